What follows belongs to an exercise in optimizing a design on an open flow for small area, a short achievable clock period and few clock cycles per item; a production flow would make more cautious choices.
Only simulation tests tie the RTL to the original design; equivalence was not proved.
Order is by start time. A run may have started before the one above it ended, and the first run may already hold edits.
Not every run is shown, and edits may drop behaviour that the tests do not exercise.
No activity file was given, so power comes from the tool's default toggle rates.

File: constraint.sdc
create_clock -name core_clock -period 12.0 [get_ports {clk_i}]
set_input_delay 2.4000 -clock core_clock [delete_from_list [all_inputs] [get_ports {clk_i}]]
set_output_delay 2.4000 -clock core_clock [all_outputs]
set_load 0.01 [all_outputs]
File: run.sh
#!/bin/bash
# synth_recipe.tcl (not shown) runs the flow's synth.tcl, then flattens the netlist and writes it again
# the make line also repeats each setting of config.mk as NAME=value (left out here)
make -C /OpenROAD-flow-scripts/flow DESIGN_CONFIG=/design/flow/config.mk WORK_HOME=/design/flow/orfs CLKGATE_MAP_FILE= SYNTH_SCRIPT=/design/flow/synth_recipe.tcl finish
File: design.v
`timescale 1ns / 1ps
module ControlPID(dataf_oo,y_k_i,clk_i,dataf_i,reset,coeff_1,coeff_2,coeff_3, ref_i, servo_o
    );
	 parameter WIDTH=12;
	 input wire clk_i;
	 input wire reset;
	 input wire dataf_i;
	 output wire dataf_oo;
	 output wire signed [WIDTH-1:0] servo_o;
	 input wire [WIDTH-1:0] y_k_i;
	 input signed [WIDTH-1:0] ref_i;
	 input wire signed [WIDTH-1:0] coeff_1;
	 input wire signed [WIDTH-1:0] coeff_2;
	 input wire signed [WIDTH-1:0] coeff_3;
	 function [11:0] ssub(input [11:0] a, input [11:0] b);
		reg [11:0] d;
		begin
			d = a - b;
			if (!a[11] && b[11] && d[11])       ssub = 12'h7FF;
			else if (a[11] && !b[11] && !d[11]) ssub = 12'hFFF;
			else                                ssub = d;
		end
	 endfunction
	 function [11:0] sadd(input [11:0] a, input [11:0] b);
		reg [11:0] s;
		begin
			s = a + b;
			if (!a[11] && !b[11] && s[11])      sadd = 12'h7FF;
			else if (a[11] && b[11] && !s[11])  sadd = 12'hFFF;
			else                                sadd = s;
		end
	 endfunction
	 function [11:0] smul(input [11:0] a, input [11:0] b);
		reg signed [23:0] p;
		begin
			p = $signed(a) * $signed(b);
			if (!p[23] && (|p[22:12]))          smul = 12'h7FF;
			else if (p[23] && !(&p[22:12]))     smul = 12'hFFF;
			else                                smul = {p[23], p[10:0]};
		end
	 endfunction
	 reg [WIDTH-1:0] Regy_k_1, Reg_I_1, Reg_servo;
	 wire [WIDTH-1:0] P  = smul(y_k_i, coeff_2);
	 wire [WIDTH-1:0] I  = sadd(smul(ssub(ref_i, y_k_i), coeff_3), Reg_I_1);
	 wire [WIDTH-1:0] D  = smul(ssub(y_k_i, Regy_k_1), coeff_1);
	 wire [WIDTH-1:0] u  = ssub(ssub(I, P), D);
	 wire done = dataf_i & ~reset;
	 assign dataf_oo = done;
	 assign servo_o  = done ? u : Reg_servo;
	 always @(posedge clk_i, posedge reset)
		if (reset) begin
			Regy_k_1  <= 12'b0;
			Reg_I_1   <= 12'b0;
			Reg_servo <= 12'b0;
		end else if (dataf_i) begin
			Regy_k_1  <= y_k_i;
			Reg_I_1   <= I;
			Reg_servo <= u;
		end
endmodule
File: config.mk
export PLATFORM = sky130hd
export DESIGN_NAME = ControlPID
export DESIGN_NICKNAME = ControlPID
export VERILOG_FILES = /design/flow/design.v
export SDC_FILE = /design/flow/constraint.sdc
export NUM_CORES = 4
export LEC_CHECK = 0
export CAP_MARGIN = 20
export CORE_MARGIN = 2
export CORE_UTILIZATION = 40
export SLEW_MARGIN = 20
==> results of run 1 <==
[final cells by class]
cell class,count,area (sq um)
multi-input cells,1797,18630
well taps,680,850.8
repair buffers,618,4977
clock inverters,2,13.76
diodes,2,5.005
clock buffers,6,138.9
flip-flops and latches,36,900.9
fillers,4754,24120
inverters,524,1979
[cells in the mapped netlist (3+ instances only)]
master,instances
a211o_1,4
a31oi_1,39
nand3b_1,3
o2111ai_1,3
o21ai_0,77
o22ai_1,4
inv_1,524
or4_1,4
a2111o_1,3
xnor2_1,67
o31ai_1,6
nand2_1,336
clkbuf_1,90
nor3_1,22
mux2_2,3
o21ai_1,6
o21a_1,16
a21oi_2,9
nand3_1,14
and3_1,5
a21o_1,27
xor2_1,32
or2_2,13
dfrtp_1,36
buf_2,11
ha_1,218
or3_1,10
nor2_1,99
a21oi_1,70
and2_1,118
nand4_1,19
a211oi_1,18
nand2b_1,12
o211ai_1,4
mux2i_1,8
o21bai_1,17
a21boi_0,7
nor4_1,7
fa_1,421
nor2b_1,39
[registers in the layout, indices dropped and copies added, names as in the netlist]
name / cells
Reg_servo: 12
Reg_I_1: 12
Regy_k_1: 12
[per-stage QoR]
step / hold slack (ns) / instances
finish: 0.5250 / 3665
global route: 0.5461 / 3663
CTS: 0.5265 / 3644
detailed placement: 0.5134 / 3615
global placement: 0.5001 / 3615
floorplan: 0.4849 / 2462
[critical path, delay by kind of cell]
family	cells	cell delay, ns
AND/OR/NAND/NOR	15	2.91
buffers and inverters	11	1.21
XOR/XNOR	2	0.32
multiplexers	3	0.66
AO/OA/AOI/OAI	28	4.44
adder cells (fa/ha/maj)	12	4.90
[timing repair]
action,CTS,global route
cloned,1,0
pin swaps,33,70
gates resized for setup,84,162
endpoints found under the setup margin,36,36
setup buffers,20,22
[cells by family (layout without fill, tap and decap cells)]
| group | Yosys count | count (layout) | synth area share, % |
|---|---|---|---|
| compound gates | 332 | 332 | 10.29 |
| xor+xnor | 100 | 100 | 4.236 |
| fa+ha+maj | 639 | 639 | 53.12 |
| buf+inv | 629 | 1150 | 11.39 |
| flops | 36 | 36 | 4.290 |
| mux | 11 | 11 | 0.5422 |
| other cells | 0 | 2 | 0 |
| simple gates | 715 | 715 | 16.13 |
[worst max path at each step]
stage	to	from	slack, ns
6_report	servo_o[2]	ref_i[1]	-7.25
5_1_grt	servo_o[2]	y_k_i[6]	-7.95
4_1_cts	servo_o[4]	y_k_i[6]	-7.81
3_5_place_dp	servo_o[5]	y_k_i[6]	-8.60
3_3_place_gp	servo_o[9]	y_k_i[0]	-8.19
2_1_floorplan	servo_o[2]	y_k_i[1]	-6.88
[metal layers]
metal | share of wire, % | routed length (microns)
met5 | 0 | 0
met4 | 1.2 | 663
met3 | 3.8 | 2073
met2 | 51 | 28000
met1 | 44 | 24380
==> summary.txt, run 1 <==
Status
  • Status: complete, but fails checks
  • Failed Checks: setup timing

Drt
  • Final wirelength: around 55000 microns
  • DR WL/cell: 15.04 microns
  • Vias per cell: between 4 and 5
  • DRT Pass-1 Iters: 5
  • Starting DRT DRC Count: a little over 800
  • Drt drc: 0
  • Post-DRT Antenna Nets: 0
  • DR vias: roughly 18k

Clocking
  • TritonCTS clock tree: built
  • Num Clock Sinks: 36
  • Num CTS Buffers: 5
  • Cts hold-fix bufs: 0
  • Worst-Skew Late Latency: 0.30 ns
  • CTS HTree Levels: 2
  • CTS Buffer Depth: 2
  • Clk slew on worst S/H paths: approximately 0.060 ns
  • Clk root buf: clkbuf_16

Logic synthesis
  • Avg Inst Size Synth: 8.530 sq um
  • Post-Synthesis Cells: 2462
  • Register bit total from synthesis: 36
  • Synth Flop Type: dfrtp_1
  • Synthesized cell area: roughly 21000 sq um
  • Sequential cell area fraction in the yosys report: around 4.3%
  • Fraction of registers with async set or reset after synthesis: 100.0%
  • Post-synth top area share: about 40%
  • Post-synth EDFFs: 0
  • Netlist cell types: 76
  • Synthesis Warnings: 1
  • Ranking of synthesized cells by area: fa_1, ha_1, inv_1, nand2_1, dfrtp_1
  • Cell type with the largest total area after synthesis: fa_1
  • Mapped Nets: approximately 3.2k

Global route
  • GR Layer Usage met1: between 20 and 30%
  • Busiest grt layer: met2
  • Global route overflow: 0
  • Largest net degree at the start of global routing: 72
  • M3 GR Usage: 1.697%
  • Initial antenna violation count: 2
  • Vias in the first global route: 19.63k
  • First-pass GRT wire length: 94300 microns
  • Total GRT Usage: a little over a fifth
  • Met2 Track Usage GR: 38.73%

Floorplan
  • IO Count: between 70 and 80
  • Die Height: between 200 and 250 microns
  • Rows: slightly above 80
  • Die area: about 54000 sq um
  • Core Region: between 50000 and 60000 sq um
  • Die Width: about 230 microns
  • Initial Util: about two fifths

Placed design
  • DP HPWL: slightly below 50000 microns
  • Placement-stage worst setup slack: -8.603 ns
  • Post-Place Cell Area: between 20000 and 30000 sq um
  • Final GP Congestion: about 0.9
  • Buffers on Ports: between 70 and 80

Timing
  • Final Hold Fails: 0
  • Worst setup margin: -7.249 ns
  • Slew @ Worst Pin: about 0.73 ns
  • Tmin final: around 19 ns
  • Final Cycle Share: 160.4%
  • Sum Neg Setup Slack: -143.01 ns
  • Clk_skew: around 0.006 ns
  • Final setup violating endpoints: 34
  • Slew margin rel.: between 50% and 60%
  • F_max: just over 50 MHz
  • Final Max Tran Viols: 0
  • RSZ-0062 raised after global routing: yes

Finish
  • P&R area growth vs syn: 30.93%
  • Most frequent cells in the layout: buf_4, inv_1, fa_1, nand2_1, ha_1
  • Final #Nets: ~3.7k
  • Final core utilization: approximately 53%
  • Layout cells sized above 1: 25.14%
  • Final Cell Area: between 20000 and 30000 sq um
  • Most common cell after layout, fill and taps aside: buf_4

Setup path
  • CP Max Fanout: 6
  • Crit path top cell by count: fa_1
  • Worst-case reg-to-reg path depth: 42
  • Critical Path Start Type: primary input
  • Worst Setup Path Type: primary input to output port
  • Highest-delay cell along the critical path: fa_2
  • CP arrival: between 15 and 20 ns
  • Slowest stage delay, CP: ~0.56 ns
  • Critical Path RT: 9.60 ns
  • R2r startpoint: Regy_k_1[1]
  • Critical Path End Type: output port
  • Critical R2R Capture: Reg_servo[1]
  • Reg2reg setup slack: 1.39 ns

Hold path
  • End point of the worst hold path: Reg_servo[11]
  • Hold_sp: Reg_servo[11]
  • Worst Hold Class: flip-flop to flip-flop
  • Worst hold stages: 2

Job
  • Max Cap Viol: 0
Testbench counts, summed over its fixed seeds: cycles 2,400, items 2,400.
Power of run 1 is left out: the tool's default activity adds up to more than one toggle a clock period on the data nets, which glitch-free logic cannot reach.
==> inputs of run 2 (changes only) <==
--- a/design.v
+++ b/design.v
@@ -32,29 +32,45 @@
 	 endfunction
 	 function [11:0] smul(input [11:0] a, input [11:0] b);
-		reg signed [23:0] p;
+		reg [13:0] p;
+		reg [11:1] ta, tb;
+		reg big;
+		integer i;
 		begin
 			p = $signed(a) * $signed(b);
-			if (!p[23] && (|p[22:12]))          smul = 12'h7FF;
-			else if (p[23] && !(&p[22:12]))     smul = 12'hFFF;
-			else                                smul = {p[23], p[10:0]};
+			for (i = 1; i <= 11; i = i + 1) begin
+				ta[i] = |((a[10:0] ^ {11{a[11]}}) >> (i-1));
+				tb[i] = |((b[10:0] ^ {11{b[11]}}) >> (i-1));
+			end
+			big = 1'b0;
+			for (i = 3; i <= 11; i = i + 1) big = big | (ta[i] & tb[14-i]);
+			if (big || (p[13] != p[12])) smul = (a[11] ^ b[11]) ? 12'hFFF : 12'h7FF;
+			else                         smul = {p[13], p[10:0]};
 		end
 	 endfunction
 	 reg [WIDTH-1:0] Regy_k_1, Reg_I_1, Reg_servo;
-	 wire [WIDTH-1:0] P  = smul(y_k_i, coeff_2);
-	 wire [WIDTH-1:0] I  = sadd(smul(ssub(ref_i, y_k_i), coeff_3), Reg_I_1);
-	 wire [WIDTH-1:0] D  = smul(ssub(y_k_i, Regy_k_1), coeff_1);
-	 wire [WIDTH-1:0] u  = ssub(ssub(I, P), D);
-	 wire done = dataf_i & ~reset;
-	 assign dataf_oo = done;
-	 assign servo_o  = done ? u : Reg_servo;
+	 reg [WIDTH-1:0] Reg_p, Reg_m, Reg_d;
+	 reg s2;
+	 always @(posedge clk_i) begin
+		Reg_p <= smul(y_k_i, coeff_2);
+		Reg_m <= smul(ssub(ref_i, y_k_i), coeff_3);
+		Reg_d <= smul(ssub(y_k_i, Regy_k_1), coeff_1);
+	 end
+	 wire [WIDTH-1:0] I = sadd(Reg_m, Reg_I_1);
+	 wire [WIDTH-1:0] u = ssub(ssub(I, Reg_p), Reg_d);
+	 assign dataf_oo = s2;
+	 assign servo_o  = s2 ? u : Reg_servo;
 	 always @(posedge clk_i, posedge reset)
 		if (reset) begin
+			s2        <= 1'b0;
 			Regy_k_1  <= 12'b0;
 			Reg_I_1   <= 12'b0;
 			Reg_servo <= 12'b0;
-		end else if (dataf_i) begin
-			Regy_k_1  <= y_k_i;
-			Reg_I_1   <= I;
-			Reg_servo <= u;
+		end else begin
+			s2 <= dataf_i;
+			if (s2) begin
+				Reg_I_1   <= I;
+				Regy_k_1  <= y_k_i;
+				Reg_servo <= u;
+			end
 		end
 endmodule
==> run 2 against run 1 <==
  * The run now finishes clean
  * Die area is 27% lower
  * Area after synthesis shrank 27%
  * Via count fell by 32%
  * Final area down 39%
  * Global-route usage decreased by 1.2 points
==> summary.txt, run 2 <==
Status
  • Status: timing/DRC/antenna clean

Logic synthesis
  • Register bit total from synthesis: 73 (+100%)
  • Synthesis Warnings: 1 (unchanged)
  • Avg Inst Size Synth: 8.212 sq um (-3.7%)
  • Leading cell types by count after synthesis: inv_1, nand2_1, fa_1
  • Netlist cell types: 91 (+20%)
  • Synth Area in Compound Gates: 11.26% (+0.96 points)
  • Sequential cell area fraction in the yosys report: 10.75% (+6.5 points)
  • Post-Synth Simple-Gate Area: 18.99% (+2.9 points)
  • Largest family of logic cells by synthesized area: adder cells
  • Post-synthesis xor/xnor area fraction: 7.337% (+3.1 points)
  • Post-synth top area share: 24.71% (-15 points)
  • Count leader, synth: inv_1
  • Synth Area in Adders: 39.33% (-14 points)
  • Post-synth EDFFs: 0 (unchanged)
  • Synth Flop Type: dfrtp_1
  • Multiplexer share of the synthesized area: 1.185% (+0.64 points)
  • Synthesized cell area: 15310 sq um (-27%)
  • Cell type with the largest total area after synthesis: fa_1
  • Mapped Nets: 2296 (-27%)
  • Post-Synthesis Cells: 1865 (-24%)
  • Fraction of registers with async set or reset after synthesis: 50.68% (-49 points)
  • Ranking of synthesized cells by area: fa_1, ha_1, inv_1, nand2_1, dfrtp_1

Global route
  • Total GRT Usage: 20.00% (-1.2 points)
  • Vias in the first global route: 12.58k (-36%)
  • Global route overflow: 0 (unchanged)
  • First-pass GRT wire length: 63360 microns (-33%)
  • Largest net degree at the start of global routing: 63 (-13%)
  • Initial antenna violation count: 0 (-2)

Clocking
  • Clk root buf: clkbuf_16
  • Worst-Skew Late Latency: 0.35 ns (+0.05 ns)
  • Num CTS Buffers: 9 (+4)
  • Clk slew on worst S/H paths: 0.07 ns (about the same)
  • TritonCTS clock tree: built
  • CTS Buffer Depth: 2 (unchanged)
  • Num Clock Sinks: 73 (+100%)
  • CTS HTree Levels: 3 (+1)

Floorplan
  • Die area: 39870 sq um (-27%)
  • Rows: 71 (-14%)
  • Die Height: 199.7 microns (-14%)
  • IO Count: 76 (unchanged)
  • Core Region: 37670 sq um (-27%)
  • Initial Util: 40.66% (about the same)
  • Die Width: 199.7 microns (-14%)

Setup path
  • Slowest stage delay, CP: 0.52 ns (-0.04 ns)
  • Worst Setup Path Type: flip-flop to output port
  • Crit path top cell by count: a21oi_1
  • Highest-delay cell along the critical path: fa_1
  • CP arrival: 8.91 ns (-7.94 ns)
  • Critical Path End Type: output port
  • Critical Path RT: 9.60 ns (about the same)
  • Critical Path Start Type: flip-flop
  • CP Max Fanout: 18 (+12)

Finish
  • Filler cell count: 3805 (-20%)
  • Most frequent cells in the layout: inv_1, nand2_1, fa_1, ha_1, and2_1
  • Antenna fix cells: 0 (-2)
  • P&R area growth vs syn: 10.07%
  • Final #Nets: 2331 (-37%)
  • Most common cell after layout, fill and taps aside: inv_1
  • Layout cells sized above 1: 4.829% (-20 points)

Timing
  • Final Max Tran Viols: 0 (unchanged)
  • Clk_skew: 0.01430 ns (+0.008389 ns)
  • Final setup violating endpoints: 0 (-100%)
  • RSZ-0062 raised after global routing: no
  • Slew @ Worst Pin: 0.7320 ns (+0.003963 ns)
  • Final Hold Fails: 0 (unchanged)
  • Sum Neg Setup Slack: 0 ns (+143.01 ns)
  • Slew margin rel.: 51.05% (-0.42 points)
  • Tmin final: 11.31 ns (-7.939 ns)
  • F_max: 88.42 MHz (+70%)
  • Final Cycle Share: 94.25% (-66 points)

Drt
  • Final wirelength: 37790 microns (-31%)
  • Drt drc: 0 (unchanged)
  • Vias per cell: 5.092 (+3.1%)
  • DR WL/cell: 15.64 microns (+4.0%)
  • DR vias: 12.30k (-32%)
  • Starting DRT DRC Count: 707 (-15%)
  • DRT Pass-1 Iters: 5 (unchanged)
  • Post-DRT Antenna Nets: 0 (unchanged)

Placed design
  • DP HPWL: 30300 microns (-37%)
  • Final GP Congestion: 0.8876 (+0.77%)
  • Buffers on Ports: 75 (unchanged)

Job
  • Max Cap Viol: 0 (unchanged)

Hold path
  • Worst Hold Class: flip-flop to flip-flop
## run 2: critical path: cells and delay by family (launching register included)
| family | cells | cell delay [ns] |
|---|---|---|
| DFF | 1 | 0.39 |
| adders and majority gates | 6 | 2.01 |
| AOI/OAI and AO/OA | 25 | 4.07 |
| buffers and inverters | 3 | 0.88 |
| and+or+nand+nor | 5 | 0.56 |
| muxes | 3 | 0.65 |
## run 2: area by class of cell
class | count | area, sq um | share of cell area (%)
Inverter | 353 | 1325 | 7.860
Multi-Input combinational cell | 1357 | 11990 | 71.11
Clock inverter | 6 | 42.54 | 0.2524
Sequential cell | 73 | 1648 | 9.775
Clock buffer | 10 | 229.0 | 1.358
Timing Repair Buffer | 106 | 987.2 | 5.856
Tap cell | 511 | 639.4 | 3.793
## run 2: per-stage QoR
step | util [%] | worst slack, ns | hold slack [ns] | cell area [sq um] | instances
after detailed placement | 43.91 | 0.5837 | 0.5050 | 16540 | 2397
after global placement | 43.91 | 0.6607 | 0.4970 | 16540 | 2397
after CTS | 44.64 | 0.1879 | 0.5205 | 16810 | 2413
after floorplan | - | 1.513 | 0.4849 | 15310 | 1865
final | 44.75 | 0.6903 | 0.5179 | 16860 | 2416
after global routing | 44.75 | 0.01909 | 0.5404 | 16860 | 2416
## run 2: path summary, 6_finish.rpt
| check | start | end | cells past startpoint | slack (ns) |
|---|---|---|---|---|
| max | Reg_I_1[1] | servo_o[10] | 42 | 0.69 |
| min | Regy_k_1[0] | Regy_k_1[0] | 1 | 0.52 |
| max reg2reg | Regy_k_1[4] | Reg_d[4] | 34 | 3.05 |
| min reg2reg | Regy_k_1[0] | Regy_k_1[0] | 1 | 0.52 |
| max in group asynchronous | reset | Regy_k_1[10] | 3 | 9.11 |
| min in group asynchronous | reset | Reg_servo[2] | 3 | 2.49 |
## run 2: cells by family (layout without fill, tap and decap cells)
group           count (synthesis)  after routing
simple gates                  594            595
compound gates                261            261
xor+xnor                      117            117
flops                          73             73
mux                            16             16
fa+ha+maj                     368            368
buf+inv                       436            475
## run 2: timing repair
action | 4_1_cts | 5_1_grt
setup buffers | 0 | 2
endpoints found under the setup margin | 0 | 12
hold buffers | 0 | 0
gates resized for setup | 0 | 14
## run 2: metal layers
layer  track usage, %  wire length (microns)
met2            33.95                  17540
met3            1.688                   1493
met1            27.76                  18130
met5                0                      0
met4            4.280                    631
Testbench counts for the RTL of run 2, summed over its fixed seeds: cycles 4,800, items 2,400.
Power of run 2 is left out for the same reason.
==> inputs of run 3 (changes only) <==
--- a/config.mk
+++ b/config.mk
@@ -6,4 +6,5 @@
 export NUM_CORES = 4
 export LEC_CHECK = 0
+export ABC_AREA = 1
 export CAP_MARGIN = 20
 export CORE_MARGIN = 2
==> run 3 against run 2 <==
  * Still clean on timing, DRC and antenna
  * Via count up 8.6%
  * Wire length up 7.7%
  * Worst hold slack worse by 0.026 ns
  * Cell count up 15%
  * Global-route usage up 0.76 points
  * Die area up 3.0%
  * Critical endpoint unchanged
  * Largest cell class unchanged
  * Highest routed layer unchanged
==> summary.txt, run 3 <==
Status
  • Status: timing/DRC/antenna clean

Setup path
  • R2r startpoint: Regy_k_1[6]
  • Crit path top cell by count: nand2_1
  • Worst Setup Path Type: flip-flop to output port
  • Reg2reg setup slack: 3.79 ns (+0.74 ns)
  • Critical Path End Type: output port
  • CP Max Fanout: 10 (-8)
  • Critical Path RT: 9.60 ns (about the same)
  • Critical Path Start Type: flip-flop
  • CP arrival: 8.67 ns (-0.24 ns)
  • Highest-delay cell along the critical path: clkdlybuf4s50_1
  • Slowest stage delay, CP: 0.62 ns (+0.10 ns)
  • Worst setup path startpoint: Reg_I_1[2]

Logic synthesis
  • Leading cell types by count after synthesis: inv_1, nand2_1, fa_1
  • Netlist cell types: 48 (-47%)
  • Sequential cell area fraction in the yosys report: 10.43% (-0.32 points)
  • Synth Flop Type: dfrtp_1
  • Count leader, synth: inv_1
  • Mapped Nets: 2653 (+16%)
  • Ranking of synthesized cells by area: fa_1, ha_1, inv_1, nand2_1, dfrtp_1
  • Fraction of registers with async set or reset after synthesis: 50.68% (unchanged)
  • Post-synth EDFFs: 0 (unchanged)
  • Register bit total from synthesis: 73 (unchanged)
  • Cell type with the largest total area after synthesis: fa_1
  • Synthesis Warnings: 1 (unchanged)
  • Synthesized cell area: 15790 sq um (+3.1%)
  • Avg Inst Size Synth: 7.106 sq um (-13%)
  • Post-synth top area share: 23.96% (-0.74 points)
  • Post-Synthesis Cells: 2222 (+19%)

Placed design
  • DP HPWL: 33730 microns (+11%)
  • Final GP Congestion: 0.9008 (+1.5%)
  • Post-Place Cell Area: 16980 sq um (+2.6%)
  • Buffers on Ports: 75 (unchanged)

Finish
  • Filler cell count: 3964 (+4.2%)
  • Layout cells sized above 1: 4.503% (-0.33 points)
  • Final #Nets: 2691 (+15%)
  • P&R area growth vs syn: 9.256%
  • Most common cell after layout, fill and taps aside: inv_1
  • Most frequent cells in the layout: inv_1, nand2_1, fa_1, ha_1, nor2_1
  • Area of the multi-input gates: 11640 sq um (-2.9%)
  • Final Cell Area: 17250 sq um (+2.3%)
  • Final core utilization: 44.43% (-0.33 points)
  • Antenna fix cells: 0 (unchanged)
  • Storage cell area: 1647 sq um (about the same)

Global route
  • Largest net degree at the start of global routing: 50 (-21%)
  • M3 GR Usage: 2.119% (+0.43 points)
  • Total GRT Usage: 20.76% (+0.76 points)
  • Initial antenna violation count: 0 (unchanged)
  • Met2 Track Usage GR: 36.59% (+2.6 points)
  • Busiest grt layer: met2
  • Vias in the first global route: 13.64k (+8.5%)
  • First-pass GRT wire length: 68430 microns (+8.0%)
  • GR Layer Usage met1: 27.55% (-0.21 points)
  • Global route overflow: 0 (unchanged)

Drt
  • Final wirelength: 40700 microns (+7.7%)
  • Vias per cell: 4.800 (-5.7%)
  • Drt drc: 0 (unchanged)
  • DR vias: 13.36k (+8.6%)
  • Starting DRT DRC Count: 698 (-1.3%)
  • DR WL/cell: 14.62 microns (-6.5%)
  • Post-DRT Antenna Nets: 0 (unchanged)
  • DRT Pass-1 Iters: 5 (unchanged)

Clocking
  • Setup bufs post-CTS: 0 (unchanged)
  • Clk slew on worst S/H paths: 0.06 ns (about the same)
  • Num Clock Sinks: 73 (unchanged)
  • CTS Buffer Depth: 2 (unchanged)
  • Clk root buf: clkbuf_16
  • CTS HTree Levels: 3 (unchanged)
  • Worst-Skew Late Latency: 0.34 ns (about the same)
  • Num CTS Buffers: 9 (unchanged)
  • TritonCTS clock tree: built
  • Cts hold-fix bufs: 0 (unchanged)
  • CTS resizes: 0 (unchanged)

Timing
  • Final Max Tran Viols: 0 (unchanged)
  • WHS: 0.4922 ns (-0.02575 ns)
  • Final setup violating endpoints: 0 (unchanged)
  • Clk_skew: 0.01004 ns (-0.004262 ns)
  • Final Hold Fails: 0 (unchanged)
  • Tmin final: 11.07 ns (-0.2381 ns)
  • Slew @ Worst Pin: 0.9292 ns (+0.1972 ns)
  • Final Cycle Share: 92.26% (-2.0 points)
  • F_max: 90.32 MHz (+2.2%)
  • Slew margin rel.: 37.59% (-13 points)
  • Sum Neg Setup Slack: 0 ns (unchanged)
  • RSZ-0062 raised after global routing: no

Floorplan
  • Rows: 72 (+1.4%)
  • Initial Util: 40.66% (about the same)
  • IO Count: 76 (unchanged)
  • Die area: 41080 sq um (+3.0%)
  • Die Width: 202.7 microns (+1.5%)
  • Core Region: 38830 sq um (+3.1%)
  • Die Height: 202.7 microns (+1.5%)

Job
  • Max Cap Viol: 0 (unchanged)

Hold path
  • Worst Hold Class: flip-flop to flip-flop
  • Hold_sp: Reg_I_1[9]
## run 3: cell types whose count changed after synthesis, sizes merged, moves of 13 or more
| cell | change |
|---|---|
| nor3 | -24 |
| nand4 | +49 |
| o21ai | -17 |
| xnor2 | -43 |
| xor2 | +24 |
| nor2 | +68 |
| or3 | -16 |
| clkbuf | -29 |
| nand2 | +324 |
| nand3 | +60 |
| and2 | -106 |
| inv | +224 |
| a21boi | -13 |
| nor2b | -18 |
## run 3: path summary, 6_finish.rpt
path	endpoint	depth (start not counted)
setup / recovery	servo_o[10]	49
hold / removal	Reg_I_1[9]	2
setup reg to reg	Reg_d[11]	41
hold reg to reg	Reg_I_1[9]	2
max in group asynchronous	Reg_I_1[8]	3
min in group asynchronous	Regy_k_1[5]	3
## run 3: area by class of cell
class,count,share of cell area (%)
multi-input combinational,1506,67.46
timing repair buffer,92,5.092
sequential,73,9.545
inverter,578,12.58
clock inverter,6,0.2466
tap,518,3.757
clock buffer,10,1.327
## run 3: critical path: cells and delay by family, from the launching register on
family	cells	cell delay, ns
AO/OA/AOI/OAI	16	3.08
adder cells (fa/ha/maj)	6	1.99
AND/OR/NAND/NOR	20	1.59
buffers and inverters	7	1.27
flip-flops	1	0.38
## run 3: layer usage
metal	share of wire (%)	up-vias
met5	0	-
li1	-	6716
met4	1.6	0
met3	3.7	41
met2	48	224
met1	46	6378
## run 3: cell families (layout without fill, tap and decap cells)
kind of cell | count (synthesis) | after routing | share of synthesized area, %
muxes | 3 | 3 | 0.2139
and+or+nand+nor | 884 | 884 | 24.50
xor gates and xnor gates | 91 | 91 | 5.096
buffers and inverters | 643 | 686 | 15.89
DFF | 73 | 73 | 10.43
AOI/OAI and AO/OA | 160 | 160 | 5.722
adders and majority gates | 368 | 368 | 38.15
## run 3: metrics by stage
step | cells | setup slack, ns
CTS | 2783 | 0.7674
floorplan | 2222 | 2.264
finish | 2783 | 0.9284
global route | 2783 | 0.02596
detailed placement | 2767 | 0.7465
global placement | 2767 | 0.9266
Power of run 3 is left out for the same reason.
==> inputs of run 4 (changes only) <==
==> flow/run.sh (new file) <==
#!/bin/bash
# Standard layout, but synthesis leaves adders to ABC: with ADDER_MAP_FILE
# empty, Yosys does not extract full/half-adder cells, so ABC maps the
# whole datapath itself.
set -euo pipefail
bash standard.sh ADDER_MAP_FILE= finish > standard_flow.log 2>&1
==> standard.sh (new file) <==
#!/bin/bash
# synth_recipe.tcl (not shown) runs the flow's synth.tcl, then flattens the netlist and writes it again
# the make line also repeats each setting of config.mk as NAME=value (left out here)
make -C /OpenROAD-flow-scripts/flow DESIGN_CONFIG=/design/flow/config.mk WORK_HOME=/design/flow/orfs CLKGATE_MAP_FILE= SYNTH_SCRIPT=/design/flow/synth_recipe.tcl "${@:-finish}"
removed: run.sh
==> run 4 against run 3 <==
  * Setup slack gained 2.8 ns
  * Wire length grew 29%
  * Still clean on timing, DRC and antenna
  * Synthesized cell count grew 63%
  * Cell count grew 52%
  * Clock skew grew 0.0026 ns
  * Critical path depth shrank 13
  * Critical endpoint unchanged
  * Sequential cell count is the same
  * Sequential share of layout area shrank 1.2 points
==> summary.txt, run 4 <==
Status
  • Status: timing/DRC/antenna clean

Timing
  • Final Max Tran Viols: 0 (unchanged)
  • Clk_skew: 0.01269 ns (+0.002646 ns)
  • Tmin final: 8.265 ns (-2.807 ns)
  • Slew @ Worst Pin: 1.050 ns (+0.1212 ns)
  • Final Hold Fails: 0 (unchanged)
  • F_max: 121.0 MHz (+34%)
  • Slew margin rel.: 29.97% (-7.6 points)
  • RSZ-0062 raised after global routing: no
  • Final Cycle Share: 68.87% (-23 points)
  • Sum Neg Setup Slack: 0 ns (unchanged)
  • Final setup violating endpoints: 0 (unchanged)

Drt
  • DR WL/cell: 12.42 microns (-15%)
  • Post-DRT Antenna Nets: 0 (unchanged)
  • DR vias: 20.79k (+56%)
  • Final wirelength: 52650 microns (+29%)
  • Vias per cell: 4.904 (+2.2%)
  • Starting DRT DRC Count: 1320 (+89%)
  • Drt drc: 0 (unchanged)
  • DRT Pass-1 Iters: 5 (unchanged)

Floorplan
  • IO Count: 76 (unchanged)
  • Core Region: 45480 sq um (+17%)
  • Die Width: 218.9 microns (+8.0%)
  • Rows: 78 (+8.3%)
  • Die Height: 218.9 microns (+8.0%)
  • Initial Util: 40.62% (about the same)
  • Die area: 47920 sq um (+17%)

Finish
  • Most frequent cells in the layout: nand2_1, inv_1, nand3_1, nor2_1, o21ai_0
  • Final #Nets: 3696 (+37%)
  • P&R area growth vs syn: 6.942%
  • Layout cells sized above 1: 7.559% (+3.1 points)
  • Most common cell after layout, fill and taps aside: nand2_1
  • Antenna fix cells: 0 (unchanged)

Setup path
  • Critical Path RT: 9.60 ns (about the same)
  • Slowest stage delay, CP: 0.64 ns (+0.02 ns)
  • Highest-delay cell along the critical path: clkdlybuf4s50_1
  • Worst Setup Path Type: flip-flop to output port
  • Crit path top cell by count: nand2_1
  • Critical Path End Type: output port
  • Critical Path Start Type: flip-flop
  • CP arrival: 5.86 ns (-2.81 ns)
  • CP Max Fanout: 18 (+8)

Job
  • Max Cap Viol: 0 (unchanged)

Logic synthesis
  • Sequential cell area fraction in the yosys report: 8.912% (-1.5 points)
  • Synth Flop Type: dfrtp_1
  • Fraction of registers with async set or reset after synthesis: 50.68% (unchanged)
  • Netlist cell types: 67 (+40%)
  • Leading cell types by count after synthesis: nand2_1, inv_1, nand3_1
  • Post-synth top area share: 30.62% (+6.7 points)
  • Ranking of synthesized cells by area: nand2_1, nand3_1, inv_1, nor2_1, dfrtp_1
  • Post-synth EDFFs: 0 (unchanged)
  • Cell type with the largest total area after synthesis: nand2_1
  • Synthesized cell area: 18480 sq um (+17%)
  • Mapped Nets: 3681 (+39%)
  • Synthesis Warnings: 1 (unchanged)
  • Register bit total from synthesis: 73 (unchanged)
  • Avg Inst Size Synth: 5.106 sq um (-28%)
  • Post-Synthesis Cells: 3618 (+63%)
  • Count leader, synth: nand2_1

Clocking
  • Worst-Skew Late Latency: 0.36 ns (+0.02 ns)
  • Setup bufs post-CTS: 0 (unchanged)
  • CTS HTree Levels: 3 (unchanged)
  • Num Clock Sinks: 73 (unchanged)
  • Clk slew on worst S/H paths: 0.06 ns (about the same)
  • Num CTS Buffers: 9 (unchanged)
  • Cts hold-fix bufs: 0 (unchanged)
  • CTS resizes: 0 (unchanged)
  • TritonCTS clock tree: built
  • CTS Buffer Depth: 2 (unchanged)
  • Clk root buf: clkbuf_16

Placed design
  • Buffers on Ports: 75 (unchanged)
  • DP HPWL: 43510 microns (+29%)
  • Final GP Congestion: 0.9408 (+4.4%)

Global route
  • First-pass GRT wire length: 88840 microns (+30%)
  • Busiest grt layer: met2
  • M3 GR Usage: 2.758% (+0.64 points)
  • Vias in the first global route: 18.81k (+38%)
  • GR Layer Usage met1: 31.19% (+3.6 points)
  • Total GRT Usage: 22.36% (+1.6 points)
  • Initial antenna violation count: 0 (unchanged)
  • Met2 Track Usage GR: 37.43% (+0.83 points)
  • Largest net degree at the start of global routing: 46 (-8.0%)
  • Global route overflow: 0 (unchanged)

Hold path
  • Worst Hold Class: flip-flop to flip-flop
==> run 4: changes by cell type in the layout (fill, tap and decap cells not counted), sizes merged, moves of 20 or more <==
| cell | previous run | this run |
|---|---|---|
| nand2 | 575 | 1586 |
| nand3 | 96 | 436 |
| fa | 189 | 0 |
| nor2 | 141 | 329 |
| ha | 179 | 0 |
| inv | 578 | 486 |
| o21ai | 57 | 141 |
| xor2 | 58 | 100 |
| nand3b | 5 | 46 |
| a21boi | 2 | 37 |
| or2 | 7 | 35 |
| xnor2 | 33 | 53 |
==> run 4: layout make-up <==
type                       instances  area, sq um
fill                            5146        25720
multi-input combinational       2981        14450
inverter                         487         1833
sequential                        73         1647
timing repair buffer              81        795.8
tap                              600        750.7
clock buffer                      13        260.3
clock inverter                     3        17.52
==> run 4: path summary, 6_finish.rpt <==
check	start	end	slack [ns]	depth (start not counted)
worst min-delay path	Reg_servo[2]	Reg_servo[2]	0.49	2
min in group asynchronous	reset	Regy_k_1[10]	2.54	2
worst max register to register	Reg_I_1[1]	Reg_servo[10]	6.96	35
max in group asynchronous	reset	Reg_servo[6]	8.86	2
worst max-delay path	Reg_I_1[1]	servo_o[10]	3.74	36
worst min register to register	Reg_servo[2]	Reg_servo[2]	0.49	2
==> run 4: critical path: cells and delay by family, from the launching register on <==
kind	cells	cell delay (ns)
compound gates	3	0.82
buf+inv	5	1.02
flops	1	0.39
simple gates	28	3.30
==> run 4: cells by family (layout without fill, tap and decap cells) <==
logic type | Yosys count | after routing | synth area share, %
buffers and inverters | 564 | 584 | 12.89
flip-flops | 73 | 73 | 8.912
AO/OA/AOI/OAI | 308 | 308 | 10.24
XOR/XNOR | 153 | 153 | 7.294
multiplexers | 2 | 2 | 0.1219
AND/OR/NAND/NOR | 2518 | 2518 | 60.54
==> run 4: per-stage QoR <==
stage	std cells	hold WS (ns)	setup WS (ns)	area, sq um	util [%]
floorplan	3618	0.4666	5.767	18480	-
global placement	4222	0.4618	4.190	19480	42.83
detailed placement	4222	0.4615	4.151	19480	42.83
CTS	4238	0.4886	3.740	19760	43.44
global route	4238	0.5050	2.991	19760	43.44
finish	4238	0.4851	3.735	19760	43.44
==> run 4: per-layer routing <==
metal / wire length [microns] / up-vias
met2: 22970 / 392
li1: - / 11410
met1: 26640 / 8938
met3: 2421 / 44
met5: 0 / -
met4: 612 / 0
Power of run 4 is not shown: the default activity estimate is doubtful for this run.
==> inputs of run 5 (changes only) <==
--- a/design.v
+++ b/design.v
@@ -31,28 +31,15 @@
 		end
 	 endfunction
-	 function [11:0] smul(input [11:0] a, input [11:0] b);
-		reg [13:0] p;
-		reg [11:1] ta, tb;
-		reg big;
-		integer i;
-		begin
-			p = $signed(a) * $signed(b);
-			for (i = 1; i <= 11; i = i + 1) begin
-				ta[i] = |((a[10:0] ^ {11{a[11]}}) >> (i-1));
-				tb[i] = |((b[10:0] ^ {11{b[11]}}) >> (i-1));
-			end
-			big = 1'b0;
-			for (i = 3; i <= 11; i = i + 1) big = big | (ta[i] & tb[14-i]);
-			if (big || (p[13] != p[12])) smul = (a[11] ^ b[11]) ? 12'hFFF : 12'h7FF;
-			else                         smul = {p[13], p[10:0]};
-		end
-	 endfunction
 	 reg [WIDTH-1:0] Regy_k_1, Reg_I_1, Reg_servo;
 	 reg [WIDTH-1:0] Reg_p, Reg_m, Reg_d;
 	 reg s2;
+	 wire [WIDTH-1:0] p_w, m_w, d_w;
+	 smul_booth mul_p(.a(y_k_i), .b(coeff_2), .q(p_w));
+	 smul_booth mul_m(.a(ssub(ref_i, y_k_i)), .b(coeff_3), .q(m_w));
+	 smul_booth mul_d(.a(ssub(y_k_i, Regy_k_1)), .b(coeff_1), .q(d_w));
 	 always @(posedge clk_i) begin
-		Reg_p <= smul(y_k_i, coeff_2);
-		Reg_m <= smul(ssub(ref_i, y_k_i), coeff_3);
-		Reg_d <= smul(ssub(y_k_i, Regy_k_1), coeff_1);
+		Reg_p <= p_w;
+		Reg_m <= m_w;
+		Reg_d <= d_w;
 	 end
 	 wire [WIDTH-1:0] I = sadd(Reg_m, Reg_I_1);
@@ -75,2 +62,165 @@
 		end
 endmodule
+module smul_booth(input [11:0] a, input [11:0] b, output [11:0] q);
+  wire one0 = b[0] ^ 1'b0;
+  wire two0 = (b[1] & ~b[0] & ~1'b0) | (~b[1] & b[0] & 1'b0);
+  wire neg0 = b[1];
+  wire r0_0 = ((one0 & a[0]) | (two0 & 1'b0)) ^ neg0;
+  wire r0_1 = ((one0 & a[1]) | (two0 & a[0])) ^ neg0;
+  wire r0_2 = ((one0 & a[2]) | (two0 & a[1])) ^ neg0;
+  wire r0_3 = ((one0 & a[3]) | (two0 & a[2])) ^ neg0;
+  wire r0_4 = ((one0 & a[4]) | (two0 & a[3])) ^ neg0;
+  wire r0_5 = ((one0 & a[5]) | (two0 & a[4])) ^ neg0;
+  wire r0_6 = ((one0 & a[6]) | (two0 & a[5])) ^ neg0;
+  wire r0_7 = ((one0 & a[7]) | (two0 & a[6])) ^ neg0;
+  wire r0_8 = ((one0 & a[8]) | (two0 & a[7])) ^ neg0;
+  wire r0_9 = ((one0 & a[9]) | (two0 & a[8])) ^ neg0;
+  wire r0_10 = ((one0 & a[10]) | (two0 & a[9])) ^ neg0;
+  wire r0_11 = ((one0 & a[11]) | (two0 & a[10])) ^ neg0;
+  wire r0_12 = ((one0 & a[11]) | (two0 & a[11])) ^ neg0;
+  wire r0_13 = ((one0 & a[11]) | (two0 & a[11])) ^ neg0;
+  wire one1 = b[2] ^ b[1];
+  wire two1 = (b[3] & ~b[2] & ~b[1]) | (~b[3] & b[2] & b[1]);
+  wire neg1 = b[3];
+  wire r1_0 = ((one1 & a[0]) | (two1 & 1'b0)) ^ neg1;
+  wire r1_1 = ((one1 & a[1]) | (two1 & a[0])) ^ neg1;
+  wire r1_2 = ((one1 & a[2]) | (two1 & a[1])) ^ neg1;
+  wire r1_3 = ((one1 & a[3]) | (two1 & a[2])) ^ neg1;
+  wire r1_4 = ((one1 & a[4]) | (two1 & a[3])) ^ neg1;
+  wire r1_5 = ((one1 & a[5]) | (two1 & a[4])) ^ neg1;
+  wire r1_6 = ((one1 & a[6]) | (two1 & a[5])) ^ neg1;
+  wire r1_7 = ((one1 & a[7]) | (two1 & a[6])) ^ neg1;
+  wire r1_8 = ((one1 & a[8]) | (two1 & a[7])) ^ neg1;
+  wire r1_9 = ((one1 & a[9]) | (two1 & a[8])) ^ neg1;
+  wire r1_10 = ((one1 & a[10]) | (two1 & a[9])) ^ neg1;
+  wire r1_11 = ((one1 & a[11]) | (two1 & a[10])) ^ neg1;
+  wire one2 = b[4] ^ b[3];
+  wire two2 = (b[5] & ~b[4] & ~b[3]) | (~b[5] & b[4] & b[3]);
+  wire neg2 = b[5];
+  wire r2_0 = ((one2 & a[0]) | (two2 & 1'b0)) ^ neg2;
+  wire r2_1 = ((one2 & a[1]) | (two2 & a[0])) ^ neg2;
+  wire r2_2 = ((one2 & a[2]) | (two2 & a[1])) ^ neg2;
+  wire r2_3 = ((one2 & a[3]) | (two2 & a[2])) ^ neg2;
+  wire r2_4 = ((one2 & a[4]) | (two2 & a[3])) ^ neg2;
+  wire r2_5 = ((one2 & a[5]) | (two2 & a[4])) ^ neg2;
+  wire r2_6 = ((one2 & a[6]) | (two2 & a[5])) ^ neg2;
+  wire r2_7 = ((one2 & a[7]) | (two2 & a[6])) ^ neg2;
+  wire r2_8 = ((one2 & a[8]) | (two2 & a[7])) ^ neg2;
+  wire r2_9 = ((one2 & a[9]) | (two2 & a[8])) ^ neg2;
+  wire one3 = b[6] ^ b[5];
+  wire two3 = (b[7] & ~b[6] & ~b[5]) | (~b[7] & b[6] & b[5]);
+  wire neg3 = b[7];
+  wire r3_0 = ((one3 & a[0]) | (two3 & 1'b0)) ^ neg3;
+  wire r3_1 = ((one3 & a[1]) | (two3 & a[0])) ^ neg3;
+  wire r3_2 = ((one3 & a[2]) | (two3 & a[1])) ^ neg3;
+  wire r3_3 = ((one3 & a[3]) | (two3 & a[2])) ^ neg3;
+  wire r3_4 = ((one3 & a[4]) | (two3 & a[3])) ^ neg3;
+  wire r3_5 = ((one3 & a[5]) | (two3 & a[4])) ^ neg3;
+  wire r3_6 = ((one3 & a[6]) | (two3 & a[5])) ^ neg3;
+  wire r3_7 = ((one3 & a[7]) | (two3 & a[6])) ^ neg3;
+  wire one4 = b[8] ^ b[7];
+  wire two4 = (b[9] & ~b[8] & ~b[7]) | (~b[9] & b[8] & b[7]);
+  wire neg4 = b[9];
+  wire r4_0 = ((one4 & a[0]) | (two4 & 1'b0)) ^ neg4;
+  wire r4_1 = ((one4 & a[1]) | (two4 & a[0])) ^ neg4;
+  wire r4_2 = ((one4 & a[2]) | (two4 & a[1])) ^ neg4;
+  wire r4_3 = ((one4 & a[3]) | (two4 & a[2])) ^ neg4;
+  wire r4_4 = ((one4 & a[4]) | (two4 & a[3])) ^ neg4;
+  wire r4_5 = ((one4 & a[5]) | (two4 & a[4])) ^ neg4;
+  wire one5 = b[10] ^ b[9];
+  wire two5 = (b[11] & ~b[10] & ~b[9]) | (~b[11] & b[10] & b[9]);
+  wire neg5 = b[11];
+  wire r5_0 = ((one5 & a[0]) | (two5 & 1'b0)) ^ neg5;
+  wire r5_1 = ((one5 & a[1]) | (two5 & a[0])) ^ neg5;
+  wire r5_2 = ((one5 & a[2]) | (two5 & a[1])) ^ neg5;
+  wire r5_3 = ((one5 & a[3]) | (two5 & a[2])) ^ neg5;
+  wire t1 = r0_10^r1_8;
+  wire t2 = r0_10&r1_8;
+  wire t3 = r0_11^r1_9;
+  wire t4 = r0_11&r1_9;
+  wire t5 = r0_12^r1_10;
+  wire t6 = r0_12&r1_10;
+  wire t7 = r0_13^r1_11;
+  wire t9 = r0_6^r1_4;
+  wire t10 = r0_6&r1_4;
+  wire t11 = r0_7^r1_5;
+  wire t12 = r0_7&r1_5;
+  wire t13 = r0_8^r1_6^r2_4;
+  wire t14 = (r0_8&r1_6)|(r0_8&r2_4)|(r1_6&r2_4);
+  wire t15 = r3_2^r4_0;
+  wire t16 = r3_2&r4_0;
+  wire t17 = r0_9^r1_7^r2_5;
+  wire t18 = (r0_9&r1_7)|(r0_9&r2_5)|(r1_7&r2_5);
+  wire t19 = r3_3^r4_1;
+  wire t20 = r3_3&r4_1;
+  wire t21 = r2_6^r3_4^r4_2;
+  wire t22 = (r2_6&r3_4)|(r2_6&r4_2)|(r3_4&r4_2);
+  wire t23 = r5_0^neg5^t1;
+  wire t24 = (r5_0&neg5)|(r5_0&t1)|(neg5&t1);
+  wire t25 = r2_7^r3_5^r4_3;
+  wire t26 = (r2_7&r3_5)|(r2_7&r4_3)|(r3_5&r4_3);
+  wire t27 = r5_1^t2^t3;
+  wire t28 = (r5_1&t2)|(r5_1&t3)|(t2&t3);
+  wire t29 = r2_8^r3_6^r4_4;
+  wire t30 = (r2_8&r3_6)|(r2_8&r4_4)|(r3_6&r4_4);
+  wire t31 = r5_2^t4^t5;
+  wire t32 = (r5_2&t4)|(r5_2&t5)|(t4&t5);
+  wire t33 = r2_9^r3_7^r4_5;
+  wire t35 = r5_3^t6^t7;
+  wire t37 = r0_4^r1_2;
+  wire t38 = r0_4&r1_2;
+  wire t39 = r0_5^r1_3;
+  wire t40 = r0_5&r1_3;
+  wire t41 = r2_2^r3_0^neg3;
+  wire t42 = (r2_2&r3_0)|(r2_2&neg3)|(r3_0&neg3);
+  wire t43 = r2_3^r3_1^t10;
+  wire t44 = (r2_3&r3_1)|(r2_3&t10)|(r3_1&t10);
+  wire t45 = neg4^t12^t13;
+  wire t46 = (neg4&t12)|(neg4&t13)|(t12&t13);
+  wire t47 = t14^t16^t17;
+  wire t48 = (t14&t16)|(t14&t17)|(t16&t17);
+  wire t49 = t18^t20^t21;
+  wire t50 = (t18&t20)|(t18&t21)|(t20&t21);
+  wire t51 = t22^t24^t25;
+  wire t52 = (t22&t24)|(t22&t25)|(t24&t25);
+  wire t53 = t26^t28^t29;
+  wire t54 = (t26&t28)|(t26&t29)|(t28&t29);
+  wire t55 = t30^t32^t33;
+  wire t57 = r0_2^r1_0;
+  wire t58 = r0_2&r1_0;
+  wire t59 = r0_3^r1_1;
+  wire t60 = r0_3&r1_1;
+  wire t61 = r2_0^neg2^t37;
+  wire t62 = (r2_0&neg2)|(r2_0&t37)|(neg2&t37);
+  wire t63 = r2_1^t38^t39;
+  wire t64 = (r2_1&t38)|(r2_1&t39)|(t38&t39);
+  wire t65 = t9^t40^t41;
+  wire t66 = (t9&t40)|(t9&t41)|(t40&t41);
+  wire t67 = t11^t42^t43;
+  wire t68 = (t11&t42)|(t11&t43)|(t42&t43);
+  wire t69 = t15^t44^t45;
+  wire t70 = (t15&t44)|(t15&t45)|(t44&t45);
+  wire t71 = t19^t46^t47;
+  wire t72 = (t19&t46)|(t19&t47)|(t46&t47);
+  wire t73 = t23^t48^t49;
+  wire t74 = (t23&t48)|(t23&t49)|(t48&t49);
+  wire t75 = t27^t50^t51;
+  wire t76 = (t27&t50)|(t27&t51)|(t50&t51);
+  wire t77 = t31^t52^t53;
+  wire t78 = (t31&t52)|(t31&t53)|(t52&t53);
+  wire t79 = t35^t54^t55;
+  wire [13:0] q0 = {t78,t76,t74,t72,t70,t68,t66,t64,t62,t60,t58,neg1,r0_1,r0_0};
+  wire [13:0] q1 = {t79,t77,t75,t73,t71,t69,t67,t65,t63,t61,t59,t57,1'b0,neg0};
+  wire [10:0] xa = a[10:0] ^ {11{a[11]}};
+  wire [10:0] xb = b[10:0] ^ {11{b[11]}};
+  wire [11:1] ta, tb;
+  genvar i;
+  generate for (i = 1; i <= 11; i = i + 1) begin : th
+    assign ta[i] = |xa[10:i-1];
+    assign tb[i] = |xb[10:i-1];
+  end endgenerate
+  wire big_w = (ta[3]&tb[11])|(ta[4]&tb[10])|(ta[5]&tb[9])|(ta[6]&tb[8])|(ta[7]&tb[7])|
+               (ta[8]&tb[6])|(ta[9]&tb[5])|(ta[10]&tb[4])|(ta[11]&tb[3]);
+  wire [13:0] p = q0 + q1;
+  assign q = (big_w || (p[13] != p[12])) ? ((a[11]^b[11]) ? 12'hFFF : 12'h7FF) : {p[13], p[10:0]};
+endmodule
==> run 5 against run 4 <==
  * Highest routed layer is now met5
  * Still clean on timing, DRC and antenna
  * Clock skew is 0.0011 ns lower
  * Wire length is 2.0% lower
  * Via count is 6.5% lower
  * Core utilization is 0.28 points higher
  * Clock-buffer cell count is 3 lower
  * Worst hold slack better by 0.0015 ns
  * Critical path depth is 5 lower
  * Sequential cell count stayed put
  * Area after synthesis is 7.4% lower
  * Die area is 7.3% lower
  * Synthesized cell count is 9.8% lower
  * Cell count is 10% lower
==> summary.txt, run 5 <==
Status
  • Status: timing/DRC/antenna clean

Logic synthesis
  • Ranking of synthesized cells by area: nand2_1, nand3_1, xor2_1, inv_1, dfrtp_1
  • Count leader, synth: nand2_1
  • Fraction of registers with async set or reset after synthesis: 50.68% (unchanged)
  • Leading cell types by count after synthesis: nand2_1, inv_1, nand3_1
  • Post-synth EDFFs: 0 (unchanged)
  • Netlist cell types: 62 (-7.5%)
  • Post-synth top area share: 30.78% (+0.17 points)
  • Avg Inst Size Synth: 5.243 sq um (+2.7%)
  • Sequential cell area fraction in the yosys report: 9.625% (+0.71 points)
  • Cell type with the largest total area after synthesis: nand2_1
  • Post-Synthesis Cells: 3263 (-9.8%)
  • Synthesized cell area: 17110 sq um (-7.4%)
  • Synth Flop Type: dfrtp_1
  • Register bit total from synthesis: 73 (unchanged)
  • Synthesis Warnings: 1 (unchanged)
  • Mapped Nets: 3326 (-9.6%)

Power and ir drop
  • Peak supply drop: 0.1697 mV
  • Leak: around 0.011 uW
  • Combinational power share: a little over four fifths
  • Clock share of power: 7.3%
  • PwrDens: around 210 nW/um^2
  • Flop pwr share: under 10%
  • P_sw: 2347 uW
  • Internal power: 1495 uW
  • Switching Share: between 60 and 70%

Finish
  • P&R area growth vs syn: 7.445%
  • Most frequent cells in the layout: nand2_1, inv_1, nand3_1, nor2_1, xor2_1
  • Area of the multi-input gates: 13460 sq um (-6.8%)
  • Filler cell count: 4633 (-10%)
  • Layout cells sized above 1: 10.29% (+2.7 points)
  • Final #Nets: 3333 (-9.8%)
  • Final core utilization: 43.72% (+0.28 points)
  • Antenna fix cells: 0 (unchanged)
  • Storage cell area: 1648 sq um (about the same)
  • Finished Layout Cells: 3814 (-10%)
  • Most common cell after layout, fill and taps aside: nand2_1

Clocking
  • Num CTS Buffers: 9 (unchanged)
  • Clk slew on worst S/H paths: 0.07 ns (about the same)
  • Cts hold-fix bufs: 0 (unchanged)
  • TritonCTS clock tree: built
  • CTS HTree Levels: 3 (unchanged)
  • Worst-Skew Late Latency: 0.36 ns (about the same)
  • Num Clock Sinks: 73 (unchanged)
  • CTS Buffer Depth: 2 (unchanged)
  • Clk root buf: clkbuf_16
  • CTS resizes: 0 (unchanged)
  • Setup bufs post-CTS: 0 (unchanged)

Drt
  • DRT Pass-1 Iters: 6 (+1)
  • Starting DRT DRC Count: 1224 (-7.3%)
  • DR vias: 19.43k (-6.5%)
  • Post-DRT Antenna Nets: 0 (unchanged)
  • Final wirelength: 51590 microns (-2.0%)
  • Vias per cell: 5.094 (+3.9%)
  • Drt drc: 0 (unchanged)
  • DR WL/cell: 13.53 microns (+8.9%)

Timing
  • F_max: 136.7 MHz (+13%)
  • Final Hold Fails: 0 (unchanged)
  • Final Cycle Share: 60.96% (-7.9 points)
  • RSZ-0062 raised after global routing: no
  • Clk_skew: 0.01157 ns (-0.001116 ns)
  • Sum Neg Setup Slack: 0 ns (unchanged)
  • Slew @ Worst Pin: 1.072 ns (+0.02144 ns)
  • Tmin final: 7.316 ns (-0.9491 ns)
  • Slew margin rel.: 28.27% (-1.7 points)
  • Worst setup margin: 4.684 ns (+0.9491 ns)
  • WHS: 0.4866 ns (+0.001509 ns)
  • Final Max Tran Viols: 0 (unchanged)
  • Final setup violating endpoints: 0 (unchanged)

Floorplan
  • IO Count: 76 (unchanged)
  • Initial Util: 40.69% (+0.069 points)
  • Die Height: 210.8 microns (-3.7%)
  • Die area: 44440 sq um (-7.3%)
  • Die Width: 210.8 microns (-3.7%)
  • Rows: 75 (-3.8%)
  • Core Region: 42040 sq um (-7.6%)

Job
  • Max Cap Viol: 0 (unchanged)

Setup path
  • Slowest stage delay, CP: 0.55 ns (-0.09 ns)
  • Worst-case reg-to-reg path depth: 27 (-23%)
  • CP arrival: 4.92 ns (-0.94 ns)
  • Highest-delay cell along the critical path: clkdlybuf4s50_1
  • Critical Path End Type: output port
  • Critical R2R Capture: Reg_d[3]
  • CP Max Fanout: 20 (+2)
  • Critical Path RT: 9.60 ns (about the same)
  • Critical Path Start Type: flip-flop
  • Crit path top cell by count: nand2_1
  • Worst Setup Path Type: flip-flop to output port
  • R2r startpoint: Regy_k_1[5]
  • Reg2reg setup slack: 7.77 ns (+0.81 ns)

Placed design
  • Placement-stage worst setup slack: 4.642 ns (+0.4907 ns)
  • Final GP Congestion: 0.9458 (+0.53%)
  • Buffers on Ports: 75 (unchanged)
  • DP HPWL: 42040 microns (-3.4%)
  • Cell Count Post-Placement: 3797 (-10%)

Global route
  • Total GRT Usage: 23.41% (+1.0 points)
  • Global route overflow: 0 (unchanged)
  • First-pass GRT wire length: 86750 microns (-2.4%)
  • Vias in the first global route: 18.24k (-3.0%)
  • Initial antenna violation count: 1 (+1)
  • Largest net degree at the start of global routing: 54 (+17%)

Hold path
  • End point of the worst hold path: Reg_servo[2]
  • Worst Hold Class: flip-flop to flip-flop
  • Hold_sp: Reg_servo[2]
  • Worst hold stages: 2 (unchanged)
run 5: cell count changes after synthesis, moves of 17 or more:
cell	before	now
nand3b_1	40	18
nand3_1	388	305
inv_1	449	308
o21ai_0	111	89
a21boi_0	20	3
nor2_1	300	240
xor2_1	99	157
nand2_2	68	104
nand2_1	1507	1403
nand4_1	63	39
inv_2	35	68
o22ai_1	7	37
run 5: layout make-up:
class | count | share of cell area, %
Clock buffer | 10 | 1.361
Clock inverter | 6 | 0.3063
Inverter | 392 | 8.080
Multi-Input combinational cell | 2713 | 73.25
Sequential cell | 73 | 8.965
Tap cell | 539 | 3.669
Timing Repair Buffer | 81 | 4.370
run 5: critical path, delay by kind of cell (launching register included):
kind,cells,cell delay (ns)
compound gates,1,0.23
buf+inv,4,0.93
xor+xnor,1,0.35
simple gates,25,2.63
flops,1,0.40
run 5: power groups by stage:
stage | logic, uW | registers [uW] | clock network, uW
after detailed placement | 3240 | 311 | 0
final | 3260 | 306 | 279
after floorplan | 2700 | 305 | 0
after global routing | 3720 | 311 | 293
after CTS | 3260 | 306 | 284
after global placement | 3180 | 310 | 0
run 5: how the worst max path moves through the flow:
stage	from	end
3_5_place_dp	y_k_i[3]	Reg_m[6]
3_3_place_gp	y_k_i[5]	Reg_m[6]
6_report	Reg_I_1[4]	servo_o[3]
2_1_floorplan	Reg_I_1[2]	servo_o[0]
5_1_grt	Reg_I_1[4]	servo_o[3]
4_1_cts	Reg_I_1[2]	servo_o[7]
run 5: metrics by stage:
step / instance area, sq um / total power, uW
6_report: 18380 / 3842
5_1_grt: 18380 / 4321
4_1_cts: 18360 / 3847
3_5_place_dp: 18050 / 3554
3_3_place_gp: 18050 / 3493
2_1_floorplan: 17110 / 3001
run 5: metal layers:
layer	part of all wire [%]	track usage, %	vias to the layer above
met1	46	30.09	8661
met3	4.1	1.769	79
li1	-	-	10240
met5	0.021	0	-
met2	47	41.69	446
met4	2.5	7.042	2
run 5: logic make-up after synthesis:
| group | Yosys count | synth area share [%] |
|---|---|---|
| simple gates | 2249 | 58.88 |
| buf+inv | 477 | 11.75 |
| compound gates | 251 | 8.667 |
| xor+xnor | 212 | 11.03 |
| flops | 73 | 9.625 |
| mux | 1 | 0.05851 |
Testbench counts for the RTL of run 5, summed over its fixed seeds: cycles 4,800, items 2,400.
==> inputs of run 6 (changes only) <==
--- a/design.v
+++ b/design.v
@@ -31,6 +31,5 @@
 		end
 	 endfunction
-	 reg [WIDTH-1:0] Regy_k_1, Reg_I_1, Reg_servo;
-	 reg [WIDTH-1:0] Reg_p, Reg_m, Reg_d;
+	 reg [WIDTH-1:0] Regy_k_1, Reg_I_1, Reg_p, Reg_d;
 	 reg s2;
 	 wire [WIDTH-1:0] p_w, m_w, d_w;
@@ -38,13 +37,4 @@
 	 smul_booth mul_m(.a(ssub(ref_i, y_k_i)), .b(coeff_3), .q(m_w));
 	 smul_booth mul_d(.a(ssub(y_k_i, Regy_k_1)), .b(coeff_1), .q(d_w));
-	 always @(posedge clk_i) begin
-		Reg_p <= p_w;
-		Reg_m <= m_w;
-		Reg_d <= d_w;
-	 end
-	 wire [WIDTH-1:0] I = sadd(Reg_m, Reg_I_1);
-	 wire [WIDTH-1:0] u = ssub(ssub(I, Reg_p), Reg_d);
-	 assign dataf_oo = s2;
-	 assign servo_o  = s2 ? u : Reg_servo;
 	 always @(posedge clk_i, posedge reset)
 		if (reset) begin
@@ -52,13 +42,17 @@
 			Regy_k_1  <= 12'b0;
 			Reg_I_1   <= 12'b0;
-			Reg_servo <= 12'b0;
+			Reg_p     <= 12'b0;
+			Reg_d     <= 12'b0;
 		end else begin
 			s2 <= dataf_i;
-			if (s2) begin
-				Reg_I_1   <= I;
+			if (dataf_i) begin
+				Reg_I_1   <= sadd(m_w, Reg_I_1);
 				Regy_k_1  <= y_k_i;
-				Reg_servo <= u;
+				Reg_p     <= p_w;
+				Reg_d     <= d_w;
 			end
 		end
+	 assign dataf_oo = s2;
+	 assign servo_o  = ssub(ssub(Reg_I_1, Reg_p), Reg_d);
 endmodule
 module smul_booth(input [11:0] a, input [11:0] b, output [11:0] q);
==> run 6 against run 5 <==
  * Combinational power decreased by 29%
  * Clock-buffer cell count decreased by 5
  * Non-clock buffer count decreased by 1
  * Clock power decreased by about 30%
  * Worst hold slack got worse by 0.0036 ns
  * Area after synthesis decreased by 15%
  * Via count decreased by 13%
  * Fmax decreased by 15%
  * Cell count decreased by 13%
  * Largest cell class unchanged
  * Highest routed layer is now met4
==> summary.txt, run 6 <==
Logic synthesis
  • Leading cell types by count after synthesis: nand2_1, inv_1, nor2_1
  • Post-Synth Simple-Gate Area: 52.25% (-6.6 points)
  • Avg Inst Size Synth: 5.162 sq um (-1.5%)
  • Multiplexer share of the synthesized area: 0.1457% (+0.087 points)
  • Sequential cell area fraction in the yosys report: 8.399% (-1.2 points)
  • Count leader, synth: nand2_1
  • Synth Area in Compound Gates: 12.96% (+4.3 points)
  • Synthesis Warnings: 1 (unchanged)
  • Cell type with the largest total area after synthesis: nand2_1
  • Post-synth top area share: 27.64% (-3.1 points)
  • Post-synthesis xor/xnor area fraction: 14.57% (+3.5 points)
  • Fraction of registers with async set or reset after synthesis: 100.0% (+49 points)
  • Mapped Nets: 2891 (-13%)
  • Synth Flop Type: dfrtp_1
  • Largest family of logic cells by synthesized area: simple AND/OR/NAND/NOR gates
  • Register bit total from synthesis: 49 (-33%)
  • Netlist cell types: 55 (-11%)
  • Synth Area in Adders: 0% (unchanged)
  • Ranking of synthesized cells by area: nand2_1, xor2_1, dfrtp_1, nand3_1, inv_1
  • Synthesized cell area: 14600 sq um (-15%)
  • Post-synth EDFFs: 0 (unchanged)
  • Post-Synthesis Cells: 2828 (-13%)

Setup path
  • R2r startpoint: Regy_k_1[3]
  • Worst-case reg-to-reg path depth: 36 (+33%)
  • CP arrival: 6.23 ns (+1.31 ns)
  • Critical Path Start Type: flip-flop
  • Slowest stage delay, CP: 0.69 ns (+0.14 ns)
  • Critical R2R Capture: Reg_d[6]
  • Critical Path RT: 9.60 ns (about the same)
  • Highest-delay cell along the critical path: nor2_1
  • Worst Setup Path Type: flip-flop to output port
  • Reg2reg setup slack: 6.53 ns (-1.24 ns)
  • CP Max Fanout: 16 (-20%)
  • Critical Path End Type: output port
  • Crit path top cell by count: nand2_1

Floorplan
  • Rows: 69 (-8.0%)
  • Die Width: 195.0 microns (-7.5%)
  • Core Region: 35740 sq um (-15%)
  • Initial Util: 40.85% (+0.15 points)
  • Die area: 38040 sq um (-14%)
  • IO Count: 76 (unchanged)
  • Die Height: 195.0 microns (-7.5%)

Timing
  • Sum Neg Setup Slack: 0 ns (unchanged)
  • Tmin final: 8.627 ns (+1.312 ns)
  • RSZ-0062 raised after global routing: no
  • Final Cycle Share: 71.89% (+11 points)
  • Final Max Tran Viols: 0 (unchanged)
  • Clk_skew: 0.01398 ns (+0.002412 ns)
  • Final setup violating endpoints: 0 (unchanged)
  • Final Hold Fails: 0 (unchanged)
  • F_max: 115.9 MHz (-15%)
  • Slew margin rel.: 28.16% (-0.12 points)
  • Slew @ Worst Pin: 1.074 ns (+0.002355 ns)

Clocking
  • Num CTS Buffers: 5 (-4)
  • CTS Buffer Depth: 2 (unchanged)
  • Num Clock Sinks: 49 (-33%)
  • TritonCTS clock tree: built
  • Clk root buf: clkbuf_16
  • Worst-Skew Late Latency: 0.31 ns (-0.05 ns)
  • CTS HTree Levels: 2 (-1)
  • Clk slew on worst S/H paths: 0.07 ns (about the same)
  • CTS resizes: 0 (unchanged)
  • Setup bufs post-CTS: 0 (unchanged)
  • Cts hold-fix bufs: 0 (unchanged)

Global route
  • GR Layer Usage met1: 31.40% (+1.3 points)
  • Total GRT Usage: 22.95% (-0.46 points)
  • Initial antenna violation count: 0 (-1)
  • Vias in the first global route: 15.35k (-16%)
  • Met2 Track Usage GR: 39.81% (-1.9 points)
  • Global route overflow: 0 (unchanged)
  • First-pass GRT wire length: 73120 microns (-16%)
  • Busiest grt layer: met2
  • M3 GR Usage: 1.710% (-0.059 points)
  • Largest net degree at the start of global routing: 72 (+33%)

Drt
  • DRT Pass-1 Iters: 21 (+15)
  • Drt drc: 0 (unchanged)
  • DR WL/cell: 13.47 microns (-0.45%)
  • Post-DRT Antenna Nets: 0 (unchanged)
  • DR vias: 16.95k (-13%)
  • Final wirelength: 44520 microns (-14%)
  • Starting DRT DRC Count: 1143 (-6.6%)
  • Vias per cell: 5.127 (+0.64%)

Power and ir drop
  • Leak: 0.008968 uW (-17%)
  • PwrDens: 171.5 nW/um^2 (-18%)
  • Overall power: 2710 uW (-29%)
  • Peak supply drop: 0.09309 mV (-45%)

Placed design
  • Buffers on Ports: 75 (unchanged)
  • Final GP Congestion: 0.9747 (+3.1%)
  • DP HPWL: 35900 microns (-15%)

Hold path
  • Worst Hold Class: flip-flop to flip-flop
  • End point of the worst hold path: Reg_d[11]
  • Worst hold stages: 2 (unchanged)
  • Hold_sp: Reg_d[11]

Finish
  • P&R area growth vs syn: 8.262%
  • Most frequent cells in the layout: nand2_1, inv_1, nor2_1, nand3_1, xor2_1
  • Most common cell after layout, fill and taps aside: nand2_1
  • Final #Nets: 2907 (-13%)
  • Antenna fix cells: 0 (unchanged)
  • Layout cells sized above 1: 6.467% (-3.8 points)

Job
  • Max Cap Viol: 0 (unchanged)

Status
  • Status: timing/DRC/antenna clean
## run 6: cell families (layout without fill, tap and decap cells)
| logic type | count (synthesis) | in the layout |
|---|---|---|
| AOI/OAI and AO/OA | 327 | 327 |
| xor gates and xnor gates | 242 | 242 |
| buffers and inverters | 431 | 448 |
| DFF | 49 | 49 |
| muxes | 2 | 2 |
| and+or+nand+nor | 1777 | 1777 |
## run 6: how the worst max path moves through the flow
stage / start / endpoint / slack, ns / depth (start not counted)
global route: Reg_I_1[1] / servo_o[7] / 2.49 / 31
floorplan: y_k_i[5] / Reg_I_1[10] / 5.52 / 46
finish: Reg_I_1[1] / servo_o[10] / 3.37 / 30
global placement: y_k_i[11] / Reg_I_1[10] / 3.52 / 30
CTS: Reg_I_1[1] / servo_o[10] / 3.39 / 30
detailed placement: y_k_i[11] / Reg_I_1[10] / 3.39 / 35
## run 6: layer usage
metal  up-vias  wire length [microns]
met5         -                      0
li1       8920                      -
met4         0                    587
met3        48                   1861
met2       390                  20540
met1      7592                  21530
## run 6: final cells by class
| type | instances | area, sq um |
|---|---|---|
| flip-flops and latches | 49 | 1226 |
| well taps | 461 | 576.8 |
| repair buffers | 80 | 783.3 |
| inverters | 360 | 1356 |
| clock inverters | 3 | 68.82 |
| fillers | 3957 | 19940 |
| clock buffers | 5 | 125.1 |
| multi-input cells | 2348 | 11670 |
## run 6: report_power, final
group	switching, uW	internal [uW]
Clock	73.9	121
Combinational	1500	825
Sequential	10.6	176
## run 6: through the flow
| step | hold WS (ns) | utilization (%) | area (sq um) | setup slack [ns] | cells |
|---|---|---|---|---|---|
| after floorplan | 0.4488 | - | 14600 | 5.518 | 2828 |
| after global routing | 0.5062 | 44.22 | 15810 | 2.493 | 3306 |
| after detailed placement | 0.4670 | 43.68 | 15610 | 3.392 | 3298 |
| final | 0.4829 | 44.22 | 15810 | 3.373 | 3306 |
| after global placement | 0.4686 | 43.67 | 15610 | 3.522 | 3298 |
| after CTS | 0.4851 | 44.22 | 15810 | 3.392 | 3306 |
## run 6: critical path: cells and delay by family (launching register included)
kind | cells | cell delay (ns)
simple gates | 18 | 2.68
compound gates | 9 | 1.93
buf+inv | 2 | 0.63
flops | 1 | 0.42
xor+xnor | 1 | 0.25
Testbench counts for the RTL of run 6, summed over its fixed seeds: cycles 4,800, items 2,400.
==> inputs of run 7 (changes only) <==
==> flow/run.sh (replaced) <==
#!/bin/bash
# Standard layout with two changes:
#  - synthesis leaves adders to ABC (ADDER_MAP_FILE empty: no full/half-adder
#    cell extraction), so ABC maps the whole datapath itself;
#  - the port buffers are buf_2 cells instead of the default choice.
set -euo pipefail
bash standard.sh ADDER_MAP_FILE= "BUFFER_PORTS_ARGS=-buffer_cell sky130_fd_sc_hd__buf_2" finish > standard_flow.log 2>&1
==> run 7 against run 6 <==
  * Sequential cell count did not move
  * Setup slack gained 0.38 ns
  * Worst hold slack better by 0.014 ns
  * Via count about the same
  * Global-route usage shrank 0.27 points
  * Clock-buffer cell count did not move
  * Register-to-register slack better by 0.12 ns
  * Cell count unchanged
  * First-iteration DRC count is 7.9% lower
  * Largest power group unchanged
  * Highest routed layer unchanged
==> summary.txt, run 7 <==
Status
  • Status: timing/DRC/antenna clean

Drt
  • Final wirelength: 43560 microns (-2.2%)
  • Drt drc: 0 (unchanged)
  • DRT Pass-1 Iters: 16 (-24%)
  • Starting DRT DRC Count: 1053 (-7.9%)
  • DR WL/cell: 13.17 microns (-2.2%)
  • Post-DRT Antenna Nets: 0 (unchanged)
  • DR vias: 16.96k (+0.077%)
  • Vias per cell: 5.131 (about the same)

Finish
  • Antenna fix cells: 0 (unchanged)
  • Most common cell after layout, fill and taps aside: nand2_1
  • Most frequent cells in the layout: nand2_1, inv_1, nor2_1, nand3_1, xor2_1
  • Filler cell count: 3997 (+1.0%)
  • Layout cells sized above 1: 9.104% (+2.6 points)
  • Storage cell area: 1226 sq um (unchanged)
  • Final #Nets: 2907 (unchanged)
  • P&R area growth vs syn: 5.442%
  • Area of the multi-input gates: 11670 sq um (about the same)

Placed design
  • Buffers on Ports: 75 (unchanged)
  • Final GP Congestion: 0.9298 (-4.6%)
  • Placement-stage worst setup slack: 4.065 ns (+0.6729 ns)
  • DP HPWL: 35640 microns (-0.72%)

Setup path
  • Crit path top cell by count: nand2_1
  • Delay-heaviest family, CP: simple AND/OR/NAND/NOR gates
  • WP buf/inv: 3 (+1)
  • Critical Path End Type: output port
  • Worst Setup Path Type: flip-flop to output port
  • Highest-delay cell along the critical path: nor2_1
  • Slowest stage delay, CP: 0.75 ns (+0.06 ns)
  • CP Max Fanout: 16 (unchanged)
  • CP arrival: 5.84 ns (-0.39 ns)
  • Critical Path Start Type: flip-flop
  • Critical Path RT: 9.60 ns (about the same)

Logic synthesis
  • Synthesized cell area: 14600 sq um (unchanged)
  • Fraction of registers with async set or reset after synthesis: 100.0% (unchanged)
  • Avg Inst Size Synth: 5.162 sq um (unchanged)
  • Post-Synthesis Cells: 2828 (unchanged)
  • Ranking of synthesized cells by area: nand2_1, xor2_1, dfrtp_1, nand3_1, inv_1
  • Netlist cell types: 55 (unchanged)
  • Mapped Nets: 2891 (unchanged)
  • Count leader, synth: nand2_1
  • Synth Flop Type: dfrtp_1
  • Post-synth top area share: 27.64% (unchanged)
  • Sequential cell area fraction in the yosys report: 8.399% (unchanged)
  • Synthesis Warnings: 1 (unchanged)
  • Post-synth EDFFs: 0 (unchanged)
  • Register bit total from synthesis: 49 (unchanged)
  • Cell type with the largest total area after synthesis: nand2_1
  • Leading cell types by count after synthesis: nand2_1, inv_1, nor2_1

Timing
  • Final Hold Fails: 0 (unchanged)
  • Worst setup margin: 3.757 ns (+0.3845 ns)
  • Slew @ Worst Pin: 1.127 ns (+0.05256 ns)
  • Clk_skew: 0.01386 ns (-0.0001250 ns)
  • Final setup violating endpoints: 0 (unchanged)
  • Final Cycle Share: 68.69% (-3.2 points)
  • Final Max Tran Viols: 0 (unchanged)
  • Slew margin rel.: 22.94% (-5.2 points)
  • Sum Neg Setup Slack: 0 ns (unchanged)
  • F_max: 121.3 MHz (+4.7%)
  • RSZ-0062 raised after global routing: no
  • Tmin final: 8.243 ns (-0.3845 ns)

Floorplan
  • Die area: 38040 sq um (unchanged)
  • Initial Util: 40.85% (unchanged)
  • Die Width: 195.0 microns (unchanged)
  • IO Count: 76 (unchanged)
  • Core Region: 35740 sq um (unchanged)
  • Rows: 69 (unchanged)
  • Die Height: 195.0 microns (unchanged)

Clocking
  • Num CTS Buffers: 5 (unchanged)
  • CTS resizes: 0 (unchanged)
  • CTS Buffer Depth: 2 (unchanged)
  • Num Clock Sinks: 49 (unchanged)
  • TritonCTS clock tree: built
  • Clk slew on worst S/H paths: 0.08 ns (about the same)
  • Setup bufs post-CTS: 0 (unchanged)
  • Cts hold-fix bufs: 0 (unchanged)
  • CTS HTree Levels: 2 (unchanged)
  • Worst-Skew Late Latency: 0.31 ns (about the same)
  • Clk root buf: clkbuf_16

Power and ir drop
  • PwrDens: 169.4 nW/um^2 (-1.2%)
  • Leak: 0.008931 uW (-0.41%)
  • Peak supply drop: 0.08415 mV (-9.6%)

Global route
  • First-pass GRT wire length: 72880 microns (-0.32%)
  • Global route overflow: 0 (unchanged)
  • Largest net degree at the start of global routing: 72 (unchanged)
  • Total GRT Usage: 22.67% (-0.27 points)
  • Vias in the first global route: 15.51k (+1.0%)
  • Initial antenna violation count: 0 (unchanged)

Hold path
  • Worst Hold Class: flip-flop to flip-flop

Job
  • Max Cap Viol: 0 (unchanged)
[run 7: tightest hold or removal path, stage by stage (launching register included)]
cell	delay [ns]
dfrtp_1	0.36
nand2_1	0.06
nand2_1	0.05
[run 7: stage by stage]
stage	area, sq um	cells	utilization, %	hold slack, ns	power (uW)
after floorplan	14600	2828	-	0.4488	1971
after global placement	15240	3298	42.64	0.4732	2406
after detailed placement	15240	3298	42.65	0.4811	2450
after CTS	15390	3306	43.07	0.4988	2611
after global routing	15390	3306	43.07	0.5340	2942
final	15390	3306	43.07	0.4968	2608
[run 7: final cells by class]
| cell class | count | share of cell area, % |
|---|---|---|
| clock buffers | 5 | 0.8128 |
| clock inverters | 3 | 0.1707 |
| inverters | 360 | 8.811 |
| multi-input cells | 2348 | 75.81 |
| flip-flops and latches | 49 | 7.966 |
| well taps | 461 | 3.747 |
| repair buffers | 80 | 2.682 |
[run 7: kinds of logic after synthesis]
| kind of cell | count (synthesis) | synth area share [%] |
|---|---|---|
| muxes | 2 | 0.1457 |
| buffers and inverters | 431 | 11.68 |
| xor gates and xnor gates | 242 | 14.57 |
| DFF | 49 | 8.399 |
| AOI/OAI and AO/OA | 327 | 12.96 |
| and+or+nand+nor | 1777 | 52.25 |
[run 7: worst paths after layout]
path,startpoint,to,slack (ns),depth (start not counted)
worst max-delay path,Reg_I_1[1],servo_o[0],3.76,31
worst min-delay path,Reg_d[11],Reg_d[11],0.50,2
worst max register to register,Regy_k_1[1],Reg_d[5],6.65,34
worst min register to register,Reg_d[11],Reg_d[11],0.50,2
max in group asynchronous,reset,Reg_p[4],9.28,3
min in group asynchronous,reset,Reg_d[0],2.26,3
[run 7: report_power, final]
| group | internal [uW] | leakage [uW] | switching, uW |
|---|---|---|---|
| registers | 176 | 0.000488 | 10.6 |
| logic | 777 | 0.00838 | 1490 |
| clock network | 79.1 | 0.0000680 | 76.1 |
[run 7: routing by layer]
layer  GRT usage [%]  wire length (microns)
met2           39.22                  19880
met3           2.124                   2406
met1           30.56                  20530
met5               0                      0
met4           4.891                    735
==> inputs of run 8 (changes only) <==
--- a/design.v
+++ b/design.v
@@ -31,5 +31,6 @@
 		end
 	 endfunction
-	 reg [WIDTH-1:0] Regy_k_1, Reg_I_1, Reg_p, Reg_d;
+	 reg [WIDTH-1:0] Regy_k_1, Reg_I_1, Reg_servo;
+	 reg [WIDTH-1:0] Reg_p, Reg_m, Reg_d;
 	 reg s2;
 	 wire [WIDTH-1:0] p_w, m_w, d_w;
@@ -37,4 +38,13 @@
 	 smul_booth mul_m(.a(ssub(ref_i, y_k_i)), .b(coeff_3), .q(m_w));
 	 smul_booth mul_d(.a(ssub(y_k_i, Regy_k_1)), .b(coeff_1), .q(d_w));
+	 always @(posedge clk_i) begin
+		Reg_p <= p_w;
+		Reg_m <= m_w;
+		Reg_d <= d_w;
+	 end
+	 wire [WIDTH-1:0] I = sadd(Reg_m, Reg_I_1);
+	 wire [WIDTH-1:0] u = ssub(ssub(I, Reg_p), Reg_d);
+	 assign dataf_oo = s2;
+	 assign servo_o  = s2 ? u : Reg_servo;
 	 always @(posedge clk_i, posedge reset)
 		if (reset) begin
@@ -42,17 +52,13 @@
 			Regy_k_1  <= 12'b0;
 			Reg_I_1   <= 12'b0;
-			Reg_p     <= 12'b0;
-			Reg_d     <= 12'b0;
+			Reg_servo <= 12'b0;
 		end else begin
 			s2 <= dataf_i;
-			if (dataf_i) begin
-				Reg_I_1   <= sadd(m_w, Reg_I_1);
+			if (s2) begin
+				Reg_I_1   <= I;
 				Regy_k_1  <= y_k_i;
-				Reg_p     <= p_w;
-				Reg_d     <= d_w;
+				Reg_servo <= u;
 			end
 		end
-	 assign dataf_oo = s2;
-	 assign servo_o  = ssub(ssub(Reg_I_1, Reg_p), Reg_d);
 endmodule
 module smul_booth(input [11:0] a, input [11:0] b, output [11:0] q);
==> run 8 against run 7 <==
  * Sequential cell count is 24 higher
  * Highest routed layer is now met5
  * Setup slack better by 1.4 ns
  * Worst hold slack worse by 0.015 ns
  * Core utilization is 0.35 points lower
  * Largest power group unchanged
  * Wire length is 11% higher
  * Global-route usage is 0.57 points lower
  * Critical path type unchanged
  * Critical endpoint is now servo_o[6]
  * Register-to-register slack better by 1.1 ns
==> summary.txt, run 8 <==
Job
  • Max Cap Viol: 0 (unchanged)

Placed design
  • Post-Place Cell Area: 17670 sq um (+16%)
  • Buffers on Ports: 75 (unchanged)
  • DP HPWL: 39760 microns (+12%)
  • Final GP Congestion: 0.9215 (-0.89%)

Timing
  • F_max: 145.2 MHz (+20%)
  • Final Max Tran Viols: 0 (unchanged)
  • Clk_skew: 0.01588 ns (+0.002025 ns)
  • RSZ-0062 raised after global routing: no
  • WHS: 0.4815 ns (-0.01536 ns)
  • Slew margin rel.: 32.26% (+9.3 points)
  • Slew @ Worst Pin: 1.016 ns (-0.1107 ns)
  • Sum Neg Setup Slack: 0 ns (unchanged)
  • Tmin final: 6.886 ns (-1.357 ns)
  • Final Hold Fails: 0 (unchanged)
  • Final Cycle Share: 57.38% (-11 points)
  • Final setup violating endpoints: 0 (unchanged)

Logic synthesis
  • Cell type with the largest total area after synthesis: nand2_1
  • Ranking of synthesized cells by area: nand2_1, nand3_1, xor2_1, inv_1, dfrtp_1
  • Count leader, synth: nand2_1
  • Synthesis Warnings: 1 (unchanged)
  • Post-synth EDFFs: 0 (unchanged)
  • Leading cell types by count after synthesis: nand2_1, inv_1, nand3_1
  • Sequential cell area fraction in the yosys report: 9.625% (+1.2 points)
  • Register bit total from synthesis: 73 (+49%)
  • Avg Inst Size Synth: 5.243 sq um (+1.6%)
  • Post-Synthesis Cells: 3263 (+15%)
  • Mapped Nets: 3326 (+15%)
  • Netlist cell types: 62 (+13%)
  • Fraction of registers with async set or reset after synthesis: 50.68% (-49 points)
  • Synth Flop Type: dfrtp_1
  • Synthesized cell area: 17110 sq um (+17%)
  • Post-synth top area share: 30.78% (+3.1 points)

Setup path
  • Highest-delay cell along the critical path: dfrtp_1
  • Slowest stage delay, CP: 0.40 ns (-0.35 ns)
  • Delay-heaviest family, CP: simple AND/OR/NAND/NOR gates
  • Critical Path End Type: output port
  • Critical Path RT: 9.60 ns (about the same)
  • WP buf/inv: 3 (unchanged)
  • CP arrival: 4.49 ns (-1.35 ns)
  • Crit path top cell by count: nand2_1
  • CP Max Fanout: 20 (+4)
  • Worst Setup Path Type: flip-flop to output port
  • Critical Path Start Type: flip-flop

Clocking
  • Clk root buf: clkbuf_16
  • TritonCTS clock tree: built
  • CTS Buffer Depth: 2 (unchanged)
  • Worst-Skew Late Latency: 0.36 ns (+0.05 ns)
  • Num CTS Buffers: 9 (+4)
  • CTS resizes: 0 (unchanged)
  • CTS HTree Levels: 3 (+1)
  • Setup bufs post-CTS: 0 (unchanged)
  • Clk slew on worst S/H paths: 0.07 ns (about the same)
  • Cts hold-fix bufs: 0 (unchanged)
  • Num Clock Sinks: 73 (+49%)

Drt
  • DR vias: 18.86k (+11%)
  • Post-DRT Antenna Nets: 0 (unchanged)
  • Drt drc: 0 (unchanged)
  • Vias per cell: 4.947 (-3.6%)
  • DR WL/cell: 12.67 microns (-3.8%)
  • Starting DRT DRC Count: 1275 (+21%)
  • DRT Pass-1 Iters: 5 (-11)
  • Final wirelength: 48290 microns (+11%)

Status
  • Status: timing/DRC/antenna clean

Finish
  • Final #Nets: 3331 (+15%)
  • Most frequent cells in the layout: nand2_1, inv_1, nand3_1, nor2_1, xor2_1
  • Antenna fix cells: 0 (unchanged)
  • Final Cell Area: 17960 sq um (+17%)
  • Layout cells sized above 1: 12.50% (+3.4 points)
  • P&R area growth vs syn: 4.980%
  • Most common cell after layout, fill and taps aside: nand2_1

Global route
  • Global route overflow: 0 (unchanged)
  • First-pass GRT wire length: 82230 microns (+13%)
  • Largest net degree at the start of global routing: 40 (-44%)
  • Total GRT Usage: 22.10% (-0.57 points)
  • Vias in the first global route: 17.26k (+11%)
  • Initial antenna violation count: 1 (+1)

Floorplan
  • IO Count: 76 (unchanged)
  • Core Region: 42040 sq um (+18%)
  • Die Width: 210.8 microns (+8.1%)
  • Die area: 44440 sq um (+17%)
  • Rows: 75 (+8.7%)
  • Initial Util: 40.69% (-0.15 points)
  • Die Height: 210.8 microns (+8.1%)

Power and ir drop
  • PwrDens: 208.6 nW/um^2 (+23%)
  • Peak supply drop: 0.1550 mV (+84%)
  • Leak: 0.01082 uW (+21%)

Hold path
  • Worst Hold Class: flip-flop to flip-flop
-- run 8: changes by cell type after synthesis, moves of 29 or more --
cell | before | now
nand2_2 | 60 | 104
inv_2 | 27 | 68
nand3_1 | 241 | 305
nor2_1 | 279 | 240
a21oi_1 | 76 | 47
nand2_1 | 1075 | 1403
dfxtp_1 | 0 | 36
xor2_1 | 194 | 157
-- run 8: power by group --
part / total [uW] / internal (uW) / switching (uW)
Sequential: 307 / 284 / 23.0
Combinational: 3170 / 1010 / 2170
Clock: 265 / 144 / 121
Total: 3750 / 1440 / 2310
-- run 8: metrics by stage --
| stage | utilization (%) | setup slack [ns] | total power, uW | cells |
|---|---|---|---|---|
| floorplan | - | 6.202 | 3001 | 3263 |
| global placement | 42.03 | 5.340 | 3474 | 3796 |
| detailed placement | 42.03 | 5.362 | 3485 | 3796 |
| CTS | 42.71 | 5.129 | 3763 | 3812 |
| global route | 42.72 | 4.443 | 4255 | 3812 |
| finish | 42.72 | 5.114 | 3747 | 3812 |
-- run 8: layout make-up --
class                   count  area [sq um]
repair buffers             79         405.4
flip-flops and latches     73          1648
multi-input cells        2713         13460
clock buffers               9         225.2
inverters                 392          1485
well taps                 539         674.4
fillers                  4729         24080
clock inverters             7         61.31
-- run 8: worst paths after layout --
path,slack [ns],cells past startpoint,to,start
setup / recovery,5.11,29,servo_o[6],Reg_I_1[2]
hold / removal,0.48,2,Reg_servo[11],Reg_servo[11]
setup reg to reg,7.76,17,Reg_d[11],Regy_k_1[10]
hold reg to reg,0.48,2,Reg_servo[11],Reg_servo[11]
min in group asynchronous,2.17,3,s2,reset
max in group asynchronous,9.43,3,s2,reset
-- run 8: cell families (layout without fill, tap and decap cells) --
kind of cell / count (synthesis) / in the layout / share of synthesized area [%]
and+or+nand+nor: 2249 / 2249 / 58.88
buffers and inverters: 477 / 487 / 11.75
AOI/OAI and AO/OA: 251 / 251 / 8.667
xor gates and xnor gates: 212 / 212 / 11.03
DFF: 73 / 73 / 9.625
muxes: 1 / 1 / 0.05851
-- run 8: per-layer routing --
metal  share of wire, %  up-vias  GRT usage, %
met5              0.033        -             0
met1                 49     8217         29.77
met2                 45      341         38.72
met4                1.9        2         4.687
li1                   -    10240             -
met3                3.5       57         1.487
-- run 8: worst min-delay path: stages (launching register included) --
cell and delay [ns]:
dfrtp_1 0.33, nand2_1 0.05, nand2_1 0.07
Testbench counts for the RTL of run 8, summed over its fixed seeds: cycles 4,800, items 2,400.
==> inputs of run 9 (changes only) <==
--- a/design.v
+++ b/design.v
@@ -31,6 +31,5 @@
 		end
 	 endfunction
-	 reg [WIDTH-1:0] Regy_k_1, Reg_I_1, Reg_servo;
-	 reg [WIDTH-1:0] Reg_p, Reg_m, Reg_d;
+	 reg [WIDTH-1:0] Regy_k_1, Reg_I_1, Reg_p, Reg_d;
 	 reg s2;
 	 wire [WIDTH-1:0] p_w, m_w, d_w;
@@ -38,13 +37,4 @@
 	 smul_booth mul_m(.a(ssub(ref_i, y_k_i)), .b(coeff_3), .q(m_w));
 	 smul_booth mul_d(.a(ssub(y_k_i, Regy_k_1)), .b(coeff_1), .q(d_w));
-	 always @(posedge clk_i) begin
-		Reg_p <= p_w;
-		Reg_m <= m_w;
-		Reg_d <= d_w;
-	 end
-	 wire [WIDTH-1:0] I = sadd(Reg_m, Reg_I_1);
-	 wire [WIDTH-1:0] u = ssub(ssub(I, Reg_p), Reg_d);
-	 assign dataf_oo = s2;
-	 assign servo_o  = s2 ? u : Reg_servo;
 	 always @(posedge clk_i, posedge reset)
 		if (reset) begin
@@ -52,13 +42,25 @@
 			Regy_k_1  <= 12'b0;
 			Reg_I_1   <= 12'b0;
-			Reg_servo <= 12'b0;
+			Reg_p     <= 12'b0;
+			Reg_d     <= 12'b0;
 		end else begin
 			s2 <= dataf_i;
-			if (s2) begin
-				Reg_I_1   <= I;
+			if (dataf_i) begin
+				Reg_I_1   <= sadd(m_w, Reg_I_1);
 				Regy_k_1  <= y_k_i;
-				Reg_servo <= u;
+				Reg_p     <= p_w;
+				Reg_d     <= d_w;
 			end
 		end
+	 assign dataf_oo = s2;
+	 wire [12:0] x_w = {Reg_I_1[11], Reg_I_1} - {Reg_p[11], Reg_p};
+	 wire [13:0] w_w = {{2{Reg_I_1[11]}}, Reg_I_1} - {{2{Reg_p[11]}}, Reg_p} - {{2{Reg_d[11]}}, Reg_d};
+	 wire x_hi = ~x_w[12] &  x_w[11];
+	 wire x_lo =  x_w[12] & ~x_w[11];
+	 wire w_hi = ~w_w[13] & (w_w[12] | w_w[11]);
+	 wire w_lo =  w_w[13] & ~(w_w[12] & w_w[11]);
+	 wire [11:0] u_n = w_hi ? 12'h7FF : w_lo ? 12'hFFF : w_w[11:0];
+	 assign servo_o  = x_hi ? (Reg_d[11] ? 12'h7FF : Reg_d ^ 12'h7FF) :
+	                   x_lo ? ~Reg_d : u_n;
 endmodule
 module smul_booth(input [11:0] a, input [11:0] b, output [11:0] q);
==> run 9 against run 8 <==
  * Combinational power is 23% lower
  * Die area shrank 12%
  * Critical path depth is 2 higher
  * Cell count is 12% lower
  * Clock power fell by 43%
  * Global-route usage grew 2.4 points
  * Via count is 8.2% lower
  * Final area down 13%
  * Clock skew hardly changed
  * Sequential cell count is 24 lower
  * Sequential share of layout area is 1.4 points lower
  * Largest cell class unchanged
  * Largest power group unchanged
==> summary.txt, run 9 <==
Status
  • Status: timing/DRC/antenna clean

Timing
  • Slew @ Worst Pin: 0.9846 ns (-0.03153 ns)
  • Slew margin rel.: 34.36% (+2.1 points)
  • F_max: 127.5 MHz (-12%)
  • Final Hold Fails: 0 (unchanged)
  • Final Max Tran Viols: 0 (unchanged)
  • RSZ-0062 raised after global routing: no
  • Sum Neg Setup Slack: 0 ns (unchanged)
  • Final Cycle Share: 65.34% (+8.0 points)
  • Tmin final: 7.841 ns (+0.9550 ns)
  • Clk_skew: 0.01616 ns (+0.0002752 ns)
  • Final setup violating endpoints: 0 (unchanged)
  • WHS: 0.5599 ns (+0.07837 ns)

Floorplan
  • Die Width: 197.8 microns (-6.2%)
  • Rows: 70 (-6.7%)
  • IO Count: 76 (unchanged)
  • Core Region: 36790 sq um (-12%)
  • Die Height: 197.8 microns (-6.2%)
  • Initial Util: 40.83% (+0.14 points)
  • Die area: 39120 sq um (-12%)

Setup path
  • Highest-delay cell along the critical path: a31oi_1
  • Worst-case reg-to-reg path depth: 28 (+11)
  • CP Max Fanout: 19 (-5.0%)
  • Critical Path End Type: flip-flop
  • CP arrival: 8.05 ns (+3.56 ns)
  • Slowest stage delay, CP: 0.63 ns (+0.23 ns)
  • Crit path top cell by count: nand2_1
  • Worst Setup Path Type: primary input to flip-flop
  • Critical Path Start Type: primary input
  • Critical Path RT: 12.20 ns (+2.60 ns)

Drt
  • Vias per cell: 5.154 (+4.2%)
  • DR WL/cell: 14.15 microns (+12%)
  • Final wirelength: 47500 microns (-1.6%)
  • DRT Pass-1 Iters: 5 (unchanged)
  • DR vias: 17.31k (-8.2%)
  • Drt drc: 0 (unchanged)
  • Post-DRT Antenna Nets: 0 (unchanged)
  • Starting DRT DRC Count: 1006 (-21%)

Logic synthesis
  • Post-synth EDFFs: 0 (unchanged)
  • Register bit total from synthesis: 49 (-33%)
  • Sequential cell area fraction in the yosys report: 8.163% (-1.5 points)
  • Avg Inst Size Synth: 5.216 sq um (-0.52%)
  • Fraction of registers with async set or reset after synthesis: 100.0% (+49 points)
  • Netlist cell types: 63 (+1.6%)
  • Cell type with the largest total area after synthesis: nand2_1
  • Mapped Nets: 2943 (-12%)
  • Leading cell types by count after synthesis: nand2_1, inv_1, nand3_1
  • Synth Flop Type: dfrtp_1
  • Synthesis Warnings: 1 (unchanged)
  • Post-Synthesis Cells: 2880 (-12%)
  • Count leader, synth: nand2_1
  • Post-synth top area share: 27.06% (-3.7 points)
  • Ranking of synthesized cells by area: nand2_1, xor2_1, inv_1, dfrtp_1, nand3_1
  • Synthesized cell area: 15020 sq um (-12%)

Global route
  • Vias in the first global route: 16.32k (-5.4%)
  • Largest net degree at the start of global routing: 69 (+73%)
  • Global route overflow: 0 (unchanged)
  • Total GRT Usage: 24.55% (+2.4 points)
  • First-pass GRT wire length: 79010 microns (-3.9%)
  • Initial antenna violation count: 0 (-1)

Finish
  • Antenna fix cells: 0 (unchanged)
  • Final Cell Area: 15710 sq um (-13%)
  • Finished Layout Cells: 3358 (-12%)
  • Most frequent cells in the layout: nand2_1, inv_1, nand3_1, nor2_1, xor2_1
  • P&R area growth vs syn: 4.615%
  • Layout cells sized above 1: 9.619% (-2.9 points)
  • Final #Nets: 2952 (-11%)
  • Most common cell after layout, fill and taps aside: nand2_1

Clocking
  • Worst-Skew Late Latency: 0.31 ns (-0.05 ns)
  • Cts hold-fix bufs: 0 (unchanged)
  • Clk slew on worst S/H paths: 0.08 ns (about the same)
  • Num CTS Buffers: 5 (-4)
  • CTS resizes: 0 (unchanged)
  • CTS HTree Levels: 2 (-1)
  • Num Clock Sinks: 49 (-33%)
  • CTS Buffer Depth: 2 (unchanged)
  • TritonCTS clock tree: built
  • Clk root buf: clkbuf_16
  • Setup bufs post-CTS: 0 (unchanged)

Job
  • Max Cap Viol: 0 (unchanged)

Power and ir drop
  • Leak: 0.009037 uW (-17%)
  • Peak supply drop: 0.1037 mV (-33%)
  • Overall power: 2776 uW (-26%)
  • PwrDens: 176.7 nW/um^2 (-15%)

Hold path
  • Worst Hold Class: flip-flop to flip-flop
  • Worst hold stages: 2 (unchanged)

Placed design
  • Final GP Congestion: 0.9680 (+5.0%)
  • Buffers on Ports: 75 (unchanged)
  • DP HPWL: 38530 microns (-3.1%)
  • Post-Place Cell Area: 15570 sq um (-12%)
  • Cell Count Post-Placement: 3350 (-12%)
## run 9: changes by cell type in the layout (fill, tap and decap cells not counted), moves of 24 or more
cell / previous run / this run
inv_2: 68 / 38
nand3_1: 305 / 240
dfxtp_1: 36 / 0
o21ai_0: 89 / 125
nand4_1: 39 / 15
a21oi_1: 46 / 77
nand2_1: 1403 / 1083
xor2_1: 157 / 201
o22ai_1: 37 / 72
nand2_2: 104 / 31
## run 9: area by class of cell
cell class	count	area, sq um
clock buffer	5	125.1
clock inverter	3	21.27
multi-input combinational	2373	11900
fill	4147	21070
sequential	49	1226
tap	468	585.6
timing repair buffer	79	405.4
inverter	381	1448
## run 9: per-stage QoR
step	worst slack, ns	utilization (%)
after global routing	3.454	42.72
after floorplan	5.501	-
after detailed placement	3.882	42.32
after global placement	3.911	42.32
after CTS	4.186	42.72
final	4.159	42.72
## run 9: worst paths after layout
| kind | start | to | slack [ns] |
|---|---|---|---|
| setup / recovery | y_k_i[9] | Reg_I_1[4] | 4.16 |
| hold / removal | Regy_k_1[7] | Regy_k_1[7] | 0.56 |
| setup reg to reg | Regy_k_1[8] | Reg_d[10] | 6.39 |
| hold reg to reg | Regy_k_1[7] | Regy_k_1[7] | 0.56 |
| max in group asynchronous | reset | Reg_p[4] | 9.25 |
| min in group asynchronous | reset | Reg_d[7] | 2.27 |
## run 9: logic make-up (layout without fill, tap and decap cells)
kind of cell / after synthesis / after routing / share of synthesized area, %
AND/OR/NAND/NOR: 1745 / 1745 / 50.11
buffers and inverters: 458 / 468 / 12.60
AO/OA/AOI/OAI: 373 / 373 / 14.19
XOR/XNOR: 254 / 254 / 14.86
flip-flops: 49 / 49 / 8.163
multiplexers: 1 / 1 / 0.07496
## run 9: metal layers
metal,up-vias,GRT usage [%],share of wire (%)
met5,-,0,0
met4,0,5.959,2.4
met3,64,1.805,3.6
met2,353,44.67,48
met1,7773,31.32,46
li1,9117,-,-
## run 9: power by group
group	internal (uW)	total [uW]	switching, uW
registers	178	198	19.9
clock network	78.0	151	72.7
logic	843	2430	1580
## run 9: critical path: cells and delay by family
| kind | cells | cell delay (ns) |
|---|---|---|
| xor+xnor | 1 | 0.53 |
| buf+inv | 4 | 0.56 |
| compound gates | 4 | 1.04 |
| simple gates | 22 | 3.48 |
Testbench counts for the RTL of run 9, summed over its fixed seeds: cycles 4,800, items 2,400.
==> inputs of run 10 (changes only) <==
--- a/design.v
+++ b/design.v
@@ -31,5 +31,6 @@
 		end
 	 endfunction
-	 reg [WIDTH-1:0] Regy_k_1, Reg_I_1, Reg_p, Reg_d;
+	 reg [WIDTH-1:0] Regy_k_1, Reg_I_1, Reg_servo;
+	 reg [WIDTH-1:0] Reg_p, Reg_m, Reg_d;
 	 reg s2;
 	 wire [WIDTH-1:0] p_w, m_w, d_w;
@@ -37,4 +38,13 @@
 	 smul_booth mul_m(.a(ssub(ref_i, y_k_i)), .b(coeff_3), .q(m_w));
 	 smul_booth mul_d(.a(ssub(y_k_i, Regy_k_1)), .b(coeff_1), .q(d_w));
+	 always @(posedge clk_i) begin
+		Reg_p <= p_w;
+		Reg_m <= m_w;
+		Reg_d <= d_w;
+	 end
+	 wire [WIDTH-1:0] I = sadd(Reg_m, Reg_I_1);
+	 wire [WIDTH-1:0] u = ssub(ssub(I, Reg_p), Reg_d);
+	 assign dataf_oo = s2;
+	 assign servo_o  = s2 ? u : Reg_servo;
 	 always @(posedge clk_i, posedge reset)
 		if (reset) begin
@@ -42,25 +52,13 @@
 			Regy_k_1  <= 12'b0;
 			Reg_I_1   <= 12'b0;
-			Reg_p     <= 12'b0;
-			Reg_d     <= 12'b0;
+			Reg_servo <= 12'b0;
 		end else begin
 			s2 <= dataf_i;
-			if (dataf_i) begin
-				Reg_I_1   <= sadd(m_w, Reg_I_1);
+			if (s2) begin
+				Reg_I_1   <= I;
 				Regy_k_1  <= y_k_i;
-				Reg_p     <= p_w;
-				Reg_d     <= d_w;
+				Reg_servo <= u;
 			end
 		end
-	 assign dataf_oo = s2;
-	 wire [12:0] x_w = {Reg_I_1[11], Reg_I_1} - {Reg_p[11], Reg_p};
-	 wire [13:0] w_w = {{2{Reg_I_1[11]}}, Reg_I_1} - {{2{Reg_p[11]}}, Reg_p} - {{2{Reg_d[11]}}, Reg_d};
-	 wire x_hi = ~x_w[12] &  x_w[11];
-	 wire x_lo =  x_w[12] & ~x_w[11];
-	 wire w_hi = ~w_w[13] & (w_w[12] | w_w[11]);
-	 wire w_lo =  w_w[13] & ~(w_w[12] & w_w[11]);
-	 wire [11:0] u_n = w_hi ? 12'h7FF : w_lo ? 12'hFFF : w_w[11:0];
-	 assign servo_o  = x_hi ? (Reg_d[11] ? 12'h7FF : Reg_d ^ 12'h7FF) :
-	                   x_lo ? ~Reg_d : u_n;
 endmodule
 module smul_booth(input [11:0] a, input [11:0] b, output [11:0] q);
==> flow/run.sh (replaced) <==
#!/bin/bash
# Standard layout with two changes:
#  - synthesis leaves adders to ABC (ADDER_MAP_FILE empty: no full/half-adder
#    cell extraction), so ABC maps the whole datapath itself;
#  - the port buffers are buf_2 cells instead of the default choice;
#  - repair_timing aims for 6 ns of setup slack.
set -euo pipefail
bash standard.sh ADDER_MAP_FILE= "BUFFER_PORTS_ARGS=-buffer_cell sky130_fd_sc_hd__buf_2" SETUP_SLACK_MARGIN=6 finish > standard_flow.log 2>&1
==> run 10 against run 9 <==
  * Critical path depth down 2
  * Fmax up 18%
  * Critical path type is now flip-flop to output port
  * Clock power up 77%
==> summary.txt, run 10 <==
Timing
  • RSZ-0062 raised after global routing: yes
  • Slew margin rel.: 47.72% (+13 points)
  • Tmin final: 6.666 ns (-1.175 ns)
  • Final setup violating endpoints: 0 (unchanged)
  • Final Cycle Share: 55.55% (-9.8 points)
  • Slew @ Worst Pin: 0.7814 ns (-0.2032 ns)
  • Sum Neg Setup Slack: 0 ns (unchanged)
  • Final Hold Fails: 0 (unchanged)
  • Final Max Tran Viols: 0 (unchanged)
  • F_max: 150.0 MHz (+18%)
  • Clk_skew: 0.01830 ns (+0.002138 ns)

Power and ir drop
  • Combinational power share: 88.1% (+0.7 points)
  • Switching Share: 60.75% (+0.35 points)
  • Peak supply drop: 0.1642 mV (+58%)
  • PwrDens: 234.7 nW/um^2 (+33%)
  • Flop pwr share: 6.4% (-0.7 points)
  • Internal power: 1915 uW (+74%)
  • Leak: 0.01176 uW (+30%)
  • P_sw: 2965 uW (+77%)
  • Clock share of power: 5.5% (about the same)

Drt
  • Final wirelength: 53210 microns (+12%)
  • Drt drc: 0 (unchanged)
  • DR vias: 19.84k (+15%)
  • DRT Pass-1 Iters: 8 (+3)
  • Vias per cell: 5.062 (-1.8%)
  • Starting DRT DRC Count: 1369 (+36%)
  • DR WL/cell: 13.58 microns (-4.0%)
  • Post-DRT Antenna Nets: 0 (unchanged)

Setup path
  • Critical R2R Capture: Reg_servo[7]
  • Critical Path End Type: output port
  • Reg2reg setup slack: 7.96 ns (+1.57 ns)
  • Highest-delay cell along the critical path: dfrtp_1
  • CP arrival: 4.27 ns (-3.78 ns)
  • Worst-case reg-to-reg path depth: 30 (+7.1%)
  • R2r startpoint: Reg_I_1[6]
  • Delay-heaviest family, CP: simple AND/OR/NAND/NOR gates
  • WP buf/inv: 3 (-1)
  • Worst Setup Path Type: flip-flop to output port
  • Critical Path RT: 9.60 ns (-2.60 ns)
  • Slowest stage delay, CP: 0.41 ns (-0.22 ns)
  • CP Max Fanout: 6 (-13)
  • Critical Path Start Type: flip-flop
  • Crit path top cell by count: nand2_4

Logic synthesis
  • Synthesized cell area: 17110 sq um (+14%)
  • Post-synth top area share: 30.78% (+3.7 points)
  • Fraction of registers with async set or reset after synthesis: 50.68% (-49 points)
  • Leading cell types by count after synthesis: nand2_1, inv_1, nand3_1
  • Mapped Nets: 3326 (+13%)
  • Post-Synthesis Cells: 3263 (+13%)
  • Synthesis Warnings: 1 (unchanged)
  • Cell type with the largest total area after synthesis: nand2_1
  • Ranking of synthesized cells by area: nand2_1, nand3_1, xor2_1, inv_1, dfrtp_1
  • Count leader, synth: nand2_1
  • Register bit total from synthesis: 73 (+49%)
  • Synth Flop Type: dfrtp_1
  • Avg Inst Size Synth: 5.243 sq um (+0.53%)
  • Post-synth EDFFs: 0 (unchanged)
  • Netlist cell types: 62 (-1.6%)
  • Sequential cell area fraction in the yosys report: 9.625% (+1.5 points)

Clocking
  • CTS Buffer Depth: 2 (unchanged)
  • Num Clock Sinks: 73 (+49%)
  • Cts hold-fix bufs: 0 (unchanged)
  • Clk root buf: clkbuf_16
  • TritonCTS clock tree: built
  • Worst-Skew Late Latency: 0.36 ns (+0.05 ns)
  • CTS HTree Levels: 3 (+1)
  • Num CTS Buffers: 9 (+4)
  • Clk slew on worst S/H paths: 0.06 ns (-0.02 ns)

Placed design
  • Buffers on Ports: 75 (unchanged)
  • DP HPWL: 39760 microns (+3.2%)
  • Final GP Congestion: 0.9215 (-4.8%)
  • Post-Place Cell Area: 17670 sq um (+14%)

Floorplan
  • Initial Util: 40.69% (-0.14 points)
  • Die Height: 210.8 microns (+6.6%)
  • Die area: 44440 sq um (+14%)
  • Die Width: 210.8 microns (+6.6%)
  • IO Count: 76 (unchanged)
  • Core Region: 42040 sq um (+14%)
  • Rows: 75 (+7.1%)

Job
  • Max Cap Viol: 0 (unchanged)

Global route
  • Vias in the first global route: 17.59k (+7.7%)
  • Largest net degree at the start of global routing: 40 (-42%)
  • Total GRT Usage: 22.53% (-2.0 points)
  • Global route overflow: 0 (unchanged)
  • GR Layer Usage met1: 30.13% (-1.2 points)
  • First-pass GRT wire length: 83750 microns (+6.0%)
  • M3 GR Usage: 1.531% (-0.27 points)
  • Met2 Track Usage GR: 39.71% (-5.0 points)
  • Busiest grt layer: met2
  • Initial antenna violation count: 1 (+1)

Finish
  • Most common cell after layout, fill and taps aside: nand2_1
  • Area of the multi-input gates: 15410 sq um (+29%)
  • Filler cell count: 4415 (+6.5%)
  • Most frequent cells in the layout: nand2_1, inv_1, nand3_1, nand2_2, nor2_1
  • Storage cell area: 1648 sq um (+34%)
  • Layout cells sized above 1: 24.35% (+15 points)
  • Antenna fix cells: 0 (unchanged)
  • P&R area growth vs syn: 21.58%
  • Final Cell Area: 20800 sq um (+32%)
  • Final #Nets: 3438 (+16%)

Hold path
  • Hold_sp: Reg_servo[11]
  • Worst hold stages: 2 (unchanged)
  • End point of the worst hold path: Reg_servo[11]
  • Worst Hold Class: flip-flop to flip-flop

Status
  • Status: timing/DRC/antenna clean
[run 10: cell types whose count changed after synthesis, moves of 30 or more]
cell and change:
inv_2 +31, nand3_1 +65, dfxtp_1 +36, o21ai_0 -37, xor2_1 -44, o22ai_1 -35, a21oi_1 -30, nand2_2 +73
nand2_1 +320
[run 10: area by class of cell]
type | instances | share of cell area, %
clock buffers | 9 | 1.083
clock inverters | 7 | 0.2948
inverters | 392 | 7.520
multi-input cells | 2728 | 74.08
flip-flops and latches | 73 | 7.923
well taps | 539 | 3.242
repair buffers | 169 | 5.757
repair inverters | 2 | 0.09625
[run 10: how the worst max path moves through the flow]
| stage | end | depth (start not counted) | start |
|---|---|---|---|
| 2_1_floorplan | servo_o[0] | 33 | Reg_I_1[2] |
| 3_3_place_gp | Reg_m[6] | 29 | y_k_i[5] |
| 3_5_place_dp | Reg_m[6] | 29 | y_k_i[5] |
| 4_1_cts | servo_o[1] | 32 | Reg_I_1[1] |
| 5_1_grt | servo_o[3] | 33 | Reg_I_1[6] |
| 6_report | servo_o[6] | 29 | Reg_I_1[6] |
[run 10: repair_timing]
| item | CTS | global route |
|---|---|---|
| setup endpoints to repair | 36 | 48 |
| gates cloned | 5 | 12 |
| hold endpoints to repair | 0 | 0 |
| setup buffers | 24 | 66 |
| gates resized for setup | 78 | 436 |
| pin swaps | 43 | 142 |
[run 10: metal layers]
layer | vias to the layer above | part of all wire [%]
met4 | 2 | 2.4
met3 | 84 | 3.9
met2 | 461 | 48
met5 | - | 0.030
li1 | 10490 | -
met1 | 8806 | 46
[run 10: logic make-up (layout without fill, tap and decap cells)]
| group | Yosys count | in the layout | synth area share, % |
|---|---|---|---|
| flops | 73 | 73 | 9.625 |
| compound gates | 251 | 251 | 8.667 |
| xor+xnor | 212 | 212 | 11.03 |
| mux | 1 | 1 | 0.05851 |
| buf+inv | 477 | 579 | 11.75 |
| simple gates | 2249 | 2264 | 58.88 |
[run 10: through the flow]
stage          instances  util, %  total power, uW  worst slack (ns)  hold WS (ns)
6_report            3919    49.47             4881             5.334        0.4856
3_5_place_dp        3796    42.03             3485             5.362        0.4573
2_1_floorplan       3263        -             3001             6.202        0.4666
5_1_grt             3919    49.47             5379             5.015        0.5278
4_1_cts             3841    44.00             3984             5.458        0.4820
3_3_place_gp        3796    42.03             3474             5.340        0.4673
[run 10: worst min-delay path, stage by stage, from the launching register on]
cell     delay [ns]
dfrtp_1        0.33
nand2_1        0.05
nand2_1        0.07
[run 10: power by group through the flow]
stage | logic [uW] | registers (uW) | clock network (uW)
CTS | 3410 | 308 | 270
detailed placement | 3170 | 312 | 0
finish | 4300 | 311 | 268
floorplan | 2700 | 305 | 0
global placement | 3160 | 311 | 0
global route | 4780 | 316 | 280
Testbench counts for the RTL of run 10, summed over its fixed seeds: cycles 4,800, items 2,400.
==> inputs of run 11 (changes only) <==
--- a/design.v
+++ b/design.v
@@ -31,6 +31,5 @@
 		end
 	 endfunction
-	 reg [WIDTH-1:0] Regy_k_1, Reg_I_1, Reg_servo;
-	 reg [WIDTH-1:0] Reg_p, Reg_m, Reg_d;
+	 reg [WIDTH-1:0] Regy_k_1, Reg_I_1, Reg_p, Reg_d;
 	 reg s2;
 	 wire [WIDTH-1:0] p_w, m_w, d_w;
@@ -38,13 +37,4 @@
 	 smul_booth mul_m(.a(ssub(ref_i, y_k_i)), .b(coeff_3), .q(m_w));
 	 smul_booth mul_d(.a(ssub(y_k_i, Regy_k_1)), .b(coeff_1), .q(d_w));
-	 always @(posedge clk_i) begin
-		Reg_p <= p_w;
-		Reg_m <= m_w;
-		Reg_d <= d_w;
-	 end
-	 wire [WIDTH-1:0] I = sadd(Reg_m, Reg_I_1);
-	 wire [WIDTH-1:0] u = ssub(ssub(I, Reg_p), Reg_d);
-	 assign dataf_oo = s2;
-	 assign servo_o  = s2 ? u : Reg_servo;
 	 always @(posedge clk_i, posedge reset)
 		if (reset) begin
@@ -52,13 +42,25 @@
 			Regy_k_1  <= 12'b0;
 			Reg_I_1   <= 12'b0;
-			Reg_servo <= 12'b0;
+			Reg_p     <= 12'b0;
+			Reg_d     <= 12'b0;
 		end else begin
 			s2 <= dataf_i;
-			if (s2) begin
-				Reg_I_1   <= I;
+			if (dataf_i) begin
+				Reg_I_1   <= sadd(m_w, Reg_I_1);
 				Regy_k_1  <= y_k_i;
-				Reg_servo <= u;
+				Reg_p     <= p_w;
+				Reg_d     <= d_w;
 			end
 		end
+	 assign dataf_oo = s2;
+	 wire [12:0] x_w = {Reg_I_1[11], Reg_I_1} - {Reg_p[11], Reg_p};
+	 wire [13:0] w_w = {{2{Reg_I_1[11]}}, Reg_I_1} - {{2{Reg_p[11]}}, Reg_p} - {{2{Reg_d[11]}}, Reg_d};
+	 wire x_hi = ~x_w[12] &  x_w[11];
+	 wire x_lo =  x_w[12] & ~x_w[11];
+	 wire w_hi = ~w_w[13] & (w_w[12] | w_w[11]);
+	 wire w_lo =  w_w[13] & ~(w_w[12] & w_w[11]);
+	 wire [11:0] u_n = w_hi ? 12'h7FF : w_lo ? 12'hFFF : w_w[11:0];
+	 assign servo_o  = x_hi ? (Reg_d[11] ? 12'h7FF : Reg_d ^ 12'h7FF) :
+	                   x_lo ? ~Reg_d : u_n;
 endmodule
 module smul_booth(input [11:0] a, input [11:0] b, output [11:0] q);
==> flow/run.sh (replaced) <==
#!/bin/bash
# Standard layout with two changes:
#  - synthesis leaves adders to ABC (ADDER_MAP_FILE empty: no full/half-adder
#    cell extraction), so ABC maps the whole datapath itself;
#  - the port buffers are buf_2 cells instead of the default choice.
set -euo pipefail
bash standard.sh ADDER_MAP_FILE= "BUFFER_PORTS_ARGS=-buffer_cell sky130_fd_sc_hd__buf_2" finish > standard_flow.log 2>&1
--- a/config.mk
+++ b/config.mk
@@ -9,4 +9,5 @@
 export CAP_MARGIN = 20
 export CORE_MARGIN = 2
-export CORE_UTILIZATION = 40
+export CORE_UTILIZATION = 65
+export PLACE_DENSITY = 0.75
 export SLEW_MARGIN = 20
==> run 11 against run 10 <==
  * Clock power decreased by 43%
  * Combinational power decreased by 43%
  * First-iteration DRC count increased by 21%
  * Still clean on timing, DRC and antenna
  * Highest routed layer is now met4
  * Largest power group unchanged
  * Area after synthesis decreased by 12%
  * Die area decreased by 45%
  * Sequential share of layout area about the same
  * Non-clock buffer count decreased by 90
  * Clock-buffer cell count decreased by 4
  * Final area decreased by 26%
  * Synthesized cell count decreased by 12%
==> summary.txt, run 11 <==
Drt
  • Final wirelength: 44450 microns (-16%)
  • Drt drc: 0 (unchanged)
  • Starting DRT DRC Count: 1650 (+21%)
  • DR vias: 17.73k (-11%)
  • Post-DRT Antenna Nets: 0 (unchanged)
  • DRT Pass-1 Iters: 8 (unchanged)
  • Vias per cell: 5.585 (+10%)
  • DR WL/cell: 14.00 microns (+3.1%)

Clocking
  • TritonCTS clock tree: built
  • Clk root buf: clkbuf_16
  • CTS resizes: 0 (-100%)
  • Cts hold-fix bufs: 0 (unchanged)
  • CTS HTree Levels: 2 (-1)
  • CTS Buffer Depth: 2 (unchanged)
  • Clk slew on worst S/H paths: 0.08 ns (+0.02 ns)
  • Worst-Skew Late Latency: 0.31 ns (-0.05 ns)
  • Setup bufs post-CTS: 0 (-100%)
  • Num Clock Sinks: 49 (-33%)
  • Num CTS Buffers: 5 (-4)

Timing
  • Slew margin rel.: 36.69% (-11 points)
  • Final setup violating endpoints: 0 (unchanged)
  • Final Cycle Share: 65.71% (+10 points)
  • Sum Neg Setup Slack: 0 ns (unchanged)
  • RSZ-0062 raised after global routing: no
  • F_max: 126.8 MHz (-15%)
  • Clk_skew: 0.01632 ns (-0.001982 ns)
  • Tmin final: 7.885 ns (+1.219 ns)
  • Final Max Tran Viols: 0 (unchanged)
  • WHS: 0.5545 ns (+0.06890 ns)
  • Final Hold Fails: 0 (unchanged)
  • Slew @ Worst Pin: 0.9497 ns (+0.1683 ns)

Global route
  • First-pass GRT wire length: 74380 microns (-11%)
  • GR Layer Usage met1: 44.28% (+14 points)
  • Initial antenna violation count: 0 (-1)
  • M3 GR Usage: 4.500% (+3.0 points)
  • Met2 Track Usage GR: 65.25% (+26 points)
  • Busiest grt layer: met2
  • Largest net degree at the start of global routing: 69 (+73%)
  • Vias in the first global route: 16.39k (-6.8%)
  • Global route overflow: 0 (unchanged)
  • Total GRT Usage: 36.65% (+14 points)

Hold path
  • Worst hold stages: 2 (unchanged)
  • End point of the worst hold path: Regy_k_1[7]
  • Hold_sp: Regy_k_1[7]
  • Worst Hold Class: flip-flop to flip-flop

Setup path
  • Crit path top cell by count: nand2_1
  • Critical Path End Type: flip-flop
  • Critical Path Start Type: primary input
  • CP Max Fanout: 19 (+13)
  • Highest-delay cell along the critical path: a31oi_1
  • Critical Path RT: 12.21 ns (+2.61 ns)
  • Worst-case reg-to-reg path depth: 28 (-6.7%)
  • Slowest stage delay, CP: 0.69 ns (+0.28 ns)
  • R2r startpoint: Regy_k_1[8]
  • CP arrival: 8.09 ns (+3.82 ns)
  • Worst Setup Path Type: primary input to flip-flop
  • Critical R2R Capture: Reg_d[7]
  • Reg2reg setup slack: 6.45 ns (-1.51 ns)

Power and ir drop
  • PwrDens: 180.7 nW/um^2 (-23%)
  • Peak supply drop: 0.1723 mV (+4.9%)
  • Overall power: 2799 uW (-43%)
  • Leak: 0.009037 uW (-23%)

Placed design
  • DP HPWL: 35790 microns (-10%)
  • Final GP Congestion: 1.024 (+11%)
  • Buffers on Ports: 75 (unchanged)

Logic synthesis
  • Post-synth top area share: 27.06% (-3.7 points)
  • Mapped Nets: 2943 (-12%)
  • Fraction of registers with async set or reset after synthesis: 100.0% (+49 points)
  • Synth Flop Type: dfrtp_1
  • Cell type with the largest total area after synthesis: nand2_1
  • Netlist cell types: 63 (+1.6%)
  • Post-Synthesis Cells: 2880 (-12%)
  • Synthesis Warnings: 1 (unchanged)
  • Post-synth EDFFs: 0 (unchanged)
  • Register bit total from synthesis: 49 (-33%)
  • Synthesized cell area: 15020 sq um (-12%)
  • Leading cell types by count after synthesis: nand2_1, inv_1, nand3_1
  • Count leader, synth: nand2_1
  • Ranking of synthesized cells by area: nand2_1, xor2_1, inv_1, dfrtp_1, nand3_1
  • Sequential cell area fraction in the yosys report: 8.163% (-1.5 points)
  • Avg Inst Size Synth: 5.216 sq um (-0.52%)

Finish
  • Final core utilization: 68.41% (+19 points)
  • P&R area growth vs syn: 3.115%
  • Final #Nets: 2952 (-14%)
  • Antenna fix cells: 0 (unchanged)
  • Layout cells sized above 1: 9.619% (-15 points)
  • Filler cell count: 2222 (-50%)
  • Most frequent cells in the layout: nand2_1, inv_1, nand3_1, nor2_1, xor2_1
  • Most common cell after layout, fill and taps aside: nand2_1

Floorplan
  • Die Width: 156.0 microns (-26%)
  • Die area: 24340 sq um (-45%)
  • IO Count: 76 (unchanged)
  • Rows: 55 (-27%)
  • Die Height: 156.0 microns (-26%)
  • Core Region: 22640 sq um (-46%)
  • Initial Util: 66.34% (+26 points)

Status
  • Status: timing/DRC/antenna clean

Job
  • Max Cap Viol: 0 (unchanged)
==> run 11: cell types whose count changed after synthesis, moves of 36 or more <==
cell     delta
xor2_1     +44
nand2_1   -320
o21ai_0    +37
nand3_1    -65
dfxtp_1    -36
nand2_2    -73
==> run 11: layer usage <==
metal | part of all wire (%) | vias to the layer above
li1 | - | 9116
met3 | 7.4 | 132
met4 | 4.4 | 0
met2 | 46 | 686
met1 | 42 | 7799
met5 | 0 | -
==> run 11: cell families (layout without fill, tap and decap cells) <==
logic type	after synthesis	after routing	share of synthesized area [%]
AND/OR/NAND/NOR	1745	1745	50.11
buffers and inverters	458	468	12.60
AO/OA/AOI/OAI	373	373	14.19
XOR/XNOR	254	254	14.86
flip-flops	49	49	8.163
multiplexers	1	1	0.07496
==> run 11: critical path, delay by kind of cell <==
kind                   cells  cell delay [ns]
buffers and inverters      4             0.71
AND/OR/NAND/NOR           24             3.60
AO/OA/AOI/OAI              5             1.39
==> run 11: final cells by class <==
| cell class | instances | area, sq um | area share (%) |
|---|---|---|---|
| clock buffer | 5 | 125.1 | 0.8078 |
| clock inverter | 3 | 25.02 | 0.1616 |
| inverter | 381 | 1449 | 9.355 |
| multi-input combinational | 2373 | 11900 | 76.84 |
| sequential | 49 | 1226 | 7.917 |
| tap | 285 | 356.6 | 2.302 |
| timing repair buffer | 79 | 405.4 | 2.617 |
==> run 11: report_power, final <==
group          switching (uW)  leakage, uW  internal, uW
registers                19.5     0.000487           178
clock network            73.5    0.0000704          78.7
logic                    1610      0.00848           843
total                    1700      0.00904          1100
==> run 11: worst max path at each step <==
stage                            end      from  cells past startpoint
after floorplan             Reg_d[0]  y_k_i[2]                     37
after global placement    Reg_I_1[0]  y_k_i[4]                     33
after detailed placement  Reg_I_1[7]  y_k_i[6]                     33
after CTS                 Reg_I_1[7]  y_k_i[6]                     33
after global routing      Reg_I_1[8]  y_k_i[3]                     34
final                     Reg_I_1[7]  y_k_i[4]                     33
==> run 11: metrics by stage <==
step                      area, sq um  instances  setup WS, ns
after floorplan                 15020       2880         5.501
after global placement          15340       3167         4.126
after detailed placement        15340       3167         3.961
after CTS                       15490       3175         4.258
after global routing            15490       3175         3.576
final                           15490       3175         4.115
Testbench counts for the RTL of run 11, summed over its fixed seeds: cycles 4,800, items 2,400.
==> inputs of run 12 (changes only) <==
--- a/design.v
+++ b/design.v
@@ -33,7 +33,8 @@
 	 reg [WIDTH-1:0] Regy_k_1, Reg_I_1, Reg_p, Reg_d;
 	 reg s2;
-	 wire [WIDTH-1:0] p_w, m_w, d_w;
+	 wire [WIDTH-1:0] p_w, d_w;
 	 smul_booth mul_p(.a(y_k_i), .b(coeff_2), .q(p_w));
-	 smul_booth mul_m(.a(ssub(ref_i, y_k_i)), .b(coeff_3), .q(m_w));
+	 wire [WIDTH-1:0] i_w;
+	 smul_sadd mul_m(.a(ssub(ref_i, y_k_i)), .b(coeff_3), .c(Reg_I_1), .q(i_w));
 	 smul_booth mul_d(.a(ssub(y_k_i, Regy_k_1)), .b(coeff_1), .q(d_w));
 	 always @(posedge clk_i, posedge reset)
@@ -47,5 +48,5 @@
 			s2 <= dataf_i;
 			if (dataf_i) begin
-				Reg_I_1   <= sadd(m_w, Reg_I_1);
+				Reg_I_1   <= i_w;
 				Regy_k_1  <= y_k_i;
 				Reg_p     <= p_w;
@@ -227,2 +228,191 @@
   assign q = (big_w || (p[13] != p[12])) ? ((a[11]^b[11]) ? 12'hFFF : 12'h7FF) : {p[13], p[10:0]};
 endmodule
+module smul_sadd(input [11:0] a, input [11:0] b, input [11:0] c, output [11:0] q);
+  function [11:0] sadd(input [11:0] a, input [11:0] b);
+    reg [11:0] s;
+    begin
+      s = a + b;
+      if (!a[11] && !b[11] && s[11])      sadd = 12'h7FF;
+      else if (a[11] && b[11] && !s[11])  sadd = 12'hFFF;
+      else                                sadd = s;
+    end
+  endfunction
+  wire [13:0] s0, s1;
+  wire big, neg;
+  smul_booth_cs m(.a(a), .b(b), .s0(s0), .s1(s1), .big(big), .neg(neg));
+  wire [13:0] p = s0 + s1;
+  wire [13:0] t = s0 + s1 + {{2{c[11]}}, c};
+  wire [2:0] adj = {~p[13] & p[11], ~p[13] & p[11], p[13] ^ p[11]};
+  wire [13:0] v = {t[13:11] + adj, t[10:0]};
+  wire v_hi = ~v[13] & (v[12] | v[11]);
+  wire v_lo =  v[13] & ~(v[12] & v[11]);
+  wire [11:0] q_n = v_hi ? 12'h7FF : v_lo ? 12'hFFF : v[11:0];
+  wire ovf = big | (p[13] ^ p[12]);
+  wire [11:0] q_s = neg ? sadd(12'hFFF, c) : sadd(12'h7FF, c);
+  assign q = ovf ? q_s : q_n;
+endmodule
+module smul_booth_cs(input [11:0] a, input [11:0] b, output [13:0] s0, output [13:0] s1, output big, output neg);
+  wire one0 = b[0] ^ 1'b0;
+  wire two0 = (b[1] & ~b[0] & ~1'b0) | (~b[1] & b[0] & 1'b0);
+  wire neg0 = b[1];
+  wire r0_0 = ((one0 & a[0]) | (two0 & 1'b0)) ^ neg0;
+  wire r0_1 = ((one0 & a[1]) | (two0 & a[0])) ^ neg0;
+  wire r0_2 = ((one0 & a[2]) | (two0 & a[1])) ^ neg0;
+  wire r0_3 = ((one0 & a[3]) | (two0 & a[2])) ^ neg0;
+  wire r0_4 = ((one0 & a[4]) | (two0 & a[3])) ^ neg0;
+  wire r0_5 = ((one0 & a[5]) | (two0 & a[4])) ^ neg0;
+  wire r0_6 = ((one0 & a[6]) | (two0 & a[5])) ^ neg0;
+  wire r0_7 = ((one0 & a[7]) | (two0 & a[6])) ^ neg0;
+  wire r0_8 = ((one0 & a[8]) | (two0 & a[7])) ^ neg0;
+  wire r0_9 = ((one0 & a[9]) | (two0 & a[8])) ^ neg0;
+  wire r0_10 = ((one0 & a[10]) | (two0 & a[9])) ^ neg0;
+  wire r0_11 = ((one0 & a[11]) | (two0 & a[10])) ^ neg0;
+  wire r0_12 = ((one0 & a[11]) | (two0 & a[11])) ^ neg0;
+  wire r0_13 = ((one0 & a[11]) | (two0 & a[11])) ^ neg0;
+  wire one1 = b[2] ^ b[1];
+  wire two1 = (b[3] & ~b[2] & ~b[1]) | (~b[3] & b[2] & b[1]);
+  wire neg1 = b[3];
+  wire r1_0 = ((one1 & a[0]) | (two1 & 1'b0)) ^ neg1;
+  wire r1_1 = ((one1 & a[1]) | (two1 & a[0])) ^ neg1;
+  wire r1_2 = ((one1 & a[2]) | (two1 & a[1])) ^ neg1;
+  wire r1_3 = ((one1 & a[3]) | (two1 & a[2])) ^ neg1;
+  wire r1_4 = ((one1 & a[4]) | (two1 & a[3])) ^ neg1;
+  wire r1_5 = ((one1 & a[5]) | (two1 & a[4])) ^ neg1;
+  wire r1_6 = ((one1 & a[6]) | (two1 & a[5])) ^ neg1;
+  wire r1_7 = ((one1 & a[7]) | (two1 & a[6])) ^ neg1;
+  wire r1_8 = ((one1 & a[8]) | (two1 & a[7])) ^ neg1;
+  wire r1_9 = ((one1 & a[9]) | (two1 & a[8])) ^ neg1;
+  wire r1_10 = ((one1 & a[10]) | (two1 & a[9])) ^ neg1;
+  wire r1_11 = ((one1 & a[11]) | (two1 & a[10])) ^ neg1;
+  wire one2 = b[4] ^ b[3];
+  wire two2 = (b[5] & ~b[4] & ~b[3]) | (~b[5] & b[4] & b[3]);
+  wire neg2 = b[5];
+  wire r2_0 = ((one2 & a[0]) | (two2 & 1'b0)) ^ neg2;
+  wire r2_1 = ((one2 & a[1]) | (two2 & a[0])) ^ neg2;
+  wire r2_2 = ((one2 & a[2]) | (two2 & a[1])) ^ neg2;
+  wire r2_3 = ((one2 & a[3]) | (two2 & a[2])) ^ neg2;
+  wire r2_4 = ((one2 & a[4]) | (two2 & a[3])) ^ neg2;
+  wire r2_5 = ((one2 & a[5]) | (two2 & a[4])) ^ neg2;
+  wire r2_6 = ((one2 & a[6]) | (two2 & a[5])) ^ neg2;
+  wire r2_7 = ((one2 & a[7]) | (two2 & a[6])) ^ neg2;
+  wire r2_8 = ((one2 & a[8]) | (two2 & a[7])) ^ neg2;
+  wire r2_9 = ((one2 & a[9]) | (two2 & a[8])) ^ neg2;
+  wire one3 = b[6] ^ b[5];
+  wire two3 = (b[7] & ~b[6] & ~b[5]) | (~b[7] & b[6] & b[5]);
+  wire neg3 = b[7];
+  wire r3_0 = ((one3 & a[0]) | (two3 & 1'b0)) ^ neg3;
+  wire r3_1 = ((one3 & a[1]) | (two3 & a[0])) ^ neg3;
+  wire r3_2 = ((one3 & a[2]) | (two3 & a[1])) ^ neg3;
+  wire r3_3 = ((one3 & a[3]) | (two3 & a[2])) ^ neg3;
+  wire r3_4 = ((one3 & a[4]) | (two3 & a[3])) ^ neg3;
+  wire r3_5 = ((one3 & a[5]) | (two3 & a[4])) ^ neg3;
+  wire r3_6 = ((one3 & a[6]) | (two3 & a[5])) ^ neg3;
+  wire r3_7 = ((one3 & a[7]) | (two3 & a[6])) ^ neg3;
+  wire one4 = b[8] ^ b[7];
+  wire two4 = (b[9] & ~b[8] & ~b[7]) | (~b[9] & b[8] & b[7]);
+  wire neg4 = b[9];
+  wire r4_0 = ((one4 & a[0]) | (two4 & 1'b0)) ^ neg4;
+  wire r4_1 = ((one4 & a[1]) | (two4 & a[0])) ^ neg4;
+  wire r4_2 = ((one4 & a[2]) | (two4 & a[1])) ^ neg4;
+  wire r4_3 = ((one4 & a[3]) | (two4 & a[2])) ^ neg4;
+  wire r4_4 = ((one4 & a[4]) | (two4 & a[3])) ^ neg4;
+  wire r4_5 = ((one4 & a[5]) | (two4 & a[4])) ^ neg4;
+  wire one5 = b[10] ^ b[9];
+  wire two5 = (b[11] & ~b[10] & ~b[9]) | (~b[11] & b[10] & b[9]);
+  wire neg5 = b[11];
+  wire r5_0 = ((one5 & a[0]) | (two5 & 1'b0)) ^ neg5;
+  wire r5_1 = ((one5 & a[1]) | (two5 & a[0])) ^ neg5;
+  wire r5_2 = ((one5 & a[2]) | (two5 & a[1])) ^ neg5;
+  wire r5_3 = ((one5 & a[3]) | (two5 & a[2])) ^ neg5;
+  wire t1 = r0_10^r1_8;
+  wire t2 = r0_10&r1_8;
+  wire t3 = r0_11^r1_9;
+  wire t4 = r0_11&r1_9;
+  wire t5 = r0_12^r1_10;
+  wire t6 = r0_12&r1_10;
+  wire t7 = r0_13^r1_11;
+  wire t9 = r0_6^r1_4;
+  wire t10 = r0_6&r1_4;
+  wire t11 = r0_7^r1_5;
+  wire t12 = r0_7&r1_5;
+  wire t13 = r0_8^r1_6^r2_4;
+  wire t14 = (r0_8&r1_6)|(r0_8&r2_4)|(r1_6&r2_4);
+  wire t15 = r3_2^r4_0;
+  wire t16 = r3_2&r4_0;
+  wire t17 = r0_9^r1_7^r2_5;
+  wire t18 = (r0_9&r1_7)|(r0_9&r2_5)|(r1_7&r2_5);
+  wire t19 = r3_3^r4_1;
+  wire t20 = r3_3&r4_1;
+  wire t21 = r2_6^r3_4^r4_2;
+  wire t22 = (r2_6&r3_4)|(r2_6&r4_2)|(r3_4&r4_2);
+  wire t23 = r5_0^neg5^t1;
+  wire t24 = (r5_0&neg5)|(r5_0&t1)|(neg5&t1);
+  wire t25 = r2_7^r3_5^r4_3;
+  wire t26 = (r2_7&r3_5)|(r2_7&r4_3)|(r3_5&r4_3);
+  wire t27 = r5_1^t2^t3;
+  wire t28 = (r5_1&t2)|(r5_1&t3)|(t2&t3);
+  wire t29 = r2_8^r3_6^r4_4;
+  wire t30 = (r2_8&r3_6)|(r2_8&r4_4)|(r3_6&r4_4);
+  wire t31 = r5_2^t4^t5;
+  wire t32 = (r5_2&t4)|(r5_2&t5)|(t4&t5);
+  wire t33 = r2_9^r3_7^r4_5;
+  wire t35 = r5_3^t6^t7;
+  wire t37 = r0_4^r1_2;
+  wire t38 = r0_4&r1_2;
+  wire t39 = r0_5^r1_3;
+  wire t40 = r0_5&r1_3;
+  wire t41 = r2_2^r3_0^neg3;
+  wire t42 = (r2_2&r3_0)|(r2_2&neg3)|(r3_0&neg3);
+  wire t43 = r2_3^r3_1^t10;
+  wire t44 = (r2_3&r3_1)|(r2_3&t10)|(r3_1&t10);
+  wire t45 = neg4^t12^t13;
+  wire t46 = (neg4&t12)|(neg4&t13)|(t12&t13);
+  wire t47 = t14^t16^t17;
+  wire t48 = (t14&t16)|(t14&t17)|(t16&t17);
+  wire t49 = t18^t20^t21;
+  wire t50 = (t18&t20)|(t18&t21)|(t20&t21);
+  wire t51 = t22^t24^t25;
+  wire t52 = (t22&t24)|(t22&t25)|(t24&t25);
+  wire t53 = t26^t28^t29;
+  wire t54 = (t26&t28)|(t26&t29)|(t28&t29);
+  wire t55 = t30^t32^t33;
+  wire t57 = r0_2^r1_0;
+  wire t58 = r0_2&r1_0;
+  wire t59 = r0_3^r1_1;
+  wire t60 = r0_3&r1_1;
+  wire t61 = r2_0^neg2^t37;
+  wire t62 = (r2_0&neg2)|(r2_0&t37)|(neg2&t37);
+  wire t63 = r2_1^t38^t39;
+  wire t64 = (r2_1&t38)|(r2_1&t39)|(t38&t39);
+  wire t65 = t9^t40^t41;
+  wire t66 = (t9&t40)|(t9&t41)|(t40&t41);
+  wire t67 = t11^t42^t43;
+  wire t68 = (t11&t42)|(t11&t43)|(t42&t43);
+  wire t69 = t15^t44^t45;
+  wire t70 = (t15&t44)|(t15&t45)|(t44&t45);
+  wire t71 = t19^t46^t47;
+  wire t72 = (t19&t46)|(t19&t47)|(t46&t47);
+  wire t73 = t23^t48^t49;
+  wire t74 = (t23&t48)|(t23&t49)|(t48&t49);
+  wire t75 = t27^t50^t51;
+  wire t76 = (t27&t50)|(t27&t51)|(t50&t51);
+  wire t77 = t31^t52^t53;
+  wire t78 = (t31&t52)|(t31&t53)|(t52&t53);
+  wire t79 = t35^t54^t55;
+  wire [13:0] q0 = {t78,t76,t74,t72,t70,t68,t66,t64,t62,t60,t58,neg1,r0_1,r0_0};
+  wire [13:0] q1 = {t79,t77,t75,t73,t71,t69,t67,t65,t63,t61,t59,t57,1'b0,neg0};
+  wire [10:0] xa = a[10:0] ^ {11{a[11]}};
+  wire [10:0] xb = b[10:0] ^ {11{b[11]}};
+  wire [11:1] ta, tb;
+  genvar i;
+  generate for (i = 1; i <= 11; i = i + 1) begin : th
+    assign ta[i] = |xa[10:i-1];
+    assign tb[i] = |xb[10:i-1];
+  end endgenerate
+  wire big_w = (ta[3]&tb[11])|(ta[4]&tb[10])|(ta[5]&tb[9])|(ta[6]&tb[8])|(ta[7]&tb[7])|
+               (ta[8]&tb[6])|(ta[9]&tb[5])|(ta[10]&tb[4])|(ta[11]&tb[3]);
+  assign s0 = q0;
+  assign s1 = q1;
+  assign big = big_w;
+  assign neg = a[11]^b[11];
+endmodule
--- a/config.mk
+++ b/config.mk
@@ -9,5 +9,4 @@
 export CAP_MARGIN = 20
 export CORE_MARGIN = 2
-export CORE_UTILIZATION = 65
-export PLACE_DENSITY = 0.75
+export CORE_UTILIZATION = 40
 export SLEW_MARGIN = 20
==> run 12 against run 11 <==
  * Die area up 65%
  * Non-clock buffer count down 1
  * Cell count up 9.8%
  * Global-route usage down 13 points
  * Core utilization down 26 points
  * Critical path type unchanged
  * Critical path depth down 8
  * Fmax up 4.9%
==> summary.txt, run 12 <==
Setup path
  • Worst Setup Path Type: primary input to flip-flop
  • Slowest stage delay, CP: 1.03 ns (+0.34 ns)
  • Delay-heaviest family, CP: compound AO/OA/AOI/OAI gates
  • Crit path top cell by count: nand2_1
  • Critical Path End Type: flip-flop
  • CP arrival: 7.65 ns (-0.44 ns)
  • Critical Path Start Type: primary input
  • Critical Path RT: 12.14 ns (-0.07 ns)
  • Highest-delay cell along the critical path: o21ai_0
  • WP buf/inv: 3 (-1)
  • CP Max Fanout: 15 (-4)

Finish
  • Final #Nets: 3031 (+2.7%)
  • Storage cell area: 1226 sq um (unchanged)
  • P&R area growth vs syn: 5.489%
  • Filler cell count: 4325 (+95%)
  • Most frequent cells in the layout: nand2_1, inv_1, nor2_1, nand3_1, xor2_1
  • Final Cell Area: 16300 sq um (+5.3%)
  • Antenna fix cells: 0 (unchanged)
  • Most common cell after layout, fill and taps aside: nand2_1
  • Area of the multi-input gates: 12370 sq um (+3.9%)
  • Layout cells sized above 1: 10.34% (+0.72 points)

Clocking
  • Clk root buf: clkbuf_16
  • Clk slew on worst S/H paths: 0.08 ns (about the same)
  • CTS HTree Levels: 2 (unchanged)
  • Setup bufs post-CTS: 0 (unchanged)
  • Worst-Skew Late Latency: 0.31 ns (about the same)
  • TritonCTS clock tree: built
  • CTS resizes: 0 (unchanged)
  • Num CTS Buffers: 5 (unchanged)
  • CTS Buffer Depth: 2 (unchanged)
  • Cts hold-fix bufs: 0 (unchanged)
  • Num Clock Sinks: 49 (unchanged)

Global route
  • Largest net degree at the start of global routing: 50 (-28%)
  • Initial antenna violation count: 1 (+1)
  • Met2 Track Usage GR: 42.09% (-23 points)
  • Global route overflow: 0 (unchanged)
  • Busiest grt layer: met2
  • M3 GR Usage: 2.240% (-2.3 points)
  • GR Layer Usage met1: 30.46% (-14 points)
  • Vias in the first global route: 16.65k (+1.6%)
  • First-pass GRT wire length: 79920 microns (+7.5%)
  • Total GRT Usage: 23.50% (-13 points)

Timing
  • Slew margin rel.: 27.39% (-9.3 points)
  • Sum Neg Setup Slack: 0 ns (unchanged)
  • Tmin final: 7.513 ns (-0.3719 ns)
  • Clk_skew: 0.01178 ns (-0.004534 ns)
  • Final Hold Fails: 0 (unchanged)
  • RSZ-0062 raised after global routing: no
  • Slew @ Worst Pin: 1.078 ns (+0.1281 ns)
  • Final Cycle Share: 62.61% (-3.1 points)
  • F_max: 133.1 MHz (+4.9%)
  • Final setup violating endpoints: 0 (unchanged)
  • Final Max Tran Viols: 0 (unchanged)
  • Worst setup margin: 4.487 ns (+0.3719 ns)

Floorplan
  • Die Height: 200.6 microns (+29%)
  • Initial Util: 40.27% (-26 points)
  • IO Count: 76 (unchanged)
  • Rows: 72 (+31%)
  • Die area: 40230 sq um (+65%)
  • Die Width: 200.6 microns (+29%)
  • Core Region: 38380 sq um (+70%)

Power and ir drop
  • Peak supply drop: 0.1655 mV (-4.0%)
  • Overall power: 3472 uW (+24%)
  • Leak: 0.009400 uW (+4.0%)
  • PwrDens: 213.0 nW/um^2 (+18%)

Logic synthesis
  • Post-Synthesis Cells: 2950 (+2.4%)
  • Synthesis Warnings: 2 (+1)
  • Leading cell types by count after synthesis: nand2_1, inv_1, nor2_1
  • Synthesized cell area: 15450 sq um (+2.9%)
  • Fraction of registers with async set or reset after synthesis: 100.0% (unchanged)
  • Sequential cell area fraction in the yosys report: 7.934% (-0.23 points)
  • Synth Flop Type: dfrtp_1
  • Post-synth top area share: 26.13% (-0.93 points)
  • Cell type with the largest total area after synthesis: nand2_1
  • Ranking of synthesized cells by area: nand2_1, xor2_1, inv_1, dfrtp_1, nand3_1
  • Netlist cell types: 64 (+1.6%)
  • Avg Inst Size Synth: 5.239 sq um (+0.45%)
  • Count leader, synth: nand2_1
  • Register bit total from synthesis: 49 (unchanged)
  • Mapped Nets: 3013 (+2.4%)
  • Post-synth EDFFs: 0 (unchanged)

Drt
  • DR WL/cell: 13.74 microns (-1.8%)
  • DRT Pass-1 Iters: 8 (unchanged)
  • Vias per cell: 5.142 (-7.9%)
  • Starting DRT DRC Count: 1144 (-31%)
  • DR vias: 17.93k (+1.1%)
  • Post-DRT Antenna Nets: 0 (unchanged)
  • Final wirelength: 47910 microns (+7.8%)
  • Drt drc: 0 (unchanged)

Placed design
  • Final GP Congestion: 0.9302 (-9.2%)
  • Buffers on Ports: 75 (unchanged)
  • DP HPWL: 39490 microns (+10%)
  • Post-Place Cell Area: 16150 sq um (+5.3%)
  • Placement-stage worst setup slack: 4.262 ns (+0.3016 ns)

Status
  • Status: timing/DRC/antenna clean

Hold path
  • Worst Hold Class: flip-flop to flip-flop

Job
  • Max Cap Viol: 0 (unchanged)
[run 12: worst paths after layout]
kind,startpoint,to,slack [ns],depth (start not counted)
max in group asynchronous,reset,Reg_p[4],9.28,3
setup / recovery,coeff_2[3],Reg_p[8],4.49,25
hold / removal,Regy_k_1[11],Regy_k_1[11],0.55,2
min in group asynchronous,reset,s2,2.26,3
hold reg to reg,Regy_k_1[11],Regy_k_1[11],0.55,2
setup reg to reg,Regy_k_1[4],Reg_d[2],6.95,34
[run 12: through the flow]
stage	hold WS, ns	util (%)	cells
6_report	0.5452	42.48	3487
5_1_grt	0.5719	42.48	3487
4_1_cts	0.5517	42.48	3487
3_5_place_dp	0.5387	42.09	3479
3_3_place_gp	0.5265	42.09	3479
2_1_floorplan	0.4949	-	2950
[run 12: cells by family (layout without fill, tap and decap cells)]
kind of cell / after synthesis / after routing / share of synthesized area (%)
xor+xnor: 249 / 249 / 14.16
compound gates: 371 / 371 / 14.18
simple gates: 1811 / 1811 / 51.59
buf+inv: 469 / 488 / 12.06
flops: 49 / 49 / 7.934
mux: 1 / 1 / 0.07286
[run 12: area by class of cell]
cell class	count	area share (%)
Clock buffer	5	0.7675
Inverter	402	9.286
Tap cell	518	3.975
Clock inverter	3	0.1612
Multi-Input combinational cell	2432	75.85
Timing Repair Buffer	78	2.441
Sequential cell	49	7.521
[run 12: where the power goes]
part | internal [uW] | total (uW) | switching, uW
Combinational | 1060 | 3110 | 2050
Clock | 79.0 | 152 | 72.6
Sequential | 179 | 211 | 31.2
Total | 1320 | 3470 | 2160
[run 12: routing by layer]
| metal | vias up | part of all wire, % |
|---|---|---|
| met5 | - | 0.027 |
| met4 | 2 | 1.9 |
| met3 | 53 | 4.1 |
| met2 | 396 | 47 |
| met1 | 8101 | 46 |
| li1 | 9378 | - |
[run 12: worst register-to-register path: cells and delay by family (launching register included)]
| kind | cells | cell delay, ns |
|---|---|---|
| DFF | 1 | 0.41 |
| and+or+nand+nor | 24 | 2.97 |
| buffers and inverters | 4 | 0.30 |
| AOI/OAI and AO/OA | 6 | 1.29 |
Testbench counts for the RTL of run 12, summed over its fixed seeds: cycles 4,800, items 2,400.
==> inputs of run 13 (changes only) <==
==> design.v: back to that of run 9 <==
==> flow/run.sh (replaced) <==
#!/bin/bash
# Standard layout with these changes:
#  - synthesis leaves adders to ABC (ADDER_MAP_FILE empty: no full/half-adder
#    cell extraction), so ABC maps the whole datapath itself, with
#    flow/abc.script (flow/synth.tcl wraps synth_recipe.tcl to use it);
#  - the port buffers are buf_2 cells instead of the default choice.
set -euo pipefail
export FLOW_ABC_SCRIPT=$PWD/flow/abc.script
export FLOW_SYNTH_TCL=$PWD/synth_recipe.tcl
bash standard.sh ADDER_MAP_FILE= "BUFFER_PORTS_ARGS=-buffer_cell sky130_fd_sc_hd__buf_2" SYNTH_SCRIPT=$PWD/flow/synth.tcl finish > standard_flow.log 2>&1
==> flow/abc.script (new file) <==
strash
dch -f
map -D 4000
topo
stime -c
buffer -c
upsize -c
dnsize -c
==> flow/synth.tcl (new file) <==
# The standard flow's synthesis script (synth_recipe.tcl in the work folder), with ABC run
# on the script in $FLOW_ABC_SCRIPT instead of ORFS's abc_area.script.
proc abc {args} {
  set i [lsearch -exact $args -script]
  if {$i >= 0} { set args [lreplace $args [expr {$i + 1}] [expr {$i + 1}] $::env(FLOW_ABC_SCRIPT)] }
  yosys abc {*}$args
}
source $::env(FLOW_SYNTH_TCL)
==> run 13 against run 12 <==
  * Still clean
  * Combinational power decreased by 8.4%
  * Clock skew is 0.0034 ns higher
  * Die area is 12% lower
  * Setup slack worse by 1.9 ns
  * Sequential cell count did not move
  * Core utilization up 0.46 points
  * Cell count down 20%
  * Worst hold slack improved by 0.0055 ns
  * Critical path type unchanged
  * Largest cell class unchanged
  * Largest power group unchanged
==> summary.txt, run 13 <==
Floorplan
  • Die Height: 187.6 microns (-6.4%)
  • Initial Util: 40.43% (+0.16 points)
  • Core Region: 33360 sq um (-13%)
  • Die area: 35210 sq um (-12%)
  • Rows: 67 (-6.9%)
  • IO Count: 76 (unchanged)
  • Die Width: 187.6 microns (-6.4%)

Power and ir drop
  • Combinational power share: 88.0% (-1.6 points)
  • Internal power: 1298 uW (-1.4%)
  • Leak: 0.007047 uW (-25%)
  • P_sw: 1942 uW (-9.9%)
  • Peak supply drop: 0.2486 mV (+50%)
  • Switching Share: 59.94% (-2.1 points)
  • Flop pwr share: 6.0% (about the same)
  • PwrDens: 226.2 nW/um^2 (+6.2%)
  • Clock share of power: 6.0% (+1.6 points)

Setup path
  • Worst Setup Path Type: primary input to flip-flop
  • Crit path top cell by count: nand2_1
  • Critical Path Start Type: primary input
  • Delay-heaviest family, CP: simple AND/OR/NAND/NOR gates
  • Highest-delay cell along the critical path: o2bb2ai_2
  • Stages on worst setup path: 31 (+24%)
  • WP buf/inv: 2 (-1)
  • Critical Path End Type: flip-flop
  • CP Max Fanout: 28 (+13)
  • CP arrival: 9.59 ns (+1.94 ns)
  • Slowest stage delay, CP: 0.87 ns (-0.16 ns)
  • Critical Path RT: 12.22 ns (+0.08 ns)
  • Worst-case reg-to-reg path depth: 33 (-2.9%)

Clocking
  • Cts hold-fix bufs: 0 (unchanged)
  • TritonCTS clock tree: built
  • Num Clock Sinks: 49 (unchanged)
  • Setup bufs post-CTS: 0 (unchanged)
  • Worst-Skew Late Latency: 0.32 ns (about the same)
  • CTS resizes: 0 (unchanged)
  • CTS HTree Levels: 2 (unchanged)
  • Clk slew on worst S/H paths: 0.08 ns (about the same)
  • Num CTS Buffers: 5 (unchanged)
  • CTS Buffer Depth: 2 (unchanged)
  • Clk root buf: clkbuf_16

Logic synthesis
  • Post-synth top area share: 16.43% (-9.7 points)
  • Cell type with the largest total area after synthesis: xor2_1
  • Count leader, synth: nand2_1
  • Mapped Nets: 2397 (-20%)
  • Synthesized cell area: 13490 sq um (-13%)
  • Post-Synthesis Cells: 2334 (-21%)
  • Fraction of registers with async set or reset after synthesis: 100.0% (unchanged)
  • Leading cell types by count after synthesis: nand2_1, nor2_1, xor2_1
  • Post-synth EDFFs: 0 (unchanged)
  • Synth Flop Type: dfrtp_1
  • Ranking of synthesized cells by area: xor2_1, nand2_1, nor2_1, dfrtp_1, inv_1
  • Register bit total from synthesis: 49 (unchanged)
  • Netlist cell types: 73 (+14%)
  • Sequential cell area fraction in the yosys report: 9.090% (+1.2 points)
  • Avg Inst Size Synth: 5.779 sq um (+10%)
  • Synthesis Warnings: 1 (-1)

Drt
  • Final wirelength: 40720 microns (-15%)
  • Post-DRT Antenna Nets: 0 (unchanged)
  • Drt drc: 0 (unchanged)
  • Vias per cell: 5.291 (+2.9%)
  • DR vias: 14.85k (-17%)
  • Starting DRT DRC Count: 950 (-17%)
  • DRT Pass-1 Iters: 5 (-3)
  • DR WL/cell: 14.51 microns (+5.6%)

Global route
  • Vias in the first global route: 13.91k (-16%)
  • Total GRT Usage: 22.89% (-0.61 points)
  • First-pass GRT wire length: 67120 microns (-16%)
  • Initial antenna violation count: 2 (+1)
  • Global route overflow: 0 (unchanged)
  • Largest net degree at the start of global routing: 69 (+38%)

Finish
  • P&R area growth vs syn: 6.215%
  • Most frequent cells in the layout: nand2_1, nor2_1, xor2_1, inv_1, o22ai_1
  • Final #Nets: 2419 (-20%)
  • Layout cells sized above 1: 9.249% (-1.1 points)
  • Finished Layout Cells: 2806 (-20%)
  • Final core utilization: 42.94% (+0.46 points)
  • Most common cell after layout, fill and taps aside: nand2_1

Timing
  • WHS: 0.5507 ns (+0.005459 ns)
  • Slew margin rel.: 26.94% (-0.44 points)
  • Clk_skew: 0.01520 ns (+0.003419 ns)
  • Final Hold Fails: 0 (unchanged)
  • Tmin final: 9.363 ns (+1.850 ns)
  • RSZ-0062 raised after global routing: no
  • Final setup violating endpoints: 0 (unchanged)
  • Final Cycle Share: 78.03% (+15 points)
  • F_max: 106.8 MHz (-20%)
  • Sum Neg Setup Slack: 0 ns (unchanged)
  • Final Max Tran Viols: 0 (unchanged)
  • Slew @ Worst Pin: 1.089 ns (+0.01160 ns)

Placed design
  • Cell Count Post-Placement: 2797 (-20%)
  • DP HPWL: 32770 microns (-17%)
  • Buffers on Ports: 75 (unchanged)
  • Final GP Congestion: 0.8850 (-4.9%)

Status
  • Status: timing/DRC/antenna clean

Hold path
  • Worst Hold Class: flip-flop to flip-flop
  • Worst hold stages: 2 (unchanged)

Job
  • Max Cap Viol: 0 (unchanged)
run 13: power by group through the flow:
stage | clock network [uW] | registers, uW | logic (uW)
after floorplan | 0 | 188 | 2320
after global placement | 0 | 196 | 2790
after detailed placement | 0 | 196 | 2830
after CTS | 199 | 193 | 2840
after global routing | 203 | 195 | 3210
final | 195 | 193 | 2850
run 13: layout make-up:
class / instances / area (sq um)
Tap cell: 448 / 560.5
Fill cell: 3724 / 19040
Multi-Input combinational cell: 1941 / 10870
Antenna cell: 1 / 2.502
Clock inverter: 3 / 68.82
Sequential cell: 49 / 1226
Inverter: 274 / 1028
Timing Repair Buffer: 85 / 450.4
Clock buffer: 5 / 125.1
run 13: worst paths after layout:
kind | endpoint | startpoint | slack (ns)
hold / removal | Regy_k_1[8] | Regy_k_1[8] | 0.55
max in group asynchronous | Reg_d[9] | reset | 9.28
hold reg to reg | Regy_k_1[8] | Regy_k_1[8] | 0.55
setup / recovery | Reg_I_1[0] | y_k_i[3] | 2.64
setup reg to reg | Reg_d[3] | Regy_k_1[1] | 5.53
min in group asynchronous | Regy_k_1[11] | reset | 2.24
run 13: cells by family (layout without fill, tap and decap cells):
| family | count (synthesis) | count (layout) | synth area share [%] |
|---|---|---|---|
| adders and majority gates | 1 | 1 | 0.07421 |
| other | 0 | 1 | 0 |
| buffers and inverters | 344 | 367 | 10.41 |
| xor gates and xnor gates | 341 | 341 | 22.36 |
| DFF | 49 | 49 | 9.090 |
| and+or+nand+nor | 1116 | 1116 | 35.20 |
| AOI/OAI and AO/OA | 482 | 482 | 22.79 |
| muxes | 1 | 1 | 0.07421 |
run 13: worst min-delay path, cell delays in order (launching register included):
cell and delay [ns]:
dfrtp_1 0.38, inv_1 0.07, o21ai_0 0.07
run 13: through the flow:
stage	setup slack, ns	power [uW]	instance area [sq um]
2_1_floorplan	4.592	2510	13490
3_3_place_gp	2.648	2984	14130
3_5_place_dp	2.412	3023	14130
4_1_cts	2.737	3230	14330
5_1_grt	1.836	3609	14330
6_report	2.637	3240	14330
run 13: metal layers:
layer / GRT usage (%) / up-vias / share of wire [%]
met3: 2.077 / 75 / 4.3
met5: 0 / - / 0.032
met1: 29.40 / 6688 / 46
li1: - / 7729 / -
met2: 40.66 / 352 / 47
met4: 6.572 / 2 / 2.7
Testbench counts for the RTL of run 13, summed over its fixed seeds: cycles 4,800, items 2,400.
==> inputs of run 14 (changes only) <==
==> flow/run.sh (replaced) <==
#!/bin/bash
# Standard layout with two changes:
#  - synthesis leaves adders to ABC (ADDER_MAP_FILE empty: no full/half-adder
#    cell extraction), so ABC maps the whole datapath itself;
#  - the port buffers are buf_2 cells instead of the default choice.
set -euo pipefail
bash standard.sh ADDER_MAP_FILE= "BUFFER_PORTS_ARGS=-buffer_cell sky130_fd_sc_hd__buf_2" finish > standard_flow.log 2>&1
--- a/config.mk
+++ b/config.mk
@@ -10,3 +10,5 @@
 export CORE_MARGIN = 2
 export CORE_UTILIZATION = 40
+export SETUP_SLACK_MARGIN = 5
 export SLEW_MARGIN = 20
+export TNS_END_PERCENT = 0
removed: flow/abc.script
removed: flow/synth.tcl
==> run 14 against run 13 <==
  * Wire length is 23% higher
  * Setup slack better by 2.4 ns
  * Cell count is 23% higher
  * Total power is 1.3% lower
  * Critical endpoint is now Reg_I_1[3]
  * Worst hold slack better by 0.0082 ns
  * Final area is 25% higher
  * Sequential cell count stayed put
  * Still clean on timing, DRC and antenna
  * Largest cell class unchanged
  * Critical path depth is 13 higher
  * Sequential share of layout area is 1.7 points lower
  * Synthesized cell count is 23% higher
==> summary.txt, run 14 <==
Power and ir drop
  • Peak supply drop: 0.1452 mV (-42%)
  • Leak: 0.009783 uW (+39%)
  • Flop pwr share: 6.2% (+0.2 points)
  • PwrDens: 178.7 nW/um^2 (-21%)
  • Internal power: 1287 uW (-0.85%)
  • P_sw: 1912 uW (-1.5%)
  • Clock share of power: 4.7% (-1.3 points)
  • Switching Share: 59.77% (-0.17 points)
  • Combinational power share: 89.1% (+1.1 points)

Hold path
  • Hold_sp: Regy_k_1[7]
  • Worst hold stages: 2 (unchanged)
  • End point of the worst hold path: Regy_k_1[7]
  • Worst Hold Class: flip-flop to flip-flop

Placed design
  • Buffers on Ports: 75 (unchanged)
  • Post-Place Cell Area: 15570 sq um (+10%)
  • Final GP Congestion: 0.9680 (+9.4%)
  • DP HPWL: 38530 microns (+18%)

Logic synthesis
  • Fraction of registers with async set or reset after synthesis: 100.0% (unchanged)
  • Register bit total from synthesis: 49 (unchanged)
  • Post-synth top area share: 27.06% (+11 points)
  • Post-Synthesis Cells: 2880 (+23%)
  • Leading cell types by count after synthesis: nand2_1, inv_1, nand3_1
  • Synth Flop Type: dfrtp_1
  • Synthesis Warnings: 1 (unchanged)
  • Ranking of synthesized cells by area: nand2_1, xor2_1, inv_1, dfrtp_1, nand3_1
  • Mapped Nets: 2943 (+23%)
  • Post-synth EDFFs: 0 (unchanged)
  • Netlist cell types: 63 (-14%)
  • Avg Inst Size Synth: 5.216 sq um (-9.8%)
  • Sequential cell area fraction in the yosys report: 8.163% (-0.93 points)
  • Count leader, synth: nand2_1
  • Cell type with the largest total area after synthesis: nand2_1
  • Synthesized cell area: 15020 sq um (+11%)

Drt
  • Starting DRT DRC Count: 1112 (+17%)
  • Drt drc: 0 (unchanged)
  • DR vias: 18.03k (+21%)
  • Vias per cell: 5.241 (-0.95%)
  • Post-DRT Antenna Nets: 0 (unchanged)
  • Final wirelength: 50160 microns (+23%)
  • DRT Pass-1 Iters: 6 (+1)
  • DR WL/cell: 14.58 microns (+0.45%)

Finish
  • Final Cell Area: 17910 sq um (+25%)
  • Layout cells sized above 1: 20.18% (+11 points)
  • Most common cell after layout, fill and taps aside: nand2_1
  • Antenna fix cells: 0 (-1)
  • Most frequent cells in the layout: nand2_1, inv_1, nor2_1, nand3_1, xor2_1
  • Final #Nets: 3035 (+25%)
  • P&R area growth vs syn: 19.21%

Clocking
  • Num Clock Sinks: 49 (unchanged)
  • TritonCTS clock tree: built
  • Clk root buf: clkbuf_16
  • Clk slew on worst S/H paths: 0.08 ns (about the same)
  • CTS Buffer Depth: 2 (unchanged)
  • CTS HTree Levels: 2 (unchanged)
  • Num CTS Buffers: 5 (unchanged)
  • Worst-Skew Late Latency: 0.31 ns (about the same)

Floorplan
  • Core Region: 36790 sq um (+10%)
  • Die Height: 197.8 microns (+5.4%)
  • Die Width: 197.8 microns (+5.4%)
  • Initial Util: 40.83% (+0.40 points)
  • IO Count: 76 (unchanged)
  • Die area: 39120 sq um (+11%)
  • Rows: 70 (+4.5%)

Setup path
  • Worst-case reg-to-reg path depth: 31 (-6.1%)
  • CP arrival: 7.12 ns (-2.47 ns)
  • Critical R2R Capture: Reg_d[0]
  • Critical Path RT: 12.21 ns (about the same)
  • Reg2reg setup slack: 7.10 ns (+1.57 ns)
  • Worst Setup Path Type: primary input to flip-flop
  • R2r startpoint: Regy_k_1[8]
  • Critical Path Start Type: primary input
  • Critical Path End Type: flip-flop
  • Slowest stage delay, CP: 0.26 ns (-0.61 ns)
  • CP Max Fanout: 8 (-71%)
  • Highest-delay cell along the critical path: xnor2_4

Timing
  • Final Hold Fails: 0 (unchanged)
  • Sum Neg Setup Slack: 0 ns (unchanged)
  • Final Max Tran Viols: 0 (unchanged)
  • Slew margin rel.: 44.02% (+17 points)
  • WHS: 0.5589 ns (+0.008215 ns)
  • Final Cycle Share: 57.61% (-20 points)
  • RSZ-0062 raised after global routing: yes
  • Final setup violating endpoints: 0 (unchanged)
  • F_max: 144.6 MHz (+35%)
  • Slew @ Worst Pin: 0.8309 ns (-0.2585 ns)
  • Tmin final: 6.913 ns (-2.450 ns)
  • Clk_skew: 0.01589 ns (+0.0006944 ns)

Job
  • Max Cap Viol: 0 (unchanged)

Global route
  • Total GRT Usage: 24.86% (+2.0 points)
  • Vias in the first global route: 16.46k (+18%)
  • Largest net degree at the start of global routing: 70 (+1.4%)
  • First-pass GRT wire length: 79980 microns (+19%)
  • Global route overflow: 0 (unchanged)
  • Initial antenna violation count: 0 (-2)

Status
  • Status: timing/DRC/antenna clean
-- run 14: worst max path at each step --
stage | slack (ns) | cells past startpoint | endpoint | startpoint
after floorplan | 5.50 | 37 | Reg_d[0] | y_k_i[2]
after global placement | 3.91 | 31 | Reg_I_1[9] | y_k_i[9]
after detailed placement | 3.88 | 31 | Reg_I_1[9] | y_k_i[9]
after CTS | 4.81 | 46 | Reg_I_1[9] | y_k_i[3]
after global routing | 4.76 | 42 | Reg_I_1[3] | ref_i[8]
final | 5.09 | 44 | Reg_I_1[3] | ref_i[9]
-- run 14: area by class of cell --
cell class	count	area, sq um
clock buffers	5	125.1
well taps	468	585.6
multi-input cells	2380	13200
repair buffers	155	1220
fillers	3962	18880
flip-flops and latches	49	1226
inverters	381	1533
clock inverters	3	21.27
-- run 14: layer usage --
metal  vias up  track usage [%]  wire length (microns)
met5         -                0                      0
met4         0            6.015                   1549
met3        83            1.925                   2155
met2       452            45.11                  24100
met1      8195            31.77                  22360
li1       9303                -                      -
-- run 14: cells by family after synthesis --
logic type | synth area share [%]
multiplexers | 0.07496
AO/OA/AOI/OAI | 14.19
XOR/XNOR | 14.86
flip-flops | 8.163
AND/OR/NAND/NOR | 50.11
buffers and inverters | 12.60
-- run 14: worst max-delay path: cells and delay by family --
family | cells | cell delay, ns
compound gates | 1 | 0.10
buf+inv | 9 | 1.00
simple gates | 32 | 3.17
xor+xnor | 2 | 0.41
-- run 14: stage by stage --
| stage | total power, uW | worst slack [ns] | util [%] | cells |
|---|---|---|---|---|
| after floorplan | 2137 | 5.501 | - | 2880 |
| after global placement | 2574 | 3.911 | 42.32 | 3350 |
| after detailed placement | 2617 | 3.882 | 42.32 | 3350 |
| after CTS | 2822 | 4.810 | 43.65 | 3374 |
| after global routing | 3576 | 4.759 | 48.68 | 3441 |
| final | 3199 | 5.087 | 48.68 | 3441 |
-- run 14: timing repair --
action                     CTS  global route
hold buffers                 0             0
resized for setup           36           376
gates cloned                 4             3
buffers inserted            12            64
pin swaps                    8           107
setup endpoints to repair   32            46
-- run 14: power by group through the flow --
stage / sequential (uW) / combinational, uW / clock (uW)
6_report: 199 / 2850 / 151
5_1_grt: 201 / 3210 / 161
4_1_cts: 198 / 2470 / 155
3_5_place_dp: 201 / 2420 / 0
3_3_place_gp: 202 / 2370 / 0
2_1_floorplan: 192 / 1950 / 0
==> inputs of run 15 (changes only) <==
==> flow/run.sh (replaced) <==
#!/bin/bash
# Standard layout with two changes:
#  - synthesis leaves adders to ABC (ADDER_MAP_FILE empty: no full/half-adder
#    cell extraction), so ABC maps the whole datapath itself;
#  - the port buffers are buf_4 cells instead of the default choice.
set -euo pipefail
bash standard.sh ADDER_MAP_FILE= "BUFFER_PORTS_ARGS=-buffer_cell sky130_fd_sc_hd__buf_4" finish > standard_flow.log 2>&1
--- a/config.mk
+++ b/config.mk
@@ -10,5 +10,3 @@
 export CORE_MARGIN = 2
 export CORE_UTILIZATION = 40
-export SETUP_SLACK_MARGIN = 5
 export SLEW_MARGIN = 20
-export TNS_END_PERCENT = 0
==> run 15 against run 14 <==
  * Core utilization decreased by 5.5 points
  * Sequential power about the same
  * Critical path type unchanged
  * Still clean
  * Total power decreased by 12%
  * Non-clock buffer count decreased by 77
  * Clock-buffer cell count unchanged
  * Synthesized cell count unchanged
  * Combinational power decreased by 14%
  * Final area decreased by 11%
  * Critical path depth decreased by 13
  * Register-to-register slack got worse by 0.62 ns
  * Sequential cell count unchanged
  * Clock power about the same
==> summary.txt, run 15 <==
Status
  • Status: timing/DRC/antenna clean

Logic synthesis
  • Register bit total from synthesis: 49 (unchanged)
  • Post-Synthesis Cells: 2880 (unchanged)
  • Synthesis Warnings: 1 (unchanged)
  • Sequential cell area fraction in the yosys report: 8.163% (unchanged)
  • Avg Inst Size Synth: 5.216 sq um (unchanged)
  • Netlist cell types: 63 (unchanged)
  • Synth Flop Type: dfrtp_1
  • Count leader, synth: nand2_1
  • Mapped Nets: 2943 (unchanged)
  • Post-synth EDFFs: 0 (unchanged)
  • Fraction of registers with async set or reset after synthesis: 100.0% (unchanged)
  • Ranking of synthesized cells by area: nand2_1, xor2_1, inv_1, dfrtp_1, nand3_1
  • Cell type with the largest total area after synthesis: nand2_1
  • Post-synth top area share: 27.06% (unchanged)
  • Leading cell types by count after synthesis: nand2_1, inv_1, nand3_1
  • Synthesized cell area: 15020 sq um (unchanged)

Power and ir drop
  • P_sw: 1677 uW (-12%)
  • Leak: 0.009104 uW (-6.9%)
  • Clock share of power: 5.4% (+0.7 points)
  • Overall power: 2810 uW (-12%)
  • PwrDens: 176.7 nW/um^2 (-1.1%)
  • Switching Share: 59.69% (-0.077 points)
  • Internal power: 1132 uW (-12%)
  • Peak supply drop: 0.1201 mV (-17%)
  • Combinational power share: 87.5% (-1.6 points)
  • Flop pwr share: 7.1% (+0.9 points)

Finish
  • Filler cell count: 4144 (+4.6%)
  • P&R area growth vs syn: 5.856%
  • Finished Layout Cells: 3357 (-2.4%)
  • Most common cell after layout, fill and taps aside: nand2_1
  • Final #Nets: 2951 (-2.8%)
  • Most frequent cells in the layout: nand2_1, inv_1, nand3_1, nor2_1, xor2_1
  • Final core utilization: 43.22% (-5.5 points)
  • Layout cells sized above 1: 9.623% (-11 points)
  • Antenna fix cells: 0 (unchanged)

Drt
  • Final wirelength: 47280 microns (-5.7%)
  • DR WL/cell: 14.08 microns (-3.4%)
  • Drt drc: 0 (unchanged)
  • DR vias: 17.42k (-3.4%)
  • Post-DRT Antenna Nets: 0 (unchanged)
  • Vias per cell: 5.190 (-0.96%)
  • DRT Pass-1 Iters: 6 (unchanged)
  • Starting DRT DRC Count: 1054 (-5.2%)

Clocking
  • CTS resizes: 0 (-100%)
  • Clk slew on worst S/H paths: 0.07 ns (about the same)
  • Setup bufs post-CTS: 0 (-12)
  • Worst-Skew Late Latency: 0.32 ns (about the same)
  • CTS Buffer Depth: 2 (unchanged)
  • Cts hold-fix bufs: 0 (unchanged)
  • Num CTS Buffers: 5 (unchanged)
  • Num Clock Sinks: 49 (unchanged)
  • Clk root buf: clkbuf_16
  • TritonCTS clock tree: built
  • CTS HTree Levels: 2 (unchanged)

Floorplan
  • Rows: 70 (unchanged)
  • Core Region: 36790 sq um (unchanged)
  • Die Width: 197.8 microns (unchanged)
  • IO Count: 76 (unchanged)
  • Die area: 39120 sq um (unchanged)
  • Initial Util: 40.83% (unchanged)
  • Die Height: 197.8 microns (unchanged)

Hold path
  • Worst Hold Class: flip-flop to flip-flop

Setup path
  • Worst Setup Path Type: primary input to flip-flop
  • Critical Path RT: 12.20 ns (about the same)
  • Critical Path End Type: flip-flop
  • Crit path top cell by count: nand2_1
  • Highest-delay cell along the critical path: a31oi_1
  • Slowest stage delay, CP: 0.64 ns (+0.38 ns)
  • CP arrival: 7.87 ns (+0.75 ns)
  • CP Max Fanout: 19 (+11)
  • Critical Path Start Type: primary input

Timing
  • Clk_skew: 0.01077 ns (-0.005120 ns)
  • Slew margin rel.: 31.18% (-13 points)
  • RSZ-0062 raised after global routing: no
  • F_max: 130.5 MHz (-9.8%)
  • Final setup violating endpoints: 0 (unchanged)
  • Final Cycle Share: 63.86% (+6.2 points)
  • Final Max Tran Viols: 0 (unchanged)
  • Slew @ Worst Pin: 1.032 ns (+0.2014 ns)
  • Final Hold Fails: 0 (unchanged)
  • Tmin final: 7.663 ns (+0.7497 ns)
  • Sum Neg Setup Slack: 0 ns (unchanged)

Global route
  • Vias in the first global route: 16.44k (-0.12%)
  • Global route overflow: 0 (unchanged)
  • Initial antenna violation count: 0 (unchanged)
  • First-pass GRT wire length: 79500 microns (-0.60%)
  • Largest net degree at the start of global routing: 69 (-1.4%)
  • Total GRT Usage: 24.69% (-0.17 points)

Placed design
  • Buffers on Ports: 75 (unchanged)
  • Final GP Congestion: 0.9606 (-0.76%)
  • DP HPWL: 38570 microns (+0.11%)
  • Cell Count Post-Placement: 3349 (-0.030%)

Job
  • Max Cap Viol: 0 (unchanged)
## run 15: final timing paths
path | start | end | slack (ns) | depth (start not counted)
setup / recovery | y_k_i[9] | Reg_I_1[0] | 4.34 | 31
hold / removal | Regy_k_1[7] | Regy_k_1[7] | 0.55 | 2
setup reg to reg | Regy_k_1[8] | Reg_d[10] | 6.48 | 28
hold reg to reg | Regy_k_1[7] | Regy_k_1[7] | 0.55 | 2
max in group asynchronous | reset | Regy_k_1[3] | 9.22 | 3
min in group asynchronous | reset | s2 | 2.29 | 3
## run 15: kinds of logic after synthesis
kind of cell | Yosys count | share of synthesized area (%)
flops | 49 | 8.163
compound gates | 373 | 14.19
simple gates | 1745 | 50.11
buf+inv | 458 | 12.60
xor+xnor | 254 | 14.86
mux | 1 | 0.07496
## run 15: worst max-delay path, delay by kind of cell
family                    cells  cell delay, ns
AOI/OAI and AO/OA             4            1.02
xor gates and xnor gates      1            0.47
buffers and inverters         4            0.55
and+or+nand+nor              22            3.38
## run 15: power groups by stage
stage | clock network (uW) | logic [uW] | registers [uW]
after floorplan | 0 | 1950 | 192
after global placement | 0 | 2420 | 202
after detailed placement | 0 | 2450 | 202
after CTS | 158 | 2460 | 199
after global routing | 163 | 2830 | 201
final | 153 | 2460 | 199
## run 15: through the flow
| stage | area [sq um] | hold WS (ns) | setup WS, ns |
|---|---|---|---|
| floorplan | 15020 | 0.4949 | 5.501 |
| global placement | 15750 | 0.5284 | 4.028 |
| detailed placement | 15750 | 0.5366 | 4.056 |
| CTS | 15900 | 0.5554 | 4.400 |
| global route | 15900 | 0.5872 | 3.737 |
| finish | 15900 | 0.5498 | 4.337 |
## run 15: layer usage
| metal | vias up | share of wire, % | track usage [%] |
|---|---|---|---|
| met2 | 435 | 48 | 44.05 |
| li1 | 9125 | - | - |
| met4 | 0 | 3.1 | 8.493 |
| met1 | 7779 | 45 | 31.05 |
| met5 | - | 0 | 0 |
| met3 | 85 | 4.3 | 2.163 |
## run 15: final cells by class
type                    count  area, sq um  share of cell area, %
multi-input cells        2373        11910                  74.89
clock buffers               5        125.1                 0.7869
repair buffers             78        585.6                  3.683
clock inverters             3        22.52                 0.1416
inverters                 381         1448                  9.105
flip-flops and latches     49         1226                  7.712
well taps                 468        585.6                  3.683
==> inputs of run 16 (changes only) <==
==> flow/run.sh (replaced) <==
#!/bin/bash
# Standard layout with two changes:
#  - synthesis leaves adders to ABC (ADDER_MAP_FILE empty: no full/half-adder
#    cell extraction), so ABC maps the whole datapath itself;
#  - the port buffers are buf_2 cells instead of the default choice.
set -euo pipefail
bash standard.sh ADDER_MAP_FILE= "BUFFER_PORTS_ARGS=-buffer_cell sky130_fd_sc_hd__buf_2" finish > standard_flow.log 2>&1
--- a/config.mk
+++ b/config.mk
@@ -10,3 +10,4 @@
 export CORE_MARGIN = 2
 export CORE_UTILIZATION = 40
+export GPL_TIMING_DRIVEN = 1
 export SLEW_MARGIN = 20
==> run 16 against run 15 <==
  * Register-to-register slack got worse by 0.09 ns
  * Die area unchanged
  * Core utilization shrank 0.51 points
  * Largest cell class unchanged
  * Fmax decreased by 2.3%
  * Largest power group unchanged
  * Highest routed layer unchanged
  * Clock-buffer cell count stayed put
  * Critical path depth did not move
==> summary.txt, run 16 <==
Job
  • Max Cap Viol: 0 (unchanged)

Setup path
  • Worst setup path startpoint: y_k_i[9]
  • WP buf/inv: 4 (unchanged)
  • CP arrival: 8.05 ns (+0.18 ns)
  • CP Max Fanout: 19 (unchanged)
  • Delay-heaviest family, CP: simple AND/OR/NAND/NOR gates
  • Critical Path Start Type: primary input
  • Highest-delay cell along the critical path: a31oi_1
  • Crit path top cell by count: nand2_1
  • R2r startpoint: Regy_k_1[8]
  • Worst Setup Path Type: primary input to flip-flop
  • Critical Path RT: 12.20 ns (about the same)
  • Critical Path End Type: flip-flop
  • Slowest stage delay, CP: 0.63 ns (about the same)

Timing
  • Final Cycle Share: 65.34% (+1.5 points)
  • Clk_skew: 0.01616 ns (+0.005384 ns)
  • Sum Neg Setup Slack: 0 ns (unchanged)
  • Final Hold Fails: 0 (unchanged)
  • F_max: 127.5 MHz (-2.3%)
  • Final Max Tran Viols: 0 (unchanged)
  • Slew @ Worst Pin: 0.9846 ns (-0.04770 ns)
  • Slew margin rel.: 34.36% (+3.2 points)
  • RSZ-0062 raised after global routing: no
  • Tmin final: 7.841 ns (+0.1782 ns)
  • Final setup violating endpoints: 0 (unchanged)
  • WHS: 0.5599 ns (+0.01007 ns)

Placed design
  • Cell Count Post-Placement: 3350 (+0.030%)
  • Final GP Congestion: 0.9680 (+0.77%)
  • Buffers on Ports: 75 (unchanged)
  • DP HPWL: 38530 microns (-0.11%)

Logic synthesis
  • Ranking of synthesized cells by area: nand2_1, xor2_1, inv_1, dfrtp_1, nand3_1
  • Cell type with the largest total area after synthesis: nand2_1
  • Synthesis Warnings: 1 (unchanged)
  • Avg Inst Size Synth: 5.216 sq um (unchanged)
  • Fraction of registers with async set or reset after synthesis: 100.0% (unchanged)
  • Post-synth top area share: 27.06% (unchanged)
  • Synthesized cell area: 15020 sq um (unchanged)
  • Post-Synthesis Cells: 2880 (unchanged)
  • Sequential cell area fraction in the yosys report: 8.163% (unchanged)
  • Mapped Nets: 2943 (unchanged)
  • Synth Flop Type: dfrtp_1
  • Register bit total from synthesis: 49 (unchanged)
  • Leading cell types by count after synthesis: nand2_1, inv_1, nand3_1
  • Post-synth EDFFs: 0 (unchanged)
  • Netlist cell types: 63 (unchanged)
  • Count leader, synth: nand2_1

Drt
  • Starting DRT DRC Count: 1006 (-4.6%)
  • DR WL/cell: 14.15 microns (+0.44%)
  • Drt drc: 0 (unchanged)
  • DRT Pass-1 Iters: 5 (-1)
  • Vias per cell: 5.154 (-0.70%)
  • Final wirelength: 47500 microns (+0.47%)
  • DR vias: 17.31k (-0.67%)
  • Post-DRT Antenna Nets: 0 (unchanged)

Floorplan
  • Rows: 70 (unchanged)
  • IO Count: 76 (unchanged)
  • Core Region: 36790 sq um (unchanged)
  • Die area: 39120 sq um (unchanged)
  • Die Width: 197.8 microns (unchanged)
  • Die Height: 197.8 microns (unchanged)
  • Initial Util: 40.83% (unchanged)

Global route
  • Vias in the first global route: 16.32k (-0.73%)
  • Initial antenna violation count: 0 (unchanged)
  • Total GRT Usage: 24.55% (-0.14 points)
  • Global route overflow: 0 (unchanged)
  • Largest net degree at the start of global routing: 69 (unchanged)
  • First-pass GRT wire length: 79010 microns (-0.62%)

Clocking
  • Num Clock Sinks: 49 (unchanged)
  • TritonCTS clock tree: built
  • Setup bufs post-CTS: 0 (unchanged)
  • Cts hold-fix bufs: 0 (unchanged)
  • Clk slew on worst S/H paths: 0.08 ns (about the same)
  • CTS resizes: 0 (unchanged)
  • Worst-Skew Late Latency: 0.31 ns (about the same)
  • CTS Buffer Depth: 2 (unchanged)
  • Num CTS Buffers: 5 (unchanged)
  • CTS HTree Levels: 2 (unchanged)
  • Clk root buf: clkbuf_16

Finish
  • Most frequent cells in the layout: nand2_1, inv_1, nand3_1, nor2_1, xor2_1
  • Final core utilization: 42.72% (-0.51 points)
  • Finished Layout Cells: 3358 (+0.030%)
  • Antenna fix cells: 0 (unchanged)
  • P&R area growth vs syn: 4.615%
  • Layout cells sized above 1: 9.619% (about the same)
  • Most common cell after layout, fill and taps aside: nand2_1
  • Final #Nets: 2952 (+0.034%)

Status
  • Status: timing/DRC/antenna clean

Power and ir drop
  • P_sw: 1677 uW (about the same)
  • Internal power: 1099 uW (-2.9%)
  • Clock share of power: 5.4% (about the same)
  • PwrDens: 176.7 nW/um^2 (about the same)
  • Switching Share: 60.40% (+0.71 points)
  • Flop pwr share: 7.1% (about the same)
  • Leak: 0.009037 uW (-0.74%)
  • Peak supply drop: 0.1037 mV (-14%)
  • Combinational power share: 87.4% (about the same)

Hold path
  • Hold_sp: Regy_k_1[7]
  • Worst Hold Class: flip-flop to flip-flop
[run 16: cell types whose count changed in the layout (fill, tap and decap cells not counted)]
cell / previous run / this run
a2111oi_1: 0 / 1
a2111oi_2: 1 / 0
buf_2: 0 / 75
buf_4: 78 / 4
clkinv_4: 2 / 0
clkinvlp_4: 0 / 1
inv_6: 2 / 3
[run 16: kinds of logic (layout without fill, tap and decap cells)]
group / after synthesis / count (layout) / synth area share (%)
AOI/OAI and AO/OA: 373 / 373 / 14.19
muxes: 1 / 1 / 0.07496
and+or+nand+nor: 1745 / 1745 / 50.11
DFF: 49 / 49 / 8.163
buffers and inverters: 458 / 468 / 12.60
xor gates and xnor gates: 254 / 254 / 14.86
[run 16: worst reg2reg max path, delay by kind of cell, from the launching register on]
family          cells  cell delay (ns)
flops               1             0.38
compound gates      3             1.29
xor+xnor            3             0.63
buf+inv             5             0.31
simple gates       17             2.89
[run 16: final timing paths]
path                               end  cells after the start  slack [ns]
max                         Reg_I_1[4]                     31        4.16
min                        Regy_k_1[7]                      2        0.56
max reg2reg                  Reg_d[10]                     28        6.39
min reg2reg                Regy_k_1[7]                      2        0.56
max in group asynchronous     Reg_p[4]                      3        9.25
min in group asynchronous     Reg_d[7]                      3        2.27
[run 16: stage by stage]
step / setup slack [ns] / total power, uW / area, sq um
2_1_floorplan: 5.501 / 2137 / 15020
3_3_place_gp: 3.911 / 2574 / 15570
3_5_place_dp: 3.882 / 2617 / 15570
4_1_cts: 4.186 / 2779 / 15710
5_1_grt: 3.454 / 3150 / 15710
6_report: 4.159 / 2776 / 15710
[run 16: power by group through the flow]
stage | registers, uW | logic (uW) | clock network (uW)
after floorplan | 192 | 1950 | 0
after global placement | 202 | 2370 | 0
after detailed placement | 201 | 2420 | 0
after CTS | 198 | 2430 | 155
after global routing | 201 | 2790 | 161
final | 198 | 2430 | 151
[run 16: layer usage]
layer / share of wire (%) / global-route usage (%) / routed length (microns)
met5: 0 / 0 / 0
met1: 46 / 31.32 / 22030
met4: 2.4 / 5.959 / 1139
met3: 3.6 / 1.805 / 1728
met2: 48 / 44.67 / 22600
[run 16: layout make-up]
| type | count | area (sq um) |
|---|---|---|
| multi-input combinational | 2373 | 11900 |
| fill | 4147 | 21070 |
| sequential | 49 | 1226 |
| inverter | 381 | 1448 |
| clock buffer | 5 | 125.1 |
| clock inverter | 3 | 21.27 |
| tap | 468 | 585.6 |
| timing repair buffer | 79 | 405.4 |
==> inputs of run 17 (changes only) <==
--- a/design.v
+++ b/design.v
@@ -31,10 +31,32 @@
 		end
 	 endfunction
+	 function [11:0] smul_hi(input [11:0] b);
+		begin
+			if (b == 12'h000)      smul_hi = 12'h000;
+			else if (b == 12'h001) smul_hi = 12'h7FF;
+			else if (b == 12'h002) smul_hi = 12'h7FE;
+			else if (b == 12'hFFF) smul_hi = 12'h801;
+			else if (b == 12'hFFE) smul_hi = 12'h802;
+			else                   smul_hi = b[11] ? 12'hFFF : 12'h7FF;
+		end
+	 endfunction
+	 function [11:0] smul_lo(input [11:0] b);
+		smul_lo = (b == 12'h800) ? 12'h000 : -b;
+	 endfunction
 	 reg [WIDTH-1:0] Regy_k_1, Reg_I_1, Reg_p, Reg_d;
 	 reg s2;
 	 wire [WIDTH-1:0] p_w, m_w, d_w;
 	 smul_booth mul_p(.a(y_k_i), .b(coeff_2), .q(p_w));
-	 smul_booth mul_m(.a(ssub(ref_i, y_k_i)), .b(coeff_3), .q(m_w));
-	 smul_booth mul_d(.a(ssub(y_k_i, Regy_k_1)), .b(coeff_1), .q(d_w));
+	 wire [WIDTH-1:0] e_w  = ref_i - y_k_i;
+	 wire e_hi = ~ref_i[11] &  y_k_i[11] &  e_w[11];
+	 wire e_lo =  ref_i[11] & ~y_k_i[11] & ~e_w[11];
+	 wire [WIDTH-1:0] dy_w = y_k_i - Regy_k_1;
+	 wire dy_hi = ~y_k_i[11] &  Regy_k_1[11] &  dy_w[11];
+	 wire dy_lo =  y_k_i[11] & ~Regy_k_1[11] & ~dy_w[11];
+	 wire [WIDTH-1:0] m_raw, d_raw;
+	 smul_booth mul_m(.a(e_w), .b(coeff_3), .q(m_raw));
+	 smul_booth mul_d(.a(dy_w), .b(coeff_1), .q(d_raw));
+	 assign m_w = e_hi  ? smul_hi(coeff_3) : e_lo  ? smul_lo(coeff_3) : m_raw;
+	 assign d_w = dy_hi ? smul_hi(coeff_1) : dy_lo ? smul_lo(coeff_1) : d_raw;
 	 always @(posedge clk_i, posedge reset)
 		if (reset) begin
--- a/config.mk
+++ b/config.mk
@@ -10,4 +10,3 @@
 export CORE_MARGIN = 2
 export CORE_UTILIZATION = 40
-export GPL_TIMING_DRIVEN = 1
 export SLEW_MARGIN = 20
==> run 17 against run 16 <==
  * Still clean on timing, DRC and antenna
  * Combinational power is 2% higher
  * Global-route usage is 0.62 points higher
  * Clock skew is 0.0090 ns lower
  * Sequential cell count stayed put
  * Non-clock buffer count is 1 higher
  * Critical endpoint is now Reg_I_1[10]
==> summary.txt, run 17 <==
Clocking
  • CTS Buffer Depth: 2 (unchanged)
  • Worst-Skew Late Latency: 0.31 ns (about the same)
  • Setup bufs post-CTS: 0 (unchanged)
  • CTS HTree Levels: 2 (unchanged)
  • Clk slew on worst S/H paths: 0.07 ns (about the same)
  • Num Clock Sinks: 49 (unchanged)
  • Clk root buf: clkbuf_16
  • Num CTS Buffers: 5 (unchanged)
  • TritonCTS clock tree: built
  • CTS resizes: 0 (unchanged)
  • Cts hold-fix bufs: 0 (unchanged)

Timing
  • Final Cycle Share: 62.48% (-2.9 points)
  • Final Hold Fails: 0 (unchanged)
  • Slew @ Worst Pin: 1.178 ns (+0.1938 ns)
  • Clk_skew: 0.007125 ns (-0.009034 ns)
  • RSZ-0062 raised after global routing: no
  • Final setup violating endpoints: 0 (unchanged)
  • Tmin final: 7.497 ns (-0.3437 ns)
  • Final Max Tran Viols: 0 (unchanged)
  • Slew margin rel.: 21.29% (-13 points)
  • WHS: 0.5472 ns (-0.01262 ns)
  • Sum Neg Setup Slack: 0 ns (unchanged)
  • F_max: 133.4 MHz (+4.6%)

Hold path
  • Worst Hold Class: flip-flop to flip-flop
  • Hold_sp: Regy_k_1[7]

Floorplan
  • Die area: 40230 sq um (+2.8%)
  • Die Width: 200.6 microns (+1.4%)
  • Rows: 72 (+2.9%)
  • Core Region: 38380 sq um (+4.3%)
  • Initial Util: 40.27% (-0.56 points)
  • Die Height: 200.6 microns (+1.4%)
  • IO Count: 76 (unchanged)

Setup path
  • CP Max Fanout: 12 (-7)
  • Highest-delay cell along the critical path: nor2_1
  • Critical Path End Type: flip-flop
  • Worst Setup Path Type: primary input to flip-flop
  • R2r startpoint: Regy_k_1[1]
  • Critical Path RT: 12.25 ns (+0.05 ns)
  • Slowest stage delay, CP: 0.82 ns (+0.19 ns)
  • CP arrival: 7.74 ns (-0.31 ns)
  • Critical Path Start Type: primary input
  • Worst setup path startpoint: coeff_3[1]
  • Crit path top cell by count: nand2_1

Logic synthesis
  • Post-Synthesis Cells: 2995 (+4.0%)
  • Ranking of synthesized cells by area: nand2_1, xor2_1, nand3_1, inv_1, dfrtp_1
  • Sequential cell area fraction in the yosys report: 7.934% (-0.23 points)
  • Cell type with the largest total area after synthesis: nand2_1
  • Synthesis Warnings: 1 (unchanged)
  • Synth Flop Type: dfrtp_1
  • Post-synth top area share: 25.53% (-1.5 points)
  • Avg Inst Size Synth: 5.160 sq um (-1.1%)
  • Register bit total from synthesis: 49 (unchanged)
  • Count leader, synth: nand2_1
  • Leading cell types by count after synthesis: nand2_1, inv_1, nor2_1
  • Post-synth EDFFs: 0 (unchanged)
  • Mapped Nets: 3058 (+3.9%)
  • Synthesized cell area: 15450 sq um (+2.9%)
  • Fraction of registers with async set or reset after synthesis: 100.0% (unchanged)
  • Netlist cell types: 61 (-3.2%)

Drt
  • DRT Pass-1 Iters: 6 (+1)
  • Vias per cell: 5.292 (+2.7%)
  • DR WL/cell: 14.84 microns (+4.9%)
  • Post-DRT Antenna Nets: 0 (unchanged)
  • Drt drc: 0 (unchanged)
  • Final wirelength: 52300 microns (+10%)
  • Starting DRT DRC Count: 1409 (+40%)
  • DR vias: 18.65k (+7.8%)

Global route
  • Total GRT Usage: 25.17% (+0.62 points)
  • Initial antenna violation count: 0 (unchanged)
  • First-pass GRT wire length: 84280 microns (+6.7%)
  • Global route overflow: 0 (unchanged)
  • Vias in the first global route: 17.15k (+5.1%)
  • Largest net degree at the start of global routing: 70 (+1.4%)

Placed design
  • Buffers on Ports: 75 (unchanged)
  • DP HPWL: 42340 microns (+9.9%)
  • Final GP Congestion: 0.9909 (+2.4%)
  • Cell Count Post-Placement: 3516 (+5.0%)

Job
  • Max Cap Viol: 0 (unchanged)

Finish
  • Layout cells sized above 1: 10.05% (+0.43 points)
  • P&R area growth vs syn: 5.627%
  • Antenna fix cells: 0 (unchanged)
  • Final #Nets: 3068 (+3.9%)
  • Finished Layout Cells: 3524 (+4.9%)
  • Final core utilization: 42.54% (-0.18 points)
  • Most frequent cells in the layout: nand2_1, inv_1, nor2_1, nand3_1, xor2_1
  • Most common cell after layout, fill and taps aside: nand2_1

Status
  • Status: timing/DRC/antenna clean

Power and ir drop
  • PwrDens: 177.0 nW/um^2 (+0.17%)
  • Overall power: 2889 uW (+4.1%)
  • Leak: 0.009319 uW (+3.1%)
  • Peak supply drop: 0.1206 mV (+16%)
==> run 17: layout make-up <==
type / instances / area [sq um]
flip-flops and latches: 49 / 1226
clock buffers: 6 / 128.9
inverters: 403 / 1515
well taps: 518 / 648.1
repair buffers: 80 / 412.9
multi-input cells: 2466 / 12350
clock inverters: 2 / 38.79
fillers: 4420 / 22050
==> run 17: worst paths after layout <==
path                       slack (ns)  depth (start not counted)          end
min in group asynchronous        2.25                          3           s2
min                              0.55                          2  Regy_k_1[7]
min reg2reg                      0.55                          2  Regy_k_1[7]
max in group asynchronous        9.29                          3  Regy_k_1[4]
max reg2reg                      6.76                         34    Reg_d[11]
max                              4.50                         37  Reg_I_1[10]
==> run 17: cells by family (layout without fill, tap and decap cells) <==
group                      count (synthesis)  in the layout  synth area share (%)
and+or+nand+nor                         1830           1830                 51.26
buffers and inverters                    480            491                 12.16
adders and majority gates                  3              3                0.1943
AOI/OAI and AO/OA                        397            397                 15.03
DFF                                       49             49                 7.934
xor gates and xnor gates                 236            236                 13.42
==> run 17: routing by layer <==
metal / vias to the layer above / track usage [%] / wire (microns)
li1: 9565 / - / -
met1: 8401 / 32.59 / 22920
met2: 608 / 45.01 / 25240
met3: 76 / 1.916 / 3113
met4: 0 / 6.587 / 1029
met5: - / 0 / 0
==> run 17: critical path: cells and delay by family <==
family / cells / cell delay, ns
AO/OA/AOI/OAI: 1 / 0.20
buffers and inverters: 3 / 0.33
AND/OR/NAND/NOR: 33 / 4.78
==> run 17: power by group <==
| group | switching, uW | leakage (uW) | internal [uW] |
|---|---|---|---|
| Clock | 71.2 | 0.0000810 | 99.1 |
| Sequential | 41.0 | 0.000505 | 189 |
| Combinational | 1640 | 0.00873 | 845 |
| Total | 1760 | 0.00932 | 1130 |
==> run 17: stage by stage <==
stage          worst slack (ns)  instance area (sq um)
6_report                  4.503                  16320
5_1_grt                   3.882                  16320
4_1_cts                   4.551                  16320
3_5_place_dp              4.235                  16160
3_3_place_gp              4.004                  16160
2_1_floorplan             5.869                  15450
Testbench counts for the RTL of run 17, summed over its fixed seeds: cycles 4,800, items 2,400.

## port drivers added, routing unchanged
No port has a modelled driver above. Below, the same layouts with a new extraction and two added sets of constraints. Step 1 (the two cells are an assumption about what drives the block):
set clk [get_ports {clk_i}]
set_driving_cell -lib_cell sky130_fd_sc_hd__clkbuf_16 $clk
set_driving_cell -lib_cell sky130_fd_sc_hd__buf_2 [delete_from_list [all_inputs] $clk]
Step 2, shift: input delay + t, output delay - t, t = (earliest + latest rising clock arrival at the registers) / 2. This alone moves slack from input paths to output paths. Three values: ideal ports, drivers, drivers and shift; two values: the first two.
| run | shift t [ns] | setup WS [ns] | clock arrival spread, ns |
|---|---|---|---|
| run 1 | 0.336 | -7.249 / -7.346 / -7.346 | 0.006 / 0.006 |
| run 2 | 0.386 | 0.690 / 0.643 / 0.510 | 0.014 / 0.014 |
| run 3 | 0.383 | 0.928 / 0.882 / 0.742 | 0.011 / 0.010 |
| run 4 | 0.406 | 3.735 / 3.686 / 4.093 | 0.013 / 0.013 |
| run 5 | 0.392 | 4.684 / 4.642 / 4.772 | 0.012 / 0.012 |
| run 6 | 0.346 | 3.373 / 3.333 / 3.275 | 0.019 / 0.019 |
| run 7 | 0.351 | 3.757 / 3.714 / 3.988 | 0.014 / 0.014 |
| run 8 | 0.393 | 5.114 / 5.073 / 5.267 | 0.016 / 0.016 |
| run 9 | 0.348 | 4.159 / 4.184 / 3.836 | 0.020 / 0.020 |
| run 10 | 0.394 | 5.334 / 5.295 / 5.689 | 0.019 / 0.019 |
| run 11 | 0.350 | 4.115 / 4.145 / 3.796 | 0.019 / 0.019 |
| run 12 | 0.349 | 4.487 / 4.493 / 4.144 | 0.014 / 0.014 |
| run 13 | 0.358 | 2.637 / 2.666 / 2.307 | 0.015 / 0.015 |
| run 14 | 0.348 | 5.087 / 5.099 / 4.751 | 0.020 / 0.020 |
| run 15 | 0.359 | 4.337 / 4.362 / 4.003 | 0.013 / 0.013 |
| run 16 | 0.348 | 4.159 / 4.184 / 3.836 | 0.020 / 0.020 |
| run 17 | 0.352 | 4.503 / 4.528 / 4.176 | 0.007 / 0.007 |
For run 12, which loses most, drivers alone change the setup slack by +0.006 ns; drivers and shift together by -0.343 ns.
